Context: an optimization exercise on an open-source flow, tuned for small area. The choices shown serve that exercise and are no tape-out recipe. At most, simulation tests tie the RTL to the original design; equivalence was not proved. Order is by start time. A run may have started before the one above it ended, and the first run may already hold edits. The series may have gaps, and a smaller design here may also do less where the tests do not look. The RTL of run 6 was laid out without a check of its function.

### flow/design.v
module FlappyBird(
	 input CLOCK_50,
	 input rst_n,
    input [1:0] KEY,
    output VGA_HS,
    output VGA_VS,
    output [7:0] VGA_R, VGA_G, VGA_B,
	 output [6:0] HEX2, HEX1, HEX0,
	 output VGA_BLANK_N,
	 output VGA_SYNC_N,
	 output VGA_CLK
    );
	wire [9:0] x;
	wire [9:0] y;
	wire tick10;
	wire [9:0] bird_y_pos;
	wire [9:0] tube1_x_pos;
	wire [9:0] tube1_y_pos;
	wire [9:0] tube2_x_pos;
	wire [9:0] tube2_y_pos;
	wire [9:0] tube3_x_pos;
	wire [9:0] tube3_y_pos;
	wire game_end;
	wire [7:0] score;
	wire bright;
	wire vgaclk;
	wire pix_en;
	assign VGA_CLK=vgaclk;
	assign VGA_BLANK_N=1'b1;
	assign VGA_SYNC_N=1'b1;
	wire isdisplay;
	wire [9:0] drawX,drawY;
	VGA_Controller synchGen(
		.clk(CLOCK_50),
		.rst_n(rst_n),
		.en(pix_en),
		.clr(KEY[1]),
		.vga_HS(VGA_HS),
		.vga_VS(VGA_VS),
		.X(drawX),
		.Y(drawY),
		.display(isdisplay)
		);
	VGA_Bitgen vga_bitgen(
		.clk(CLOCK_50),
		.rst_n(rst_n),
		.en(pix_en),
		.bright(isdisplay),
		.x(drawX),
		.y(drawY),
		.bird_y_pos(bird_y_pos),
	   .tube1_x_pos(tube1_x_pos),
		.tube1_y_pos(tube1_y_pos),
		.tube2_x_pos(tube2_x_pos),
		.tube2_y_pos(tube2_y_pos),
		.tube3_x_pos(tube3_x_pos),
		.tube3_y_pos(tube3_y_pos),
		.game_end(game_end),
		.score(score),
		.red(VGA_R),
		.green(VGA_G),
		.blue(VGA_B)
		);
	VGAFrequency vga_clk(
		.clk(CLOCK_50),
		.rst_n(rst_n),
		.VGAclk(vgaclk),
		.pix_en(pix_en)
		);
	SevenSegScoreDisplay seven_seg_score_display(
		.clk(CLOCK_50),
		.rst_n(rst_n),
		.en(pix_en),
		.score(score),
		.HEX0(HEX0),
		.HEX1(HEX1),
		.HEX2(HEX2)
		);
	SignalFrequency signalfrequency(
		.clk(CLOCK_50),
		.rst_n(rst_n),
		.tick10(tick10)
		);
	Draw_Bird draw_bird(
		.clk(CLOCK_50),
		.rst_n(rst_n),
		.tick10(tick10),
		.clr(KEY[1]),
		.game_end(game_end),
		.up(~KEY[0]),
		.down(KEY[0]),
		.bird_y_pos(bird_y_pos)
		);
	Draw_Tubes draw_tubes(
		.clk(CLOCK_50),
		.rst_n(rst_n),
		.tick10(tick10),
		.clr(KEY[1]),
		.game_end(game_end),
	   .tube1_x_pos(tube1_x_pos),
		.tube1_y_pos(tube1_y_pos),
		.tube2_x_pos(tube2_x_pos),
		.tube2_y_pos(tube2_y_pos),
		.tube3_x_pos(tube3_x_pos),
		.tube3_y_pos(tube3_y_pos),
		.score(score)
		);
	Crash_Detect crash_detect(
		.clr(KEY[1]),
		.bird_y_pos(bird_y_pos),
		.tube1_x_pos(tube1_x_pos),
		.tube1_y_pos(tube1_y_pos),
		.tube2_x_pos(tube2_x_pos),
		.tube2_y_pos(tube2_y_pos),
		.tube3_x_pos(tube3_x_pos),
		.tube3_y_pos(tube3_y_pos),
		.game_end(game_end)
		);
endmodule
module VGA_Controller(
	input clk,
	input rst_n,
	input en,
	input clr,
	output reg vga_HS,
	output reg vga_VS,
	output reg [9:0] X,
	output reg [9:0] Y,
	output reg display
);
	parameter H_color_scan=640;
	parameter H_front_porch=16;
	parameter H_synch_pulse=96;
	parameter H_back_porch=48;
	parameter H_scan_width=800;
	parameter V_color_scan=480;
	parameter V_front_porch=10;
	parameter V_synch_pulse=2;
	parameter V_back_porch=33;
	parameter V_scan_width=525;
	reg [9:0] V_pos,H_pos;
	always @(posedge clk, negedge rst_n) begin
	 if (!rst_n) begin
		H_pos <= 0;
		V_pos <= 0;
		vga_HS <= 1'b1;
		vga_VS <= 1'b1;
		display <= 1'b0;
		X <= 0;
		Y <= 0;
		end
	 else if (!clr) begin
		H_pos <= 0;
		V_pos <= 0;
		end
	 else if (en) begin
		if(H_pos < H_scan_width) begin
			H_pos <= H_pos + 1;
		end else begin  
			H_pos <= 0;
			if(V_pos < V_scan_width) begin
				V_pos <= V_pos + 1;
			end else begin
				V_pos <= 0;
			end
		end
		if(H_pos > H_front_porch && H_pos < (H_front_porch+H_synch_pulse)) begin
			vga_HS <= 1'b0;
		end else begin
			vga_HS <= 1'b1;
		end
		if(V_pos > V_front_porch && V_pos < (V_front_porch+V_synch_pulse)) begin
			vga_VS <= 1'b0;
		end else begin
			vga_VS <= 1'b1;
		end
		if((H_pos > (H_front_porch + H_synch_pulse + H_back_porch))) begin
				display <= 1'b1;
				X <= H_pos - (H_front_porch + H_synch_pulse + H_back_porch -1) + 144;
				Y <= V_pos - (V_front_porch + V_synch_pulse + V_back_porch -1);
		end else begin
				display <= 1'b0;
				X <= 0;
				Y <= 0;
		end
		end
	end
endmodule
module VGA_Bitgen(
	 input clk,
	 input rst_n,
	 input en,
    input bright,
    input [9:0] x,
    input [9:0] y,
	 input [9:0] bird_y_pos,
	 input [9:0] tube1_x_pos,
	 input [9:0] tube1_y_pos,
	 input [9:0] tube2_x_pos,
	 input [9:0] tube2_y_pos,
	 input [9:0] tube3_x_pos,
	 input [9:0] tube3_y_pos,
	 input game_end,
	 input [7:0] score,
    output reg [7:0] red,
	 output reg [7:0] green,
	 output reg [7:0] blue
    );
	wire [9:0] bird_x_pos;
	assign bird_x_pos = 10'd180;
	reg [3:0] dig_2;
	reg [3:0] dig_1;
	reg [3:0] dig_0;
	reg Dig0Seg0, Dig0Seg1, Dig0Seg2, Dig0Seg3, Dig0Seg4, Dig0Seg5, Dig0Seg6;
	reg Dig1Seg0, Dig1Seg1, Dig1Seg2, Dig1Seg3, Dig1Seg4, Dig1Seg5, Dig1Seg6;
	reg Dig2Seg0, Dig2Seg1, Dig2Seg2, Dig2Seg3, Dig2Seg4, Dig2Seg5, Dig2Seg6;
	reg digit_display_2, digit_display_1, digit_display_0;
	always @ (posedge clk, negedge rst_n) begin
		if (!rst_n)
		begin
			red = 8'b0;
			green = 8'b0;
			blue = 8'b0;
		end
		else if (en) begin
		if (~game_end) 
		begin
			if (~bright)
			begin
				red = 8'b0;
				green = 8'b0;
				blue = 8'b0;
			end	
			else if ((x >= bird_x_pos - 10'd15) && (x <= bird_x_pos + 10'd15) && (y >= bird_y_pos - 10'd15) && (y <= bird_y_pos + 10'd15))
			begin
				red = 8'b11111111;
				green = 8'b0;
				blue = 8'b0;
			end	
			else if (
				((x >= tube1_x_pos - 10'd30) && (x <= tube1_x_pos + 10'd30) && ((y >= tube1_y_pos + 10'd35) || (y <= tube1_y_pos - 10'd35))) || 
				((x >= tube2_x_pos - 10'd30) && (x <= tube2_x_pos + 10'd30) && ((y >= tube2_y_pos + 10'd35) || (y <= tube2_y_pos - 10'd35))) || 
				((x >= tube3_x_pos - 10'd30) && (x <= tube3_x_pos + 10'd30) && ((y >= tube3_y_pos + 10'd35) || (y <= tube3_y_pos - 10'd35)))
				)
				begin
				red = 8'b0;
				green = 8'b11111111;
				blue = 8'b0; 
				end
			else
			begin
				red = 8'b0;
				green = 8'b0;
				blue = 8'b11111111;
				end
		end
		else begin
			dig_2 = score / 8'd100;
			dig_1 = (score / 8'd10) % 8'd10;
			dig_0 = score % 8'd10;
			Dig0Seg0 = ((x >= 10'd559) & (x <= 10'd609) & (y >= 10'd160) & (y <= 10'd170));
			Dig0Seg1 = ((x >= 10'd614) & (x <= 10'd624) & (y >= 10'd160) & (y <= 10'd237));
			Dig0Seg2 = ((x >= 10'd614) & (x <= 10'd624) & (y >= 10'd243) & (y <= 10'd320));
			Dig0Seg3 = ((x >= 10'd559) & (x <= 10'd609) & (y >= 10'd310) & (y <= 10'd320));
			Dig0Seg4 = ((x >= 10'd544) & (x <= 10'd554) & (y >= 10'd243) & (y <= 10'd320));
			Dig0Seg5 = ((x >= 10'd544) & (x <= 10'd554) & (y >= 10'd160) & (y <= 10'd237));
			Dig0Seg6 = ((x >= 10'd559) & (x <= 10'd609) & (y >= 10'd235) & (y <= 10'd245));
			Dig1Seg0 = ((x + 10'd120 >= 10'd559) & (x + 10'd120 <= 10'd609) & (y >= 10'd160) & (y <= 10'd170));
			Dig1Seg1 = ((x + 10'd120 >= 10'd614) & (x + 10'd120 <= 10'd624) & (y >= 10'd160) & (y <= 10'd237));
			Dig1Seg2 = ((x + 10'd120 >= 10'd614) & (x + 10'd120 <= 10'd624) & (y >= 10'd243) & (y <= 10'd320));
			Dig1Seg3 = ((x + 10'd120 >= 10'd559) & (x + 10'd120 <= 10'd609) & (y >= 10'd310) & (y <= 10'd320));
			Dig1Seg4 = ((x + 10'd120 >= 10'd544) & (x + 10'd120 <= 10'd554) & (y >= 10'd243) & (y <= 10'd320));
			Dig1Seg5 = ((x + 10'd120 >= 10'd544) & (x + 10'd120 <= 10'd554) & (y >= 10'd160) & (y <= 10'd237));
			Dig1Seg6 = ((x + 10'd120 >= 10'd559) & (x + 10'd120 <= 10'd609) & (y >= 10'd235) & (y <= 10'd245));
			Dig2Seg0 = ((x + 10'd240 >= 10'd559) & (x + 10'd240 <= 10'd609) & (y >= 10'd160) & (y <= 10'd170));
			Dig2Seg1 = ((x + 10'd240 >= 10'd614) & (x + 10'd240 <= 10'd624) & (y >= 10'd160) & (y <= 10'd237));
			Dig2Seg2 = ((x + 10'd240 >= 10'd614) & (x + 10'd240 <= 10'd624) & (y >= 10'd243) & (y <= 10'd320));
			Dig2Seg3 = ((x + 10'd240 >= 10'd559) & (x + 10'd240 <= 10'd609) & (y >= 10'd310) & (y <= 10'd320));
			Dig2Seg4 = ((x + 10'd240 >= 10'd544) & (x + 10'd240 <= 10'd554) & (y >= 10'd243) & (y <= 10'd320));
			Dig2Seg5 = ((x + 10'd240 >= 10'd544) & (x + 10'd240 <= 10'd554) & (y >= 10'd160) & (y <= 10'd237));
			Dig2Seg6 = ((x + 10'd240 >= 10'd559) & (x + 10'd240 <= 10'd609) & (y >= 10'd235) & (y <= 10'd245));
			case (dig_2)
				8'd0: digit_display_2 = (Dig2Seg0 | Dig2Seg1 | Dig2Seg2 | Dig2Seg3 | Dig2Seg4 | Dig2Seg5);
				8'd1: digit_display_2 = (Dig2Seg1 | Dig2Seg2);
				8'd2: digit_display_2 = (Dig2Seg0 | Dig2Seg1 | Dig2Seg6 | Dig2Seg4 | Dig2Seg3);
				8'd3: digit_display_2 = (Dig2Seg0 | Dig2Seg1 | Dig2Seg6 | Dig2Seg2 | Dig2Seg3);
				8'd4: digit_display_2 = (Dig2Seg5 | Dig2Seg6 | Dig2Seg1 | Dig2Seg2);
				8'd5: digit_display_2 = (Dig2Seg0 | Dig2Seg5 | Dig2Seg6 | Dig2Seg2 | Dig2Seg3);
				8'd6: digit_display_2 = (Dig2Seg0 | Dig2Seg5 | Dig2Seg6 | Dig2Seg2 | Dig2Seg3 | Dig2Seg4);
				8'd7: digit_display_2 = (Dig2Seg0 | Dig2Seg1 | Dig2Seg2);
				8'd8: digit_display_2 = (Dig2Seg0 | Dig2Seg1 | Dig2Seg2 | Dig2Seg3 | Dig2Seg4 | Dig2Seg5 | Dig2Seg6);
				8'd9: digit_display_2 = (Dig2Seg0 | Dig2Seg5 | Dig2Seg6 | Dig2Seg1 | Dig2Seg2 | Dig2Seg3);
				default: digit_display_2 = 1'b0;
			endcase
			case (dig_1)
				8'd0: digit_display_1 = (Dig1Seg0 | Dig1Seg1 | Dig1Seg2 | Dig1Seg3 | Dig1Seg4 | Dig1Seg5);
				8'd1: digit_display_1 = (Dig1Seg1 | Dig1Seg2);
				8'd2: digit_display_1 = (Dig1Seg0 | Dig1Seg1 | Dig1Seg6 | Dig1Seg4 | Dig1Seg3);
				8'd3: digit_display_1 = (Dig1Seg0 | Dig1Seg1 | Dig1Seg6 | Dig1Seg2 | Dig1Seg3);
				8'd4: digit_display_1 = (Dig1Seg5 | Dig1Seg6 | Dig1Seg1 | Dig1Seg2);
				8'd5: digit_display_1 = (Dig1Seg0 | Dig1Seg5 | Dig1Seg6 | Dig1Seg2 | Dig1Seg3);
				8'd6: digit_display_1 = (Dig1Seg0 | Dig1Seg5 | Dig1Seg6 | Dig1Seg2 | Dig1Seg3 | Dig1Seg4);
				8'd7: digit_display_1 = (Dig1Seg0 | Dig1Seg1 | Dig1Seg2);
				8'd8: digit_display_1 = (Dig1Seg0 | Dig1Seg1 | Dig1Seg2 | Dig1Seg3 | Dig1Seg4 | Dig1Seg5 | Dig1Seg6);
				8'd9: digit_display_1 = (Dig1Seg0 | Dig1Seg5 | Dig1Seg6 | Dig1Seg1 | Dig1Seg2 | Dig1Seg3);
				default: digit_display_1 = 1'b0;
			endcase
			case (dig_0)
				8'd0: digit_display_0 = (Dig0Seg0 | Dig0Seg1 | Dig0Seg2 | Dig0Seg3 | Dig0Seg4 | Dig0Seg5);
				8'd1: digit_display_0 = (Dig0Seg1 | Dig0Seg2);
				8'd2: digit_display_0 = (Dig0Seg0 | Dig0Seg1 | Dig0Seg6 | Dig0Seg4 | Dig0Seg3);
				8'd3: digit_display_0 = (Dig0Seg0 | Dig0Seg1 | Dig0Seg6 | Dig0Seg2 | Dig0Seg3);
				8'd4: digit_display_0 = (Dig0Seg5 | Dig0Seg6 | Dig0Seg1 | Dig0Seg2);
				8'd5: digit_display_0 = (Dig0Seg0 | Dig0Seg5 | Dig0Seg6 | Dig0Seg2 | Dig0Seg3);
				8'd6: digit_display_0 = (Dig0Seg0 | Dig0Seg5 | Dig0Seg6 | Dig0Seg2 | Dig0Seg3 | Dig0Seg4);
				8'd7: digit_display_0 = (Dig0Seg0 | Dig0Seg1 | Dig0Seg2);
				8'd8: digit_display_0 = (Dig0Seg0 | Dig0Seg1 | Dig0Seg2 | Dig0Seg3 | Dig0Seg4 | Dig0Seg5 | Dig0Seg6);
				8'd9: digit_display_0 = (Dig0Seg0 | Dig0Seg5 | Dig0Seg6 | Dig0Seg1 | Dig0Seg2 | Dig0Seg3);
				default: digit_display_0 = 1'b0;
			endcase
			if (digit_display_2 | digit_display_1 | digit_display_0)
			begin
				red = 8'b11111111;
				green = 8'b11111111;
				blue = 8'b11111111;
			end
			else
			begin
				red = 8'b00000000;
				green = 8'b00000000;
				blue = 8'b00000000;
			end	
		end
	end
	end
endmodule
module VGAFrequency(
	 input clk,
	 input rst_n,
    output reg VGAclk,
    output pix_en
    );
	assign pix_en = ~VGAclk;
	always @ (posedge clk, negedge rst_n) begin
		if (!rst_n)
				VGAclk <= 1;
		else
				VGAclk <= ~VGAclk;  
	end
endmodule
module SevenSegScoreDisplay(
	 input clk,
	 input rst_n,
	 input en,
    input [7:0] score,
	 output [6:0] HEX2, HEX1, HEX0 
    );
	reg [3:0] dig_2;
	reg [3:0] dig_1;
	reg [3:0] dig_0;
	always @ (posedge clk, negedge rst_n)
	begin
		if (!rst_n) begin
				dig_2 <= 4'd0;
				dig_1 <= 4'd0;
				dig_0 <= 4'd0;
		end
		else if (en) begin
				dig_2 <= score / 8'd100;  
				dig_1 <= (score / 8'd10) % 8'd10;   
				dig_0 <= score % 8'd10;  
		end
	end
	dec_decoder D0(
					.dec_digit(dig_0),
					.segments(HEX0)
					);
				dec_decoder D1(
					.dec_digit(dig_1),
					.segments(HEX1)
					);
				dec_decoder D2(
					.dec_digit(dig_2),
					.segments(HEX2)
					);
endmodule
module dec_decoder(dec_digit, segments);
    input [3:0] dec_digit;
    output reg [6:0] segments;
    always @(*)
        case (dec_digit)
            4'd0: segments = 7'b100_0000;
            4'd1: segments = 7'b111_1001;
            4'd2: segments = 7'b010_0100;
            4'd3: segments = 7'b011_0000;
            4'd4: segments = 7'b001_1001;
            4'd5: segments = 7'b001_0010;
            4'd6: segments = 7'b000_0010;
            4'd7: segments = 7'b111_1000;
            4'd8: segments = 7'b000_0000;
            4'd9: segments = 7'b001_1000;
				default: segments = 7'b0;
        endcase
endmodule
module SignalFrequency(
	 input clk,
	 input rst_n,
    output tick10
    );
	reg [7:0] count;
	reg clk10;
	assign tick10 = (count == 8'd250) & ~clk10;
	always @ (posedge clk, negedge rst_n) begin
		if (!rst_n) begin
			count <= 0;
			clk10 <= 1;
		end
		else begin
			count <= count + 1;
			if (count == 8'd250) begin
				count <= 0;
				clk10 <= ~clk10;
			end
		end
	end
endmodule
module Draw_Bird(
    input clk,
    input rst_n,
    input tick10,
    input clr,
	 input game_end,
    input up,
	 input down,
    output reg [9:0] bird_y_pos
    );
	 always @ (posedge clk, negedge rst_n) 
	 begin
		if (!rst_n)
			bird_y_pos <= 10'd70;
		else if (!clr)
			bird_y_pos <= 10'd70;
		else if (tick10 && ~game_end) 
		 begin
			if ((up == 1) && (bird_y_pos >= 10'd15))
				bird_y_pos <= bird_y_pos - 10'd6;
			if ((down == 1) && (bird_y_pos <= 10'd465))
				bird_y_pos <= bird_y_pos + 10'd6;
			else if (bird_y_pos >=10'd466)
				bird_y_pos <= 10'd465;
			else if (bird_y_pos <=10'd14)
				bird_y_pos <= 10'd15;
		end
	 end
endmodule
module Draw_Tubes(
	input clk,
	input rst_n,
	input tick10,
	input clr,
	input game_end,
	output reg [9:0] tube1_y_pos,
	output reg [9:0] tube2_y_pos,
	output reg [9:0] tube3_y_pos,
	output reg [9:0] tube1_x_pos,
	output reg [9:0] tube2_x_pos,
	output reg [9:0] tube3_x_pos,
	output reg [7:0] score
    );
	wire [6:0] rand_out;
	reg [9:0] randconv;
	random_gen pipe_gen(
		.clk(clk),
		.rst_n(rst_n),
		.en(tick10),
		.out(rand_out)
	);
	always @ (posedge clk, negedge rst_n) begin
		if (!rst_n) begin
			score <= 8'b0;
			tube1_x_pos <= 10'd404;
			tube2_x_pos <= 10'd664;
			tube3_x_pos <= 10'd904;
			tube1_y_pos <= 10'd240;
			tube2_y_pos <= 10'd180;
			tube3_y_pos <= 10'd200;
			randconv <= 10'd0;
		end
		else if (!clr) begin
			score <= 8'b0;
			tube1_x_pos <= 10'd404;
			tube2_x_pos <= 10'd664;
			tube3_x_pos <= 10'd904;
			tube1_y_pos <= 10'd240;
			tube2_y_pos <= 10'd180;
			tube3_y_pos <= 10'd200;
		end
		else if (tick10 && ~game_end) begin
			randconv <= rand_out + 10'd150;
			tube1_x_pos <= tube1_x_pos - 10'd5;
			tube2_x_pos <= tube2_x_pos - 10'd5;
			tube3_x_pos <= tube3_x_pos - 10'd5;
			if (tube1_x_pos <= 10'd114) begin
				tube1_x_pos <= 10'd904;
				tube1_y_pos <= randconv;
				score <= score + 8'd1;
			end
			if (tube2_x_pos <= 10'd114) begin
				tube2_x_pos <= 10'd904;
				tube2_y_pos <= randconv;
				score <= score + 8'd1;
			end
			if (tube3_x_pos <= 10'd114) begin
				tube3_x_pos <= 10'd904;
				tube3_y_pos <= randconv;
				score <= score + 8'd1;
			end
		end
	end
endmodule
module random_gen(
	input clk, 
	input rst_n,
	input en,
	output reg [6:0] out
    );
	 reg [20:0] rand_reg;
	 reg [20:0] rand_next;
	 wire feed0;
	 wire feed1;
	 assign feed0 = rand_reg[20] ^ rand_reg[15];
	 assign feed1 = rand_reg[0] ^ rand_reg [8]; 
	 always @ (posedge clk, negedge rst_n)
	 begin
		if (!rst_n) begin
			rand_reg <= ~(20'b0);
			out <= 7'd0;
		end
		else if (en) begin
			rand_reg <= rand_next;
			out <= rand_reg[6:0];
		end
	 end
	 always @ (*)
	 begin
		rand_next = {rand_reg[18:0], feed0, feed1};
	 end
endmodule
module Crash_Detect(
    input clr,
    input [9:0] bird_y_pos,
    input [9:0] tube1_x_pos,
    input [9:0] tube1_y_pos,
    input [9:0] tube2_x_pos,
    input [9:0] tube2_y_pos,
    input [9:0] tube3_x_pos,
    input [9:0] tube3_y_pos,
    output game_end
    );
	wire crash;
	wire [9:0] bird_x_pos;
	assign bird_x_pos = 10'd180; 
	assign crash = (
		(((bird_y_pos + 10'd15 >= tube1_y_pos + 10'd35) | (bird_y_pos - 10'd15 <= tube1_y_pos - 10'd35)) &
			((bird_x_pos + 10'd15 >= tube1_x_pos - 10'd30) & (bird_x_pos - 10'd15 <= tube1_x_pos + 10'd30))) |
		(((bird_y_pos + 10'd15 >= tube2_y_pos + 10'd35) | (bird_y_pos -10'd15 <= tube2_y_pos - 10'd35)) &
			((bird_x_pos + 10'd15 >= tube2_x_pos - 10'd30) & (bird_x_pos - 10'd15 <= tube2_x_pos + 10'd30))) |
		(((bird_y_pos + 10'd15 >= tube3_y_pos + 10'd35) | (bird_y_pos - 10'd15 <= tube3_y_pos - 10'd35)) &
			((bird_x_pos + 10'd15 >= tube3_x_pos - 10'd30) & (bird_x_pos - 10'd15 <= tube3_x_pos + 10'd30)))
		);
	assign game_end = 
		(!clr) ? 0:
		(crash) ? 1:
		0;
endmodule
### flow/run.sh
#!/bin/bash
# synth_recipe.tcl (not shown) runs the flow's synth.tcl, then flattens the netlist and writes it again
# the make line also repeats each setting of config.mk as NAME=value (left out here)
make -C /OpenROAD-flow-scripts/flow DESIGN_CONFIG=/design/flow/config.mk WORK_HOME=/design/flow/orfs CLKGATE_MAP_FILE= SYNTH_SCRIPT=/design/flow/synth_recipe.tcl finish
### flow/config.mk
export PLATFORM = sky130hd
export DESIGN_NAME = FlappyBird
export DESIGN_NICKNAME = FlappyBird
export VERILOG_FILES = /design/flow/design.v
export SDC_FILE = /design/flow/constraint.sdc
export NUM_CORES = 4
export LEC_CHECK = 0
export CAP_MARGIN = 20
export CORE_MARGIN = 2
export CORE_UTILIZATION = 40
export PLACE_DENSITY = 0.6
export SLEW_MARGIN = 20
### flow/constraint.sdc
create_clock -name core_clock -period 10.0 [get_ports {CLOCK_50}]
set_input_delay 2.0000 -clock core_clock [delete_from_list [all_inputs] [get_ports {CLOCK_50}]]
set_output_delay 2.0000 -clock core_clock [all_outputs]
set_load 0.01 [all_outputs]
==> results of run 1 <==
## layer usage
metal  vias up  global-route usage  share of wire
li1       8089                   -              -
met1      7942               0.303           0.47
met2       418               0.354           0.45
met3        77              0.0231          0.045
met4         0              0.0821          0.027
met5         -                   0              0
## critical path, stage by stage (launching register included)
cell and delay (ps):
dfstp_2 650, inv_1 170, ha_1 270, a21boi_0 160, nand2b_1 160, or4b_2 620, xnor2_1 470, ha_1 340
nand3_1 90, o22ai_1 90, a211oi_1 160, o21ai_0 120, a211o_1 310, nand3_1 80, o22ai_1 120, o21ai_2 520
nand2_1 640, or4b_2 810, a21oi_1 150
## logic make-up (layout without fill, tap and decap cells)
| family | after synthesis | in the layout |
|---|---|---|
| AO/OA/AOI/OAI | 661 | 661 |
| buffers and inverters | 266 | 205 |
| multiplexers | 19 | 19 |
| XOR/XNOR | 150 | 150 |
| other | 2 | 3 |
| adder cells (fa/ha/maj) | 256 | 256 |
| AND/OR/NAND/NOR | 748 | 748 |
| flip-flops | 176 | 176 |
## worst paths after layout
check	start	endpoint	slack [ps]
setup / recovery	draw_bird.bird_y_pos[1]	draw_tubes.tube1_x_pos[6]	3970
hold / removal	draw_tubes.pipe_gen.rand_reg[13]	draw_tubes.pipe_gen.rand_reg[15]	450
hold reg to reg	draw_tubes.pipe_gen.rand_reg[13]	draw_tubes.pipe_gen.rand_reg[15]	450
setup reg to reg	draw_bird.bird_y_pos[1]	draw_tubes.tube1_x_pos[6]	3970
min in group asynchronous	rst_n	draw_tubes.tube1_x_pos[3]	1460
max in group asynchronous	rst_n	draw_tubes.tube2_x_pos[1]	7280
## metrics by stage
step           hold WS (ps)  area (µm²)  instances  worst slack, ps   util
2_1_floorplan           435       18400       2279             5320      -
3_3_place_gp            440       19100       2785             4340  0.420
3_5_place_dp            444       19100       2785             4080  0.420
4_1_cts                 453       19700       2817             4040  0.433
5_1_grt                 459       19700       2818             3660  0.433
6_report                449       19700       2818             3970  0.433
## final cells by class
cell class	count	area, µm²
multi-input cells	1837	12800
clock buffers	19	453
flip-flops and latches	176	4470
fillers	4541	25700
clock inverters	13	148
inverters	108	405
well taps	600	751
repair buffers	65	614
## synthesized netlist by cell type, drive strengths merged (24+ instances only)
cell type	n	area share
o21ai	178	0.049
a21o	68	0.028
dfrtp	127	0.17
nor2	147	0.030
nand3	67	0.018
clkbuf	99	0.020
dfstp	49	0.070
buf	59	0.020
nor3	38	0.011
ha	256	0.17
inv	106	0.022
xnor2	96	0.046
o31ai	25	0.010
nand2b	48	0.016
nand2	257	0.053
xor2	54	0.026
and3	24	0.0082
nor2b	29	0.0098
a21oi	140	0.038
nand4	31	0.011
==> summary.md, run 1 <==
| Metric | Value |
|---|---|
| Worst Max-Slew Pin Slew | `1040 ps` |
| Diodes inserted | `0` |
| Chip height | `219 µm` |
| Nets | `2465` |
| Reg clk slew, reported paths | `70 ps` |
| Post-synthesis simple-gate area fraction | `0.200` |
| Critical path type | `reg -> reg` |
| Top Ports | `54` |
| Total setup buffers inserted after CTS | `0` |
| Tot GR Track Use | `0.220` |
| Ys flop type | `dfrtp_1` |
| First-pass GRT wire length | `84800 µm` |
| GP Congestion | `0.919` |
| Initial Utilization | `0.406` |
| Post-Route Skew | `11.9 ps` |
| RSZ-0062 raised after global routing | `false` |
| Multiplexer area fraction after synthesis | `0.0106` |
| Hold Buf Count CTS | `0` |
| Req. time, crit path | `10390 ps` |
| IO Port Bufs | `50` |
| Via count | `16526` |
| Core area | `45400 µm²` |
| CTS H-tree lvls | `4` |
| Slew Limit Fails | `0` |
| Clock Tree Buf Depth | `2` |
| Minimum clock period | `6030 ps` |
| Drt wl/cell | `18.3 µm` |
| Setup crit end kind | `flip-flop` |
| FF+latch count, synth | `176` |
| Initial antenna violation count | `0` |
| Routed vias/inst | `5.86` |
| # DRC | `0` |
| Syn-to-layout area delta | `6.80%` |
| Root buffer cell | `clkbuf_16` |
| Max reg flops | `19` |
| Post-route ant nets | `0` |
| Chip width | `219 µm` |
| Clock latency on the worst-skew pair | `470 ps` |
| CP Data Arrival Time | `6420 ps` |
| WL final | `51500 µm` |
| Post-synthesis adder-cell area fraction | `0.174` |
| Max_cap viols | `0` |
| TNS Setup | `0 ps` |
| Hold Path Depth | `2` |
| Vias in the first global route | `16167` |
| Finish-stage setup viols | `0` |
| Endpoints failing hold | `0` |
| Post-DP HPWL | `38200 µm` |
| Xor/xnor share of the synthesized area | `0.0717` |
| Synthesized area per cell | `8.09 µm²` |
| Count of cell types in the netlist | `101` |
| Number of synthesized flops with an enable pin | `0` |
| Largest net degree at the start of global routing | `70` |
| CTS tree | `yes` |
| Post-cts resize count | `0` |
| Most frequent cells in the layout | `nand2_1 (256), ha_1 (256), o21ai_0 (171)` |
| Syn. warnings | `9` |
| Mapped Cells | `2278` |
| Largest family of logic cells by synthesized area | `compound AO/OA/AOI/OAI gates` |
| 1st-iter DRT viols | `1274` |
| Drt pass-1 iters | `5` |
| Rows | `78` |
| Cts bufs inserted | `17` |
| Register area share after synthesis | `0.242` |
| FFs w/ async S/R, synth | `1.00` |
| R2R depth | `18` |
| Worst slew margin | `0.303` |
| Max FO, Critical Path | `26` |
| CP Launch Type | `flip-flop` |
| Status | `finished clean` |
| Die area | `47800 µm²` |
| Hold WC Path Type | `reg -> reg` |
| Mapped Area | `18400 µm²` |
| Gr ovfl total | `0` |
| Achievable frequency | `0.166 GHz` |
| Final Cycle Share | `0.603` |
| Post-synthesis compound-gate area fraction | `0.239` |
| CTS sink cnt | `176` |
| Layout cells sized above 1 | `0.0645` |
Power of run 1 is not shown: the default activity estimate is doubtful for this run.
==> run 2: changes to the inputs <==
==> flow/design.v (replaced) <==
module FlappyBird(
    input CLOCK_50,
    input rst_n,
    input [1:0] KEY,
    output VGA_HS,
    output VGA_VS,
    output [7:0] VGA_R, VGA_G, VGA_B,
    output [6:0] HEX2, HEX1, HEX0,
    output VGA_BLANK_N,
    output VGA_SYNC_N,
    output VGA_CLK
    );
    wire clr_n = KEY[1];
    reg [8:0] tb;
    wire pix_en = ~tb[0];
    wire tick = (tb == 9'd0);
    always @(posedge CLOCK_50, negedge rst_n)
        if (!rst_n) tb <= 9'd1;
        else tb <= (tb == 9'd501) ? 9'd0 : tb + 9'd1;
    assign VGA_CLK = tb[0];
    assign VGA_BLANK_N = 1'b1;
    assign VGA_SYNC_N = 1'b1;
    reg [9:0] hp, vp;
    reg hz;
    wire hwrap = (hp == 10'd800);
    wire vwrap = (vp == 10'd525);
    always @(posedge CLOCK_50, negedge rst_n)
        if (!rst_n) begin
            hp <= 10'd0; vp <= 10'd0; hz <= 1'b1;
        end else if (!clr_n) begin
            hz <= 1'b1;
        end else if (pix_en) begin
            hz <= 1'b0;
            if (hz) begin
                hp <= 10'd0; vp <= 10'd0;
            end else begin
                hp <= hwrap ? 10'd0 : hp + 10'd1;
                if (hwrap) vp <= vwrap ? 10'd0 : vp + 10'd1;
            end
        end
    assign VGA_HS = ~((hp > 10'd16) & (hp < 10'd112));
    assign VGA_VS = ~(vp == 10'd11);
    wire display = (hp > 10'd160);
    reg [20:0] lfsr;
    always @(posedge CLOCK_50, negedge rst_n)
        if (!rst_n) lfsr <= {21{1'b1}};
        else if (tick) lfsr <= {lfsr[18:0], lfsr[20] ^ lfsr[15], lfsr[0] ^ lfsr[8]};
    wire [6:0] newy = lfsr[10:4];
    reg [9:0] bird;
    reg [9:0] x1;
    reg [6:0] ty1, ty2, ty3;
    wire c1 = (x1 >= 10'd135) & (x1 <= 10'd225);
    wire c2 = (x1 >= 10'd670) & (x1 <= 10'd760);
    wire c3 = (x1 >= 10'd430) & (x1 <= 10'd520);
    wire [6:0] tyc = c1 ? ty1 : c2 ? ty2 : ty3;
    wire [10:0] fd = {1'b0, bird} - {4'b0, tyc};
    wire [10:0] fd_u = {~fd[10], fd[9:0]};  
    wire fin = ((fd_u >= 11'd1155)) & ((fd_u <= 11'd1193));
    wire bird_ok = (bird >= 10'd15);
    wire crash = (c1 | c2 | c3) & bird_ok & ~fin;
    wire game_end = clr_n & crash;
    wire active = tick & clr_n & ~crash;
    wire w1 = (x1 <= 10'd114);
    wire w2 = (x1 == 10'd649);
    wire w3 = (x1 == 10'd409);
    always @(posedge CLOCK_50, negedge rst_n)
        if (!rst_n) begin
            bird <= 10'd70; x1 <= 10'd404;
            ty1 <= 7'd90; ty2 <= 7'd30; ty3 <= 7'd50;
        end else if (!clr_n) begin
            bird <= 10'd70; x1 <= 10'd404;
            ty1 <= 7'd90; ty2 <= 7'd30; ty3 <= 7'd50;
        end else if (active) begin
            if (!KEY[0]) begin
                if (bird >= 10'd466) bird <= 10'd465;
                else if (bird >= 10'd15) bird <= bird - 10'd6;
                else bird <= 10'd15;
            end else begin
                if (bird <= 10'd465) bird <= bird + 10'd6;
                else bird <= 10'd465;
            end
            x1 <= w1 ? 10'd904 : x1 - 10'd5;
            if (w1) ty1 <= newy;
            if (w2) ty2 <= newy;
            if (w3) ty3 <= newy;
        end
    reg [1:0] sd2;
    reg [3:0] sd1, sd0;
    reg sc, si;
    wire d0n = (sd0 == 4'd9);
    wire d1n = (sd1 == 4'd9);
    wire top = (sd2 == 2'd2) & (sd1 == 4'd5) & (sd0 == 4'd5);
    wire [1:0] i2 = top ? 2'd0 : (d0n & d1n) ? sd2 + 2'd1 : sd2;
    wire [3:0] i1 = top ? 4'd0 : d0n ? (d1n ? 4'd0 : sd1 + 4'd1) : sd1;
    wire [3:0] i0 = (top | d0n) ? 4'd0 : sd0 + 4'd1;
    wire [1:0] s2 = sc ? 2'd0 : si ? i2 : sd2;
    wire [3:0] s1 = sc ? 4'd0 : si ? i1 : sd1;
    wire [3:0] s0 = sc ? 4'd0 : si ? i0 : sd0;
    always @(posedge CLOCK_50, negedge rst_n)
        if (!rst_n) begin
            sd2 <= 2'd0; sd1 <= 4'd0; sd0 <= 4'd0; sc <= 1'b0; si <= 1'b0;
        end else begin
            if (pix_en) begin
                sd2 <= s2; sd1 <= s1; sd0 <= s0;
            end
            if (!clr_n) begin
                sc <= 1'b1; si <= 1'b0;
            end else if (active & (w1 | w2 | w3)) begin
                sc <= 1'b0; si <= 1'b1;
            end else if (pix_en) begin
                sc <= 1'b0; si <= 1'b0;
            end
        end
    hex_decoder H0(.d(sd0), .seg(HEX0));
    hex_decoder H1(.d(sd1), .seg(HEX1));
    hex_decoder H2(.d({2'b0, sd2}), .seg(HEX2));
    wire [10:0] bd = {1'b0, vp} - {1'b0, bird};
    wire [10:0] bd_u = {~bd[10], bd[9:0]};  
    wire bpix = (hp >= 10'd180) & (hp <= 10'd210) & bird_ok &
                ((bd_u >= 11'd1053)) & ((bd_u <= 11'd1083));
    wire [10:0] w = {1'b0, hp} - {1'b0, x1};
    wire [10:0] w_u = {~w[10], w[9:0]};  
    wire sw = (w_u >= 11'd1009) && (w_u <= 11'd1069);
    wire s2a = (w_u >= 11'd1269) && (w_u <= 11'd1329);
    wire s2b = (w_u >= 11'd474) && (w_u <= 11'd534);
    wire s3a = (w_u >= 11'd1509) && (w_u <= 11'd1569);
    wire s3b = (w_u >= 11'd714) && (w_u <= 11'd774);
    wire t2 = s2a | s2b;
    wire t3 = s3a | s3b;
    wire [6:0] tyb = sw ? ty1 : t2 ? ty2 : ty3;
    wire [10:0] ed = {1'b0, vp} - {4'b0, tyb};
    wire [10:0] ed_u = {~ed[10], ed[9:0]};  
    wire gap = ((ed_u >= 11'd1184)) & ((ed_u <= 11'd1252));
    wire tpix = (sw | t2 | t3) & ~gap;
    wire xl = ((hp >= 10'd559) & (hp <= 10'd569)) | ((hp >= 10'd439) & (hp <= 10'd449)) | ((hp >= 10'd319) & (hp <= 10'd329));
    wire xm = ((hp >= 10'd574) & (hp <= 10'd624)) | ((hp >= 10'd454) & (hp <= 10'd504)) | ((hp >= 10'd334) & (hp <= 10'd384));
    wire xr = ((hp >= 10'd629) & (hp <= 10'd639)) | ((hp >= 10'd509) & (hp <= 10'd519)) | ((hp >= 10'd389) & (hp <= 10'd399));
    wire [3:0] dsel = (hp >= 10'd559) ? s0 : (hp >= 10'd439) ? s1 : {2'b0, s2};
    wire y0 = (vp >= 10'd204) & (vp <= 10'd214);
    wire yu = (vp >= 10'd204) & (vp <= 10'd281);
    wire yd = (vp >= 10'd287) & (vp <= 10'd364);
    wire y3 = (vp >= 10'd354) & (vp <= 10'd364);
    wire y6 = (vp >= 10'd279) & (vp <= 10'd289);
    reg [6:0] sg;  
    always @(*)
        case (dsel)
            4'd0: sg = 7'b0111111;
            4'd1: sg = 7'b0000110;
            4'd2: sg = 7'b1011011;
            4'd3: sg = 7'b1001111;
            4'd4: sg = 7'b1100110;
            4'd5: sg = 7'b1101101;
            4'd6: sg = 7'b1111101;
            4'd7: sg = 7'b0000111;
            4'd8: sg = 7'b1111111;
            4'd9: sg = 7'b1101111;
            default: sg = 7'b0000000;
        endcase
    wire lit = (xm & ((y0 & sg[0]) | (y3 & sg[3]) | (y6 & sg[6]))) |
               (xr & ((yu & sg[1]) | (yd & sg[2]))) |
               (xl & ((yd & sg[4]) | (yu & sg[5])));
    reg pr, pg, pb;
    always @(posedge CLOCK_50, negedge rst_n)
        if (!rst_n) begin
            pr <= 1'b0; pg <= 1'b0; pb <= 1'b0;
        end else if (pix_en) begin
            if (!game_end) begin
                pr <= display & bpix;
                pg <= display & ~bpix & tpix;
                pb <= display & ~bpix & ~tpix;
            end else begin
                pr <= lit; pg <= lit; pb <= lit;
            end
        end
    assign VGA_R = {8{pr}};
    assign VGA_G = {8{pg}};
    assign VGA_B = {8{pb}};
endmodule
module hex_decoder(input [3:0] d, output reg [6:0] seg);
    always @(*)
        case (d)
            4'd0: seg = 7'b100_0000;
            4'd1: seg = 7'b111_1001;
            4'd2: seg = 7'b010_0100;
            4'd3: seg = 7'b011_0000;
            4'd4: seg = 7'b001_1001;
            4'd5: seg = 7'b001_0010;
            4'd6: seg = 7'b000_0010;
            4'd7: seg = 7'b111_1000;
            4'd8: seg = 7'b000_0000;
            4'd9: seg = 7'b001_1000;
            default: seg = 7'b0;
        endcase
endmodule
==> run 2 against run 1 <==
  * Clock skew increased by 1.0 ps
  * Maximum frequency decreased by 2.7%
  * Critical path depth increased by 5
  * Count of clock-buffer cells in the layout decreased by 10
  * Utilization increased by 0.76 points
  * Sequential cell count decreased by 71
  * First-iteration DRC count decreased by 65%
  * Sequential share of layout area increased by 3.3 points
  * Worst setup slack got worse by 170 ps
  * Synthesized area decreased by 49%
  * Final cell count decreased by 47%
  * Synthesized cell count decreased by 48%
==> summary.md, run 2 <==
| Metric | Value |
|---|---|
| Syn. warnings | `2 (-7)` |
| FF+latch count, synth | `105 (-40%)` |
| Gr ovfl total | `0 (unchanged)` |
| Tot GR Track Use | `0.205 (-0.0145)` |
| Syn-to-layout area delta | `8.59%` |
| Post-cts resize count | `0 (unchanged)` |
| Most common cell after layout, fill and taps aside | `nand2_1` |
| Number of synthesized flops with an enable pin | `0 (unchanged)` |
| Req. time, crit path | `10250 ps (-140 ps)` |
| Nets | `1235 (-50%)` |
| Mapped Cells | `1179 (-48%)` |
| Initial Utilization | `0.406 (about the same)` |
| # DRC | `0 (unchanged)` |
| Achievable frequency | `0.161 GHz (-2.7%)` |
| 1st-iter DRT viols | `452 (-65%)` |
| Root buffer cell | `clkbuf_16` |
| Max FO, Critical Path | `9 (-65%)` |
| Post-route ant nets | `0 (unchanged)` |
| HP Start | `lfsr[13]` |
| CP Data Arrival Time | `6450 ps (+30 ps)` |
| TNS Setup | `0 ps (unchanged)` |
| Via count | `8519 (-48%)` |
| CTS H-tree lvls | `3 (-1)` |
| Vias in the first global route | `7968 (-51%)` |
| Drt pass-1 iters | `5 (unchanged)` |
| Biggest area consumer among synthesized cells | `dfrtp_1` |
| Max reg flops | `19 (unchanged)` |
| Rows | `56 (-28%)` |
| Endpoints failing hold | `0 (unchanged)` |
| Minimum clock period | `6200 ps (+170 ps)` |
| Core area | `23300 µm² (-49%)` |
| Layout cells sized above 1 | `0.0919 (+0.0275)` |
| Chip height | `158 µm (-28%)` |
| Finish-stage setup viols | `0 (unchanged)` |
| Hold Buf Count CTS | `0 (unchanged)` |
| Count leader, synth | `nand2_1` |
| Final Cycle Share | `0.620 (+0.0170)` |
| First-pass GRT wire length | `41000 µm (-52%)` |
| Reg clk slew, reported paths | `90 ps (+20 ps)` |
| Status | `finished clean` |
| WL final | `24900 µm (-52%)` |
| Slew Limit Fails | `0 (unchanged)` |
| Critical path type | `reg -> reg` |
| Diodes inserted | `0 (unchanged)` |
| Synthesized area per cell | `8.04 µm² (-0.58%)` |
| Initial antenna violation count | `0 (unchanged)` |
| Ys flop type | `dfrtp_1` |
| Filler cells | `2337 (-49%)` |
| Clock latency on the worst-skew pair | `370 ps (-100 ps)` |
| Setup crit end kind | `flip-flop` |
| FFs w/ async S/R, synth | `1.00 (unchanged)` |
| Register area share after synthesis | `0.282 (+0.0399)` |
| Largest net degree at the start of global routing | `60 (-14%)` |
| Most frequent cells in the layout | `nand2_1 (164), o21ai_0 (86), nor2_1 (81)` |
| Reg2reg start | `hp[0]` |
| Worst Max-Slew Pin Slew | `911 ps (-132 ps)` |
| Top Ports | `54 (unchanged)` |
| Count of cell types in the netlist | `98 (-3.0%)` |
| Hold WC Path Type | `reg -> reg` |
| Total setup buffers inserted after CTS | `0 (unchanged)` |
| Post-synth top cells | `nand2_1 (164), o21ai_0 (86), nor2_1 (81)` |
| Drt wl/cell | `16.8 µm (-8.0%)` |
| Post-DP HPWL | `18500 µm (-52%)` |
| Synth area leaders | `dfrtp_1 (17%), dfstp_2 (11%), ha_1 (9.0%)` |
| CP Launch Type | `flip-flop` |
| RSZ-0062 raised after global routing | `false` |
| Routed vias/inst | `5.74 (-2.0%)` |
| Post-Route Skew | `12.9 ps (+1.03 ps)` |
| CTS sink cnt | `105 (-40%)` |
| Worst slew margin | `0.384 (+0.0813)` |
| Post-synth top area share | `0.174 (+0.000368)` |
| Cts bufs inserted | `9 (-8)` |
| IO Port Bufs | `50 (unchanged)` |
| Chip width | `158 µm (-28%)` |
| Die area | `24900 µm² (-48%)` |
| Mapped Area | `9480 µm² (-49%)` |
| Clock Tree Buf Depth | `2 (unchanged)` |
| Max_cap viols | `0 (unchanged)` |
| Worst setup path startpoint | `hp[0]` |
| GP Congestion | `0.945 (+2.9%)` |
| CTS tree | `yes` |
==> run 2: cell types whose count changed after synthesis, moves of 61 or more <==
cell     previous run  this run
ha_1              256        68
a21oi_1           139        59
xnor2_1            95        26
nand2_1           256       164
dfrtp_1           127        66
nor2_1            146        81
o21ai_0           172        86
==> run 2: cells by family after synthesis <==
family / Yosys count / synth area share
AO/OA/AOI/OAI: 307 / 0.219
XOR/XNOR: 36 / 0.0341
adder cells (fa/ha/maj): 72 / 0.0982
buffers and inverters: 151 / 0.0738
flip-flops: 105 / 0.282
multiplexers: 45 / 0.0511
other: 2 / 0.000792
AND/OR/NAND/NOR: 461 / 0.241
==> run 2: path summary, 6_finish.rpt <==
check | end | slack (ps) | cells past startpoint
min in group asynchronous | hp[2] | 1610 | 1
worst max register to register | pb | 3800 | 23
worst min-delay path | lfsr[15] | 450 | 2
worst min register to register | lfsr[15] | 450 | 2
worst max-delay path | pb | 3800 | 23
max in group asynchronous | bird[5] | 7180 | 2
==> run 2: cell type report <==
cell class	instances	area, µm²	share of cell area
flip-flops and latches	105	2680	0.260
clock inverters	7	91.3	0.00887
multi-input cells	924	6120	0.595
clock buffers	9	225	0.0219
inverters	63	236	0.0230
repair buffers	56	543	0.0528
well taps	319	399	0.0388
==> run 2: stage by stage <==
stage / cells / instance area (µm²) / hold slack, ps / utilization / worst slack (ps)
after floorplan: 1180 / 9480 / 435 / - / 4870
after global placement: 1467 / 9970 / 441 / 0.427 / 4000
after detailed placement: 1467 / 9980 / 443 / 0.428 / 3880
after CTS: 1483 / 10300 / 456 / 0.441 / 3860
after global routing: 1483 / 10300 / 473 / 0.441 / 3330
final: 1483 / 10300 / 455 / 0.441 / 3800
==> run 2: routing by layer <==
metal	GRT usage	share of wire
met5	0	0
met1	0.281	0.47
met2	0.342	0.46
met4	0.0532	0.015
met3	0.0274	0.050
==> run 2: worst max-delay path, stage by stage (launching register included) <==
cell and delay [ps]:
dfrtp_1 490, inv_1 130, ha_1 240, fa_1 420
nand2b_1 190, a211oi_1 310, o22ai_2 130, xor2_2 330
a2111oi_1 110, nor3_1 350, o22a_1 510, mux2i_1 230
o21ai_0 100, ha_1 250, fa_1 400, nor2b_1 120
o21ai_0 100, a21boi_0 260, o21ai_0 160, a221o_1 320
mux2_2 270, a22oi_1 350, a21boi_1 120, nand4b_1 180
Power of run 2 is not shown: the default activity estimate is doubtful for this run.
==> run 3: changes to the inputs <==
--- a/flow/design.v
+++ b/flow/design.v
@@ -11,11 +11,84 @@
     output VGA_CLK
     );
+    function ge10(input [9:0] x, input [9:0] c);
+        integer i;
+        reg r;
+        begin
+            r = 1'b1;
+            for (i = 0; i < 10; i = i + 1)
+                r = c[i] ? (x[i] & r) : (x[i] | r);
+            ge10 = r;
+        end
+    endfunction
+    function ge11(input [10:0] x, input [10:0] c);
+        integer i;
+        reg r;
+        begin
+            r = 1'b1;
+            for (i = 0; i < 11; i = i + 1)
+                r = c[i] ? (x[i] & r) : (x[i] | r);
+            ge11 = r;
+        end
+    endfunction
+    function in10(input [9:0] x, input [9:0] lo, input [9:0] hi1);
+        in10 = ge10(x, lo) & ~ge10(x, hi1);
+    endfunction
+    function in11(input [10:0] x, input [10:0] lo, input [10:0] hi1);
+        in11 = ge11(x, lo) & ~ge11(x, hi1);
+    endfunction
+    function [9:0] addk10(input [9:0] a, input [9:0] k);
+        integer i;
+        reg c;
+        begin
+            c = 1'b0;
+            for (i = 0; i < 10; i = i + 1) begin
+                addk10[i] = a[i] ^ k[i] ^ c;
+                c = k[i] ? (a[i] | c) : (a[i] & c);
+            end
+        end
+    endfunction
+    function [9:0] inc10(input [9:0] a, input ci);
+        integer i;
+        reg c;
+        begin
+            c = ci;
+            for (i = 0; i < 10; i = i + 1) begin
+                inc10[i] = a[i] ^ c;
+                c = a[i] & c;
+            end
+        end
+    endfunction
+    function [10:0] sub11(input [10:0] a, input [10:0] b);
+        integer i;
+        reg c, nb;
+        begin
+            c = 1'b1;
+            for (i = 0; i < 11; i = i + 1) begin
+                nb = ~b[i];
+                sub11[i] = a[i] ^ nb ^ c;
+                c = (a[i] & nb) | (c & (a[i] | nb));
+            end
+        end
+    endfunction
+    function [9:0] sub10(input [9:0] a, input [9:0] b);
+        integer i;
+        reg c, nb;
+        begin
+            c = 1'b1;
+            for (i = 0; i < 10; i = i + 1) begin
+                nb = ~b[i];
+                sub10[i] = a[i] ^ nb ^ c;
+                c = (a[i] & nb) | (c & (a[i] | nb));
+            end
+        end
+    endfunction
     wire clr_n = KEY[1];
     reg [8:0] tb;
     wire pix_en = ~tb[0];
     wire tick = (tb == 9'd0);
+    wire [9:0] tb_inc = inc10({1'b0, tb}, 1'b1);
     always @(posedge CLOCK_50, negedge rst_n)
         if (!rst_n) tb <= 9'd1;
-        else tb <= (tb == 9'd501) ? 9'd0 : tb + 9'd1;
+        else tb <= (tb == 9'd501) ? 9'd0 : tb_inc[8:0];
     assign VGA_CLK = tb[0];
     assign VGA_BLANK_N = 1'b1;
@@ -25,4 +98,6 @@
     wire hwrap = (hp == 10'd800);
     wire vwrap = (vp == 10'd525);
+    wire [9:0] hp_inc = inc10(hp, 1'b1);
+    wire [9:0] vp_inc = inc10(vp, 1'b1);
     always @(posedge CLOCK_50, negedge rst_n)
         if (!rst_n) begin
@@ -35,11 +110,11 @@
                 hp <= 10'd0; vp <= 10'd0;
             end else begin
-                hp <= hwrap ? 10'd0 : hp + 10'd1;
-                if (hwrap) vp <= vwrap ? 10'd0 : vp + 10'd1;
-            end
-        end
-    assign VGA_HS = ~((hp > 10'd16) & (hp < 10'd112));
+                hp <= hwrap ? 10'd0 : hp_inc;
+                if (hwrap) vp <= vwrap ? 10'd0 : vp_inc;
+            end
+        end
+    assign VGA_HS = ~in10(hp, 10'd17, 10'd112);
     assign VGA_VS = ~(vp == 10'd11);
-    wire display = (hp > 10'd160);
+    wire display = ge10(hp, 10'd161);
     reg [20:0] lfsr;
     always @(posedge CLOCK_50, negedge rst_n)
@@ -50,18 +125,20 @@
     reg [9:0] x1;
     reg [6:0] ty1, ty2, ty3;
-    wire c1 = (x1 >= 10'd135) & (x1 <= 10'd225);
-    wire c2 = (x1 >= 10'd670) & (x1 <= 10'd760);
-    wire c3 = (x1 >= 10'd430) & (x1 <= 10'd520);
+    wire c1 = in10(x1, 10'd135, 10'd226);
+    wire c2 = in10(x1, 10'd670, 10'd761);
+    wire c3 = in10(x1, 10'd430, 10'd521);
     wire [6:0] tyc = c1 ? ty1 : c2 ? ty2 : ty3;
-    wire [10:0] fd = {1'b0, bird} - {4'b0, tyc};
-    wire [10:0] fd_u = {~fd[10], fd[9:0]};  
-    wire fin = ((fd_u >= 11'd1155)) & ((fd_u <= 11'd1193));
-    wire bird_ok = (bird >= 10'd15);
+    wire [9:0] fd = sub10(bird, {3'b0, tyc});
+    wire fin = in10(fd, 10'd131, 10'd170);
+    wire bird_ok = ge10(bird, 10'd15);
     wire crash = (c1 | c2 | c3) & bird_ok & ~fin;
     wire game_end = clr_n & crash;
     wire active = tick & clr_n & ~crash;
-    wire w1 = (x1 <= 10'd114);
+    wire w1 = ~ge10(x1, 10'd115);
     wire w2 = (x1 == 10'd649);
     wire w3 = (x1 == 10'd409);
+    wire [9:0] bird_up = addk10(bird, -10'd6);
+    wire [9:0] bird_dn = addk10(bird, 10'd6);
+    wire [9:0] x1_mv = addk10(x1, -10'd5);
     always @(posedge CLOCK_50, negedge rst_n)
         if (!rst_n) begin
@@ -73,12 +150,12 @@
         end else if (active) begin
             if (!KEY[0]) begin
-                if (bird >= 10'd466) bird <= 10'd465;
-                else if (bird >= 10'd15) bird <= bird - 10'd6;
+                if (ge10(bird, 10'd466)) bird <= 10'd465;
+                else if (bird_ok) bird <= bird_up;
                 else bird <= 10'd15;
             end else begin
-                if (bird <= 10'd465) bird <= bird + 10'd6;
-                else bird <= 10'd465;
-            end
-            x1 <= w1 ? 10'd904 : x1 - 10'd5;
+                if (ge10(bird, 10'd466)) bird <= 10'd465;
+                else bird <= bird_dn;
+            end
+            x1 <= w1 ? 10'd904 : x1_mv;
             if (w1) ty1 <= newy;
             if (w2) ty2 <= newy;
@@ -91,7 +168,9 @@
     wire d1n = (sd1 == 4'd9);
     wire top = (sd2 == 2'd2) & (sd1 == 4'd5) & (sd0 == 4'd5);
-    wire [1:0] i2 = top ? 2'd0 : (d0n & d1n) ? sd2 + 2'd1 : sd2;
-    wire [3:0] i1 = top ? 4'd0 : d0n ? (d1n ? 4'd0 : sd1 + 4'd1) : sd1;
-    wire [3:0] i0 = (top | d0n) ? 4'd0 : sd0 + 4'd1;
+    wire [9:0] sd0_inc = inc10({6'b0, sd0}, 1'b1);
+    wire [9:0] sd1_inc = inc10({6'b0, sd1}, 1'b1);
+    wire [1:0] i2 = top ? 2'd0 : (d0n & d1n) ? {sd2[1] | sd2[0], ~sd2[0]} : sd2;
+    wire [3:0] i1 = top ? 4'd0 : d0n ? (d1n ? 4'd0 : sd1_inc[3:0]) : sd1;
+    wire [3:0] i0 = (top | d0n) ? 4'd0 : sd0_inc[3:0];
     wire [1:0] s2 = sc ? 2'd0 : si ? i2 : sd2;
     wire [3:0] s1 = sc ? 4'd0 : si ? i1 : sd1;
@@ -115,31 +194,28 @@
     hex_decoder H1(.d(sd1), .seg(HEX1));
     hex_decoder H2(.d({2'b0, sd2}), .seg(HEX2));
-    wire [10:0] bd = {1'b0, vp} - {1'b0, bird};
-    wire [10:0] bd_u = {~bd[10], bd[9:0]};  
-    wire bpix = (hp >= 10'd180) & (hp <= 10'd210) & bird_ok &
-                ((bd_u >= 11'd1053)) & ((bd_u <= 11'd1083));
-    wire [10:0] w = {1'b0, hp} - {1'b0, x1};
-    wire [10:0] w_u = {~w[10], w[9:0]};  
-    wire sw = (w_u >= 11'd1009) && (w_u <= 11'd1069);
-    wire s2a = (w_u >= 11'd1269) && (w_u <= 11'd1329);
-    wire s2b = (w_u >= 11'd474) && (w_u <= 11'd534);
-    wire s3a = (w_u >= 11'd1509) && (w_u <= 11'd1569);
-    wire s3b = (w_u >= 11'd714) && (w_u <= 11'd774);
+    wire [9:0] bd = sub10(vp, bird);
+    wire bpix = in10(hp, 10'd180, 10'd211) & bird_ok & in10(bd, 10'd29, 10'd60);
+    wire [10:0] w = sub11({1'b0, hp}, {1'b0, x1});
+    wire [10:0] wu = {~w[10], w[9:0]};
+    wire sw = in11(wu, 11'd1009, 11'd1070);    
+    wire s2a = in11(wu, 11'd1269, 11'd1330);   
+    wire s2b = in11(wu, 11'd474, 11'd535);     
+    wire s3a = in11(wu, 11'd1509, 11'd1570);   
+    wire s3b = in11(wu, 11'd714, 11'd775);     
     wire t2 = s2a | s2b;
     wire t3 = s3a | s3b;
     wire [6:0] tyb = sw ? ty1 : t2 ? ty2 : ty3;
-    wire [10:0] ed = {1'b0, vp} - {4'b0, tyb};
-    wire [10:0] ed_u = {~ed[10], ed[9:0]};  
-    wire gap = ((ed_u >= 11'd1184)) & ((ed_u <= 11'd1252));
+    wire [9:0] ed = sub10(vp, {3'b0, tyb});
+    wire gap = in10(ed, 10'd160, 10'd229);
     wire tpix = (sw | t2 | t3) & ~gap;
-    wire xl = ((hp >= 10'd559) & (hp <= 10'd569)) | ((hp >= 10'd439) & (hp <= 10'd449)) | ((hp >= 10'd319) & (hp <= 10'd329));
-    wire xm = ((hp >= 10'd574) & (hp <= 10'd624)) | ((hp >= 10'd454) & (hp <= 10'd504)) | ((hp >= 10'd334) & (hp <= 10'd384));
-    wire xr = ((hp >= 10'd629) & (hp <= 10'd639)) | ((hp >= 10'd509) & (hp <= 10'd519)) | ((hp >= 10'd389) & (hp <= 10'd399));
-    wire [3:0] dsel = (hp >= 10'd559) ? s0 : (hp >= 10'd439) ? s1 : {2'b0, s2};
-    wire y0 = (vp >= 10'd204) & (vp <= 10'd214);
-    wire yu = (vp >= 10'd204) & (vp <= 10'd281);
-    wire yd = (vp >= 10'd287) & (vp <= 10'd364);
-    wire y3 = (vp >= 10'd354) & (vp <= 10'd364);
-    wire y6 = (vp >= 10'd279) & (vp <= 10'd289);
+    wire xl = in10(hp, 10'd559, 10'd570) | in10(hp, 10'd439, 10'd450) | in10(hp, 10'd319, 10'd330);
+    wire xm = in10(hp, 10'd574, 10'd625) | in10(hp, 10'd454, 10'd505) | in10(hp, 10'd334, 10'd385);
+    wire xr = in10(hp, 10'd629, 10'd640) | in10(hp, 10'd509, 10'd520) | in10(hp, 10'd389, 10'd400);
+    wire [3:0] dsel = ge10(hp, 10'd559) ? s0 : ge10(hp, 10'd439) ? s1 : {2'b0, s2};
+    wire y0 = in10(vp, 10'd204, 10'd215);
+    wire yu = in10(vp, 10'd204, 10'd282);
+    wire yd = in10(vp, 10'd287, 10'd365);
+    wire y3 = in10(vp, 10'd354, 10'd365);
+    wire y6 = in10(vp, 10'd279, 10'd290);
     reg [6:0] sg;  
     always @(*)
==> run 3 against run 2 <==
  * First-iteration DRC count decreased by 4.4%
  * Critical path type unchanged
  * Cell area decreased by 9.2%
  * Via count decreased by 20%
  * Die area decreased by 9.2%
  * Critical path depth increased by 8
  * Sequential cell count unchanged
  * Maximum frequency decreased by 34%
  * Largest cell class unchanged
==> summary.md, run 3 <==
| Metric | Value |
|---|---|
| Most frequent cells in the layout | `nand2_1 (126), ha_1 (84), inv_1 (82)` |
| Worst slew margin | `0.447 (+0.0626)` |
| Largest family of logic cells by synthesized area | `simple AND/OR/NAND/NOR gates` |
| Hold Path Depth | `2 (unchanged)` |
| CP Launch Type | `flip-flop` |
| Die area | `22600 µm² (-9.2%)` |
| FFs w/ async S/R, synth | `1.00 (unchanged)` |
| Total setup buffers inserted after CTS | `0 (unchanged)` |
| Hold WC Path Type | `reg -> reg` |
| Most common cell after layout, fill and taps aside | `nand2_1` |
| Critical path type | `reg -> reg` |
| Post-Route Skew | `9.64 ps (-3.28 ps)` |
| Biggest area consumer among synthesized cells | `dfrtp_1` |
| FF+latch count, synth | `105 (unchanged)` |
| Critical Path Stages | `31 (+35%)` |
| Via count | `6803 (-20%)` |
| Root buffer cell | `clkbuf_16` |
| Hold Buf Count CTS | `0 (unchanged)` |
| Diodes inserted | `0 (unchanged)` |
| Gr ovfl total | `0 (unchanged)` |
| Max reg flops | `19 (unchanged)` |
| Mapped Cells | `974 (-17%)` |
| CTS sink cnt | `105 (unchanged)` |
| Initial antenna violation count | `0 (unchanged)` |
| IO Port Bufs | `50 (unchanged)` |
| Post-synth top area share | `0.193 (+0.0182)` |
| Initial Utilization | `0.408 (+0.00192)` |
| Post-synth top cells | `nand2_1 (126), ha_1 (84), inv_1 (82)` |
| Synthesized area per cell | `8.81 µm² (+9.6%)` |
| Achievable frequency | `0.106 GHz (-34%)` |
| Sequential Area | `2680 µm² (unchanged)` |
| Worst Max-Slew Pin Slew | `830 ps (-81.1 ps)` |
| Setup crit end kind | `flip-flop` |
| Multi-input gate area | `5170 µm² (-15%)` |
| Minimum clock period | `9390 ps (+3200 ps)` |
| Xor/xnor share of the synthesized area | `0.00919 (-0.0249)` |
| Post-synthesis adder-cell area fraction | `0.190 (+0.0920)` |
| Chip height | `150 µm (-4.7%)` |
| Count leader, synth | `nand2_1` |
| Finish-stage setup viols | `0 (unchanged)` |
| WP buf/inv | `2 (+1)` |
| CP Data Arrival Time | `9670 ps (+3220 ps)` |
| WL final | `19800 µm (-21%)` |
| Cts bufs inserted | `9 (unchanged)` |
| Count of cell types in the netlist | `83 (-15%)` |
| Final Cycle Share | `0.939 (+0.320)` |
| RSZ-0062 raised after global routing | `false` |
| Drt wl/cell | `15.9 µm (-5.6%)` |
| Top delay family on crit path | `adder cells` |
| Slew Limit Fails | `0 (unchanged)` |
| Tot GR Track Use | `0.184 (-0.0219)` |
| Largest net degree at the start of global routing | `56 (-6.7%)` |
| Register area share after synthesis | `0.312 (+0.0296)` |
| Ys flop type | `dfrtp_1` |
| Maximum single-stage delay on the critical path | `720 ps (+210 ps)` |
| Critical path's most frequent cell | `fa_1` |
| Drt pass-1 iters | `5 (unchanged)` |
| Filler cells | `2064 (-12%)` |
| Syn-to-layout area delta | `8.93%` |
| Mapped Area | `8580 µm² (-9.5%)` |
| Syn. warnings | `2 (unchanged)` |
| GP Congestion | `0.898 (-5.0%)` |
| Crit-path slowest cell | `o41ai_4` |
| Post-route ant nets | `0 (unchanged)` |
| R2R depth | `31 (+35%)` |
| Layout cells sized above 1 | `0.0914 (-0.000549)` |
| Core area | `21000 µm² (-9.9%)` |
| 1st-iter DRT viols | `432 (-4.4%)` |
| TNS Setup | `0 ps (unchanged)` |
| # DRC | `0 (unchanged)` |
| Nets | `1086 (-12%)` |
| Routed vias/inst | `5.45 (-5.2%)` |
| Rows | `53 (-5.4%)` |
| CTS H-tree lvls | `3 (unchanged)` |
| Clock Tree Buf Depth | `2 (unchanged)` |
| Max_cap viols | `0 (unchanged)` |
| Synth area leaders | `dfrtp_1 (19%), ha_1 (12%), dfstp_2 (12%)` |
| Multiplexer area fraction after synthesis | `0.0365 (-0.0146)` |
| Number of synthesized flops with an enable pin | `0 (unchanged)` |
| CTS tree | `yes` |
| Top Ports | `54 (unchanged)` |
| Chip width | `150 µm (-4.7%)` |
| First-pass GRT wire length | `33300 µm (-19%)` |
| Post-cts resize count | `0 (unchanged)` |
| Reg clk slew, reported paths | `80 ps (about the same)` |
| Vias in the first global route | `6405 (-20%)` |
| Status | `finished clean` |
| Post-synthesis compound-gate area fraction | `0.168 (-0.0514)` |
| Max FO, Critical Path | `8 (-1)` |
| Req. time, crit path | `10280 ps (+30 ps)` |
| Post-synthesis simple-gate area fraction | `0.198 (-0.0425)` |
| Clock latency on the worst-skew pair | `360 ps (about the same)` |
| Post-DP HPWL | `14600 µm (-21%)` |
| Endpoints failing hold | `0 (unchanged)` |
run 3: worst reg2reg max path: cells and delay by family, from the launching register on:
kind / cells / cell delay, ps
xor+xnor: 1 / 120
fa+ha+maj: 19 / 6650
mux: 1 / 250
flops: 1 / 380
simple gates: 3 / 490
compound gates: 5 / 1250
buf+inv: 2 / 170
run 3: logic make-up after synthesis:
| family | Yosys count |
|---|---|
| buffers and inverters | 157 |
| adder cells (fa/ha/maj) | 113 |
| AND/OR/NAND/NOR | 339 |
| AO/OA/AOI/OAI | 218 |
| other | 2 |
| flip-flops | 105 |
| XOR/XNOR | 9 |
| multiplexers | 31 |
run 3: worst paths after layout:
check	startpoint	endpoint	slack (ps)
min reg2reg	lfsr[16]	lfsr[18]	450
max	hp[0]	pg	610
min in group asynchronous	rst_n	tb[4]	1670
min	lfsr[16]	lfsr[18]	450
max reg2reg	hp[0]	pg	610
max in group asynchronous	rst_n	x1[5]	7160
run 3: area by class of cell:
| cell class | count | share of cell area |
|---|---|---|
| well taps | 275 | 0.0368 |
| clock buffers | 9 | 0.0241 |
| clock inverters | 7 | 0.00736 |
| multi-input cells | 713 | 0.553 |
| flip-flops and latches | 105 | 0.286 |
| inverters | 84 | 0.0337 |
| repair buffers | 56 | 0.0581 |
run 3: metal layers:
metal  global-route usage  up-vias  part of all wire
met5                    0        -                 0
met2                0.293      174              0.46
met3               0.0212       13             0.045
li1                     -     3362                 -
met4               0.0420        0             0.010
met1                0.267     3254              0.49
run 3: metrics by stage:
stage                util  area, µm²  hold slack (ps)  setup WS (ps)  instances
finish              0.445       9350              453            607       1249
detailed placement  0.431       9050              447            573       1233
CTS                 0.445       9350              456            578       1249
floorplan               -       8580              435           1140        975
global route        0.445       9350              472            108       1249
global placement    0.431       9050              439            775       1233
Power of run 3 is not shown: the default activity estimate is doubtful for this run.
==> run 4: changes to the inputs <==
--- a/flow/design.v
+++ b/flow/design.v
@@ -90,5 +90,5 @@
     always @(posedge CLOCK_50, negedge rst_n)
         if (!rst_n) tb <= 9'd1;
-        else tb <= (tb == 9'd501) ? 9'd0 : tb_inc[8:0];
+        else tb <= (tb[8] & tb[7] & tb[6] & tb[5] & tb[4] & tb[2] & tb[0]) ? 9'd0 : tb_inc[8:0];
     assign VGA_CLK = tb[0];
     assign VGA_BLANK_N = 1'b1;
@@ -96,21 +96,19 @@
     reg [9:0] hp, vp;
     reg hz;
-    wire hwrap = (hp == 10'd800);
-    wire vwrap = (vp == 10'd525);
-    wire [9:0] hp_inc = inc10(hp, 1'b1);
-    wire [9:0] vp_inc = inc10(vp, 1'b1);
+    wire hwrap = hp[9] & hp[8] & hp[5];               
+    wire vwrap = vp[9] & vp[3] & vp[2] & vp[0];       
+    wire ce = pix_en & clr_n;
+    wire [9:0] hp_inc = inc10(hp, ce);
+    wire [9:0] vp_inc = inc10(vp, ce & hwrap & ~hz);
+    wire hclr = ce & (hz | hwrap);
+    wire vclr = ce & (hz | (hwrap & vwrap));
     always @(posedge CLOCK_50, negedge rst_n)
         if (!rst_n) begin
             hp <= 10'd0; vp <= 10'd0; hz <= 1'b1;
-        end else if (!clr_n) begin
-            hz <= 1'b1;
-        end else if (pix_en) begin
-            hz <= 1'b0;
-            if (hz) begin
-                hp <= 10'd0; vp <= 10'd0;
-            end else begin
-                hp <= hwrap ? 10'd0 : hp_inc;
-                if (hwrap) vp <= vwrap ? 10'd0 : vp_inc;
-            end
+        end else begin
+            hp <= hclr ? 10'd0 : hp_inc;
+            vp <= vclr ? 10'd0 : vp_inc;
+            if (!clr_n) hz <= 1'b1;
+            else if (pix_en) hz <= 1'b0;
         end
     assign VGA_HS = ~in10(hp, 10'd17, 10'd112);
@@ -125,17 +123,27 @@
     reg [9:0] x1;
     reg [6:0] ty1, ty2, ty3;
-    wire c1 = in10(x1, 10'd135, 10'd226);
-    wire c2 = in10(x1, 10'd670, 10'd761);
-    wire c3 = in10(x1, 10'd430, 10'd521);
-    wire [6:0] tyc = c1 ? ty1 : c2 ? ty2 : ty3;
-    wire [9:0] fd = sub10(bird, {3'b0, tyc});
-    wire fin = in10(fd, 10'd131, 10'd170);
-    wire bird_ok = ge10(bird, 10'd15);
-    wire crash = (c1 | c2 | c3) & bird_ok & ~fin;
+    wire c1 = in10(x1, 10'd136, 10'd228);
+    wire c2 = in10(x1, 10'd672, 10'd760);
+    wire c3 = in10(x1, 10'd432, 10'd520);
+    wire bird_ok = ge10(bird, 10'd12);   
+    wire sw, t2, t3;
+    wire sel1 = pix_en ? sw : c1;
+    wire sel2 = pix_en ? t2 : c2;
+    wire [6:0] tys = sel1 ? ty1 : sel2 ? ty2 : ty3;
+    wire [9:0] sd_a = pix_en ? vp : bird;
+    wire [9:0] dif = sub10(sd_a, {3'b0, tys});
+    wire fin = in10(dif, 10'd131, 10'd170);
+    wire crash_now = (c1 | c2 | c3) & bird_ok & ~fin;
+    reg crash_r;
+    always @(posedge CLOCK_50, negedge rst_n)
+        if (!rst_n) crash_r <= 1'b0;
+        else if (!clr_n) crash_r <= 1'b0;
+        else if (!pix_en) crash_r <= crash_now;
+    wire crash = crash_r;
     wire game_end = clr_n & crash;
     wire active = tick & clr_n & ~crash;
-    wire w1 = ~ge10(x1, 10'd115);
-    wire w2 = (x1 == 10'd649);
-    wire w3 = (x1 == 10'd409);
+    wire w1 = ~x1[9] & ~x1[8] & ~x1[7] & ~x1[2];                
+    wire w2 = x1[9] & x1[7] & ~x1[4] & ~x1[2] & ~x1[1] & x1[0];   
+    wire w3 = x1[8] & ~x1[6] & x1[4] & ~x1[2] & ~x1[1] & x1[0];   
     wire [9:0] bird_up = addk10(bird, -10'd6);
     wire [9:0] bird_dn = addk10(bird, 10'd6);
@@ -165,22 +173,21 @@
     reg [3:0] sd1, sd0;
     reg sc, si;
-    wire d0n = (sd0 == 4'd9);
-    wire d1n = (sd1 == 4'd9);
-    wire top = (sd2 == 2'd2) & (sd1 == 4'd5) & (sd0 == 4'd5);
-    wire [9:0] sd0_inc = inc10({6'b0, sd0}, 1'b1);
-    wire [9:0] sd1_inc = inc10({6'b0, sd1}, 1'b1);
-    wire [1:0] i2 = top ? 2'd0 : (d0n & d1n) ? {sd2[1] | sd2[0], ~sd2[0]} : sd2;
-    wire [3:0] i1 = top ? 4'd0 : d0n ? (d1n ? 4'd0 : sd1_inc[3:0]) : sd1;
-    wire [3:0] i0 = (top | d0n) ? 4'd0 : sd0_inc[3:0];
-    wire [1:0] s2 = sc ? 2'd0 : si ? i2 : sd2;
-    wire [3:0] s1 = sc ? 4'd0 : si ? i1 : sd1;
-    wire [3:0] s0 = sc ? 4'd0 : si ? i0 : sd0;
+    wire d0n = sd0[3] & sd0[0];
+    wire d1n = sd1[3] & sd1[0];
+    wire top = sd2[1] & sd1[2] & ~sd1[1] & sd1[0] & sd0[2] & ~sd0[1] & sd0[0];  
+    wire k0 = pix_en & si;
+    wire k1 = k0 & d0n;
+    wire k2 = k1 & d1n;
+    wire zall = pix_en & sc | k0 & top;
+    wire [9:0] sd0_inc = inc10({6'b0, sd0}, k0);
+    wire [9:0] sd1_inc = inc10({6'b0, sd1}, k1);
+    wire [9:0] sd2_inc = inc10({8'b0, sd2}, k2);
     always @(posedge CLOCK_50, negedge rst_n)
         if (!rst_n) begin
             sd2 <= 2'd0; sd1 <= 4'd0; sd0 <= 4'd0; sc <= 1'b0; si <= 1'b0;
         end else begin
-            if (pix_en) begin
-                sd2 <= s2; sd1 <= s1; sd0 <= s0;
-            end
+            sd0 <= (zall | k1) ? 4'd0 : sd0_inc[3:0];
+            sd1 <= (zall | k2) ? 4'd0 : sd1_inc[3:0];
+            sd2 <= zall ? 2'd0 : sd2_inc[1:0];
             if (!clr_n) begin
                 sc <= 1'b1; si <= 1'b0;
@@ -193,24 +200,22 @@
     hex_decoder H0(.d(sd0), .seg(HEX0));
     hex_decoder H1(.d(sd1), .seg(HEX1));
-    hex_decoder H2(.d({2'b0, sd2}), .seg(HEX2));
+    assign HEX2 = {~sd2[1], sd2[0] | sd2[1], sd2[0], sd2[0], sd2[1], 1'b0, sd2[0]};
     wire [9:0] bd = sub10(vp, bird);
     wire bpix = in10(hp, 10'd180, 10'd211) & bird_ok & in10(bd, 10'd29, 10'd60);
     wire [10:0] w = sub11({1'b0, hp}, {1'b0, x1});
     wire [10:0] wu = {~w[10], w[9:0]};
-    wire sw = in11(wu, 11'd1009, 11'd1070);    
+    assign sw = in11(wu, 11'd1009, 11'd1070);    
     wire s2a = in11(wu, 11'd1269, 11'd1330);   
     wire s2b = in11(wu, 11'd474, 11'd535);     
     wire s3a = in11(wu, 11'd1509, 11'd1570);   
     wire s3b = in11(wu, 11'd714, 11'd775);     
-    wire t2 = s2a | s2b;
-    wire t3 = s3a | s3b;
-    wire [6:0] tyb = sw ? ty1 : t2 ? ty2 : ty3;
-    wire [9:0] ed = sub10(vp, {3'b0, tyb});
-    wire gap = in10(ed, 10'd160, 10'd229);
+    assign t2 = s2a | s2b;
+    assign t3 = s3a | s3b;
+    wire gap = in10(dif, 10'd160, 10'd229);
     wire tpix = (sw | t2 | t3) & ~gap;
     wire xl = in10(hp, 10'd559, 10'd570) | in10(hp, 10'd439, 10'd450) | in10(hp, 10'd319, 10'd330);
     wire xm = in10(hp, 10'd574, 10'd625) | in10(hp, 10'd454, 10'd505) | in10(hp, 10'd334, 10'd385);
     wire xr = in10(hp, 10'd629, 10'd640) | in10(hp, 10'd509, 10'd520) | in10(hp, 10'd389, 10'd400);
-    wire [3:0] dsel = ge10(hp, 10'd559) ? s0 : ge10(hp, 10'd439) ? s1 : {2'b0, s2};
+    wire [3:0] d = ge10(hp, 10'd559) ? sd0 : ge10(hp, 10'd439) ? sd1 : {2'b0, sd2};
     wire y0 = in10(vp, 10'd204, 10'd215);
     wire yu = in10(vp, 10'd204, 10'd282);
@@ -218,19 +223,12 @@
     wire y3 = in10(vp, 10'd354, 10'd365);
     wire y6 = in10(vp, 10'd279, 10'd290);
-    reg [6:0] sg;  
-    always @(*)
-        case (dsel)
-            4'd0: sg = 7'b0111111;
-            4'd1: sg = 7'b0000110;
-            4'd2: sg = 7'b1011011;
-            4'd3: sg = 7'b1001111;
-            4'd4: sg = 7'b1100110;
-            4'd5: sg = 7'b1101101;
-            4'd6: sg = 7'b1111101;
-            4'd7: sg = 7'b0000111;
-            4'd8: sg = 7'b1111111;
-            4'd9: sg = 7'b1101111;
-            default: sg = 7'b0000000;
-        endcase
+    wire [6:0] sg;  
+    assign sg[0] = d[3] | (d[2] & d[0]) | (~d[2] & ~d[0]) | d[1];
+    assign sg[1] = (~d[1] & ~d[0]) | ~d[2] | (d[1] & d[0]);
+    assign sg[2] = ~d[1] | d[2] | d[0];
+    assign sg[3] = ~((d[2] & ~d[1] & ~d[0]) | (~d[3] & ~d[2] & ~d[1] & d[0]) | (d[2] & d[1] & d[0]));
+    assign sg[4] = (~d[2] & ~d[0]) | (d[1] & ~d[0]);
+    assign sg[5] = (d[2] & ~d[1]) | (d[2] & ~d[0]) | (~d[1] & ~d[0]) | d[3];
+    assign sg[6] = (d[2] & ~d[0]) | (~d[2] & d[1]) | (d[2] & ~d[1]) | d[3];
     wire lit = (xm & ((y0 & sg[0]) | (y3 & sg[3]) | (y6 & sg[6]))) |
                (xr & ((yu & sg[1]) | (yd & sg[2]))) |
@@ -253,18 +251,11 @@
     assign VGA_B = {8{pb}};
 endmodule
-module hex_decoder(input [3:0] d, output reg [6:0] seg);
-    always @(*)
-        case (d)
-            4'd0: seg = 7'b100_0000;
-            4'd1: seg = 7'b111_1001;
-            4'd2: seg = 7'b010_0100;
-            4'd3: seg = 7'b011_0000;
-            4'd4: seg = 7'b001_1001;
-            4'd5: seg = 7'b001_0010;
-            4'd6: seg = 7'b000_0010;
-            4'd7: seg = 7'b111_1000;
-            4'd8: seg = 7'b000_0000;
-            4'd9: seg = 7'b001_1000;
-            default: seg = 7'b0;
-        endcase
+module hex_decoder(input [3:0] d, output [6:0] seg);
+    assign seg[0] = (~d[3] & ~d[2] & ~d[1] & d[0]) | (d[2] & ~d[1] & ~d[0]);
+    assign seg[1] = (d[2] & d[1] & ~d[0]) | (d[2] & ~d[1] & d[0]);
+    assign seg[2] = ~d[2] & d[1] & ~d[0];
+    assign seg[3] = (d[2] & ~d[1] & ~d[0]) | (~d[2] & ~d[1] & d[0]) | (d[2] & d[1] & d[0]);
+    assign seg[4] = (d[2] & ~d[1]) | d[0];
+    assign seg[5] = (~d[2] & d[1]) | (~d[3] & ~d[2] & d[0]) | (d[1] & d[0]);
+    assign seg[6] = (~d[3] & ~d[2] & ~d[1]) | (d[2] & d[1] & d[0]);
 endmodule
==> flow/flow/run.sh (new file) <==
#!/bin/bash
set -euo pipefail
W=$(pwd)
# synthesis script: the standard flow's, sourcing a copy of ORFS's synth.tcl whose abc
# call uses our script
sed -e "s#^  log_cmd abc {\*}\$abc_args#  log_cmd abc {*}[lreplace \$abc_args 1 1 $W/flow/abc_area.script]#" \
    "$FLOW_HOME/scripts/synth.tcl" > "$W/synth_area.tcl"
grep -q "abc_area.script" "$W/synth_area.tcl"
sed -e "s#source \$::env(SCRIPTS_DIR)/synth.tcl#source $W/synth_area.tcl#" \
    "$W/synth_recipe.tcl" > "$W/synth_recipe_area.tcl"
grep -q "synth_area.tcl" "$W/synth_recipe_area.tcl"
# standard.sh with our synthesis script and no adder cell mapping
sed -e "s#SYNTH_SCRIPT=[^ ]*#SYNTH_SCRIPT=$W/synth_recipe_area.tcl ADDER_MAP_FILE=#" \
    "$W/standard.sh" > "$W/standard_area.sh"
grep -q "synth_recipe_area.tcl" "$W/standard_area.sh"
export BUFFER_PORTS_ARGS="-buffer_cell sky130_fd_sc_hd__buf_1"
bash "$W/standard_area.sh" > "$W/flow.log" 2>&1
==> flow/flow/abc_area.script (new file) <==
&get -n
&st
&dch -f
&nf -a -R 1000
&put
==> flow/standard.sh (new file) <==
#!/bin/bash
# synth_recipe.tcl (not shown) runs the flow's synth.tcl, then flattens the netlist and writes it again
# the make line also repeats each setting of config.mk as NAME=value (left out here)
make -C /OpenROAD-flow-scripts/flow DESIGN_CONFIG=/design/flow/config.mk WORK_HOME=/design/flow/orfs CLKGATE_MAP_FILE= SYNTH_SCRIPT=/design/flow/synth_recipe.tcl "${@:-finish}"
--- a/flow/config.mk
+++ b/flow/config.mk
@@ -8,5 +8,6 @@
 export CAP_MARGIN = 20
 export CORE_MARGIN = 2
-export CORE_UTILIZATION = 40
-export PLACE_DENSITY = 0.6
+export CORE_UTILIZATION = 60
+export CTS_BUF_LIST = sky130_fd_sc_hd__clkbuf_8
+export PLACE_DENSITY = 0.75
 export SLEW_MARGIN = 20
removed: flow/run.sh
==> run 4 against run 3 <==
  * Critical path depth is 4 higher
  * Still clean on timing, DRC and antenna
  * Non-clock buffer count is 1 lower
  * Worst hold slack better by 5.2 ps
  * Final cell count is 14% lower
==> summary.md, run 4 <==
| Metric | Value |
|---|---|
| Status | `finished clean` |
| Max_cap viols | `0 (unchanged)` |
| Max reg flops | `19 (unchanged)` |
| Nets | `927 (-15%)` |
| Die area | `12600 µm² (-44%)` |
| DRT met1 WL | `7680 µm (-21%)` |
| Ys flop type | `dfrtp_1` |
| Endpoints failing hold | `0 (unchanged)` |
| Critical path's most frequent cell | `o21ai_0` |
| Synth area leaders | `dfrtp_1 (24%), dfstp_2 (15%), nand2_1 (9.0%)` |
| Hold Buf Count CTS | `0 (unchanged)` |
| Mapped Cells | `885 (-9.1%)` |
| Reg clk slew, reported paths | `110 ps (+30 ps)` |
| Slew Limit Fails | `0 (unchanged)` |
| Vias in the first global route | `6085 (-5.0%)` |
| Hold WC Path Type | `reg -> reg` |
| Clock latency on the worst-skew pair | `400 ps (+40 ps)` |
| Rows | `39 (-26%)` |
| Initial antenna violation count | `0 (unchanged)` |
| Chip width | `112 µm (-25%)` |
| Worst slew margin | `0.369 (-0.0776)` |
| Reg2reg start | `hp[0]` |
| Cts bufs inserted | `9 (unchanged)` |
| WP buf/inv | `1 (-1)` |
| CTS tree | `yes` |
| First-pass GRT wire length | `29800 µm (-11%)` |
| Top layer reached by signal wires | `met4` |
| Syn-to-layout area delta | `5.50%` |
| Gr ovfl total | `0 (unchanged)` |
| Chip height | `112 µm (-25%)` |
| Drt wl/cell | `16.5 µm (+4.0%)` |
| Syn. warnings | `1 (-1)` |
| Initial Utilization | `0.615 (+0.207)` |
| Post-route ant nets | `0 (unchanged)` |
| Top delay family on crit path | `compound AO/OA/AOI/OAI gates` |
| Req. time, crit path | `10270 ps (about the same)` |
| Worst Max-Slew Pin Slew | `946 ps (+116 ps)` |
| TNS Setup | `0 ps (unchanged)` |
| Core area | `11400 µm² (-46%)` |
| R2R depth | `35 (+13%)` |
| Diodes inserted | `0 (unchanged)` |
| Max FO, Critical Path | `11 (+3)` |
| Post-synth top area share | `0.239 (+0.0461)` |
| Synthesized area per cell | `7.94 µm² (-9.9%)` |
| 1st-iter DRT viols | `706 (+63%)` |
| Final Cycle Share | `0.869 (-0.0702)` |
| Critical Path Stages | `35 (+13%)` |
| Achievable frequency | `0.115 GHz (+8.1%)` |
| Biggest area consumer among synthesized cells | `dfrtp_1` |
| CTS sink cnt | `106 (+0.95%)` |
| Largest net degree at the start of global routing | `77 (+38%)` |
| WL final | `17700 µm (-11%)` |
| IO Port Bufs | `50 (unchanged)` |
| CP Data Arrival Time | `8960 ps (-710 ps)` |
| Finish-stage setup viols | `0 (unchanged)` |
| Final core utilization | `0.649 (+0.205)` |
| Root buffer cell | `clkbuf_8` |
| Tot GR Track Use | `0.288 (+0.104)` |
| # DRC | `0 (unchanged)` |
| Routed wl met3 | `1030 µm (+17%)` |
| Top Ports | `54 (unchanged)` |
| Drt pass-1 iters | `5 (unchanged)` |
| FF+latch count, synth | `106 (+0.95%)` |
| Post-cts resize count | `0 (unchanged)` |
| CTS H-tree lvls | `3 (unchanged)` |
| Post-synth top cells | `nand2_1 (169), o21ai_0 (88), nor2_1 (87)` |
| Via count | `6646 (-2.3%)` |
| Count of cell types in the netlist | `55 (-34%)` |
| RR Endpoint | `pg` |
| Layout cells sized above 1 | `0.0657 (-0.0256)` |
| Count leader, synth | `nand2_1` |
| Post-DP HPWL | `12900 µm (-12%)` |
| Crit-path slowest cell | `a21oi_1` |
| Setup crit end kind | `flip-flop` |
| Maximum single-stage delay on the critical path | `700 ps (-20 ps)` |
| Clock Tree Buf Depth | `2 (unchanged)` |
| Total setup buffers inserted after CTS | `0 (unchanged)` |
| Final hold slack | `458 ps (+5.20 ps)` |
| Post-Route Skew | `9.60 ps (-0.0395 ps)` |
| Most frequent cells in the layout | `nand2_1 (169), o21ai_0 (88), nor2_1 (87)` |
| FFs w/ async S/R, synth | `1.00 (unchanged)` |
| Most common cell after layout, fill and taps aside | `nand2_1` |
| FF-to-FF setup slack | `1310 ps (+700 ps)` |
| Minimum clock period | `8690 ps (-702 ps)` |
| RSZ-0062 raised after global routing | `false` |
| Register area share after synthesis | `0.385 (+0.0726)` |
| Routed vias/inst | `6.21 (+14%)` |
| Worst setup path endpoint | `pg` |
| GP Congestion | `0.911 (+1.4%)` |
| Mapped Area | `7030 µm² (-18%)` |
| WL met2 | `8490 µm (-6.1%)` |
| Critical path type | `reg -> reg` |
| Number of synthesized flops with an enable pin | `0 (unchanged)` |
| CP Launch Type | `flip-flop` |
| Worst setup path startpoint | `hp[0]` |
[run 4: cell types whose count changed after synthesis, moves of 10 or more]
| cell | previous run | this run |
|---|---|---|
| ha_1 | 84 | 0 |
| inv_1 | 82 | 0 |
| nand2_1 | 126 | 169 |
| xnor2_1 | 7 | 46 |
| o21ai_0 | 58 | 88 |
| fa_1 | 29 | 0 |
| clkbuf_1 | 28 | 0 |
| clkinv_1 | 1 | 26 |
| nor2_1 | 69 | 87 |
| a21oi_1 | 50 | 64 |
| and2_0 | 0 | 13 |
| mux2i_1 | 29 | 17 |
| nor3_1 | 28 | 38 |
[run 4: worst min-delay path by stage]
stage | start | end | slack, ps | cells after the start
6_report | lfsr[14] | lfsr[16] | 460 | 2
5_1_grt | lfsr[11] | lfsr[11] | 480 | 2
4_1_cts | lfsr[1] | lfsr[3] | 460 | 2
3_5_place_dp | lfsr[1] | lfsr[3] | 440 | 2
3_3_place_gp | lfsr[12] | lfsr[14] | 440 | 2
2_1_floorplan | ty2[2] | ty2[2] | 430 | 2
[run 4: cell type report]
cell class	count	area, µm²
Sequential cell	106	2700
Multi-Input combinational cell	725	4020
Fill cell	1009	4010
Inverter	26	97.6
Clock buffer	9	124
Tap cell	143	179
Clock inverter	7	63.8
Timing Repair Buffer	55	229
[run 4: worst register-to-register path, delay by kind of cell, from the launching register on]
family | cells | cell delay, ps
AO/OA/AOI/OAI | 19 | 4460
adder cells (fa/ha/maj) | 5 | 2040
AND/OR/NAND/NOR | 8 | 1210
flip-flops | 1 | 510
multiplexers | 1 | 170
buffers and inverters | 1 | 100
XOR/XNOR | 1 | 90
[run 4: kinds of logic after synthesis]
logic type / synth area share
other: 0.00107
xor gates and xnor gates: 0.0711
DFF: 0.385
AOI/OAI and AO/OA: 0.203
buffers and inverters: 0.0449
adders and majority gates: 0.00997
and+or+nand+nor: 0.261
muxes: 0.0242
[run 4: metal layers]
metal | up-vias | track usage
met5 | - | 0
li1 | 3213 | -
met2 | 262 | 0.476
met3 | 49 | 0.0459
met1 | 3122 | 0.383
met4 | 0 | 0.112
[run 4: metrics by stage]
stage / std cells / setup slack [ps] / area [µm²]
global placement: 1055 / 1990 / 7220
global route: 1071 / 434 / 7410
finish: 1071 / 1310 / 7410
CTS: 1071 / 1400 / 7410
floorplan: 886 / 2460 / 7030
detailed placement: 1055 / 1430 / 7220
Power of run 4 is not shown: the default activity estimate is doubtful for this run.
==> run 5: changes to the inputs <==
--- a/flow/config.mk
+++ b/flow/config.mk
@@ -8,6 +8,5 @@
 export CAP_MARGIN = 20
 export CORE_MARGIN = 2
-export CORE_UTILIZATION = 60
-export CTS_BUF_LIST = sky130_fd_sc_hd__clkbuf_8
-export PLACE_DENSITY = 0.75
+export CORE_UTILIZATION = 40
+export PLACE_DENSITY = 0.6
 export SLEW_MARGIN = 20
==> run 5 against run 4 <==
  * Critical path depth rose by 1
  * Non-clock buffer count rose by 1
  * Worst setup slack improved by 85 ps
  * Worst hold slack got worse by 5.7 ps
  * Synthesized cell count did not move
  * Cell area rose by 3.2%
  * Synthesized area did not move
  * First-iteration DRC count fell by 52%
  * Register-to-register slack improved by 80 ps
  * Count of clock-buffer cells in the layout rose by 2
  * Critical path type unchanged
==> summary.md, run 5 <==
| Metric | Value |
|---|---|
| Biggest area consumer among synthesized cells | `dfrtp_1` |
| Post-Route Skew | `8.63 ps (-0.973 ps)` |
| Initial Utilization | `0.408 (-0.208)` |
| Max FO, Critical Path | `11 (unchanged)` |
| Max reg flops | `19 (unchanged)` |
| FFs w/ async S/R, synth | `1.00 (unchanged)` |
| # DRC | `0 (unchanged)` |
| Post-synth top area share | `0.239 (unchanged)` |
| CP Data Arrival Time | `8850 ps (-110 ps)` |
| GP Congestion | `0.889 (-2.4%)` |
| CP Launch Type | `flip-flop` |
| Vias in the first global route | `5687 (-6.5%)` |
| Drt pass-1 iters | `5 (unchanged)` |
| Tot GR Track Use | `0.197 (-0.0914)` |
| Number of synthesized flops with an enable pin | `0 (unchanged)` |
| Worst slew margin | `0.363 (-0.00596)` |
| Post-synth top cells | `nand2_1 (169), o21ai_0 (88), nor2_1 (87)` |
| Die area | `18600 µm² (+48%)` |
| Mapped Cells | `885 (unchanged)` |
| Chip width | `137 µm (+22%)` |
| Top Ports | `54 (unchanged)` |
| CTS H-tree lvls | `3 (unchanged)` |
| Critical path's most frequent cell | `o21ai_0` |
| Final Cycle Share | `0.861 (-0.00850)` |
| Status | `finished clean` |
| RSZ-0062 raised after global routing | `false` |
| Syn. warnings | `1 (unchanged)` |
| Chip height | `137 µm (+22%)` |
| CTS sink cnt | `106 (unchanged)` |
| Largest net degree at the start of global routing | `57 (-26%)` |
| Count leader, synth | `nand2_1` |
| Gr ovfl total | `0 (unchanged)` |
| Syn-to-layout area delta | `8.92%` |
| 1st-iter DRT viols | `340 (-52%)` |
| Initial antenna violation count | `0 (unchanged)` |
| Via count | `6379 (-4.0%)` |
| Post-Layout Cell Count | `1154 (+7.7%)` |
| Root buffer cell | `clkbuf_16` |
| Post-DP HPWL | `12600 µm (-2.0%)` |
| Drt wl/cell | `15.3 µm (-7.3%)` |
| TNS Setup | `0 ps (unchanged)` |
| Slew Limit Fails | `0 (unchanged)` |
| Total setup buffers inserted after CTS | `0 (unchanged)` |
| Minimum clock period | `8610 ps (-85.0 ps)` |
| Max_cap viols | `0 (unchanged)` |
| Post-route ant nets | `0 (unchanged)` |
| Layout cells sized above 1 | `0.0678 (+0.00208)` |
| Synthesized area per cell | `7.94 µm² (unchanged)` |
| Req. time, crit path | `10240 ps (-30 ps)` |
| Clock Tree Buf Depth | `2 (unchanged)` |
| Cell Count Post-Placement | `1138 (+7.9%)` |
| Achievable frequency | `0.116 GHz (+0.99%)` |
| Nets | `928 (+0.11%)` |
| Mapped Area | `7030 µm² (unchanged)` |
| Worst Max-Slew Pin Slew | `955 ps (+8.94 ps)` |
| Register area share after synthesis | `0.385 (unchanged)` |
| Finish-stage setup viols | `0 (unchanged)` |
| Count of cell types in the netlist | `55 (unchanged)` |
| Synth area leaders | `dfrtp_1 (24%), dfstp_2 (15%), nand2_1 (9.0%)` |
| Most frequent cells in the layout | `nand2_1 (169), o21ai_0 (88), nor2_1 (87)` |
| Endpoints failing hold | `0 (unchanged)` |
| Hold Buf Count CTS | `0 (unchanged)` |
| FF+latch count, synth | `106 (unchanged)` |
| Hold WC Path Type | `reg -> reg` |
| Ys flop type | `dfrtp_1` |
| Setup crit end kind | `flip-flop` |
| Cts bufs inserted | `9 (unchanged)` |
| Diodes inserted | `0 (unchanged)` |
| Most common cell after layout, fill and taps aside | `nand2_1` |
| Rows | `48 (+23%)` |
| Reg clk slew, reported paths | `80 ps (-30 ps)` |
| First-pass GRT wire length | `29100 µm (-2.2%)` |
| Crit-path slowest cell | `a21oi_1` |
| Filler cells | `1740 (+72%)` |
| CTS tree | `yes` |
| Post-cts resize count | `0 (unchanged)` |
| Routed vias/inst | `5.53 (-11%)` |
| Maximum single-stage delay on the critical path | `760 ps (+60 ps)` |
| Clock latency on the worst-skew pair | `360 ps (-40 ps)` |
| WL final | `17600 µm (-0.15%)` |
| Critical path type | `reg -> reg` |
| Core area | `17200 µm² (+51%)` |
| IO Port Bufs | `50 (unchanged)` |
## run 5: cell types whose count changed in the layout (fill, tap and decap cells not counted)
cell,change
clkbuf_16,+10
inv_6,-1
clkbuf_8,-8
buf_4,+1
inv_1,-1
inv_8,+1
clkinv_4,-1
## run 5: layout make-up
cell class              count  area, µm²  area share
clock buffers              11        264      0.0345
repair buffers             56        236      0.0309
clock inverters             5       53.8     0.00703
inverters                  26       97.6      0.0128
well taps                 225        282      0.0368
multi-input cells         725       4020       0.525
flip-flops and latches    106       2700       0.353
## run 5: cells by family after synthesis
logic type | after synthesis | share of synthesized area
XOR/XNOR | 57 | 0.0711
other | 2 | 0.00107
AO/OA/AOI/OAI | 236 | 0.203
multiplexers | 17 | 0.0242
flip-flops | 106 | 0.385
AND/OR/NAND/NOR | 405 | 0.261
buffers and inverters | 55 | 0.0449
adder cells (fa/ha/maj) | 7 | 0.00997
## run 5: worst max-delay path: cells and delay by family, from the launching register on
family / cells / cell delay [ps]
buffers and inverters: 1 / 110
adder cells (fa/ha/maj): 5 / 2010
XOR/XNOR: 2 / 590
AO/OA/AOI/OAI: 18 / 3810
multiplexers: 1 / 170
flip-flops: 1 / 500
AND/OR/NAND/NOR: 9 / 1290
## run 5: final timing paths
path / start / end / slack (ps) / cells past startpoint
max in group asynchronous: rst_n / vp[9] / 7100 / 2
setup / recovery: hp[0] / pg / 1390 / 36
hold reg to reg: ty3[5] / ty3[5] / 450 / 2
hold / removal: ty3[5] / ty3[5] / 450 / 2
setup reg to reg: hp[0] / pg / 1390 / 36
min in group asynchronous: rst_n / ty3[3] / 1730 / 1
## run 5: metal layers
layer	GRT usage	wire length, µm	up-vias
li1	-	-	3225
met5	0	0	-
met1	0.268	8520	2980
met4	0.0625	291	0
met2	0.324	8110	152
met3	0.0263	720	22
## run 5: through the flow
step                utilization  hold slack [ps]  setup WS [ps]  cell area (µm²)
global route              0.444              472            685             7650
global placement          0.425              445           1780             7330
CTS                       0.444              457           1440             7650
finish                    0.444              453           1390             7650
detailed placement        0.425              445           1480             7330
floorplan                     -              434           2460             7030
Power of run 5 is not shown: the default activity estimate is doubtful for this run.
==> run 6: changes to the inputs <==
--- a/flow/design.v
+++ b/flow/design.v
@@ -94,24 +94,24 @@
     assign VGA_BLANK_N = 1'b1;
     assign VGA_SYNC_N = 1'b1;
-    reg [9:0] hp, vp;
+    reg [9:0] hp, vq;
     reg hz;
     wire hwrap = hp[9] & hp[8] & hp[5];               
-    wire vwrap = vp[9] & vp[3] & vp[2] & vp[0];       
+    wire vwrap = ~vq[9] & vq[8] & vq[6] & vq[5] & vq[3] & vq[2] & vq[0];   
     wire ce = pix_en & clr_n;
     wire [9:0] hp_inc = inc10(hp, ce);
-    wire [9:0] vp_inc = inc10(vp, ce & hwrap & ~hz);
+    wire [9:0] vq_inc = inc10(vq, ce & hwrap & ~hz);
     wire hclr = ce & (hz | hwrap);
     wire vclr = ce & (hz | (hwrap & vwrap));
     always @(posedge CLOCK_50, negedge rst_n)
         if (!rst_n) begin
-            hp <= 10'd0; vp <= 10'd0; hz <= 1'b1;
+            hp <= 10'd0; vq <= 10'd864; hz <= 1'b1;
         end else begin
             hp <= hclr ? 10'd0 : hp_inc;
-            vp <= vclr ? 10'd0 : vp_inc;
+            vq <= vclr ? 10'd864 : vq_inc;
             if (!clr_n) hz <= 1'b1;
             else if (pix_en) hz <= 1'b0;
         end
     assign VGA_HS = ~in10(hp, 10'd17, 10'd112);
-    assign VGA_VS = ~(vp == 10'd11);
+    assign VGA_VS = ~(vq[9] & ~vq[7] & ~vq[4] & vq[3] & ~vq[2] & vq[1] & vq[0]);   
     wire display = ge10(hp, 10'd161);
     reg [20:0] lfsr;
@@ -120,18 +120,19 @@
         else if (tick) lfsr <= {lfsr[18:0], lfsr[20] ^ lfsr[15], lfsr[0] ^ lfsr[8]};
     wire [6:0] newy = lfsr[10:4];
-    reg [9:0] bird;
-    reg [9:0] x1;
+    reg [9:0] bq;
+    reg [9:0] xq;
     reg [6:0] ty1, ty2, ty3;
-    wire c1 = in10(x1, 10'd136, 10'd228);
-    wire c2 = in10(x1, 10'd672, 10'd760);
-    wire c3 = in10(x1, 10'd432, 10'd520);
-    wire bird_ok = ge10(bird, 10'd12);   
+    wire c1 = in10(xq, 10'd120, 10'd212);    
+    wire c2 = in10(xq, 10'd656, 10'd748);    
+    wire c3 = in10(xq, 10'd416, 10'd508);    
+    wire blow = bq[9] & ~bq[5] & ~bq[3] & bq[2] & bq[1];    
+    wire bird_ok = ~blow;                                   
     wire sw, t2, t3;
     wire sel1 = pix_en ? sw : c1;
     wire sel2 = pix_en ? t2 : c2;
     wire [6:0] tys = sel1 ? ty1 : sel2 ? ty2 : ty3;
-    wire [9:0] sd_a = pix_en ? vp : bird;
+    wire [9:0] sd_a = pix_en ? vq : bq;
     wire [9:0] dif = sub10(sd_a, {3'b0, tys});
-    wire fin = in10(dif, 10'd131, 10'd170);
+    wire fin = ~ge10(dif, 10'd39);      
     wire crash_now = (c1 | c2 | c3) & bird_ok & ~fin;
     reg crash_r;
@@ -143,27 +144,28 @@
     wire game_end = clr_n & crash;
     wire active = tick & clr_n & ~crash;
-    wire w1 = ~x1[9] & ~x1[8] & ~x1[7] & ~x1[2];                
-    wire w2 = x1[9] & x1[7] & ~x1[4] & ~x1[2] & ~x1[1] & x1[0];   
-    wire w3 = x1[8] & ~x1[6] & x1[4] & ~x1[2] & ~x1[1] & x1[0];   
-    wire [9:0] bird_up = addk10(bird, -10'd6);
-    wire [9:0] bird_dn = addk10(bird, 10'd6);
-    wire [9:0] x1_mv = addk10(x1, -10'd5);
-    always @(posedge CLOCK_50, negedge rst_n)
-        if (!rst_n) begin
-            bird <= 10'd70; x1 <= 10'd404;
+    wire w1 = ~xq[9] & ~xq[8] & ~xq[7] & ~xq[2] & xq[0];       
+    wire w2 = ~xq[7] & xq[6] & xq[4] & xq[3] & xq[1] & ~xq[0];   
+    wire w3 = xq[8] & ~xq[6] & ~xq[4] & ~xq[2] & xq[1] & ~xq[0];  
+    wire btop = bq[8] & ~bq[7] & bq[6] & (bq[4] | bq[2] & bq[0]);  
+    wire [9:0] bird_up = addk10(bq, -10'd6);
+    wire [9:0] bird_dn = addk10(bq, 10'd6);
+    wire [9:0] x1_mv = addk10(xq, -10'd5);
+    always @(posedge CLOCK_50, negedge rst_n)
+        if (!rst_n) begin
+            bq <= 10'd963; xq <= 10'd389;
             ty1 <= 7'd90; ty2 <= 7'd30; ty3 <= 7'd50;
         end else if (!clr_n) begin
-            bird <= 10'd70; x1 <= 10'd404;
+            bq <= 10'd963; xq <= 10'd389;
             ty1 <= 7'd90; ty2 <= 7'd30; ty3 <= 7'd50;
         end else if (active) begin
             if (!KEY[0]) begin
-                if (ge10(bird, 10'd466)) bird <= 10'd465;
-                else if (bird_ok) bird <= bird_up;
-                else bird <= 10'd15;
+                if (btop) bq <= 10'd334;
+                else if (bird_ok) bq <= bird_up;
+                else bq <= 10'd908;
             end else begin
-                if (ge10(bird, 10'd466)) bird <= 10'd465;
-                else bird <= bird_dn;
-            end
-            x1 <= w1 ? 10'd904 : x1_mv;
+                if (btop) bq <= 10'd334;
+                else bq <= bird_dn;
+            end
+            xq <= w1 ? 10'd889 : x1_mv;
             if (w1) ty1 <= newy;
             if (w2) ty2 <= newy;
@@ -201,16 +203,16 @@
     hex_decoder H1(.d(sd1), .seg(HEX1));
     assign HEX2 = {~sd2[1], sd2[0] | sd2[1], sd2[0], sd2[0], sd2[1], 1'b0, sd2[0]};
-    wire [9:0] bd = sub10(vp, bird);
-    wire bpix = in10(hp, 10'd180, 10'd211) & bird_ok & in10(bd, 10'd29, 10'd60);
-    wire [10:0] w = sub11({1'b0, hp}, {1'b0, x1});
+    wire [9:0] bd = sub10(vq, bq);
+    wire bpix = in10(hp, 10'd180, 10'd211) & bird_ok & ~ge10(bd, 10'd31);
+    wire [10:0] w = sub11({1'b0, hp}, {1'b0, xq});
     wire [10:0] wu = {~w[10], w[9:0]};
-    assign sw = in11(wu, 11'd1009, 11'd1070);    
-    wire s2a = in11(wu, 11'd1269, 11'd1330);   
-    wire s2b = in11(wu, 11'd474, 11'd535);     
-    wire s3a = in11(wu, 11'd1509, 11'd1570);   
-    wire s3b = in11(wu, 11'd714, 11'd775);     
+    assign sw = in11(wu, 11'd1024, 11'd1085);    
+    wire s2a = in11(wu, 11'd1284, 11'd1345);   
+    wire s2b = in11(wu, 11'd489, 11'd550);     
+    wire s3a = in11(wu, 11'd1524, 11'd1585);   
+    wire s3b = in11(wu, 11'd729, 11'd790);     
     assign t2 = s2a | s2b;
     assign t3 = s3a | s3b;
-    wire gap = in10(dif, 10'd160, 10'd229);
+    wire gap = ~ge10(dif, 10'd69);      
     wire tpix = (sw | t2 | t3) & ~gap;
     wire xl = in10(hp, 10'd559, 10'd570) | in10(hp, 10'd439, 10'd450) | in10(hp, 10'd319, 10'd330);
@@ -218,9 +220,9 @@
     wire xr = in10(hp, 10'd629, 10'd640) | in10(hp, 10'd509, 10'd520) | in10(hp, 10'd389, 10'd400);
     wire [3:0] d = ge10(hp, 10'd559) ? sd0 : ge10(hp, 10'd439) ? sd1 : {2'b0, sd2};
-    wire y0 = in10(vp, 10'd204, 10'd215);
-    wire yu = in10(vp, 10'd204, 10'd282);
-    wire yd = in10(vp, 10'd287, 10'd365);
-    wire y3 = in10(vp, 10'd354, 10'd365);
-    wire y6 = in10(vp, 10'd279, 10'd290);
+    wire y0 = in10(vq, 10'd44, 10'd55);      
+    wire yu = in10(vq, 10'd44, 10'd122);     
+    wire yd = in10(vq, 10'd127, 10'd205);    
+    wire y3 = in10(vq, 10'd194, 10'd205);    
+    wire y6 = in10(vq, 10'd119, 10'd130);    
     wire [6:0] sg;  
     assign sg[0] = d[3] | (d[2] & d[0]) | (~d[2] & ~d[0]) | d[1];
==> flow/flow/abc_area.script (replaced) <==
strash
dc2
&get -n
&deepsyn -T 120
&put
strash
dc2
&get -n
&dch -f
&nf -a -R 1000
&put
--- a/flow/config.mk
+++ b/flow/config.mk
@@ -8,5 +8,6 @@
 export CAP_MARGIN = 20
 export CORE_MARGIN = 2
-export CORE_UTILIZATION = 40
-export PLACE_DENSITY = 0.6
+export CORE_UTILIZATION = 60
+export CTS_BUF_LIST = sky130_fd_sc_hd__clkbuf_8
+export PLACE_DENSITY = 0.75
 export SLEW_MARGIN = 20
==> run 6 against run 5 <==
  * Final cell count down 14%
  * Non-clock buffer count down 3
  * Clock skew about the same
  * Still clean
  * First-iteration DRC count up 26%
  * Count of clock-buffer cells in the layout unchanged
  * Critical path type unchanged
  * Critical endpoint is now crash_r
  * Synthesized cell count down 8.5%
  * Register-to-register slack better by 1400 ps
  * Via count down 4.0%
  * Cell area down 7.7%
==> summary.md, run 6 <==
| Metric | Value |
|---|---|
| Post-Route Skew | `8.50 ps (-0.131 ps)` |
| First-pass GRT wire length | `26800 µm (-7.8%)` |
| Top Ports | `54 (unchanged)` |
| Synthesized area per cell | `8.26 µm² (+4.1%)` |
| Tot GR Track Use | `0.288 (+0.0914)` |
| GP Congestion | `0.931 (+4.7%)` |
| Max reg flops | `19 (unchanged)` |
| Reg clk slew, reported paths | `100 ps (+20 ps)` |
| Nets | `850 (-8.4%)` |
| Post-DP HPWL | `12100 µm (-4.2%)` |
| Total setup buffers inserted after CTS | `0 (unchanged)` |
| Core area | `10800 µm² (-37%)` |
| CP Launch Type | `flip-flop` |
| WP buf/inv | `0 (-1)` |
| Chip width | `110 µm (-20%)` |
| Endpoints failing hold | `0 (unchanged)` |
| Chip height | `110 µm (-20%)` |
| Cts bufs inserted | `9 (unchanged)` |
| Hold WC Path Type | `reg -> reg` |
| Post-cts resize count | `0 (unchanged)` |
| Number of synthesized flops with an enable pin | `0 (unchanged)` |
| RSZ-0062 raised after global routing | `false` |
| Achievable frequency | `0.138 GHz (+19%)` |
| Diodes inserted | `0 (unchanged)` |
| Worst Max-Slew Pin Slew | `960 ps (+4.48 ps)` |
| Count leader, synth | `nand2_1` |
| Largest net degree at the start of global routing | `79 (+39%)` |
| RR Endpoint | `crash_r` |
| Hold Crit Endpoint | `lfsr[5]` |
| Max_cap viols | `0 (unchanged)` |
| Req. time, crit path | `10290 ps (+50 ps)` |
| CP Data Arrival Time | `7530 ps (-1320 ps)` |
| Initial antenna violation count | `0 (unchanged)` |
| FFs w/ async S/R, synth | `1.00 (unchanged)` |
| Syn. warnings | `1 (unchanged)` |
| Gr ovfl total | `0 (unchanged)` |
| CTS sink cnt | `106 (unchanged)` |
| Critical path type | `reg -> reg` |
| Maximum single-stage delay on the critical path | `750 ps (about the same)` |
| Syn-to-layout area delta | `5.53%` |
| Setup crit end kind | `flip-flop` |
| Routed vias/inst | `6.18 (+12%)` |
| Rows | `38 (-21%)` |
| Status | `finished clean` |
| Top delay family on crit path | `compound AO/OA/AOI/OAI gates` |
| TNS Setup | `0 ps (unchanged)` |
| Post-synth top area share | `0.224 (-0.0143)` |
| Via count | `6122 (-4.0%)` |
| Register area share after synthesis | `0.405 (+0.0204)` |
| Minimum clock period | `7240 ps (-1370 ps)` |
| Clock Tree Buf Depth | `2 (unchanged)` |
| DRT met1 WL | `7330 µm (-14%)` |
| R2R depth | `29 (-19%)` |
| 1st-iter DRT viols | `430 (+26%)` |
| Finish-stage setup viols | `0 (unchanged)` |
| Placed Area | `6870 µm² (-6.3%)` |
| FF+latch count, synth | `106 (unchanged)` |
| Count of cell types in the netlist | `57 (+3.6%)` |
| Drt wl/cell | `16.7 µm (+9.3%)` |
| FF-to-FF setup slack | `2760 ps (+1370 ps)` |
| Drt pass-1 iters | `5 (unchanged)` |
| WL met2 | `7870 µm (-2.9%)` |
| Root buffer cell | `clkbuf_8` |
| IO Port Bufs | `50 (unchanged)` |
| CTS H-tree lvls | `3 (unchanged)` |
| Slew Limit Fails | `0 (unchanged)` |
| Ys flop type | `dfrtp_1` |
| Worst slew margin | `0.360 (-0.00299)` |
| Initial Utilization | `0.617 (+0.210)` |
| Top layer reached by signal wires | `met4` |
| Final std cell area, no fill | `7060 µm² (-7.7%)` |
| Post-synth top cells | `nand2_1 (122), nor2_1 (83), o21ai_0 (67)` |
| Hold Buf Count CTS | `0 (unchanged)` |
| Routed wl met3 | `945 µm (+31%)` |
| Reg2reg start | `xq[0]` |
| Die area | `12000 µm² (-36%)` |
| Mapped Area | `6690 µm² (-4.7%)` |
| Crit-path slowest cell | `o21ai_0` |
| WL final | `16600 µm (-6.1%)` |
| Max FO, Critical Path | `10 (-1)` |
| Most common cell after layout, fill and taps aside | `nand2_1` |
| Post-route ant nets | `0 (unchanged)` |
| Final hold slack | `458 ps (+5.66 ps)` |
| Critical path's most frequent cell | `nor2_1` |
| CTS tree | `yes` |
| Mapped Cells | `810 (-8.5%)` |
| Layout cells sized above 1 | `0.0776 (+0.00974)` |
| Biggest area consumer among synthesized cells | `dfrtp_1` |
| Hold Path Depth | `2 (unchanged)` |
| HP Start | `lfsr[3]` |
| # DRC | `0 (unchanged)` |
| Vias in the first global route | `5536 (-2.7%)` |
| Synth area leaders | `dfrtp_1 (22%), dfstp_2 (18%), nand2_1 (6.8%)` |
| Clock latency on the worst-skew pair | `400 ps (+40 ps)` |
| Most frequent cells in the layout | `nand2_1 (122), nor2_1 (83), o21ai_0 (67)` |
| Final Cycle Share | `0.724 (-0.137)` |
## run 6: cell count changes in the layout (fill, tap and decap cells not counted), sizes merged, moves of 8 or more
cell / previous run / this run
o21ai: 88 / 67
o22a: 0 / 10
nand2: 169 / 122
xnor2: 46 / 28
mux2i: 17 / 8
or3: 9 / 1
## run 6: cell families after synthesis
kind of cell | count (synthesis) | synth area share
and+or+nand+nor | 369 | 0.264
other | 2 | 0.00112
xor gates and xnor gates | 43 | 0.0563
AOI/OAI and AO/OA | 225 | 0.211
buffers and inverters | 54 | 0.0465
DFF | 106 | 0.405
muxes | 8 | 0.0120
adders and majority gates | 3 | 0.00449
## run 6: worst max path at each step
| stage | from | to | slack, ps | cells past startpoint |
|---|---|---|---|---|
| after floorplan | xq[0] | crash_r | 3530 | 29 |
| after global placement | xq[0] | crash_r | 3120 | 29 |
| after detailed placement | xq[0] | crash_r | 2840 | 29 |
| after CTS | xq[0] | crash_r | 2820 | 29 |
| after global routing | xq[0] | crash_r | 2040 | 29 |
| final | xq[0] | crash_r | 2760 | 29 |
## run 6: per-layer routing
layer	global-route usage	vias up
met5	0	-
li1	-	2957
met1	0.382	2932
met3	0.0528	37
met4	0.127	0
met2	0.461	196
## run 6: final cells by class
type / instances / area (µm²)
Timing Repair Buffer: 53 / 214
Inverter: 25 / 93.8
Tap cell: 140 / 175
Multi-Input combinational cell: 651 / 3680
Sequential cell: 106 / 2710
Clock inverter: 5 / 43.8
Fill cell: 928 / 3780
Clock buffer: 11 / 151
## run 6: worst min-delay path, cell delays in order, from the launching register on
cell and delay [ps]:
dfstp_2 380, nand2_1 50, nand2_1 40
## run 6: per-stage QoR
step	setup slack (ps)	util	cells
finish	2760	0.652	991
global placement	3120	0.634	975
CTS	2820	0.652	991
floorplan	3530	-	811
detailed placement	2840	0.634	975
global route	2040	0.652	991
Power of run 6 is not shown: the default activity estimate is doubtful for this run.
==> run 7: changes to the inputs <==
--- a/flow/design.v
+++ b/flow/design.v
@@ -115,12 +115,12 @@
     assign VGA_VS = ~(vq[9] & ~vq[7] & ~vq[4] & vq[3] & ~vq[2] & vq[1] & vq[0]);   
     wire display = ge10(hp, 10'd161);
-    reg [20:0] lfsr;
-    always @(posedge CLOCK_50, negedge rst_n)
-        if (!rst_n) lfsr <= {21{1'b1}};
-        else if (tick) lfsr <= {lfsr[18:0], lfsr[20] ^ lfsr[15], lfsr[0] ^ lfsr[8]};
-    wire [6:0] newy = lfsr[10:4];
+    reg [20:0] nl;     
+    always @(posedge CLOCK_50, negedge rst_n)
+        if (!rst_n) nl <= 21'd0;
+        else if (tick) nl <= {nl[18:0], ~(nl[20] ^ nl[15]), ~(nl[0] ^ nl[8])};
+    wire [6:0] newny = nl[10:4];
     reg [9:0] bq;
     reg [9:0] xq;
-    reg [6:0] ty1, ty2, ty3;
+    reg [6:0] ny1, ny2, ny3;
     wire c1 = in10(xq, 10'd120, 10'd212);    
     wire c2 = in10(xq, 10'd656, 10'd748);    
@@ -131,14 +131,12 @@
     wire sel1 = pix_en ? sw : c1;
     wire sel2 = pix_en ? t2 : c2;
-    wire [6:0] tys = sel1 ? ty1 : sel2 ? ty2 : ty3;
+    wire [6:0] nys = sel1 ? ny1 : sel2 ? ny2 : ny3;
     wire [9:0] sd_a = pix_en ? vq : bq;
-    wire [9:0] dif = sub10(sd_a, {3'b0, tys});
+    wire [9:0] dif = sub10(sd_a, ~{3'b111, nys});
     wire fin = ~ge10(dif, 10'd39);      
     wire crash_now = (c1 | c2 | c3) & bird_ok & ~fin;
     reg crash_r;
-    always @(posedge CLOCK_50, negedge rst_n)
-        if (!rst_n) crash_r <= 1'b0;
-        else if (!clr_n) crash_r <= 1'b0;
-        else if (!pix_en) crash_r <= crash_now;
+    always @(posedge CLOCK_50)
+        crash_r <= clr_n & crash_now;
     wire crash = crash_r;
     wire game_end = clr_n & crash;
@@ -154,8 +152,8 @@
         if (!rst_n) begin
             bq <= 10'd963; xq <= 10'd389;
-            ty1 <= 7'd90; ty2 <= 7'd30; ty3 <= 7'd50;
+            ny1 <= ~7'd90; ny2 <= ~7'd30; ny3 <= ~7'd50;
         end else if (!clr_n) begin
             bq <= 10'd963; xq <= 10'd389;
-            ty1 <= 7'd90; ty2 <= 7'd30; ty3 <= 7'd50;
+            ny1 <= ~7'd90; ny2 <= ~7'd30; ny3 <= ~7'd50;
         end else if (active) begin
             if (!KEY[0]) begin
@@ -168,7 +166,7 @@
             end
             xq <= w1 ? 10'd889 : x1_mv;
-            if (w1) ty1 <= newy;
-            if (w2) ty2 <= newy;
-            if (w3) ty3 <= newy;
+            if (w1) ny1 <= newny;
+            if (w2) ny2 <= newny;
+            if (w3) ny3 <= newny;
         end
     reg [1:0] sd2;
==> run 7 against run 6 <==
  * Via count fell by 4.0%
  * First-iteration DRC count increased by 20%
  * Synthesized cell count is 6.0% lower
  * Clock skew is 2.2 ps higher
  * Final cell count fell by 4.9%
  * Sequential cell count did not move
  * Register-to-register slack got worse by 640 ps
  * Sequential share of layout area up 0.11 points
  * Worst hold slack improved by 12 ps
  * Die area down 1.6%
  * Still clean on timing, DRC and antenna
  * Maximum frequency fell by 8.1%
==> summary.md, run 7 <==
| Metric | Value |
|---|---|
| Cell Count Post-Placement | `926 (-5.0%)` |
| Worst Max-Slew Pin Slew | `933 ps (-26.6 ps)` |
| Final std cell area, no fill | `6970 µm² (-1.4%)` |
| Most frequent cells in the layout | `nor2_1 (91), dfrtp_1 (79), a21oi_1 (67)` |
| FFs w/ async S/R, synth | `0.991 (-0.00943)` |
| Total setup buffers inserted after CTS | `0 (unchanged)` |
| Post-synth top area share | `0.300 (+0.0761)` |
| Post-DP HPWL | `11400 µm (-5.6%)` |
| Status | `finished clean` |
| GP Congestion | `0.987 (+6.0%)` |
| Finish-stage setup viols | `0 (unchanged)` |
| Largest net degree at the start of global routing | `66 (-16%)` |
| Gr ovfl total | `0 (unchanged)` |
| Slew Limit Fails | `0 (unchanged)` |
| CP Data Arrival Time | `8160 ps (+630 ps)` |
| Clock latency on the worst-skew pair | `380 ps (-20 ps)` |
| Chip height | `109 µm (-0.83%)` |
| Hold Buf Count CTS | `0 (unchanged)` |
| First-pass GRT wire length | `26000 µm (-3.2%)` |
| CP Launch Type | `flip-flop` |
| Clock Tree Buf Depth | `2 (unchanged)` |
| Synth area leaders | `dfrtp_1 (30%), dfstp_2 (10%), nor2_1 (5.2%)` |
| Drt wl/cell | `16.8 µm (+0.37%)` |
| Routed vias/inst | `6.24 (+1.0%)` |
| CTS H-tree lvls | `3 (unchanged)` |
| Die area | `11800 µm² (-1.6%)` |
| Vias in the first global route | `5307 (-4.1%)` |
| Final Cycle Share | `0.788 (+0.0636)` |
| Achievable frequency | `0.127 GHz (-8.1%)` |
| Tot GR Track Use | `0.279 (-0.00876)` |
| RSZ-0062 raised after global routing | `false` |
| Number of synthesized flops with an enable pin | `0 (unchanged)` |
| Via count | `5880 (-4.0%)` |
| Placed Area | `6760 µm² (-1.7%)` |
| WL final | `15800 µm (-4.6%)` |
| Core area | `10800 µm² (-0.44%)` |
| TNS Setup | `0 ps (unchanged)` |
| Syn-to-layout area delta | `5.88%` |
| Nets | `801 (-5.8%)` |
| Max FO, Critical Path | `8 (-2)` |
| Ys flop type | `dfrtp_1` |
| Cts bufs inserted | `9 (unchanged)` |
| Root buffer cell | `clkbuf_8` |
| Layout cells sized above 1 | `0.0549 (-0.0227)` |
| Endpoints failing hold | `0 (unchanged)` |
| Reg clk slew, reported paths | `100 ps (about the same)` |
| Mapped Area | `6580 µm² (-1.7%)` |
| Post-Layout Cell Count | `942 (-4.9%)` |
| Max_cap viols | `0 (unchanged)` |
| CTS sink cnt | `106 (unchanged)` |
| # DRC | `0 (unchanged)` |
| Top Ports | `54 (unchanged)` |
| Initial Utilization | `0.610 (-0.00783)` |
| Hold WC Path Type | `reg -> reg` |
| Chip width | `109 µm (-0.83%)` |
| Count leader, synth | `nor2_1` |
| DP Worst Slack | `2410 ps (-435 ps)` |
| Register area share after synthesis | `0.407 (+0.00244)` |
| Rows | `38 (unchanged)` |
| Most common cell after layout, fill and taps aside | `nor2_1` |
| Req. time, crit path | `10280 ps (about the same)` |
| Crit-path slowest cell | `dfstp_2` |
| Post-synth top cells | `nor2_1 (91), dfrtp_1 (79), a21oi_1 (67)` |
| Diodes inserted | `0 (unchanged)` |
| FF+latch count, synth | `106 (unchanged)` |
| Minimum clock period | `7880 ps (+636 ps)` |
| IO Port Bufs | `50 (unchanged)` |
| Synthesized area per cell | `8.65 µm² (+4.6%)` |
| Biggest area consumer among synthesized cells | `dfrtp_1` |
| Worst slew margin | `0.376 (+0.0160)` |
| CTS tree | `yes` |
| Post-Route Skew | `10.7 ps (+2.25 ps)` |
| 1st-iter DRT viols | `518 (+20%)` |
| Mapped Cells | `761 (-6.0%)` |
| Final worst setup slack | `2120 ps (-636 ps)` |
| Max reg flops | `19 (unchanged)` |
| Initial antenna violation count | `0 (unchanged)` |
| Maximum single-stage delay on the critical path | `600 ps (-150 ps)` |
| Syn. warnings | `1 (unchanged)` |
| Count of cell types in the netlist | `60 (+5.3%)` |
| Drt pass-1 iters | `6 (+1)` |
| Post-route ant nets | `0 (unchanged)` |
| Critical path type | `reg -> reg` |
| Post-cts resize count | `0 (unchanged)` |
| Setup crit end kind | `flip-flop` |
run 7: changes by cell type after synthesis, sizes merged, moves of 5 or more:
cell | previous run | this run
a21oi | 59 | 67
dfrtp | 60 | 79
o21ai | 67 | 56
mux2 | 0 | 19
nor2 | 83 | 91
and2 | 15 | 8
nand2 | 122 | 66
dfstp | 46 | 26
a22oi | 6 | 1
clkinv | 25 | 19
nand3 | 17 | 23
run 7: final timing paths:
check | slack, ps | to | cells after the start | startpoint
min in group asynchronous | 1630 | hp[6] | 1 | rst_n
worst min register to register | 470 | nl[0] | 1 | nl[0]
max in group asynchronous | 7140 | nl[8] | 2 | rst_n
worst min-delay path | 470 | nl[0] | 1 | nl[0]
worst max register to register | 2120 | pg | 29 | xq[0]
worst max-delay path | 2120 | pg | 29 | xq[0]
run 7: cell families after synthesis:
group | after synthesis | synth area share
simple gates | 318 | 0.237
compound gates | 212 | 0.201
flops | 106 | 0.407
buf+inv | 48 | 0.0439
xor+xnor | 43 | 0.0572
mux | 28 | 0.0462
fa+ha+maj | 4 | 0.00609
other cells | 2 | 0.00114
run 7: layer usage:
| layer | vias up | share of wire | GRT usage |
|---|---|---|---|
| li1 | 2828 | - | - |
| met1 | 2828 | 0.44 | 0.384 |
| met2 | 193 | 0.49 | 0.450 |
| met3 | 31 | 0.054 | 0.0341 |
| met4 | 0 | 0.021 | 0.113 |
| met5 | - | 0 | 0 |
run 7: cell type report:
type / instances / area (µm²)
fillers: 884 / 3830
well taps: 140 / 175
clock buffers: 9 / 124
repair buffers: 53 / 214
inverters: 19 / 71.3
flip-flops and latches: 106 / 2680
multi-input cells: 608 / 3610
clock inverters: 7 / 87.6
run 7: critical path: cells and delay by family, from the launching register on:
family                   cells  cell delay [ps]
AO/OA/AOI/OAI               12             3290
XOR/XNOR                     2              400
adder cells (fa/ha/maj)      4             1540
flip-flops                   1              600
multiplexers                 1              360
AND/OR/NAND/NOR             10             1580
run 7: metrics by stage:
stage	utilization	hold WS (ps)
2_1_floorplan	-	435
3_3_place_gp	0.626	451
3_5_place_dp	0.626	457
4_1_cts	0.645	472
5_1_grt	0.645	486
6_report	0.645	470
Power of run 7 is not shown: the default activity estimate is doubtful for this run.
==> run 8: changes to the inputs <==
--- a/flow/config.mk
+++ b/flow/config.mk
@@ -8,6 +8,6 @@
 export CAP_MARGIN = 20
 export CORE_MARGIN = 2
-export CORE_UTILIZATION = 60
-export CTS_BUF_LIST = sky130_fd_sc_hd__clkbuf_8
-export PLACE_DENSITY = 0.75
+export CORE_UTILIZATION = 70
+export CTS_BUF_LIST = sky130_fd_sc_hd__clkbuf_4 sky130_fd_sc_hd__clkbuf_8
+export PLACE_DENSITY = 0.8
 export SLEW_MARGIN = 20
==> run 8 against run 7 <==
  * Still clean on timing, DRC and antenna
  * Global-route usage increased by 4.0 points
  * Final cell count decreased by 3.1%
  * First-iteration DRC count decreased by 18%
  * Synthesized cell count unchanged
  * Critical path depth unchanged
  * Synthesized area unchanged
  * Count of clock-buffer cells in the layout unchanged
  * Sequential share of layout area increased by 0.30 points
  * Non-clock buffer count unchanged
  * Via count increased by 0.22%
  * Highest routed layer unchanged
==> summary.md, run 8 <==
| Metric | Value |
|---|---|
| Post-DP HPWL | `11400 µm (-0.39%)` |
| Maximum single-stage delay on the critical path | `590 ps (about the same)` |
| CTS tree | `yes` |
| Rows | `35 (-7.9%)` |
| Hold Path Depth | `1 (unchanged)` |
| Gr ovfl total | `0 (unchanged)` |
| Post-synth top cells | `nor2_1 (91), dfrtp_1 (79), a21oi_1 (67)` |
| Final std cell area, no fill | `6910 µm² (-0.77%)` |
| CP Launch Type | `flip-flop` |
| Post-route ant nets | `0 (unchanged)` |
| RSZ-0062 raised after global routing | `false` |
| Hold WC Path Type | `reg -> reg` |
| Register area share after synthesis | `0.407 (unchanged)` |
| Post-synth top area share | `0.300 (unchanged)` |
| Post-cts resize count | `0 (unchanged)` |
| Status | `finished clean` |
| Reg clk slew, reported paths | `110 ps (about the same)` |
| Minimum clock period | `7740 ps (-140 ps)` |
| Worst slew margin | `0.329 (-0.0477)` |
| Die area | `10200 µm² (-14%)` |
| Initial Utilization | `0.716 (+0.106)` |
| Total setup buffers inserted after CTS | `0 (unchanged)` |
| Most frequent cells in the layout | `nor2_1 (91), dfrtp_1 (79), a21oi_1 (67)` |
| Number of synthesized flops with an enable pin | `0 (unchanged)` |
| Biggest area consumer among synthesized cells | `dfrtp_1` |
| Endpoints failing hold | `0 (unchanged)` |
| Hold Buf Count CTS | `0 (unchanged)` |
| Clock Tree Buf Depth | `2 (unchanged)` |
| Synthesized area per cell | `8.65 µm² (unchanged)` |
| Cell Count Post-Placement | `897 (-3.1%)` |
| Root buffer cell | `clkbuf_8` |
| Via count | `5893 (+0.22%)` |
| WP buf/inv | `0 (unchanged)` |
| First-pass GRT wire length | `25900 µm (-0.24%)` |
| Clock latency on the worst-skew pair | `380 ps (about the same)` |
| Tot GR Track Use | `0.319 (+0.0398)` |
| Req. time, crit path | `10280 ps (about the same)` |
| Chip height | `101 µm (-7.1%)` |
| Initial antenna violation count | `0 (unchanged)` |
| Hold Crit Endpoint | `nl[0]` |
| Largest net degree at the start of global routing | `70 (+6.1%)` |
| HP Start | `nl[0]` |
| Max FO, Critical Path | `8 (unchanged)` |
| Chip width | `101 µm (-7.1%)` |
| CTS sink cnt | `106 (unchanged)` |
| WL final | `15500 µm (-1.6%)` |
| Final hold slack | `467 ps (-3.42 ps)` |
| FFs w/ async S/R, synth | `0.991 (unchanged)` |
| Final Cycle Share | `0.774 (-0.0140)` |
| Worst Max-Slew Pin Slew | `1000 ps (+71.3 ps)` |
| RR Endpoint | `pg` |
| Top delay family on crit path | `compound AO/OA/AOI/OAI gates` |
| FF-to-FF setup slack | `2260 ps (+140 ps)` |
| Top Ports | `54 (unchanged)` |
| Crit-path slowest cell | `dfstp_2` |
| 1st-iter DRT viols | `427 (-18%)` |
| Routed vias/inst | `6.45 (+3.4%)` |
| Count of cell types in the netlist | `60 (unchanged)` |
| Setup crit end kind | `flip-flop` |
| R2R depth | `29 (unchanged)` |
| Mapped Cells | `761 (unchanged)` |
| GP Congestion | `0.894 (-9.4%)` |
| Achievable frequency | `0.129 GHz (+1.8%)` |
| Cts bufs inserted | `9 (unchanged)` |
| Syn. warnings | `1 (unchanged)` |
| Mapped Area | `6580 µm² (unchanged)` |
| Reg2reg start | `xq[0]` |
| Placed Area | `6720 µm² (-0.54%)` |
| Slew Limit Fails | `0 (unchanged)` |
| Critical path type | `reg -> reg` |
| CTS H-tree lvls | `3 (unchanged)` |
| Post-Route Skew | `9.86 ps (-0.886 ps)` |
| Max_cap viols | `0 (unchanged)` |
| Drt pass-1 iters | `6 (unchanged)` |
| Layout cells sized above 1 | `0.0574 (+0.00249)` |
| Multi-input gate area | `3610 µm² (unchanged)` |
| # DRC | `0 (unchanged)` |
| Drt wl/cell | `17.0 µm (+1.5%)` |
| Syn-to-layout area delta | `5.06%` |
| Synth area leaders | `dfrtp_1 (30%), dfstp_2 (10%), nor2_1 (5.2%)` |
| Most common cell after layout, fill and taps aside | `nor2_1` |
| Vias in the first global route | `5562 (+4.8%)` |
| CP Data Arrival Time | `8020 ps (-140 ps)` |
| Nets | `801 (unchanged)` |
| Sequential Area | `2680 µm² (unchanged)` |
| IO Port Bufs | `50 (unchanged)` |
| Finish-stage setup viols | `0 (unchanged)` |
| Core area | `9200 µm² (-15%)` |
| Count leader, synth | `nor2_1` |
| Max reg flops | `19 (unchanged)` |
| FF+latch count, synth | `106 (unchanged)` |
| Ys flop type | `dfrtp_1` |
| Diodes inserted | `0 (unchanged)` |
| Filler cells | `702 (-21%)` |
| TNS Setup | `0 ps (unchanged)` |
| Post-Layout Cell Count | `913 (-3.1%)` |
==> run 8: cell counts after synthesis <==
No cell type changed its count.
==> run 8: cell families (layout without fill, tap and decap cells) <==
logic type	count (synthesis)	after routing	share of synthesized area
and+or+nand+nor	318	318	0.237
AOI/OAI and AO/OA	212	212	0.201
DFF	106	106	0.407
buffers and inverters	48	88	0.0439
xor gates and xnor gates	43	43	0.0572
muxes	28	28	0.0462
adders and majority gates	4	4	0.00609
other	2	3	0.00114
==> run 8: area by class of cell <==
cell class              instances  share of cell area
multi-input cells             608               0.523
clock inverters                 7              0.0101
repair buffers                 53              0.0310
inverters                      19              0.0103
clock buffers                   9              0.0179
flip-flops and latches        106               0.388
well taps                     111              0.0201
==> run 8: how the worst max path moves through the flow <==
stage | startpoint | depth (start not counted) | slack, ps | to
2_1_floorplan | xq[0] | 29 | 3360 | pg
3_3_place_gp | xq[0] | 29 | 2850 | pg
3_5_place_dp | xq[0] | 29 | 2430 | pg
4_1_cts | xq[0] | 29 | 2390 | pg
5_1_grt | xq[0] | 29 | 1480 | pg
6_report | xq[0] | 29 | 2260 | pg
==> run 8: through the flow <==
step / util / setup WS [ps]
2_1_floorplan: - / 3360
3_3_place_gp: 0.731 / 2850
3_5_place_dp: 0.731 / 2430
4_1_cts: 0.752 / 2390
5_1_grt: 0.752 / 1480
6_report: 0.752 / 2260
==> run 8: metal layers <==
metal	vias to the layer above	wire length [µm]	track usage
met3	43	1010	0.0555
met1	2790	6490	0.415
met5	-	0	0
met4	0	439	0.131
met2	235	7610	0.531
li1	2825	-	-
Power of run 8 is not shown: the default activity estimate is doubtful for this run.
==> run 9: changes to the inputs <==
--- a/flow/design.v
+++ b/flow/design.v
@@ -172,5 +172,5 @@
     reg [1:0] sd2;
     reg [3:0] sd1, sd0;
-    reg sc, si;
+    reg si;
     wire d0n = sd0[3] & sd0[0];
     wire d1n = sd1[3] & sd1[0];
@@ -179,5 +179,5 @@
     wire k1 = k0 & d0n;
     wire k2 = k1 & d1n;
-    wire zall = pix_en & sc | k0 & top;
+    wire zall = pix_en & hz | k0 & top;
     wire [9:0] sd0_inc = inc10({6'b0, sd0}, k0);
     wire [9:0] sd1_inc = inc10({6'b0, sd1}, k1);
@@ -185,5 +185,5 @@
     always @(posedge CLOCK_50, negedge rst_n)
         if (!rst_n) begin
-            sd2 <= 2'd0; sd1 <= 4'd0; sd0 <= 4'd0; sc <= 1'b0; si <= 1'b0;
+            sd2 <= 2'd0; sd1 <= 4'd0; sd0 <= 4'd0; si <= 1'b0;
         end else begin
             sd0 <= (zall | k1) ? 4'd0 : sd0_inc[3:0];
@@ -191,9 +191,9 @@
             sd2 <= zall ? 2'd0 : sd2_inc[1:0];
             if (!clr_n) begin
-                sc <= 1'b1; si <= 1'b0;
+                si <= 1'b0;
             end else if (active & (w1 | w2 | w3)) begin
-                sc <= 1'b0; si <= 1'b1;
+                si <= 1'b1;
             end else if (pix_en) begin
-                sc <= 1'b0; si <= 1'b0;
+                si <= 1'b0;
             end
         end
==> run 9 against run 8 <==
  * Worst setup slack improved by 690 ps
  * Global-route usage decreased by 0.14 points
  * Critical path type unchanged
  * Final cell count is 0.11% lower
  * First-iteration DRC count rose by 0.47%
  * Clock skew up 6.0 ps
  * Sequential cell count down 1
  * Via count grew 0.56%
  * Still clean
  * Worst hold slack better by 11 ps
  * Utilization grew 0.22 points
  * Register-to-register slack gained 690 ps
==> summary.md, run 9 <==
| Metric | Value |
|---|---|
| Status | `finished clean` |
| Slew Limit Fails | `0 (unchanged)` |
| Post-synth top area share | `0.298 (-0.00278)` |
| Post-cts resize count | `0 (unchanged)` |
| WL final | `15600 µm (+0.63%)` |
| Worst slew margin | `0.335 (+0.00599)` |
| FFs w/ async S/R, synth | `0.990 (about the same)` |
| Ys flop type | `dfrtp_1` |
| Tot GR Track Use | `0.318 (-0.00136)` |
| Achievable frequency | `0.142 GHz (+9.8%)` |
| Critical path type | `reg -> reg` |
| Mapped Cells | `761 (unchanged)` |
| Drt pass-1 iters | `5 (-1)` |
| Max FO, Critical Path | `8 (unchanged)` |
| Chip height | `101 µm (-0.17%)` |
| Req. time, crit path | `10310 ps (+30 ps)` |
| Root buffer cell | `clkbuf_8` |
| First-pass GRT wire length | `25700 µm (-0.80%)` |
| Gr ovfl total | `0 (unchanged)` |
| TNS Setup | `0 ps (unchanged)` |
| Drt wl/cell | `17.2 µm (+0.74%)` |
| Syn. warnings | `1 (unchanged)` |
| RSZ-0062 raised after global routing | `false` |
| Max reg flops | `19 (unchanged)` |
| CP Launch Type | `flip-flop` |
| Diodes inserted | `0 (unchanged)` |
| Layout cells sized above 1 | `0.0562 (-0.00118)` |
| Setup crit end kind | `flip-flop` |
| Maximum single-stage delay on the critical path | `630 ps (+40 ps)` |
| Clock Tree Buf Depth | `2 (unchanged)` |
| Clock latency on the worst-skew pair | `400 ps (+20 ps)` |
| Number of synthesized flops with an enable pin | `0 (unchanged)` |
| Die area | `10200 µm² (-0.34%)` |
| Post-route ant nets | `0 (unchanged)` |
| Count leader, synth | `nor2_1` |
| GP Congestion | `0.872 (-2.4%)` |
| Rows | `35 (unchanged)` |
| Routed vias/inst | `6.50 (+0.67%)` |
| Nets | `800 (-0.12%)` |
| # DRC | `0 (unchanged)` |
| Finish-stage setup viols | `0 (unchanged)` |
| 1st-iter DRT viols | `429 (+0.47%)` |
| Core area | `9150 µm² (-0.48%)` |
| Initial antenna violation count | `0 (unchanged)` |
| Largest net degree at the start of global routing | `69 (-1.4%)` |
| Critical path's most frequent cell | `nor2_1` |
| CTS H-tree lvls | `3 (unchanged)` |
| IO Port Bufs | `50 (unchanged)` |
| CTS tree | `yes` |
| Synthesized area per cell | `8.62 µm² (-0.34%)` |
| WP buf/inv | `0 (unchanged)` |
| Biggest area consumer among synthesized cells | `dfrtp_1` |
| Top delay family on crit path | `compound AO/OA/AOI/OAI gates` |
| Max_cap viols | `0 (unchanged)` |
| Via count | `5926 (+0.56%)` |
| FF+latch count, synth | `105 (-0.94%)` |
| Endpoints failing hold | `0 (unchanged)` |
| Post-DP HPWL | `11300 µm (-0.39%)` |
| Total setup buffers inserted after CTS | `0 (unchanged)` |
| Hold Buf Count CTS | `0 (unchanged)` |
| Filler cells | `671 (-4.4%)` |
| Hold WC Path Type | `reg -> reg` |
| Vias in the first global route | `5387 (-3.1%)` |
| Worst Max-Slew Pin Slew | `995 ps (-8.96 ps)` |
| Cts bufs inserted | `9 (unchanged)` |
| Syn-to-layout area delta | `5.23%` |
| Minimum clock period | `7050 ps (-690 ps)` |
| Final Cycle Share | `0.705 (-0.0690)` |
| Count of cell types in the netlist | `55 (-8.3%)` |
| Top Ports | `54 (unchanged)` |
| CTS sink cnt | `105 (-0.94%)` |
| Register area share after synthesis | `0.405 (-0.00242)` |
| Post-synth top cells | `nor2_1 (92), dfrtp_1 (78), nand2_1 (74)` |
| Mapped Area | `6560 µm² (-0.34%)` |
| Most common cell after layout, fill and taps aside | `nor2_1` |
| Crit-path slowest cell | `dfstp_2` |
| Chip width | `101 µm (-0.17%)` |
| Reg clk slew, reported paths | `110 ps (about the same)` |
| Post-Route Skew | `15.8 ps (+5.99 ps)` |
| Initial Utilization | `0.716 (+0.000963)` |
| Most frequent cells in the layout | `nor2_1 (92), dfrtp_1 (78), nand2_1 (74)` |
| Synth area leaders | `dfrtp_1 (30%), dfstp_2 (10%), nor2_1 (5.3%)` |
| CP Data Arrival Time | `7360 ps (-660 ps)` |
[run 9: logic make-up (layout without fill, tap and decap cells)]
kind of cell / Yosys count / in the layout / synth area share
XOR/XNOR: 42 / 42 / 0.0561
multiplexers: 26 / 26 / 0.0425
other: 2 / 3 / 0.00115
buffers and inverters: 47 / 86 / 0.0435
adder cells (fa/ha/maj): 3 / 3 / 0.00458
AND/OR/NAND/NOR: 339 / 339 / 0.253
AO/OA/AOI/OAI: 197 / 197 / 0.194
flip-flops: 105 / 105 / 0.405
[run 9: per-stage QoR]
stage | setup WS (ps) | hold WS [ps] | cells | area [µm²] | util
floorplan | 3900 | 435 | 762 | 6560 | -
global placement | 3500 | 453 | 896 | 6690 | 0.731
detailed placement | 3080 | 462 | 896 | 6690 | 0.731
CTS | 3030 | 479 | 912 | 6900 | 0.754
global route | 2130 | 490 | 912 | 6900 | 0.754
finish | 2950 | 478 | 912 | 6900 | 0.754
[run 9: final cells by class]
| cell class | instances | area [µm²] | share of cell area |
|---|---|---|---|
| sequential | 105 | 2660 | 0.385 |
| tap | 111 | 139 | 0.0201 |
| clock inverter | 7 | 87.6 | 0.0127 |
| multi-input combinational | 610 | 3620 | 0.525 |
| timing repair buffer | 52 | 206 | 0.0299 |
| clock buffer | 9 | 124 | 0.0180 |
| inverter | 18 | 67.6 | 0.00979 |
[run 9: worst register-to-register path, delay by kind of cell (launching register included)]
kind | cells | cell delay, ps
simple gates | 14 | 1860
fa+ha+maj | 3 | 1200
compound gates | 15 | 2930
mux | 1 | 170
flops | 1 | 630
xor+xnor | 1 | 150
[run 9: final timing paths]
kind / from / end / slack (ps) / cells past startpoint
max in group asynchronous: rst_n / vq[3] / 7180 / 2
setup / recovery: xq[0] / pg / 2950 / 34
min in group asynchronous: rst_n / hp[0] / 1600 / 1
hold / removal: hz / hz / 480 / 2
hold reg to reg: hz / hz / 480 / 2
setup reg to reg: xq[0] / pg / 2950 / 34
[run 9: layer usage]
metal | GRT usage | vias up | wire [µm] | share of wire
li1 | - | 2807 | - | -
met1 | 0.426 | 2840 | 6620 | 0.42
met2 | 0.534 | 244 | 7750 | 0.50
met3 | 0.0492 | 35 | 981 | 0.063
met4 | 0.0969 | 0 | 289 | 0.018
met5 | 0 | - | 0 | 0
Power of run 9 is not shown: the default activity estimate is doubtful for this run.
==> run 10: changes to the inputs <==
--- a/flow/design.v
+++ b/flow/design.v
@@ -85,11 +85,11 @@
     wire clr_n = KEY[1];
     reg [8:0] tb;
-    wire pix_en = ~tb[0];
-    wire tick = (tb == 9'd0);
+    wire pix_en = tb[0];
+    wire tick = tb[8] & tb[7] & tb[6] & tb[5] & tb[4] & tb[2] & tb[0];   
     wire [9:0] tb_inc = inc10({1'b0, tb}, 1'b1);
     always @(posedge CLOCK_50, negedge rst_n)
-        if (!rst_n) tb <= 9'd1;
-        else tb <= (tb[8] & tb[7] & tb[6] & tb[5] & tb[4] & tb[2] & tb[0]) ? 9'd0 : tb_inc[8:0];
-    assign VGA_CLK = tb[0];
+        if (!rst_n) tb <= 9'd0;
+        else tb <= tick ? 9'd0 : tb_inc[8:0];
+    assign VGA_CLK = ~tb[0];
     assign VGA_BLANK_N = 1'b1;
     assign VGA_SYNC_N = 1'b1;
@@ -185,17 +185,14 @@
     always @(posedge CLOCK_50, negedge rst_n)
         if (!rst_n) begin
-            sd2 <= 2'd0; sd1 <= 4'd0; sd0 <= 4'd0; si <= 1'b0;
+            sd2 <= 2'd0; sd1 <= 4'd0; sd0 <= 4'd0;
         end else begin
             sd0 <= (zall | k1) ? 4'd0 : sd0_inc[3:0];
             sd1 <= (zall | k2) ? 4'd0 : sd1_inc[3:0];
             sd2 <= zall ? 2'd0 : sd2_inc[1:0];
-            if (!clr_n) begin
-                si <= 1'b0;
-            end else if (active & (w1 | w2 | w3)) begin
-                si <= 1'b1;
-            end else if (pix_en) begin
-                si <= 1'b0;
-            end
-        end
+        end
+    always @(posedge CLOCK_50)
+        if (!clr_n) si <= 1'b0;
+        else if (active & (w1 | w2 | w3)) si <= 1'b1;
+        else if (pix_en) si <= 1'b0;
     hex_decoder H0(.d(sd0), .seg(HEX0));
     hex_decoder H1(.d(sd1), .seg(HEX1));
==> run 10 against run 9 <==
  * Largest cell class unchanged
  * Utilization increased by 0.76 points
  * Via count increased by 3.9%
  * Still clean
  * Register-to-register slack got worse by 650 ps
  * Critical path type unchanged
==> summary.md, run 10 <==
| Metric | Value |
|---|---|
| Critical path type | `reg -> reg` |
| Worst slew margin | `0.418 (+0.0833)` |
| Number of synthesized flops with an enable pin | `0 (unchanged)` |
| Register area share after synthesis | `0.399 (-0.00613)` |
| GP Congestion | `0.957 (+9.8%)` |
| Vias in the first global route | `5619 (+4.3%)` |
| Req. time, crit path | `10310 ps (about the same)` |
| Final Cycle Share | `0.770 (+0.0651)` |
| WL final | `16500 µm (+5.6%)` |
| Placed Area | `6820 µm² (+2.0%)` |
| Via count | `6155 (+3.9%)` |
| Post-route ant nets | `0 (unchanged)` |
| Clock Tree Buf Depth | `2 (unchanged)` |
| Filler cells | `650 (-3.1%)` |
| Reg clk slew, reported paths | `120 ps (about the same)` |
| Layout cells sized above 1 | `0.0585 (+0.00236)` |
| Multi-input gate area | `3690 µm² (+1.9%)` |
| Worst Max-Slew Pin Slew | `864 ps (-131 ps)` |
| Post-DP HPWL | `11800 µm (+4.1%)` |
| Nets | `819 (+2.4%)` |
| Most common cell after layout, fill and taps aside | `nor2_1` |
| Routed vias/inst | `6.49 (-0.19%)` |
| Mapped Cells | `777 (+2.1%)` |
| Post-synth top cells | `nor2_1 (83), dfrtp_1 (78), nand2_1 (76)` |
| Max FO, Critical Path | `12 (+4)` |
| Most frequent cells in the layout | `nor2_1 (83), dfrtp_1 (78), nand2_1 (76)` |
| Status | `finished clean` |
| IO Port Bufs | `50 (unchanged)` |
| Diodes inserted | `0 (unchanged)` |
| Cell Count Post-Placement | `933 (+4.1%)` |
| Chip width | `101 µm (+0.63%)` |
| RSZ-0062 raised after global routing | `false` |
| Maximum single-stage delay on the critical path | `570 ps (-60 ps)` |
| Drt pass-1 iters | `7 (+2)` |
| Sequential Area | `2650 µm² (-0.24%)` |
| Rows | `35 (unchanged)` |
| Critical path's most frequent cell | `o21ai_0` |
| Top Ports | `54 (unchanged)` |
| Minimum clock period | `7700 ps (+651 ps)` |
| Cts bufs inserted | `9 (unchanged)` |
| CTS H-tree lvls | `3 (unchanged)` |
| Max_cap viols | `0 (unchanged)` |
| Synthesized area per cell | `8.55 µm² (-0.79%)` |
| Hold WC Path Type | `reg -> reg` |
| Final core utilization | `0.762 (+0.00761)` |
| Hold Buf Count CTS | `0 (unchanged)` |
| 1st-iter DRT viols | `611 (+42%)` |
| FFs w/ async S/R, synth | `0.981 (-0.00952)` |
| Crit-path slowest cell | `dfrtp_1` |
| CTS tree | `yes` |
| Chip height | `101 µm (+0.63%)` |
| Root buffer cell | `clkbuf_8` |
| Drt wl/cell | `17.4 µm (+1.5%)` |
| Largest net degree at the start of global routing | `67 (-2.9%)` |
| Hold Path Depth | `1 (-1)` |
| Max reg flops | `19 (unchanged)` |
| TNS Setup | `0 ps (unchanged)` |
| Post-Layout Cell Count | `949 (+4.1%)` |
| Post-Route Skew | `16.1 ps (+0.274 ps)` |
| Count leader, synth | `nor2_1` |
| Count of cell types in the netlist | `60 (+9.1%)` |
| CTS sink cnt | `105 (unchanged)` |
| Initial antenna violation count | `0 (unchanged)` |
| CP Data Arrival Time | `8010 ps (+650 ps)` |
| R2R depth | `34 (unchanged)` |
| Achievable frequency | `0.130 GHz (-8.5%)` |
| Finish-stage setup viols | `0 (unchanged)` |
| Core area | `9240 µm² (+0.96%)` |
| Final std cell area, no fill | `7040 µm² (+2.0%)` |
| Slew Limit Fails | `0 (unchanged)` |
| Post-cts resize count | `0 (unchanged)` |
| Mapped Area | `6640 µm² (+1.3%)` |
| Gr ovfl total | `0 (unchanged)` |
| Total setup buffers inserted after CTS | `0 (unchanged)` |
| First-pass GRT wire length | `27300 µm (+6.2%)` |
| Initial Utilization | `0.719 (+0.00242)` |
| Biggest area consumer among synthesized cells | `dfrtp_1` |
| Die area | `10300 µm² (+1.3%)` |
| Syn-to-layout area delta | `5.93%` |
| CP Launch Type | `flip-flop` |
| Synth area leaders | `dfrtp_1 (29%), dfstp_2 (9.9%), nor2_1 (4.7%)` |
| # DRC | `0 (unchanged)` |
| Endpoints failing hold | `0 (unchanged)` |
| FF+latch count, synth | `105 (unchanged)` |
| Ys flop type | `dfrtp_1` |
| Tot GR Track Use | `0.338 (+0.0199)` |
| Post-synth top area share | `0.294 (-0.00381)` |
| Clock latency on the worst-skew pair | `400 ps (about the same)` |
| Setup crit end kind | `flip-flop` |
| Syn. warnings | `1 (unchanged)` |
[run 10: cell types whose count changed after synthesis, sizes merged, moves of 7 or more]
cell    before  now
a21oi       49   56
nor2        92   83
clkinv      18   25
nand2b      22   15
o21ai       45   56
nor2b       16   27
[run 10: path summary, 6_finish.rpt]
kind	slack, ps	startpoint	to
hold / removal	480	nl[0]	nl[0]
max in group asynchronous	7200	rst_n	bq[3]
hold reg to reg	480	nl[0]	nl[0]
setup reg to reg	2300	hp[1]	pg
min in group asynchronous	1610	rst_n	hp[1]
setup / recovery	2300	hp[1]	pg
[run 10: metrics by stage]
stage	hold slack, ps	setup slack [ps]
6_report	480	2300
5_1_grt	492	1410
4_1_cts	479	2390
3_5_place_dp	461	2470
3_3_place_gp	457	2870
2_1_floorplan	438	3410
[run 10: final cells by class]
cell class | instances | share of cell area
inverters | 25 | 0.0133
clock buffers | 9 | 0.0176
flip-flops and latches | 105 | 0.376
well taps | 129 | 0.0229
repair buffers | 55 | 0.0325
multi-input cells | 619 | 0.525
clock inverters | 7 | 0.0126
[run 10: cells by family after synthesis]
logic type | after synthesis | share of synthesized area
simple gates | 329 | 0.242
compound gates | 212 | 0.203
flops | 105 | 0.399
buf+inv | 54 | 0.0469
xor+xnor | 45 | 0.0593
mux | 27 | 0.0443
fa+ha+maj | 3 | 0.00452
other cells | 2 | 0.00113
[run 10: worst max-delay path: cells and delay by family, from the launching register on]
kind,cells,cell delay [ps]
compound gates,15,2750
flops,1,570
xor+xnor,2,380
simple gates,14,2970
fa+ha+maj,3,970
[run 10: metal layers]
| metal | track usage | up-vias | wire length (µm) |
|---|---|---|---|
| li1 | - | 2866 | - |
| met1 | 0.458 | 2921 | 6990 |
| met2 | 0.552 | 319 | 7840 |
| met3 | 0.0449 | 49 | 1160 |
| met4 | 0.140 | 0 | 539 |
| met5 | 0 | - | 0 |
Power of run 10 is not shown: the default activity estimate is doubtful for this run.
==> run 11: changes to the inputs <==
--- a/flow/config.mk
+++ b/flow/config.mk
@@ -9,5 +9,5 @@
 export CORE_MARGIN = 2
 export CORE_UTILIZATION = 70
-export CTS_BUF_LIST = sky130_fd_sc_hd__clkbuf_4 sky130_fd_sc_hd__clkbuf_8
+export CTS_BUF_LIST = sky130_fd_sc_hd__clkbuf_2 sky130_fd_sc_hd__clkbuf_4 sky130_fd_sc_hd__clkbuf_8
 export PLACE_DENSITY = 0.8
 export SLEW_MARGIN = 20
==> run 11 against run 10 <==
  * Count of clock-buffer cells in the layout stayed put
  * Wire length is the same
  * Still clean on timing, DRC and antenna
  * Synthesized area unchanged
  * Critical path type unchanged
  * Highest routed layer unchanged
  * Non-clock buffer count unchanged
  * Die area unchanged
  * Synthesized cell count unchanged
==> summary.md, run 11 <==
| Metric | Value |
|---|---|
| # DRC | `0 (unchanged)` |
| WP buf/inv | `0 (unchanged)` |
| Mapped Cells | `777 (unchanged)` |
| Slew Limit Fails | `0 (unchanged)` |
| Maximum single-stage delay on the critical path | `570 ps (about the same)` |
| Hold Buf Count CTS | `0 (unchanged)` |
| CTS H-tree lvls | `3 (unchanged)` |
| Layout cells sized above 1 | `0.0585 (unchanged)` |
| Minimum clock period | `7700 ps (unchanged)` |
| Ys flop type | `dfrtp_1` |
| RSZ-0062 raised after global routing | `false` |
| CTS tree | `yes` |
| Crit-path slowest cell | `dfrtp_1` |
| Setup crit end kind | `flip-flop` |
| Total setup buffers inserted after CTS | `0 (unchanged)` |
| Chip height | `101 µm (unchanged)` |
| DP Worst Slack | `2470 ps (unchanged)` |
| CP Data Arrival Time | `8010 ps (about the same)` |
| Critical path's most frequent cell | `o21ai_0` |
| 1st-iter DRT viols | `611 (unchanged)` |
| Final Cycle Share | `0.770 (unchanged)` |
| Initial Utilization | `0.719 (unchanged)` |
| Most frequent cells in the layout | `nor2_1 (83), dfrtp_1 (78), nand2_1 (76)` |
| Chip width | `101 µm (unchanged)` |
| FFs w/ async S/R, synth | `0.981 (unchanged)` |
| Drt pass-1 iters | `7 (unchanged)` |
| CTS sink cnt | `105 (unchanged)` |
| Hold WC Path Type | `reg -> reg` |
| Synthesized area per cell | `8.55 µm² (unchanged)` |
| Post-synth top cells | `nor2_1 (83), dfrtp_1 (78), nand2_1 (76)` |
| TNS Setup | `0 ps (unchanged)` |
| Status | `finished clean` |
| Clock latency on the worst-skew pair | `400 ps (about the same)` |
| Routed vias/inst | `6.49 (unchanged)` |
| Finish-stage setup viols | `0 (unchanged)` |
| Initial antenna violation count | `0 (unchanged)` |
| Root buffer cell | `clkbuf_8` |
| Count of cell types in the netlist | `60 (unchanged)` |
| Worst slew margin | `0.418 (unchanged)` |
| Final worst setup slack | `2300 ps (unchanged)` |
| Post-DP HPWL | `11800 µm (unchanged)` |
| Post-route ant nets | `0 (unchanged)` |
| Mapped Area | `6640 µm² (unchanged)` |
| First-pass GRT wire length | `27300 µm (unchanged)` |
| Via count | `6155 (unchanged)` |
| Final std cell area, no fill | `7040 µm² (unchanged)` |
| Largest net degree at the start of global routing | `67 (unchanged)` |
| Core area | `9240 µm² (unchanged)` |
| Biggest area consumer among synthesized cells | `dfrtp_1` |
| Worst Max-Slew Pin Slew | `864 ps (unchanged)` |
| Drt wl/cell | `17.4 µm (unchanged)` |
| Placed Area | `6820 µm² (unchanged)` |
| Hold Path Depth | `1 (unchanged)` |
| Diodes inserted | `0 (unchanged)` |
| Achievable frequency | `0.130 GHz (unchanged)` |
| Most common cell after layout, fill and taps aside | `nor2_1` |
| IO Port Bufs | `50 (unchanged)` |
| FF+latch count, synth | `105 (unchanged)` |
| Max_cap viols | `0 (unchanged)` |
| Critical path type | `reg -> reg` |
| Number of synthesized flops with an enable pin | `0 (unchanged)` |
| Synth area leaders | `dfrtp_1 (29%), dfstp_2 (9.9%), nor2_1 (4.7%)` |
| Clock Tree Buf Depth | `2 (unchanged)` |
| Endpoints failing hold | `0 (unchanged)` |
| Count leader, synth | `nor2_1` |
| Max reg flops | `19 (unchanged)` |
| Gr ovfl total | `0 (unchanged)` |
| Reg clk slew, reported paths | `120 ps (about the same)` |
| R2R depth | `34 (unchanged)` |
| Post-synth top area share | `0.294 (unchanged)` |
| Post-cts resize count | `0 (unchanged)` |
| WL final | `16500 µm (unchanged)` |
| Top delay family on crit path | `simple AND/OR/NAND/NOR gates` |
| Register area share after synthesis | `0.399 (unchanged)` |
| Top Ports | `54 (unchanged)` |
| Cts bufs inserted | `9 (unchanged)` |
| Nets | `819 (unchanged)` |
| Tot GR Track Use | `0.338 (unchanged)` |
| GP Congestion | `0.957 (unchanged)` |
| Syn-to-layout area delta | `5.93% (unchanged)` |
| Filler cells | `650 (unchanged)` |
| Syn. warnings | `1 (unchanged)` |
| Die area | `10300 µm² (unchanged)` |
| Req. time, crit path | `10310 ps (about the same)` |
| Critical Path Stages | `34 (unchanged)` |
| Post-Route Skew | `16.1 ps (unchanged)` |
| Rows | `35 (unchanged)` |
| Vias in the first global route | `5619 (unchanged)` |
| Max FO, Critical Path | `12 (unchanged)` |
| CP Launch Type | `flip-flop` |
[run 11: cell counts after synthesis]
Identical to the previous run, type by type.
[run 11: kinds of logic after synthesis]
logic type | share of synthesized area
and+or+nand+nor | 0.242
AOI/OAI and AO/OA | 0.203
DFF | 0.399
buffers and inverters | 0.0469
xor gates and xnor gates | 0.0593
muxes | 0.0443
adders and majority gates | 0.00452
other | 0.00113
[run 11: per-layer routing]
metal  track usage  vias to the layer above  share of wire
met2         0.552                      319           0.47
met3        0.0449                       49          0.070
li1              -                     2866              -
met4         0.140                        0          0.033
met1         0.458                     2921           0.42
met5             0                        -              0
[run 11: cell type report]
class | count | area (µm²) | share of cell area
clock buffers | 9 | 124 | 0.0176
flip-flops and latches | 105 | 2650 | 0.376
multi-input cells | 619 | 3690 | 0.525
clock inverters | 7 | 88.8 | 0.0126
inverters | 25 | 93.8 | 0.0133
well taps | 129 | 161 | 0.0229
repair buffers | 55 | 229 | 0.0325
[run 11: worst reg2reg max path: cells and delay by family, from the launching register on]
kind / cells / cell delay [ps]
xor gates and xnor gates: 2 / 380
adders and majority gates: 3 / 970
and+or+nand+nor: 14 / 2970
AOI/OAI and AO/OA: 15 / 2750
DFF: 1 / 570
[run 11: final timing paths]
kind	from	to	slack, ps
max	hp[1]	pg	2300
min	nl[0]	nl[0]	480
max reg2reg	hp[1]	pg	2300
min reg2reg	nl[0]	nl[0]	480
max in group asynchronous	rst_n	bq[3]	7200
min in group asynchronous	rst_n	hp[1]	1610
[run 11: metrics by stage]
| stage | hold WS (ps) | instances | utilization |
|---|---|---|---|
| 2_1_floorplan | 438 | 778 | - |
| 4_1_cts | 479 | 949 | 0.762 |
| 5_1_grt | 492 | 949 | 0.762 |
| 3_3_place_gp | 457 | 933 | 0.739 |
| 3_5_place_dp | 461 | 933 | 0.739 |
| 6_report | 480 | 949 | 0.762 |
Power of run 11 is not shown: the default activity estimate is doubtful for this run.

==> static timing again, ports no longer ideal <==
How much do the figures lean on ideal ports? The routed layouts below were timed once more, with nothing changed but the port constraints. Step 1 sets driving cells, clkbuf_16 on the clock port and buf_2 on the other inputs (assumed; they add their load-dependent delay and slew). Step 2 also shifts input and output timing later by t, the mid clock arrival at the registers, as if the neighbouring blocks saw the same clock. Three values: ideal ports, drivers, drivers and shift; two values: the first two.
run | t (ns) | slack for setup (ns) | hold WS [ns] | worst data-port slew with drivers (ns) | pins driven straight from the clock port
run 1 | 0.524 | 3.974 / 3.974 / 3.974 | 0.449 / 0.449 / 0.449 | 0.04 | 1
run 2 | 0.412 | 3.803 / 3.803 / 3.803 | 0.455 / 0.455 / 0.455 | 0.04 | 1
run 3 | 0.398 | 0.607 / 0.607 / 0.607 | 0.453 / 0.453 / 0.453 | 0.03 | 1
run 4 | 0.426 | 1.308 / 1.308 / 1.308 | 0.458 / 0.458 / 0.458 | 0.04 | 1
run 5 | 0.397 | 1.393 / 1.393 / 1.393 | 0.453 / 0.453 / 0.453 | 0.03 | 1
run 6 | 0.429 | 2.761 / 2.761 / 2.761 | 0.458 / 0.458 / 0.458 | 0.03 | 1
run 7 | 0.407 | 2.125 / 2.125 / 2.125 | 0.470 / 0.470 / 0.470 | 0.03 | 1
run 8 | 0.411 | 2.264 / 2.264 / 2.264 | 0.467 / 0.467 / 0.467 | 0.03 | 1
run 9 | 0.425 | 2.954 / 2.954 / 2.954 | 0.478 / 0.478 / 0.478 | 0.03 | 1
run 10 | 0.424 | 2.303 / 2.303 / 2.303 | 0.480 / 0.480 / 0.480 | 0.03 | 1
run 11 | 0.424 | 2.303 / 2.303 / 2.303 | 0.480 / 0.480 / 0.480 | 0.03 | 1
After both steps every run listed still meets setup and hold.
